This is an optimization exercise on Yosys and OpenROAD, whose aim is small area, a short achievable clock period and few clock cycles, not a production implementation. RTL that was checked went through simulation tests only; none was proved equivalent to the original. Runs are listed by start time; runs that overlapped did not see each other's results, and the first one shown may already differ from the original design. Some runs may be left out. An edit can pass the tests and still lose a function that they never use. No functional check of the RTL was part of runs 3 to 5. Power and IR drop assume default switching activity.

==> design/flow/design.v <==
module programCounter (
  input   wire          clk,
  input   wire          reset,
  input         [31:0]  dataIn,
  output  wire  [31:0]  dataOut,
  input                 write,       
  input                 writeAdd,    
  input                 count        
);
    reg [31:0] programCounter;
    always @(posedge clk) begin
        if (reset) begin
            programCounter <= 0;
        end
        else if (write) begin
            programCounter <= writeAdd ? programCounter + $signed(dataIn) - 4 : dataIn;
        end
        else if (count) begin
            programCounter <= programCounter + 4;
        end
    end
    assign dataOut = programCounter;
endmodule
module registerBank (
    input  wire  clk,
    input  wire  reset, 
    output wire  [31:0]dataOut,   
    input        [31:0]dataIn,   
    input        [3:0]select,     
    input        write            
);
integer i;
reg [31:0] registers [0:15];  
always @(posedge clk ) begin
    if (reset) begin
        for (i = 0; i < 16; i = i + 1) begin
            registers[i] <= 0;
        end
    end
    if ((write == 1) && (select != 0)) begin
        registers[select] <= dataIn;
    end
end
assign dataOut = registers[select];
endmodule
module ALU (
  input     [3:0]   operation,
  input     [31:0]  A,
  input     [31:0]  B,
  output    [31:0]  Out
);
    parameter ADD = 4'h0;
    parameter SUB = 4'h1;
    parameter OR = 4'h2;
    parameter XOR = 4'h3;
    parameter AND = 4'h4;
    parameter LesserThanUnsigned = 4'h5;
    parameter LesserThanSigned = 4'h6;
    parameter ShiftRightUnsigned = 4'h7;
    parameter ShiftRightSigned = 4'h8;
    parameter ShiftLeftUnsigned = 4'h9;
    parameter ShiftLeftSigned = 4'hA;
    parameter GreaterThanOrEqualUnsigned = 4'hB;
    parameter GreaterThanOrEqualSigned = 4'hC;
    parameter Equal = 4'hD;
    parameter NotEqual = 4'hE;
    reg [31:0] result;
    integer i;
    always @(*) begin
        case (operation)
            ADD:  
                result = A + B;
            SUB: 
                result = A - B;
            OR: 
                result = A | B;
            XOR:
                result = A ^ B;
            AND:
                result = A & B;
            LesserThanUnsigned: 
                result = A < B;
            LesserThanSigned:
                result = $signed(A) < $signed(B);
            ShiftRightUnsigned:
                result = A >> (B % 32);
            ShiftRightSigned:
                result = $signed(A) >>> (B % 32);         
            ShiftLeftUnsigned:          
                result = A << (B % 32);                             
            ShiftLeftSigned:
                result = $signed(A) <<< (B % 32);          
            GreaterThanOrEqualUnsigned:
                result = A >= B;
            GreaterThanOrEqualSigned:
                result = $signed(A) >= $signed(B);
            Equal:  
                result = A == B;
            NotEqual:                   
                result = A != B;
            default:       
                result = 0;
        endcase
    end
    assign Out = result;
endmodule
module InstructionDecoder (
    input   wire          clk,
    input   wire          reset,
    input   wire  [31:0]  dataIn,
    output  reg   [31:0]  dataOut,
    output  reg   [31:0]  address,
    output  reg           busWriteEnable,      
    input   wire  [31:0]  pcDataOut,
    output  reg           pcWriteEnable,
    output  reg           pcWriteAdd,
    output  reg           pcCountEnable,
    output  reg   [31:0]  pcDataIn,
    output  reg   [31:0]  regIn,
    input   wire  [31:0]  regOut,
    output  reg   [3:0]   regNum,
    output  reg           regWriteEnable,
    input   wire  [31:0]   aluO,
    output  reg   [3:0]    aluOp,
    output  reg   [31:0]   aluX,
    output  reg   [31:0]   aluY
);
parameter ADD = 4'h0;
parameter SUB = 4'h1;
parameter OR = 4'h2;
parameter XOR = 4'h3;
parameter AND = 4'h4;
parameter LesserThanUnsigned = 4'h5;
parameter LesserThanSigned = 4'h6;
parameter ShiftRightUnsigned = 4'h7;
parameter ShiftRightSigned = 4'h8;
parameter ShiftLeftUnsigned = 4'h9;
parameter ShiftLeftSigned = 4'hA;
parameter GreaterThanOrEqualUnsigned = 4'hB;
parameter GreaterThanOrEqualSigned = 4'hC;
parameter Equal = 4'hD;
parameter NotEqual = 4'hE;
localparam ExceptionHandlerAddress = 32'h5E_F0DE0;
localparam Fetch0   = 4'h0;
localparam Fetch1   = 4'h1;
localparam Decode   = 4'h2;
localparam Execute0 = 4'h3;
localparam Execute1 = 4'h4;
localparam Execute2 = 4'h5;
localparam Execute3 = 4'h6;
localparam Execute4 = 4'h7;
localparam Execute5 = 4'h8;
reg   [3:0]  currentState;
wire  [6:0]  inputOpcode = dataIn[6:0];
wire  [2:0]  inputFunct3 = dataIn[14:12];
wire  [6:0]  inputFunct7 = dataIn[31:25];
wire  [4:0]  inputRd     = dataIn[11:7];
wire  [4:0]  inputRs1    = dataIn[19:15];
wire  [4:0]  inputRs2    = dataIn[24:20];                                                  
wire  [11:0] immTypeI    = dataIn[31:20];                                                  
wire  [11:0] immTypeS    = {dataIn[31:25], dataIn[11:7]};                                  
wire  [12:0] immTypeB    = {dataIn[31], dataIn[7], dataIn[30:25], dataIn[11:8], 1'b0};     
wire  [19:0] immTypeU    = dataIn[31:12];                                                  
wire  [19:0] immTypeJ    = {dataIn[31], dataIn[19:12], dataIn[20], dataIn[30:21], 1'b0};   
wire  [1:0]  inputByteOffset  = aluO[1:0];
wire  [1:0]  numberOfBytes    = funct3[1:0];
reg   [4:0]   rs1;
reg   [4:0]   rs2;
reg   [4:0]   rd;
reg   [31:0]  imm;
reg   [6:0]   opcode;
reg   [2:0]   funct3;
reg   [6:0]   funct7;
reg   [31:0]  tmpInstruction;  
always @(posedge clk) begin
    if (reset) begin
        currentState    <= Fetch0;
        rs1             <= 0;
        rs2             <= 0;
        rd              <= 0;
        imm             <= 0;
        opcode          <= 0;
        funct3          <= 0;
        funct7          <= 0;
        tmpInstruction  <= 0;
        dataOut         <= 0;
        address         <= 0;    
        busWriteEnable  <= 0;
        aluX            <= 0;
        aluY            <= 0;
        aluOp           <= 0;
        pcCountEnable   <= 0;
        pcWriteEnable   <= 0;
        pcDataIn        <= 0;
        pcWriteAdd      <= 0;
        regIn           <= 0;
        regNum          <= 0;
        regWriteEnable  <= 0;
    end
    else begin
        if (currentState == Fetch0) begin  
            busWriteEnable <= 0;
            regWriteEnable <= 0;
            pcWriteEnable  <= 0;
            pcWriteAdd     <= 0;
            address        <= pcDataOut;
            pcCountEnable  <= 1;
            currentState   <= Fetch1;
        end
        else if (currentState == Fetch1) begin
            pcCountEnable <= 0;
            currentState <= Decode;
        end
        else if (currentState == Decode) begin   
            tmpInstruction <= dataIn;
            opcode         <= inputOpcode;
            funct3         <= inputFunct3;
            funct7         <= inputFunct7;
            rd             <= inputRd;
            rs1            <= inputRs1;
            rs2            <= inputRs2;
            if (inputOpcode == 7'b0010011 || inputOpcode == 7'b1100111 || inputOpcode == 7'b0000011) begin   
                if (inputOpcode == 7'b0010011 && (inputFunct3 == 3'b001 || inputFunct3 == 3'b101)) begin  
                    imm <= immTypeI;
                end
                else begin  
                    imm <= { {20{immTypeI[11]}}, immTypeI[11:0] };
                end
            end
            else if (inputOpcode == 7'b0100011) begin
                imm <= { {20{immTypeS[11]}}, immTypeS[11:0] };
            end
            else if (inputOpcode == 7'b1100011) begin
                imm <= { {19{immTypeB[12]}}, immTypeB[12:0] };
            end
            else if (inputOpcode == 7'b0010111 || inputOpcode == 7'b0110111) begin
                imm <= { immTypeU[19:0], 12'b0 };
            end
            else if (inputOpcode == 7'b1101111) begin
                imm <= { {12{immTypeJ[19]}}, immTypeJ[19:0] };
            end
            currentState  <= Execute0;
        end
        else begin  
            if (opcode == 7'b0010011) begin  
                case (currentState)
                    Execute0: begin  
                        regNum <= rs1;
                        case (funct3)
                            0: aluOp <= ADD;
                            1: aluOp <= ShiftLeftUnsigned;
                            2: aluOp <= LesserThanSigned;
                            3: aluOp <= LesserThanUnsigned;
                            4: aluOp <= XOR;
                            5: aluOp <= imm[10] ? ShiftRightSigned : ShiftRightUnsigned;
                            6: aluOp <= OR;
                            7: aluOp <= AND;
                        endcase
                        aluY            <= funct3 == 5 ? {27'b0, imm[4:0]} : imm;
                        currentState    <= Execute1;
                    end
                    Execute1: begin  
                        aluX            <= regOut;
                        regNum          <= rd;
                        currentState    <= Execute2;
                    end
                    Execute2: begin  
                        regIn           <= aluO;
                        regWriteEnable  <= 1;
                        currentState    <= Fetch0;
                    end
                endcase
            end
            else if (opcode == 7'b0110011) begin  
                case (currentState)
                    Execute0: begin  
                        regNum <= rs1;
                        case (funct3)
                            0: aluOp <= funct7[5] ? SUB : ADD;
                            1: aluOp <= ShiftLeftUnsigned;
                            2: aluOp <= LesserThanSigned;
                            3: aluOp <= LesserThanUnsigned;
                            4: aluOp <= XOR;
                            5: aluOp <= funct7[5] ? ShiftRightSigned : ShiftRightUnsigned;
                            6: aluOp <= OR;
                            7: aluOp <= AND;
                        endcase
                        currentState <= Execute1;
                    end
                    Execute1: begin  
                        aluX            <= regOut;
                        regNum          <= rs2;
                        currentState    <= Execute2;
                    end
                    Execute2: begin  
                        aluY            <= regOut;
                        regNum          <= rd;
                        currentState    <= Execute3;
                    end
                    Execute3: begin  
                        regIn           <= aluO;
                        regWriteEnable  <= 1;
                        currentState    <= Fetch0;
                    end
                endcase
            end
            else if (opcode == 7'b1100011) begin  
                case (currentState)
                    Execute0: begin  
                        regNum <= rs1;
                        case (funct3)
                            0: aluOp <= Equal;
                            1: aluOp <= NotEqual;
                            4: aluOp <= LesserThanSigned;
                            5: aluOp <= GreaterThanOrEqualSigned;
                            6: aluOp <= LesserThanUnsigned;
                            7: aluOp <= GreaterThanOrEqualUnsigned;
                        endcase
                        currentState <= Execute1;
                    end
                    Execute1: begin  
                        aluX            <= regOut;
                        regNum          <= rs2;
                        currentState    <= Execute2;
                    end
                    Execute2: begin  
                        aluY            <= regOut;
                        currentState    <= Execute3;
                    end
                    Execute3: begin  
                        if (aluO[0]) begin
                            pcWriteEnable <= 1;
                            pcWriteAdd    <= 1;
                            pcDataIn      <= imm;
                        end
                        currentState <= Execute4;
                    end
                    Execute4: begin
                        pcWriteEnable <= 0;
                        pcWriteAdd    <= 0;
                        currentState  <= Fetch0;
                    end
                endcase
            end
            else if (opcode == 7'b0010111) begin  
                case (currentState)
                    Execute0: begin  
                        regNum          <= rd;
                        aluX            <= pcDataOut - 4;
                        aluY            <= imm;
                        aluOp           <= ADD;
                        currentState    <= Execute1;
                    end
                    Execute1: begin  
                        regIn           <= aluO;
                        regWriteEnable  <= 1;
                        currentState    <= Fetch0;
                    end
                endcase
            end
            else if (opcode == 7'b0110111) begin  
                case (currentState)
                    Execute0: begin  
                        regIn           <= imm;
                        regNum          <= rd;
                        regWriteEnable  <= 1;
                        currentState    <= Fetch0;
                    end
                endcase
            end
            else if (opcode == 7'b1101111) begin  
                case (currentState)
                    Execute0: begin
                        regNum          <= rd;           
                        regIn           <= pcDataOut;    
                        regWriteEnable  <= 1;            
                        aluX            <= pcDataOut-4;  
                        aluY            <= imm;          
                        aluOp           <= ADD;          
                        currentState    <= Execute1;
                    end
                    Execute1: begin
                        regWriteEnable  <= 0;          
                        pcDataIn        <= aluO;       
                        pcWriteEnable   <= 1;          
                        currentState    <= Execute2;
                    end
                    Execute2: begin
                        pcWriteEnable   <= 0;
                        currentState    <= Fetch0;
                    end
                endcase
            end
            else if (opcode == 7'b1100111) begin  
                case (currentState)
                    Execute0: begin
                        regNum          <= rs1;        
                        aluX            <= imm;        
                        aluOp           <= ADD;        
                        currentState    <= Execute1;
                    end
                    Execute1: begin
                        aluY            <= regOut;     
                        regNum          <= rd;         
                        regWriteEnable  <= 1;          
                        regIn           <= pcDataOut;  
                        currentState    <= Execute2;
                    end
                    Execute2: begin
                        regWriteEnable  <= 0;          
                        pcDataIn        <= aluO & ~1;  
                        pcWriteEnable   <= 1;          
                        currentState    <= Execute3;
                    end
                    Execute3: begin
                        pcWriteEnable   <= 0;
                        currentState    <= Fetch0;
                    end
                endcase
            end
            else if (opcode == 7'b0000011) begin  
                case (currentState)
                    Execute0: begin  
                        regNum        <= rs1;
                        aluX          <= imm;
                        aluOp         <= ADD;
                        currentState  <= Execute1;
                    end
                    Execute1: begin  
                        aluY          <= regOut;
                        regNum        <= rd;
                        currentState  <= Execute2;
                    end
                    Execute2: begin  
                        if ((inputByteOffset != 0 && numberOfBytes == 2) || (inputByteOffset == 3 && numberOfBytes == 1)) begin
                            currentState    <= Fetch0;
                            pcDataIn        <= ExceptionHandlerAddress;
                            regNum          <= 1;
                            regIn           <= pcDataOut - 4;
                            regWriteEnable  <= 1;
                            pcWriteEnable   <= 1;
                        end
                        else begin
                            address       <= {aluO[31:2], 2'b00};
                            currentState  <= Execute3;
                        end
                    end
                    Execute3: begin  
                        currentState  <= Execute4;
                    end
                    Execute4: begin  
                        case (inputByteOffset)
                            0: begin
                                case (numberOfBytes)
                                    0: regIn <= (funct3[2]) ? dataIn[7:0]  : { {24{dataIn[7]}},  dataIn[7:0]  };  
                                    1: regIn <= (funct3[2]) ? dataIn[15:0] : { {16{dataIn[15]}}, dataIn[15:0] };  
                                    2: regIn <= dataIn;                                                           
                                endcase
                            end
                            1: begin
                                case (numberOfBytes)
                                    0: regIn <= (funct3[2]) ? dataIn[15:8]  : { {24{dataIn[15]}},  dataIn[15:8]  };  
                                    1: regIn <= (funct3[2]) ? dataIn[23:8]  : { {16{dataIn[23]}},  dataIn[23:8]  };  
                                endcase
                            end
                            2: begin
                                case (numberOfBytes)
                                    0: regIn <= (funct3[2]) ? dataIn[23:16] : { {24{dataIn[23]}},  dataIn[23:16] };   
                                    1: regIn <= (funct3[2]) ? dataIn[31:16] : { {16{dataIn[31]}},  dataIn[31:16] };   
                                endcase
                            end
                            3: begin
                                regIn <= (funct3[2]) ? dataIn[31:24] : { {24{dataIn[31]}},  dataIn[31:24]  };    
                            end
                        endcase
                        regWriteEnable <= 1;
                        currentState <= Fetch0;
                    end
                endcase
            end
            else if (opcode == 7'b0100011) begin  
                case (currentState)  
                    Execute0: begin  
                        regNum          <= rs1;
                        aluX            <= imm;
                        aluOp           <= ADD;
                        currentState    <= Execute1;
                    end
                    Execute1: begin  
                        aluY            <= regOut;
                        regNum          <= rs2;
                        currentState    <= Execute2;
                    end
                    Execute2: begin  
                        if ((inputByteOffset != 0 && numberOfBytes == 2) || (inputByteOffset == 3 && numberOfBytes == 1)) begin
                            currentState    <= Fetch0;
                            pcDataIn        <= ExceptionHandlerAddress;
                            regNum          <= 1;
                            regIn           <= pcDataOut - 4;
                            regWriteEnable  <= 1;
                            pcWriteEnable   <= 1;
                        end
                        else begin
                            address <= {aluO[31:2], 2'b00};
                            currentState <= Execute3;
                        end
                    end
                    Execute3: begin  
                        currentState  <= Execute4;
                    end
                    Execute4: begin  
                        case (inputByteOffset)     
                            0: begin
                                case (numberOfBytes)   
                                    0: dataOut <= {dataIn[31:8], regOut[7:0]};     
                                    1: dataOut <= {dataIn[31:16], regOut[15:0]};   
                                    2: dataOut <= regOut;                          
                                endcase
                            end
                            1: begin
                                case (numberOfBytes)
                                    0: dataOut <= {dataIn[31:16], regOut[7:0], dataIn[7:0]};   
                                    1: dataOut <= {dataIn[31:24], regOut[15:0], dataIn[7:0]};  
                                endcase
                            end
                            2: begin
                                case (numberOfBytes)
                                    0: dataOut <= {dataIn[31:24], regOut[7:0], dataIn[15:0]};  
                                    1: dataOut <= {regOut[15:0], dataIn[15:0]};                
                                endcase
                            end
                            3: begin
                                dataOut <= {regOut[7:0], dataIn[23:0]};  
                            end
                        endcase
                        busWriteEnable <= 1;
                        currentState <= Fetch0;
                    end
                endcase
            end
        end
    end
end
endmodule
module CPU (
    input   wire          clk,
    input   wire          reset,
    input         [31:0]  dataIn,
    output  wire  [31:0]  dataOut,
    output  wire  [31:0]  address,
    output                busWriteEnable      
);
wire  [31:0]   pcDataOut;
wire  [31:0]   pcDataIn;
wire           pcWriteEnable;
wire           pcWriteAdd;
wire           pcCountEnable;
programCounter PC(.clk(clk), .reset(reset), .dataIn(pcDataIn), .dataOut(pcDataOut), .write(pcWriteEnable), .writeAdd(pcWriteAdd), .count(pcCountEnable));
wire  [31:0]  regIn;
wire  [31:0]  regOut;
wire  [3:0]   regNum;
wire          regWriteEnable;
registerBank registers(.clk(clk), .reset(reset), .dataIn(regIn), .dataOut(regOut), .select(regNum), .write(regWriteEnable));
wire  [3:0]   aluOp;
wire  [31:0]  aluX;
wire  [31:0]  aluY;
wire  [31:0]  aluO;
ALU alu(.operation(aluOp), .A(aluX), .B(aluY), .Out(aluO));
InstructionDecoder decoder(
    .clk(clk),
    .reset(reset),
    .dataIn(dataIn),
    .dataOut(dataOut),
    .address(address),
    .busWriteEnable(busWriteEnable),
    .pcDataOut(pcDataOut),
    .pcWriteEnable(pcWriteEnable),
    .pcWriteAdd(pcWriteAdd),
    .pcCountEnable(pcCountEnable),
    .pcDataIn(pcDataIn),
    .regIn(regIn),
    .regOut(regOut),
    .regNum(regNum),
    .regWriteEnable(regWriteEnable),
    .aluO(aluO),
    .aluOp(aluOp),
    .aluX(aluX),
    .aluY(aluY)
);
endmodule
==> design/flow/run.sh <==
#!/bin/bash
# synth_recipe.tcl (not shown) runs the flow's synth.tcl, then flattens the netlist and writes it again
# the make line also repeats each setting of config.mk as NAME=value (left out here)
make -C /OpenROAD-flow-scripts/flow DESIGN_CONFIG=/design/flow/config.mk WORK_HOME=/design/flow/orfs CLKGATE_MAP_FILE= SYNTH_SCRIPT=/design/flow/synth_recipe.tcl finish
==> design/flow/config.mk <==
export PLATFORM = sky130hd
export DESIGN_NAME = CPU
export DESIGN_NICKNAME = CPU
export VERILOG_FILES = /design/flow/design.v
export SDC_FILE = /design/flow/constraint.sdc
export NUM_CORES = 4
export LEC_CHECK = 0
export CAP_MARGIN = 20
export CORE_MARGIN = 2
export CORE_UTILIZATION = 35
export SLEW_MARGIN = 20
==> design/flow/constraint.sdc <==
create_clock -name core_clock -period 8.0 [get_ports {clk}]
set_input_delay 1.6000 -clock core_clock [delete_from_list [all_inputs] [get_ports {clk}]]
set_output_delay 1.6000 -clock core_clock [all_outputs]
set_load 0.01 [all_outputs]
==> flow_results.org, run 1 <==
** Outcome
- Outcome :: timing/DRC/antenna clean

** Global route
- Across every metal layer, demand over resource in global routing totals 0.294.
- First-pass GRT wire length :: 329 mm
- Vias in the first global route :: 45,100
- Initial antenna violation count :: 15
- Entering global routing, the biggest net connects 122 pins.
- Global routing finished with a remaining overflow of 0.

** STA
- Timing would allow up to 0.159 GHz.
- Number of slew-limit violations in the final report :: 0
- Across all setup checks in the final design, the least slack found is 1730 ps.
- Final TNS setup :: 0 ps
- Final number of hold-violating endpoints :: 0
- Setup violations remaining at the end of the flow were counted as 0.
- Final Cycle Share :: 0.784
- Normalized max-slew margin :: 0.189
- For the final database, setup skew stands at 39.5 ps.
- Across all hold checks on the routed design, the worst slack comes to 452 ps.
- The worst path needs 6270 ps of the cycle, external delays included.
- At the pin with the least slew margin, the transition time is 1210 ps.
- Setup repair after global routing left no endpoint under its margin.

** Placed design
- Port buffer count :: 98
- Final HPWL from detailed placement :: 160 mm
- Placed Instances :: 7,422
- Worst slack after detailed placement :: 1950 ps
- Routability cong. :: 1.05

** Yosys
- After synthesis the netlist holds a flip-flop and latch count of 812.
- For this run, the register share of the synthesized area comes to 0.405.
- Counting every instance in the synthesized netlist gives 5,622.
- The synthesized design contains 512 enable-type register cells.
- Post-synthesis cell type count :: 109
- The most used flip-flop cell after synthesis is sky130_fd_sc_hd__edfxtp_1.
- Async set or reset register ratio after synthesis :: 0
- The synthesized netlist occupies a cell area of 52,800 µm².
- Number of synthesis warnings :: 4
- Dividing the synthesized area by the synthesized cell count gives 9.40 µm².

** Cells and area
- Most common library cell in the layout ignoring fill and taps :: sky130_fd_sc_hd__edfxtp_1
- For this run, the number of standard cells in the final layout without fillers is 7,597.
- Multi-input gate area in the final layout :: 29,000 µm²
- Number of nets at the end of the flow :: 5,700
- Area grow syn2layout :: 11.9%
- Register Area :: 21,400 µm²
- The filler cells instantiated in the layout total 14,900.
- In the final layout, the share of cells above drive strength 1 is 0.120.
- In the layout the commonest cells are sky130_fd_sc_hd__edfxtp_1, sky130_fd_sc_hd__nand2_1, sky130_fd_sc_hd__nor2_1, sky130_fd_sc_hd__and2_1, sky130_fd_sc_hd__a21oi_1.

** Clock network
- Total clock sinks :: 812
- Hold repair after CTS inserted 0 buffers.
- Level count of the clock H-tree :: 3
- Worst-skew pair later-pin latency :: 720 ps
- Worst-path clk slew :: 60 ps
- No sink is reached through more buffers than the 3 on the longest clock path.
- The cell sitting at the root of the clock tree is a sky130_fd_sc_hd__clkbuf_16.
- The number of setup buffers added after CTS is 0.
- CTS tree :: built
- Number of buffers created by CTS :: 90
- Post-cts gate resize count :: 0

** Flow run
- Number of max-cap violations :: 0

** Power and ir drop
- Maximum resistive drop on vdd :: 0.000181 V
- Static power due to leakage :: 0.0205 µW
- For this design the ratio of total power to cell area is 163 nW/µm².

** Floorplanning
- The floorplan has 142 rows.
- Die span in x :: 393 µm
- The die is 393 µm tall.
- Initial Util :: 0.352
- IO Pins :: 99
- Floorplan die area :: 154,000 µm²
- Core box area :: 150,000 µm²

** Worst setup path
- Of all nets on the critical path, the largest fanout is 55.
- The cell that appears most often on the critical path is sky130_fd_sc_hd__a211oi_1.
- Traced cell by cell, the critical path runs through clkinv_1, fa_1, nor2b_1, o211ai_1, a211oi_1, or3_1, and3_1, o2bb2ai_1, nand3_2, buf_4, a31oi_1, o21a_1, a221oi_1, a211oi_1.
- The worst setup path is launched from a flop.
- Crit path buffers/inverters :: 2
- The critical path in this run is classified as flop to flop.
- STA puts the critical path data required time at 8610 ps.
- Data arrival at the endpoint of the critical path :: 6880 ps
- Largest delay contributor family on the critical path :: compound AO/OA/AOI/OAI gates
- The slowest stage of the critical path is the sky130_fd_sc_hd__dfxtp_4 cell.
- STA classifies the critical path endpoint as a flop.
- For this run, the slowest stage of the critical path takes 790 ps.

** Detailed routing
- DRC :: 0
- Starting DRC count in detailed routing :: 6,757
- Number of routed nets with antenna violations :: 0
- Wire per inst :: 30.6 µm
- DRT Wirelength :: 232 mm
- Number of detailed-routing iterations run before antenna repair :: 9
- Avg Vias per Cell :: 6.28
- Total via count after detailed routing :: 47,700

** Hold path
- Type of the worst min-delay path :: flop to flop
==> worst reg2reg max path, delay by kind of cell (launching register included) <==
family | cells | cell delay [ps]
flops | 1 | 790
fa+ha+maj | 1 | 600
simple gates | 4 | 1230
compound gates | 7 | 2650
buf+inv | 2 | 890
==> per-stage QoR <==
step | power, µW | utilization | cell area (µm²)
floorplan | 5030 | - | 53000
global placement | 5360 | 0.374 | 56000
detailed placement | 5360 | 0.374 | 56000
CTS | 9600 | 0.394 | 59100
global route | 9820 | 0.394 | 59100
finish | 9620 | 0.394 | 59100
==> cells in the mapped netlist (31+ instances only) <==
cell type / instances / share of area
sky130_fd_sc_hd__nor4_1: 70 / 0.0083
sky130_fd_sc_hd__buf_1: 49 / 0.0035
sky130_fd_sc_hd__nand3_1: 101 / 0.0096
sky130_fd_sc_hd__edfxtp_1: 512 / 0.29
sky130_fd_sc_hd__o221ai_1: 32 / 0.0053
sky130_fd_sc_hd__and2_1: 430 / 0.051
sky130_fd_sc_hd__mux2i_1: 108 / 0.020
sky130_fd_sc_hd__buf_2: 45 / 0.0043
sky130_fd_sc_hd__o22ai_1: 61 / 0.0072
sky130_fd_sc_hd__nand2_1: 463 / 0.033
sky130_fd_sc_hd__o211ai_1: 62 / 0.0088
sky130_fd_sc_hd__a221oi_1: 64 / 0.011
sky130_fd_sc_hd__nor3_1: 153 / 0.014
sky130_fd_sc_hd__a31oi_1: 52 / 0.0062
sky130_fd_sc_hd__o21ai_0: 355 / 0.034
sky130_fd_sc_hd__nor2_1: 470 / 0.033
sky130_fd_sc_hd__nand2b_1: 44 / 0.0052
sky130_fd_sc_hd__a21o_1: 41 / 0.0058
sky130_fd_sc_hd__a22oi_1: 60 / 0.0085
sky130_fd_sc_hd__inv_1: 230 / 0.016
sky130_fd_sc_hd__dfxtp_1: 300 / 0.11
sky130_fd_sc_hd__xnor2_1: 76 / 0.013
sky130_fd_sc_hd__ha_1: 164 / 0.039
sky130_fd_sc_hd__or3_1: 31 / 0.0037
sky130_fd_sc_hd__mux4_2: 210 / 0.089
sky130_fd_sc_hd__a211oi_1: 93 / 0.013
sky130_fd_sc_hd__or2_2: 32 / 0.0038
sky130_fd_sc_hd__clkbuf_1: 393 / 0.028
sky130_fd_sc_hd__a21oi_1: 433 / 0.041
==> sequential cells by signal (all words and copies together), names as in the netlist, 7 cells and up, named ones only <==
signal / cells
decoder.opcode: 7
decoder.aluX: 32
decoder.address: 32
decoder.regIn: 32
registers.registers: 512
decoder.aluY: 32
decoder.dataOut: 32
decoder.pcDataIn: 32
PC.programCounter: 32
decoder.imm: 32
==> kinds of logic (layout without fill, tap and decap cells) <==
family,count (synthesis),after routing,share of synthesized area
AO/OA/AOI/OAI,1542,1542,0.189
XOR/XNOR,90,90,0.0149
adder cells (fa/ha/maj),167,167,0.0400
buffers and inverters,739,659,0.0549
flip-flops,812,812,0.405
multiplexers,342,342,0.115
other,1,40,0.0000710
AND/OR/NAND/NOR,1929,1929,0.181
==> layout make-up <==
cell class,count,share of cell area
multi-input cells,4102,0.491
flip-flops and latches,812,0.362
well taps,2016,0.0427
clock buffers,117,0.0417
repair buffers,259,0.0377
inverters,234,0.0149
clock inverters,49,0.00959
diodes,8,0.000339
==> power by group <==
group          total [µW]  leakage (µW)  switching (µW)  internal, µW
clock                4310       0.00148            1860          2450
sequential           4590       0.00769            39.5          4550
combinational         722        0.0113             512           210
total                9620        0.0205            2410          7210
==> layer usage <==
| metal | vias to the layer above | track usage | share of wire |
|---|---|---|---|
| li1 | 20500 | - | - |
| met1 | 23500 | 0.374 | 0.38 |
| met2 | 2938 | 0.456 | 0.44 |
| met3 | 710 | 0.0735 | 0.11 |
| met4 | 18 | 0.161 | 0.065 |
| met5 | - | 0 | 0.00062 |
==> final timing paths <==
kind	cells after the start	slack, ps	end	start
setup / recovery	14	1730	decoder.pcDataIn[30]	decoder.aluY[1]
hold / removal	2	450	decoder.pcDataIn[19]	decoder.pcDataIn[19]
setup reg to reg	14	1730	decoder.pcDataIn[30]	decoder.aluY[1]
hold reg to reg	2	450	decoder.pcDataIn[19]	decoder.pcDataIn[19]
Testbench counts, summed over its fixed seeds: cycles 464,225.
==> inputs of run 2 (changes only) <==
==> design/flow/design.v (replaced) <==
module CPU (
    input   wire          clk,
    input   wire          reset,
    input         [31:0]  dataIn,
    output  wire  [31:0]  dataOut,
    output  wire  [31:0]  address,
    output                busWriteEnable      
);
reg  [11:0] fpc;         
reg         dslot;       
reg  [29:0] daddr;       
reg         we;          
reg  [31:0] sdat;        
reg  [3:0]  smask;       
reg         ldq1;        
reg         ldq2;        
reg         stq1;        
reg  [3:0]  ld1_rd, ld2_rd;      
reg  [2:0]  ld1_f3, ld2_f3;
reg  [1:0]  ld1_off, ld2_off;
reg         ld1_live, ld2_live;  
reg         dv;          
reg  [11:0] dpc;
reg         ev;
reg         e_wr;        
reg  [3:0]  erd;
reg  [31:0] opA, opB, estore;
reg         e_sub, s_add, s_log, s_sh, s_slt, s_link;
reg  [2:0]  e_f3;        
reg         e_left, e_arith, e_uns;
reg         e_br, e_pred, e_jalr, e_ld, e_st;
reg  [11:0] e_pcx;       
reg  [31:0] regs [1:15];
wire [31:0] bx   = e_sub ? ~opB : opB;
wire [32:0] sum  = {1'b0, opA} + {1'b0, bx} + {32'b0, e_sub};
wire        ltu  = ~sum[32];
wire        lts  = (opA[31] ^ opB[31]) ? opA[31] : sum[31];
wire        eq   = (opA == opB);
reg  [31:0] logr;
always @(*) begin
    case (e_f3[1:0])
        2'b00:   logr = opA ^ opB;
        2'b10:   logr = opA | opB;
        default: logr = opA & opB;
    endcase
end
function [31:0] rev32(input [31:0] x);
    integer k;
    begin
        for (k = 0; k < 32; k = k + 1) rev32[k] = x[31 - k];
    end
endfunction
wire [31:0] shin  = e_left ? rev32(opA) : opA;
wire        fill  = e_arith & opA[31];
wire [32:0] shr   = $signed({fill, shin}) >>> opB[4:0];
wire [31:0] shres = e_left ? rev32(shr[31:0]) : shr[31:0];
wire [31:0] eres = ({32{s_add}}  & sum[31:0])
                 | ({32{s_log}}  & logr)
                 | ({32{s_sh}}   & shres)
                 | ({32{s_slt}}  & {31'b0, e_uns ? ltu : lts})
                 | ({32{s_link}} & {18'b0, e_pcx, 2'b00});
wire        cond  = e_f3[2] ? (e_f3[1] ? ltu : lts) : eq;
wire        taken = cond ^ e_f3[0];
wire        redirE = ev & ((e_br & (taken != e_pred)) | e_jalr);
wire [11:0] tgtE   = e_jalr ? sum[13:2] : e_pcx;
wire        memE  = ev & (e_ld | e_st);
wire        rmwE  = ev & e_st & (e_f3[1:0] != 2'b10);
wire [31:0] ins   = dataIn;
wire [4:0]  opc   = ins[6:2];
wire [2:0]  f3    = ins[14:12];
wire [3:0]  rs1   = ins[18:15];
wire [3:0]  rs2   = ins[23:20];
wire [3:0]  rd    = ins[10:7];
wire isLUI   = opc == 5'b01101;
wire isAUIPC = opc == 5'b00101;
wire isJAL   = opc == 5'b11011;
wire isJALR  = opc == 5'b11001;
wire isBR    = opc == 5'b11000;
wire isLD    = opc == 5'b00000;
wire isST    = opc == 5'b01000;
wire isOPI   = opc == 5'b00100;
wire isOP    = opc == 5'b01100;
wire useRs1  = ~(isLUI | isAUIPC | isJAL);
wire useRs2  = isBR | isST | isOP;
wire wrRd    = isLUI | isAUIPC | isJAL | isJALR | isOPI | isOP;
wire [31:0] immI = {{20{ins[31]}}, ins[31:20]};
wire [31:0] immS = {{20{ins[31]}}, ins[31:25], ins[11:7]};
wire [31:0] immU = {ins[31:12], 12'b0};
wire [11:0] offB = {ins[31], ins[31], ins[7], ins[30:25], ins[11:9]};        
wire [11:0] offJ = {ins[13:12], ins[20], ins[30:22]};                
wire [31:0] rf1 = (rs1 == 4'd0) ? 32'b0 : regs[rs1];
wire [31:0] rf2 = (rs2 == 4'd0) ? 32'b0 : regs[rs2];
wire [31:0] a1  = (e_wr && erd == rs1) ? eres : rf1;
wire [31:0] a2  = (e_wr && erd == rs2) ? eres : rf2;
wire [31:0] lsh  = dataIn >> {ld2_off, 3'b000};
wire [31:0] ldata = (ld2_f3[1:0] == 2'b00) ? {{24{~ld2_f3[2] & lsh[7]}},  lsh[7:0]}  :
                    (ld2_f3[1:0] == 2'b01) ? {{16{~ld2_f3[2] & lsh[15]}}, lsh[15:0]} : lsh;
wire ldE    = ev & e_ld;
wire hitE   = (erd != 4'd0)    && ((useRs1 && rs1 == erd)    || (useRs2 && rs2 == erd));
wire hit1   = (ld1_rd != 4'd0) && ((useRs1 && rs1 == ld1_rd) || (useRs2 && rs2 == ld1_rd));
wire rawLd  = (ldE & hitE) | (ldq1 & hit1);
wire replayD = dv & ~redirE & (rawLd | (rmwE & (isLD | isST)));
wire killD   = redirE | replayD;
wire goD     = dv & ~killD;
wire predT   = isJAL | (isBR & ins[31]);
wire redirD  = goD & predT;
wire [11:0] dpc1 = dpc + 12'd1;
wire [11:0] tgtD = dpc + (isJAL ? offJ : offB);
integer i;
always @(posedge clk) begin
    if (reset) begin
        fpc   <= 12'd0;
        dslot <= 1'b0;
        we    <= 1'b0;
        ldq1  <= 1'b0;
        ldq2  <= 1'b0;
        stq1  <= 1'b0;
        dv    <= 1'b0;
        ev    <= 1'b0;
        e_wr  <= 1'b0;
    end else begin
        dv  <= ~dslot & ~redirE & ~replayD & ~redirD;
        dpc <= fpc;
        if (redirE)       fpc <= tgtE;
        else if (replayD) fpc <= dpc;
        else if (redirD)  fpc <= tgtD;
        else if (~dslot)  fpc <= fpc + 12'd1;
        dslot <= memE | stq1;
        we    <= (memE & e_st & ~rmwE) | stq1;
        ldq1  <= ldE;
        ldq2  <= ldq1;
        stq1  <= rmwE;
        ev   <= goD | ldq2;
        e_wr <= ldq2 ? (ld2_live & (ld2_rd != 4'd0)) : (goD & wrRd & (rd != 4'd0));
    end
    if (memE) begin
        daddr  <= sum[31:2];
        case (e_f3[1:0])
            2'b00: begin
                smask <= 4'b0001 << sum[1:0];
                sdat  <= {4{estore[7:0]}};
            end
            2'b01: begin
                smask <= 4'b0011 << sum[1:0];
                sdat  <= {sum[1] ? estore[15:8] : estore[7:0],
                          sum[1:0] == 2'b01 ? estore[15:8] : estore[7:0],
                          sum[1:0] == 2'b00 ? estore[15:8] : estore[7:0],
                          estore[7:0]};
            end
            default: begin
                smask <= 4'b1111;
                sdat  <= estore;
            end
        endcase
    end
    if (ldE) begin
        ld1_rd   <= erd;
        ld1_f3   <= e_f3;
        ld1_off  <= sum[1:0];
        ld1_live <= ~(goD & wrRd & rd == erd);
    end
    if (ldq1) begin
        ld2_rd   <= ld1_rd;
        ld2_f3   <= ld1_f3;
        ld2_off  <= ld1_off;
        ld2_live <= ld1_live & ~(goD & wrRd & rd == ld1_rd);
    end
    erd    <= ldq2 ? ld2_rd : rd;
    opA    <= (ldq2 | isLUI) ? 32'b0 : isAUIPC ? {18'b0, dpc, 2'b00} : a1;
    opB    <= ldq2 ? ldata : (isOP | isBR) ? a2 : isST ? immS : (isLUI | isAUIPC) ? immU : immI;
    estore <= a2;
    e_sub  <= ~ldq2 & (isBR | ((isOP | isOPI) & (f3[2:1] == 2'b01)) | (isOP & f3 == 3'b000 & ins[30]));
    s_add  <= ldq2 | ((isOP | isOPI) & f3 == 3'b000) | isLUI | isAUIPC;
    s_log  <= ~ldq2 & (isOP | isOPI) & f3[2] & (f3[1:0] != 2'b01);
    s_sh   <= ~ldq2 & (isOP | isOPI) & (f3[1:0] == 2'b01);
    s_slt  <= ~ldq2 & (isOP | isOPI) & (f3[2:1] == 2'b01);
    s_link <= ~ldq2 & (isJAL | isJALR);
    e_f3   <= ldq2 ? 3'b010 : f3;
    e_left <= ~f3[2];
    e_arith<= ins[30];
    e_uns  <= f3[0];
    e_br   <= ~ldq2 & isBR;
    e_pred <= ins[31];
    e_jalr <= ~ldq2 & isJALR;
    e_ld   <= ~ldq2 & isLD;
    e_st   <= ~ldq2 & isST;
    e_pcx  <= (isBR & ~ins[31]) ? tgtD : dpc1;
    for (i = 1; i < 16; i = i + 1)
        if (reset || (e_wr && erd == i))
            regs[i] <= reset ? 32'b0 : eres;
end
assign address        = dslot ? {daddr, 2'b00} : {18'b0, fpc, 2'b00};
assign busWriteEnable = we;
assign dataOut        = {smask[3] ? sdat[31:24] : dataIn[31:24],
                         smask[2] ? sdat[23:16] : dataIn[23:16],
                         smask[1] ? sdat[15:8]  : dataIn[15:8],
                         smask[0] ? sdat[7:0]   : dataIn[7:0]};
endmodule
==> run 2 against run 1 <==
Effect of this change:
- wire length is 32% lower
- critical path depth is 4 higher
- via count fell by 32%
- non-clock buffer count fell by 60
- core utilization is 0.87 points higher
- worst setup slack improved by 770 ps
- sequential cell count fell by 85
==> flow_results.org, run 2 <==
** STA
- Timing would allow up to 0.182 GHz.
- In the finished design, the share of the clock period the worst path needs comes to 0.688.
- The final hold violation count came to 0.
- Final critical-path required period :: 5500 ps
- In this run the tightest slew margin relative to its limit is 0.253.
- Setup total negative slack on the finished layout was measured at 0 ps.
- Setup repair after global routing left no endpoint under its margin.
- Number of setup violations in the final report :: 0
- At the pin with the least slew margin, the transition time is 1120 ps.
- Number of slew-limit violations in the final report :: 0
- For the final database, setup skew stands at 38.5 ps.

** Power and ir drop
- Clock Power Share :: 0.365
- Combinational Power Share :: 0.182
- VDD sags by at most 0.000156 V.
- The analysis attributes to cell leakage a power of 0.0158 µW.
- Of the total power, the share spent switching nets is 0.303.
- The share of total power dissipated in sequential elements is 0.453.
- For this design the ratio of total power to cell area is 232 nW/µm².
- The internal portion of the total power is 7090 µW.
- In this run the power spent charging and discharging nets is 3080 µW.

** Worst setup path
- On the critical path, the stage with the largest delay is an instance of sky130_fd_sc_hd__clkdlybuf4s50_1.
- Crit end category :: flop
- Of all nets on the critical path, the largest fanout is 11.
- The number of cells on the worst reg-to-reg path is 14.
- STA puts the critical path data required time at 8550 ps.
- Across all register-to-register paths, the minimum setup slack is 2600 ps.
- The endpoint identified for the worst register-to-register timing path is regs[12][28].
- By instance count, the cell type seen most on the critical path is sky130_fd_sc_hd__a21oi_1.
- Longest individual stage delay on the worst path :: 680 ps
- Crit start category :: input pin
- Data arrival at the endpoint of the critical path :: 6060 ps
- The worst setup path is of the input pin to flop kind.
- The critical path goes through clkdlybuf4s50_1, nand2_1, nor2_1, nand3_1, mux2_2, ha_1, fa_1, a21o_1, a21oi_1, nor2b_1, o21a_1, o41ai_1, o21bai_1, a21oi_1, xnor2_1, o221ai_1, a21boi_0, o31a_1.
- The startpoint identified for the worst register-to-register timing path is opB[0].

** Global route
- Congestion Overflow GR :: 0
- Initial antenna violation count :: 4
- Pin count of the biggest net entering global routing :: 81
- First-pass GRT wire length :: 221 mm
- Vias in the first global route :: 30,000
- Overall fraction of global-route tracks in use :: 0.273

** Yosys
- In this run, synthesis inferred 578 flip-flops with an integrated enable.
- Simple-gate share of the synthesized area :: 0.0960
- Count of state elements after synthesis :: 727
- Share of the yosys chip area belonging to registers :: 0.529
- Parity-gate share of the synthesized area counting xor and xnor cells :: 0.0257
- Counting every instance in the synthesized netlist gives 3,423.
- Fraction of the mapped netlist area in adder cells :: 0.0362
- After synthesis, the most frequently instantiated cells are sky130_fd_sc_hd__edfxtp_1, sky130_fd_sc_hd__a22oi_1, sky130_fd_sc_hd__nand2_1.
- Synth area leaders :: sky130_fd_sc_hd__edfxtp_1, sky130_fd_sc_hd__dfxtp_1, sky130_fd_sc_hd__a22oi_1, sky130_fd_sc_hd__ha_1, sky130_fd_sc_hd__a21oi_1
- Compound-gate portion of the synthesized area :: 0.198
- Post-synthesis cell type count :: 87
- In the synthesized netlist the dominant register cell turns out to be sky130_fd_sc_hd__edfxtp_1.
- In this run the cell area of the synthesized design comes to 38,500 µm².
- Share of the synthesized area in the top cell type :: 0.451
- Cell accounting for the most synthesized area :: sky130_fd_sc_hd__edfxtp_1
- Dominant combinational cell family by area after synthesis :: compound AO/OA/AOI/OAI gates
- Counting flops with an async set or reset pin after synthesis yields a share of 0.
- After synthesis, the mean cell area works out to 11.2 µm².
- Leading cell type by number of instances after synthesis :: sky130_fd_sc_hd__edfxtp_1
- The Yosys step of the flow raised 34 warnings.
- Mux cell area share after synthesis :: 0.0795

** Cells and area
- Largest register by flop count :: regs
- Number of nets at the end of the flow :: 3,588
- Filler instances :: 10,300
- Leaving out filler cells and counting taps, the final layout contains 4,920.
- Leaving out fill and tap cells, the most frequent cell in the layout is sky130_fd_sc_hd__edfxtp_1.
- Of the cells placed in the final design, the portion with a size suffix greater than 1 is 0.125.
- The number of antenna diodes in the final layout is 0.
- The register with the most flip-flops in the layout has 480 of them.
- From synthesis to final layout, the design area changed by 14.1%.
- Leaving out fill and tap cells, the most frequent cells in the layout are sky130_fd_sc_hd__edfxtp_1, sky130_fd_sc_hd__a22oi_1, sky130_fd_sc_hd__nand2_1, sky130_fd_sc_hd__a21oi_1, sky130_fd_sc_hd__nor2_1.

** Detailed routing
- Detailed-routed wire length on met3 :: 23.1 mm
- After detailed routing, the met2 layer carries 67.6 mm of wire.
- After the first detailed-routing iteration, the DRC count stood at 6,247.
- Wl on met1 :: 59.3 mm
- DRC :: 0
- Number of detailed-routing iterations run before antenna repair :: 10
- DRT Wirelength :: 159 mm
- The detailed router used layers up to and including met5.
- Avg Vias per Cell :: 6.58
- Total via count after detailed routing :: 32,400
- Number of routed nets with antenna violations :: 0
- Wire per inst :: 32.3 µm

** Clock network
- Total clock sinks :: 727
- Worst-skew pair later-pin latency :: 670 ps
- In this run the clock root is driven by a sky130_fd_sc_hd__clkbuf_16.
- CTS Hold Bufs :: 0
- Level count of the clock H-tree :: 3
- TritonCTS built the clock tree.
- Number of buffers between clock root and the deepest sink :: 3
- Post-CTS setup buffer count :: 0
- Worst-path clk slew :: 60 ps
- After clock tree synthesis, the repair step resized 0 gates.
- Number of buffers created by CTS :: 77

** Placed design
- Placed Instances :: 4,775
- At the end of routability-driven placement, the weighted congestion stood at 1.02.
- Final HPWL from detailed placement :: 100 mm
- Port buffer count :: 96

** Floorplanning
- Floorplan die area :: 113,000 µm²
- Initial Util :: 0.353
- Floorplan row count :: 121
- The die is 336 µm wide.
- The floorplan step defined a core boundary enclosing 109,000 µm².
- 99 I/O pins were placed.
- From bottom edge to top edge, the die measures 336 µm.

** Hold path
- Number of cells traversed by the worst hold path :: 0
- Hold_sp :: ld1_f3[0]
- In this run the worst hold path is classified as flop to flop.
- Hold-critical path endpoint :: ld2_f3[0]

** Outcome
- Outcome :: timing/DRC/antenna clean

** Flow run
- Number of max-cap violations :: 0
## run 2: cell types whose count changed after synthesis, sizes merged, moves of 70 or more
cell | before | now
and2 | 432 | 35
nor2 | 471 | 181
a22oi | 60 | 302
nand2 | 464 | 252
a21oi | 434 | 245
clkbuf | 394 | 209
o21ai | 371 | 202
mux4 | 210 | 42
dfxtp | 300 | 149
inv | 232 | 91
nor3 | 156 | 37
a222oi | 4 | 86
a211oi | 95 | 20
mux2 | 24 | 94
## run 2: worst max-delay path: cells and delay by family
kind | cells | cell delay, ps
compound gates | 9 | 1930
xor+xnor | 1 | 130
fa+ha+maj | 2 | 650
buf+inv | 1 | 680
mux | 1 | 380
simple gates | 4 | 680
## run 2: layout make-up
type | instances | area [µm²] | share of cell area
sequential | 727 | 20400 | 0.463
multi-input combinational | 2347 | 17100 | 0.390
clock buffer | 103 | 2090 | 0.0475
tap | 1414 | 1770 | 0.0403
timing repair buffer | 199 | 1730 | 0.0394
clock inverter | 38 | 498 | 0.0113
inverter | 92 | 345 | 0.00786
## run 2: worst max-delay path by stage
stage | from | end | slack, ps | depth (start not counted)
finish | dataIn[5] | fpc[10] | 2500 | 18
detailed placement | dataIn[5] | fpc[10] | 1860 | 18
global placement | dataIn[6] | fpc[10] | 1830 | 18
floorplan | dataIn[6] | fpc[10] | 2730 | 18
CTS | dataIn[5] | fpc[10] | 2540 | 18
global route | dataIn[5] | fpc[10] | 2150 | 18
## run 2: cells by family after synthesis
kind of cell / after synthesis
compound gates: 1111
xor+xnor: 113
fa+ha+maj: 110
buf+inv: 350
flops: 727
mux: 240
other cells: 1
simple gates: 771
## run 2: layer usage
metal,global-route usage,vias to the layer above
met4,0.125,2
li1,-,13400
met1,0.358,15700
met5,0,-
met3,0.0867,557
met2,0.410,2736
## run 2: per-stage QoR
| stage | utilization | hold slack [ps] | setup WS [ps] | cell area, µm² | total power [µW] |
|---|---|---|---|---|---|
| global placement | 0.379 | 400 | 1830 | 41300 | 6430 |
| finish | 0.403 | 420 | 2500 | 43900 | 10200 |
| CTS | 0.402 | 421 | 2540 | 43900 | 10100 |
| floorplan | - | 400 | 2730 | 38500 | 5660 |
| global route | 0.403 | 436 | 2150 | 43900 | 10400 |
| detailed placement | 0.379 | 407 | 1860 | 41300 | 6440 |
## run 2: power groups by stage
stage                     sequential [µW]  combinational, µW  clock, µW
final                                4610               1850       3720
after global placement               4660               1770          0
after CTS                            4590               1780       3740
after global routing                 4610               1940       3880
after floorplan                      4540               1120          0
after detailed placement             4670               1770          0
Testbench counts for the RTL of run 2, summed over its fixed seeds: cycles 107,312.
==> inputs of run 3 (changes only) <==
--- a/design/flow/design.v
+++ b/design/flow/design.v
@@ -11,9 +11,10 @@
 reg  [29:0] daddr;       
 reg         we;          
-reg  [31:0] sdat;        
+reg  [31:0] dout;        
 reg  [3:0]  smask;       
 reg         ldq1;        
 reg         ldq2;        
 reg         stq1;        
+reg         stq2;        
 reg  [3:0]  ld1_rd, ld2_rd;      
 reg  [2:0]  ld1_f3, ld2_f3;
@@ -100,5 +101,5 @@
 wire hit1   = (ld1_rd != 4'd0) && ((useRs1 && rs1 == ld1_rd) || (useRs2 && rs2 == ld1_rd));
 wire rawLd  = (ldE & hitE) | (ldq1 & hit1);
-wire replayD = dv & ~redirE & (rawLd | (rmwE & (isLD | isST)));
+wire replayD = dv & ~redirE & (rawLd | ((rmwE | stq1) & (isLD | isST)));
 wire killD   = redirE | replayD;
 wire goD     = dv & ~killD;
@@ -106,5 +107,23 @@
 wire redirD  = goD & predT;
 wire [11:0] dpc1 = dpc + 12'd1;
-wire [11:0] tgtD = dpc + (isJAL ? offJ : offB);
+function [11:0] add12(input [11:0] a, input [11:0] b);
+    reg [11:0] g, p;
+    integer k, l;
+    begin
+        g = a & b;
+        p = a ^ b;
+        add12 = p;
+        for (l = 1; l < 12; l = l * 2)
+            for (k = 11; k >= 0; k = k - 1)
+                if ((k / l) % 2 == 1) begin
+                    g[k] = g[k] | (p[k] & g[(k / l) * l - 1]);
+                    p[k] = p[k] & p[(k / l) * l - 1];
+                end
+        add12 = add12 ^ {g[10:0], 1'b0};
+    end
+endfunction
+wire [11:0] tgtB = add12(dpc, offB);
+wire [11:0] tgtJ = add12(dpc, offJ);
+wire [11:0] tgtD = ins[2] ? tgtJ : tgtB;
 integer i;
 always @(posedge clk) begin
@@ -116,4 +135,5 @@
         ldq2  <= 1'b0;
         stq1  <= 1'b0;
+        stq2  <= 1'b0;
         dv    <= 1'b0;
         ev    <= 1'b0;
@@ -126,9 +146,10 @@
         else if (redirD)  fpc <= tgtD;
         else if (~dslot)  fpc <= fpc + 12'd1;
-        dslot <= memE | stq1;
-        we    <= (memE & e_st & ~rmwE) | stq1;
+        dslot <= memE | stq2;
+        we    <= (memE & e_st & ~rmwE) | stq2;
         ldq1  <= ldE;
         ldq2  <= ldq1;
         stq1  <= rmwE;
+        stq2  <= stq1;
         ev   <= goD | ldq2;
         e_wr <= ldq2 ? (ld2_live & (ld2_rd != 4'd0)) : (goD & wrRd & (rd != 4'd0));
@@ -139,9 +160,9 @@
             2'b00: begin
                 smask <= 4'b0001 << sum[1:0];
-                sdat  <= {4{estore[7:0]}};
+                dout  <= {4{estore[7:0]}};
             end
             2'b01: begin
                 smask <= 4'b0011 << sum[1:0];
-                sdat  <= {sum[1] ? estore[15:8] : estore[7:0],
+                dout  <= {sum[1] ? estore[15:8] : estore[7:0],
                           sum[1:0] == 2'b01 ? estore[15:8] : estore[7:0],
                           sum[1:0] == 2'b00 ? estore[15:8] : estore[7:0],
@@ -150,8 +171,13 @@
             default: begin
                 smask <= 4'b1111;
-                sdat  <= estore;
+                dout  <= estore;
             end
         endcase
     end
+    if (stq2)
+        dout <= {smask[3] ? dout[31:24] : dataIn[31:24],
+                 smask[2] ? dout[23:16] : dataIn[23:16],
+                 smask[1] ? dout[15:8]  : dataIn[15:8],
+                 smask[0] ? dout[7:0]   : dataIn[7:0]};
     if (ldE) begin
         ld1_rd   <= erd;
@@ -192,7 +218,4 @@
 assign address        = dslot ? {daddr, 2'b00} : {18'b0, fpc, 2'b00};
 assign busWriteEnable = we;
-assign dataOut        = {smask[3] ? sdat[31:24] : dataIn[31:24],
-                         smask[2] ? sdat[23:16] : dataIn[23:16],
-                         smask[1] ? sdat[15:8]  : dataIn[15:8],
-                         smask[0] ? sdat[7:0]   : dataIn[7:0]};
+assign dataOut        = dout;
 endmodule
--- a/design/flow/config.mk
+++ b/design/flow/config.mk
@@ -9,3 +9,4 @@
 export CORE_MARGIN = 2
 export CORE_UTILIZATION = 35
+export SETUP_SLACK_MARGIN = 4
 export SLEW_MARGIN = 20
==> run 3 against run 2 <==
Effect of this change:
- still clean
- sequential share of layout area is 2.0 points lower
- critical path depth stayed put
- design area is 4.7% higher
- synthesized cell count is 2.7% higher
==> flow_results.org, run 3 <==
** Clock network
- Worst-skew pair later-pin latency :: 690 ps
- After clock tree synthesis, the clock-pin slew on the worst setup and hold paths is 60 ps.
- TritonCTS built the clock tree.
- Number of buffers created by CTS :: 77
- CTS saw 728 sinks.
- Clock Tree Root :: sky130_fd_sc_hd__clkbuf_16
- The number of hold buffers added after CTS was 0.
- Level count of the clock H-tree :: 3
- Number of buffers between clock root and the deepest sink :: 3

** Global route
- Entering global routing, the biggest net connects 71 pins.
- The number of antenna violations at the first check in global routing came to 8.
- For this run the aggregate overflow at the end of global routing stands at 0.
- The via count of the first global-routing pass was 31,600.
- Across every metal layer, demand over resource in global routing totals 0.277.
- First-pass GRT wire length :: 228 mm

** Power and ir drop
- Of the total power, registers draw 0.448.
- In this run the power spent charging and discharging nets is 3220 µW.
- Dividing total power by cell area gives a power density of 225 nW/µm².
- For this design the static power due to leakage is 0.0164 µW.
- Maximum resistive drop on vdd :: 0.000192 V
- The share of total power dissipated in combinational logic is 0.196.
- Clock Power Share :: 0.355
- Int Pwr :: 7130 µW
- Of the total power, the share spent switching nets is 0.311.
- Final Power :: 10,300 µW

** STA
- On the final layout, the worst clock skew is 43.5 ps.
- The final hold violation count came to 0.
- Final TNS setup :: 0 ps
- At the pin with the least slew margin, the transition time is 1130 ps.
- Maximum clock rate :: 0.242 GHz
- Setup violations remaining at the end of the flow were counted as 0.
- Setup repair after global routing could not meet its margin everywhere.
- Final critical-path required period :: 4120 ps
- Number of slew-limit violations in the final report :: 0
- In this run the tightest slew margin relative to its limit is 0.245.
- In the finished design, the share of the clock period the worst path needs comes to 0.516.

** Floorplanning
- Die span in x :: 338 µm
- Die extent in y :: 338 µm
- The core region is 111,000 µm².
- Floorplan die area :: 114,000 µm²
- Initial Util :: 0.352
- For this design the top-level I/O count stands at 99.
- The initialized floorplan defines 122 standard-cell rows.

** Worst setup path
- For the worst setup path, the data required time is 8550 ps.
- By startpoint and endpoint, the worst setup path is classified as flop to flop.
- Critical Path, Cell by Cell :: buf_12, buf_6, xor2_1, ha_1, o211ai_1, o211ai_1, buf_4, nand3_4, a21oi_4, o31a_1, o41a_1, a31oi_4, buf_6, buf_6, or4_4, and3_4, nor2_4, clkbuf_16
- STA classifies the critical path endpoint as a flop.
- In this design, the stage delay of the slowest critical-path cell is 470 ps.
- Largest delay contributor family on the critical path :: compound AO/OA/AOI/OAI gates
- In this design, the critical path's most frequently occurring cell is sky130_fd_sc_hd__buf_6.
- Along the worst path, the maximum fanout reaches 7.
- Data arrives at the worst endpoint at 4670 ps.
- Critical path's slowest cell :: sky130_fd_sc_hd__or4_4
- STA classifies the critical path startpoint as a flop.
- Crit path buffers/inverters :: 6

** Placed design
- At the end of routability-driven placement, the weighted congestion stood at 0.997.
- Final HPWL from detailed placement :: 104 mm
- Port buffer count :: 96

** Yosys
- sky130_fd_sc_hd__edfxtp_1 is the most common cell in the netlist.
- Post-synth EDFFs :: 578
- A synthesized cell averages 11.1 µm².
- After synthesis, the netlist uses 79 different library cells.
- Share of the yosys chip area belonging to registers :: 0.523
- Number of synthesis warnings :: 34
- Netlist area before placement :: 38,900 µm²
- The commonest cells after synthesis are sky130_fd_sc_hd__edfxtp_1, sky130_fd_sc_hd__a22oi_1, sky130_fd_sc_hd__a21oi_1.
- In the synthesized netlist, the number of instances is 3,514.
- In this run, synthesis produced a sequential element count of 728.
- Synth area leaders :: sky130_fd_sc_hd__edfxtp_1, sky130_fd_sc_hd__dfxtp_1, sky130_fd_sc_hd__a22oi_1, sky130_fd_sc_hd__ha_1, sky130_fd_sc_hd__a21oi_1
- Top flip-flop cell by instance count after synthesis :: sky130_fd_sc_hd__edfxtp_1
- Async set or reset register ratio after synthesis :: 0
- Of all cell types, the one taking the most synthesized area is sky130_fd_sc_hd__edfxtp_1.
- Of the post-synthesis cell area, the dominant cell type holds 0.446.

** Detailed routing
- DRC :: 0
- In the routed layout, each cell is associated on average with a via count of 6.56.
- Starting DRC count in detailed routing :: 7,000
- Total via count after detailed routing :: 33,800
- Number of detailed-routing iterations run before antenna repair :: 11
- DRT Wirelength :: 163 mm
- Number of routed nets with antenna violations :: 0
- Wire per inst :: 31.6 µm

** Cells and area
- Leading cell types in the layout, fill and taps excluded :: sky130_fd_sc_hd__edfxtp_1, sky130_fd_sc_hd__a22oi_1, sky130_fd_sc_hd__nand2_1, sky130_fd_sc_hd__a21oi_1, sky130_fd_sc_hd__o21ai_0
- Of the cells placed in the final design, the portion with a size suffix greater than 1 is 0.169.
- Compared with the post-synthesis result, the final layout area differs by 18.0%.
- Number of flip-flops in the largest register :: 480
- The register with the most flip-flops in the final layout is regs.
- Number of nets at the end of the flow :: 3,753
- Most common library cell in the layout ignoring fill and taps :: sky130_fd_sc_hd__edfxtp_1

** Outcome
- Outcome :: timing/DRC/antenna clean

** Flow run
- Number of max-cap violations :: 0

** Hold path
- The worst hold path belongs to the class flop to flop.
## run 3: cell count changes after synthesis, moves of 11 or more
cell                       before  now
sky130_fd_sc_hd__nand2_1      252  263
sky130_fd_sc_hd__o21ai_0      162  217
sky130_fd_sc_hd__nand2b_1      29   45
sky130_fd_sc_hd__nand4_1       59   70
sky130_fd_sc_hd__and4_1        17    6
sky130_fd_sc_hd__o21ai_1       39    8
sky130_fd_sc_hd__nor2_1       181  161
sky130_fd_sc_hd__inv_1         88  100
sky130_fd_sc_hd__a21oi_1      242  264
sky130_fd_sc_hd__nand3_1       74   89
sky130_fd_sc_hd__clkbuf_1     209  222
sky130_fd_sc_hd__mux2_2        88   77
## run 3: what timing repair did
action                                  in CTS  in global routing
setup buffers                               45                 26
endpoints found under the hold margin        0                  0
endpoints found under the setup margin     552                398
pin swaps                                   28                 30
gates resized for setup                    143                108
gates cloned                                 4                  1
## run 3: power groups by stage
| stage | clock network, µW | logic [µW] | registers, µW |
|---|---|---|---|
| after floorplan | 0 | 1140 | 4560 |
| after global placement | 0 | 1770 | 4700 |
| after detailed placement | 0 | 1780 | 4700 |
| after global routing | 3840 | 2130 | 4640 |
| after CTS | 3690 | 1870 | 4620 |
| final | 3680 | 2030 | 4640 |
## run 3: final timing paths
kind	endpoint	depth (start not counted)	slack, ps	start
max	regs[14][30]	18	3880	e_sub
min	ld2_f3[1]	0	420	ld1_f3[1]
max reg2reg	regs[14][30]	18	3880	e_sub
min reg2reg	ld2_f3[1]	0	420	ld1_f3[1]
## run 3: layout make-up
class	instances	area, µm²
timing repair buffer	271	2560
clock inverter	42	452
sequential	728	20400
clock buffer	100	2090
multi-input combinational	2415	18200
antenna	1	2.50
tap	1488	1860
fill	10300	64600
inverter	106	402
## run 3: per-layer routing
layer / GRT usage / routed length, µm / vias up
met5: 0 / 25 / -
met4: 0.146 / 10900 / 4
met3: 0.0825 / 21600 / 738
met2: 0.420 / 70200 / 2822
met1: 0.355 / 59900 / 16300
li1: - / - / 13900
## run 3: cells by family (layout without fill, tap and decap cells)
logic type      count (synthesis)  count (layout)  synth area share
other cells                     1               3         0.0000963
fa+ha+maj                     120             120            0.0403
simple gates                  801             803            0.0986
mux                           224             224            0.0769
buf+inv                       375             519            0.0374
compound gates               1158            1159             0.200
xor+xnor                      107             107            0.0241
flops                         728             728             0.523
## run 3: metrics by stage
step                      setup WS (ps)  hold slack (ps)  area (µm²)  utilization  std cells
after floorplan                    3560              400       39000            -       3515
after global placement             2410              402       41800        0.378       4930
after detailed placement           2430              413       41900        0.379       4932
after CTS                          3890              421       45200        0.409       5123
after global routing               3740              430       46000        0.416       5150
final                              3880              422       46000        0.416       5151
==> inputs of run 4 (changes only) <==
--- a/design/flow/design.v
+++ b/design/flow/design.v
@@ -33,9 +33,25 @@
 reg  [11:0] e_pcx;       
 reg  [31:0] regs [1:15];
-wire [31:0] bx   = e_sub ? ~opB : opB;
-wire [32:0] sum  = {1'b0, opA} + {1'b0, bx} + {32'b0, e_sub};
+function [32:0] addp(input [31:0] a, input [31:0] b, input cin);
+    reg [31:0] g, p, x;
+    integer k, l;
+    begin
+        x = a ^ b;
+        g = a & b;
+        p = x;
+        g[0] = g[0] | (p[0] & cin);
+        for (l = 1; l < 32; l = l * 2)
+            for (k = 31; k >= 0; k = k - 1)
+                if ((k / l) % 2 == 1) begin
+                    g[k] = g[k] | (p[k] & g[(k / l) * l - 1]);
+                    p[k] = p[k] & p[(k / l) * l - 1];
+                end
+        addp = {g[31], x ^ {g[30:0], cin}};
+    end
+endfunction
+wire [32:0] sum  = addp(opA, opB, e_sub);
 wire        ltu  = ~sum[32];
-wire        lts  = (opA[31] ^ opB[31]) ? opA[31] : sum[31];
-wire        eq   = (opA == opB);
+wire        lts  = (opA[31] == opB[31]) ? opA[31] : sum[31];
+wire        eq   = &(opA ^ opB);
 reg  [31:0] logr;
 always @(*) begin
@@ -107,4 +123,5 @@
 wire redirD  = goD & predT;
 wire [11:0] dpc1 = dpc + 12'd1;
+wire subD = ~ldq2 & (isBR | ((isOP | isOPI) & (f3[2:1] == 2'b01)) | (isOP & f3 == 3'b000 & ins[30]));
 function [11:0] add12(input [11:0] a, input [11:0] b);
     reg [11:0] g, p;
@@ -194,7 +211,7 @@
     erd    <= ldq2 ? ld2_rd : rd;
     opA    <= (ldq2 | isLUI) ? 32'b0 : isAUIPC ? {18'b0, dpc, 2'b00} : a1;
-    opB    <= ldq2 ? ldata : (isOP | isBR) ? a2 : isST ? immS : (isLUI | isAUIPC) ? immU : immI;
+    opB    <= (ldq2 ? ldata : (isOP | isBR) ? a2 : isST ? immS : (isLUI | isAUIPC) ? immU : immI) ^ {32{subD}};
     estore <= a2;
-    e_sub  <= ~ldq2 & (isBR | ((isOP | isOPI) & (f3[2:1] == 2'b01)) | (isOP & f3 == 3'b000 & ins[30]));
+    e_sub  <= subD;
     s_add  <= ldq2 | ((isOP | isOPI) & f3 == 3'b000) | isLUI | isAUIPC;
     s_log  <= ~ldq2 & (isOP | isOPI) & f3[2] & (f3[1:0] != 2'b01);
==> run 4 against run 3 <==
Effect of this change:
- still clean
- worst setup slack improved by 110 ps
- sequential share of layout area barely moved
- register-to-register slack better by 130 ps
- total power about the same
- hold slack better by 1.8 ps
- combinational power about the same
- synthesized area up 1.4%
- via count is 5.1% higher
- design area rose by 0.23%
- global-route usage increased by 1.6 points
- die area up 1.4%
- clock-buffer cell count is 3 lower
- largest cell class unchanged
==> flow_results.org, run 4 <==
** Outcome
- The run finished with no timing, DRC or antenna violations.

** Yosys
- In the synthesized netlist the dominant register cell turns out to be sky130_fd_sc_hd__edfxtp_1.
- Commonest cells in the netlist :: sky130_fd_sc_hd__edfxtp_1, sky130_fd_sc_hd__a22oi_1, sky130_fd_sc_hd__nand2_1
- Each instance of the synthesized netlist takes up on average 10.9 µm².
- For this run, asynchronously set or reset flops after synthesis account for 0.
- Share of the synthesized area in the top cell type :: 0.439
- The synthesized design contains 728 register bits.
- The most common cell in the synthesized netlist is sky130_fd_sc_hd__edfxtp_1.
- For this run, the register share of the synthesized area comes to 0.515.
- Synth area leaders :: sky130_fd_sc_hd__edfxtp_1, sky130_fd_sc_hd__dfxtp_1, sky130_fd_sc_hd__a22oi_1, sky130_fd_sc_hd__o21ai_0, sky130_fd_sc_hd__mux2i_1
- The largest total area in the synthesized netlist belongs to sky130_fd_sc_hd__edfxtp_1.
- In this run, synthesis inferred 578 flip-flops with an integrated enable.
- Number of instances in the synthesized netlist :: 3,622
- Netlist area before placement :: 39,500 µm²
- Counting distinct cell types in the post-synthesis netlist gives 92.
- For this run, the number of Yosys warnings is 34.

** Clock network
- Worst-path clk slew :: 60 ps
- In this run the clock root is driven by a sky130_fd_sc_hd__clkbuf_16.
- The clock passes through at most 3 buffers.
- CTS tree :: built
- CTS Hold Bufs :: 0
- Level count of the clock H-tree :: 3
- Total clock sinks :: 728
- Number of buffers created by CTS :: 78
- For the worst-skew pair, the clock arrives at the later sink with an insertion delay of 690 ps.

** Detailed routing
- Number of detailed-routing iterations run before antenna repair :: 14
- Length of routed met2 wiring :: 73.4 mm
- Number of routed nets with antenna violations :: 0
- After detailed routing, the wire length on met1 is 63.0 mm.
- For this run, design rule violations remaining after detail routing come to 0.
- Total via count after detailed routing :: 35,500
- The detailed router used layers up to and including met5.
- In the final routed layout, each cell accounts on average for 33.8 µm.
- Avg Vias per Cell :: 6.79
- For this block, the initial DRC count from the detailed router was 6,970.
- The routed design has 176 mm of wire.
- Detailed routing placed a total of 27.8 mm of wire on met3.

** Floorplanning
- The floorplan step defined a die boundary enclosing 116,000 µm².
- After floorplanning, the core was divided into 123 placement rows.
- The initial utilization of the core area, before any placement, comes to 0.352.
- In this run the horizontal extent of the chip is 340 µm.
- In this run the count of I/O pins placed on the die edge is 99.
- From bottom edge to top edge, the die measures 340 µm.
- The core region is 112,000 µm².

** Cells and area
- Counting the fill cells in the layout gives 10,600.
- Non-Filler Cell Area, Final :: 46,100 µm²
- Most common library cell in the layout ignoring fill and taps :: sky130_fd_sc_hd__edfxtp_1
- In the final layout, the share of cells above drive strength 1 is 0.149.
- The top cell types in the final layout, fill and taps aside, are sky130_fd_sc_hd__edfxtp_1, sky130_fd_sc_hd__a22oi_1, sky130_fd_sc_hd__nand2_1, sky130_fd_sc_hd__a21oi_1, sky130_fd_sc_hd__o21ai_0.
- Largest register by flop count :: regs
- In the final design database the tool counted 3,793 nets.
- Number of flip-flops in the largest register :: 480
- Antenna diode count :: 0
- Compared with the post-synthesis result, the final layout area differs by 16.6%.

** Worst setup path
- The worst setup path is of the input pin to flop kind.
- Along the worst path, the maximum fanout reaches 32.
- Crit end category :: flop
- STA puts the critical path data required time at 8510 ps.
- Crit start category :: input pin
- Data on the critical path arrives at its endpoint at 4530 ps.

** Placed design
- Port buffer count :: 96
- Worst slack after detailed placement :: 2330 ps
- Placed cell area :: 42,500 µm²
- Final HPWL from detailed placement :: 110 mm
- Routability cong. :: 0.996

** STA
- At the pin with the least slew margin, the transition time is 1280 ps.
- Setup repair after global routing could not meet its margin everywhere.
- The worst path needs 4010 ps of the cycle, external delays included.
- Static timing analysis puts the maximum clock frequency at 0.249 GHz.
- After routing, the total negative slack on setup checks comes to 0 ps.
- Normalized max-slew margin :: 0.138
- Once routing completed, OpenROAD measured the worst setup slack at 3990 ps.
- Worst Hold Slack :: 424 ps
- The total count of max-transition violations in the final report was 0.
- On the final layout, the worst clock skew is 63.2 ps.
- The final hold violation count is 0.
- Number of setup violations in the final report :: 0
- Dividing the final minimum period by the clock period gives 0.502.

** Power and ir drop
- Final Power :: 10,300 µW
- Maximum resistive drop on vdd :: 0.000173 V
- Power spread over the standard cell area amounts to 225 nW/µm².
- Static power due to leakage :: 0.0162 µW

** Hold path
- In this run the worst hold path is classified as flop to flop.

** Global route
- Congestion Overflow GR :: 0
- The via count of the first global-routing pass was 33,400.
- Pin count of the biggest net entering global routing :: 72
- The first global-routing pass estimated 246 mm of wire.
- Overall fraction of global-route tracks in use :: 0.293
- The number of antenna violations at the first check in global routing was 3.

** Flow run
- Max-cap violations in this run came to 0.
-- run 4: changes by cell type after synthesis, moves of 14 or more --
cell	delta
sky130_fd_sc_hd__a211oi_1	+25
sky130_fd_sc_hd__a21oi_1	-51
sky130_fd_sc_hd__a22oi_1	+26
sky130_fd_sc_hd__ha_1	-31
sky130_fd_sc_hd__mux2_2	-30
sky130_fd_sc_hd__mux2i_1	+14
sky130_fd_sc_hd__nand3_1	+29
sky130_fd_sc_hd__nor2_1	+39
sky130_fd_sc_hd__o21a_1	+17
sky130_fd_sc_hd__o21ai_0	+15
sky130_fd_sc_hd__xnor2_1	+20
sky130_fd_sc_hd__xor2_1	-45
-- run 4: metal layers --
layer  global-route usage  up-vias
li1                     -    14300
met4                0.164        6
met1                0.371    17200
met3                0.118      823
met2                0.424     3135
met5                    0        -
-- run 4: path summary, 6_finish.rpt --
kind	slack, ps	end	startpoint	cells after the start
max	3990	opB[10]	dataIn[20]	11
min	420	ld2_f3[1]	ld1_f3[1]	0
max reg2reg	4010	opB[8]	opA[0]	14
min reg2reg	420	ld2_f3[1]	ld1_f3[1]	0
-- run 4: cells by family (layout without fill, tap and decap cells) --
logic type / count (synthesis) / count (layout) / synth area share
AOI/OAI and AO/OA: 1231 / 1231 / 0.217
and+or+nand+nor: 884 / 885 / 0.109
DFF: 728 / 728 / 0.515
buffers and inverters: 400 / 503 / 0.0400
muxes: 202 / 202 / 0.0678
adders and majority gates: 94 / 94 / 0.0324
xor gates and xnor gates: 82 / 82 / 0.0182
other: 1 / 2 / 0.0000949
-- run 4: per-stage QoR --
stage                     instances  utilization
after global routing           5227        0.411
final                          5227        0.411
after global placement         5049        0.379
after CTS                      5207        0.406
after floorplan                3623            -
after detailed placement       5049        0.379
-- run 4: final cells by class --
type | instances | area, µm² | share of cell area
repair buffers | 250 | 2430 | 0.0527
clock buffers | 97 | 2030 | 0.0441
well taps | 1500 | 1880 | 0.0407
multi-input cells | 2496 | 18400 | 0.400
flip-flops and latches | 728 | 20400 | 0.443
clock inverters | 45 | 470 | 0.0102
inverters | 111 | 422 | 0.00915
-- run 4: report_power, final --
group / switching [µW] / internal [µW]
logic: 1310 / 729
registers: 326 / 4370
clock network: 1610 / 1990
-- run 4: critical path: stages --
cell and delay (ps):
sky130_fd_sc_hd__buf_4 220, sky130_fd_sc_hd__buf_12 220, sky130_fd_sc_hd__nor4bb_4 260, sky130_fd_sc_hd__buf_4 560
sky130_fd_sc_hd__a22oi_1 200, sky130_fd_sc_hd__and4_1 240, sky130_fd_sc_hd__a31oi_1 520, sky130_fd_sc_hd__nor2_1 150
sky130_fd_sc_hd__a211oi_1 270, sky130_fd_sc_hd__o211a_1 180, sky130_fd_sc_hd__a211oi_1 40
-- run 4: what timing repair did --
| action | in CTS | in global routing |
|---|---|---|
| gates resized for setup | 132 | 114 |
| setup endpoints to repair | 582 | 526 |
| cloned | 4 | 3 |
| buffers inserted | 12 | 17 |
| pin swaps | 11 | 17 |
==> inputs of run 5 (changes only) <==
--- a/design/flow/design.v
+++ b/design/flow/design.v
@@ -9,5 +9,6 @@
 reg  [11:0] fpc;         
 reg         dslot;       
-reg  [29:0] daddr;       
+reg  [11:0] daddr;       
+reg  [11:0] areg;        
 reg         we;          
 reg  [31:0] dout;        
@@ -27,4 +28,5 @@
 reg  [3:0]  erd;
 reg  [31:0] opA, opB, estore;
+reg  [4:0]  e_sh;        
 reg         e_sub, s_add, s_log, s_sh, s_slt, s_link;
 reg  [2:0]  e_f3;        
@@ -33,4 +35,5 @@
 reg  [11:0] e_pcx;       
 reg  [31:0] regs [1:15];
+reg  [15:1] rvalid;      
 function [32:0] addp(input [31:0] a, input [31:0] b, input cin);
     reg [31:0] g, p, x;
@@ -70,5 +73,5 @@
 wire [31:0] shin  = e_left ? rev32(opA) : opA;
 wire        fill  = e_arith & opA[31];
-wire [32:0] shr   = $signed({fill, shin}) >>> opB[4:0];
+wire [32:0] shr   = $signed({fill, shin}) >>> e_sh;
 wire [31:0] shres = e_left ? rev32(shr[31:0]) : shr[31:0];
 wire [31:0] eres = ({32{s_add}}  & sum[31:0])
@@ -89,13 +92,13 @@
 wire [3:0]  rs2   = ins[23:20];
 wire [3:0]  rd    = ins[10:7];
-wire isLUI   = opc == 5'b01101;
-wire isAUIPC = opc == 5'b00101;
-wire isJAL   = opc == 5'b11011;
-wire isJALR  = opc == 5'b11001;
-wire isBR    = opc == 5'b11000;
-wire isLD    = opc == 5'b00000;
-wire isST    = opc == 5'b01000;
-wire isOPI   = opc == 5'b00100;
-wire isOP    = opc == 5'b01100;
+wire isLUI   =  ins[5] &  ins[4] &  ins[2];
+wire isAUIPC = ~ins[5] &  ins[4] &  ins[2];
+wire isJAL   =  ins[3];
+wire isJALR  =  ins[6] &  ins[2] & ~ins[3];
+wire isBR    =  ins[6] & ~ins[2];
+wire isLD    = ~ins[5] & ~ins[4];
+wire isST    = ~ins[6] &  ins[5] & ~ins[4];
+wire isOPI   = ~ins[5] &  ins[4] & ~ins[2];
+wire isOP    =  ins[5] &  ins[4] & ~ins[2];
 wire useRs1  = ~(isLUI | isAUIPC | isJAL);
 wire useRs2  = isBR | isST | isOP;
@@ -106,6 +109,6 @@
 wire [11:0] offB = {ins[31], ins[31], ins[7], ins[30:25], ins[11:9]};        
 wire [11:0] offJ = {ins[13:12], ins[20], ins[30:22]};                
-wire [31:0] rf1 = (rs1 == 4'd0) ? 32'b0 : regs[rs1];
-wire [31:0] rf2 = (rs2 == 4'd0) ? 32'b0 : regs[rs2];
+wire [31:0] rf1 = (rs1 != 4'd0 && rvalid[rs1]) ? regs[rs1] : 32'b0;
+wire [31:0] rf2 = (rs2 != 4'd0 && rvalid[rs2]) ? regs[rs2] : 32'b0;
 wire [31:0] a1  = (e_wr && erd == rs1) ? eres : rf1;
 wire [31:0] a2  = (e_wr && erd == rs2) ? eres : rf2;
@@ -123,4 +126,6 @@
 wire redirD  = goD & predT;
 wire [11:0] dpc1 = dpc + 12'd1;
+wire        selR = ~ldq2 & (isOP | isBR);
+wire [31:0] immX = (ldq2 ? ldata : isST ? immS : (isLUI | isAUIPC) ? immU : immI) ^ {32{subD}};
 wire subD = ~ldq2 & (isBR | ((isOP | isOPI) & (f3[2:1] == 2'b01)) | (isOP & f3 == 3'b000 & ins[30]));
 function [11:0] add12(input [11:0] a, input [11:0] b);
@@ -143,8 +148,10 @@
 wire [11:0] tgtJ = add12(dpc, offJ);
 wire [11:0] tgtD = ins[2] ? tgtJ : tgtB;
+wire [11:0] fpcN = redirE ? tgtE : replayD ? dpc : redirD ? tgtD : ~dslot ? fpc + 12'd1 : fpc;
 integer i;
 always @(posedge clk) begin
     if (reset) begin
         fpc   <= 12'd0;
+        areg  <= 12'd0;
         dslot <= 1'b0;
         we    <= 1'b0;
@@ -159,8 +166,6 @@
         dv  <= ~dslot & ~redirE & ~replayD & ~redirD;
         dpc <= fpc;
-        if (redirE)       fpc <= tgtE;
-        else if (replayD) fpc <= dpc;
-        else if (redirD)  fpc <= tgtD;
-        else if (~dslot)  fpc <= fpc + 12'd1;
+        fpc  <= fpcN;
+        areg <= memE ? sum[13:2] : stq2 ? daddr : fpcN;
         dslot <= memE | stq2;
         we    <= (memE & e_st & ~rmwE) | stq2;
@@ -173,5 +178,5 @@
     end
     if (memE) begin
-        daddr  <= sum[31:2];
+        daddr  <= sum[13:2];
         case (e_f3[1:0])
             2'b00: begin
@@ -211,5 +216,6 @@
     erd    <= ldq2 ? ld2_rd : rd;
     opA    <= (ldq2 | isLUI) ? 32'b0 : isAUIPC ? {18'b0, dpc, 2'b00} : a1;
-    opB    <= (ldq2 ? ldata : (isOP | isBR) ? a2 : isST ? immS : (isLUI | isAUIPC) ? immU : immI) ^ {32{subD}};
+    e_sh   <= (isOP ? a2[4:0] : ins[24:20]);
+    opB    <= selR ? a2 ^ {32{subD}} : immX;
     estore <= a2;
     e_sub  <= subD;
@@ -229,9 +235,14 @@
     e_st   <= ~ldq2 & isST;
     e_pcx  <= (isBR & ~ins[31]) ? tgtD : dpc1;
-    for (i = 1; i < 16; i = i + 1)
-        if (reset || (e_wr && erd == i))
-            regs[i] <= reset ? 32'b0 : eres;
+    for (i = 1; i < 16; i = i + 1) begin
+        if (e_wr && erd == i)
+            regs[i] <= eres;
+        if (reset)
+            rvalid[i] <= 1'b0;
+        else if (e_wr && erd == i)
+            rvalid[i] <= 1'b1;
+    end
 end
-assign address        = dslot ? {daddr, 2'b00} : {18'b0, fpc, 2'b00};
+assign address        = {18'b0, areg, 2'b00};
 assign busWriteEnable = we;
 assign dataOut        = dout;
==> run 5 against run 4 <==
Effect of this change:
- still clean on timing, DRC and antenna
- design area up 0.92%
- sequential cell count up 14
- combinational power up 11%
- global-route usage down 0.72 points
- non-clock buffer count down 7
- worst setup slack worse by 43 ps
- wire length down 1.8%
- critical path type unchanged
- critical endpoint is now opB[14]
- largest cell class unchanged
- largest power group unchanged
==> flow_results.org, run 5 <==
** STA
- Maximum clock rate :: 0.246 GHz
- The smallest clock period supported by the final layout is computed as 4060 ps.
- Setup repair after global routing could not meet its margin everywhere.
- The total count of max-transition violations in the final report was 0.
- Setup slack on the critical path of the routed design comes to 3940 ps.
- Actual transition at the worst max-transition pin :: 1330 ps
- Number of setup violations in the final report :: 0
- The final hold violation count was 0.
- Across the routed clock network, the largest skew measured is 44.1 ps.
- Dividing the final minimum period by the clock period gives 0.507.
- After routing, the total negative slack on setup checks comes to 0 ps.
- Normalized max-slew margin :: 0.115

** Yosys
- After synthesis, the share of flip-flops with an asynchronous set or reset is 0.
- Synth area leaders :: sky130_fd_sc_hd__edfxtp_1, sky130_fd_sc_hd__dfxtp_1, sky130_fd_sc_hd__a22oi_1, sky130_fd_sc_hd__mux2i_1, sky130_fd_sc_hd__mux4_2
- Post-synth EDFFs :: 560
- Counting instances in the post-synthesis netlist gives the leading cell types as sky130_fd_sc_hd__edfxtp_1, sky130_fd_sc_hd__a22oi_1, sky130_fd_sc_hd__nand2_1.
- Yosys instantiated no cell more often than sky130_fd_sc_hd__edfxtp_1.
- Netlist area before placement :: 40,100 µm²
- Share of the synthesized area in the top cell type :: 0.420
- Post-synthesis cell type count :: 89
- The most used flip-flop cell after synthesis is sky130_fd_sc_hd__edfxtp_1.
- Share of the yosys chip area belonging to registers :: 0.511
- Each instance of the synthesized netlist takes up on average 10.9 µm².
- Of all cell types, the one taking the most synthesized area is sky130_fd_sc_hd__edfxtp_1.
- Number of synthesis warnings :: 34
- Synthesis inferred 742 register bits.
- Number of instances in the synthesized netlist :: 3,663

** Worst setup path
- Critical Path Fanout Max :: 12
- The signal on the critical path passes through clkdlybuf4s50_1, nand3b_1, buf_4, nor2b_1, a21oi_1, o21ai_4, or4b_1, and3_1.
- The worst setup path is launched from an input pin.
- For this run, the slowest stage of the critical path takes 710 ps.
- For this design, the slowest cell found on the critical path is sky130_fd_sc_hd__clkdlybuf4s50_1.
- Critical path class :: input pin to flop
- Required time of the worst setup path :: 8550 ps
- The number of buffers and inverters on the critical path is 2.
- Data arrival at the endpoint of the critical path :: 4610 ps
- Largest delay contributor family on the critical path :: simple AND/OR/NAND/NOR gates
- The worst setup path is captured at a flop.

** Floorplanning
- For this configuration, the core starts out at a cell density of 0.352.
- The die covers 117,000 µm².
- The die is 342 µm wide.
- The floorplan step set the die height to 342 µm.
- IO Pins :: 99
- Core box area :: 114,000 µm²
- Floorplan row count :: 124

** Global route
- The number of antenna violations at the first check in global routing came to 6.
- For this run, the total global-route usage over all layers was measured as 0.286.
- Pin count of the biggest net entering global routing :: 80
- The first global-routing pass estimated 242 mm of wire.
- Congestion Overflow GR :: 0
- Vias in the first global route :: 32,700

** Detailed routing
- Wire per inst :: 32.8 µm
- Once detail routing completed, the nets flagged for antenna violations numbered 0.
- Number of detailed-routing iterations run before antenna repair :: 8
- In the routed layout, each cell is associated on average with a via count of 6.62.
- The routed layout has 34,900 vias.
- Starting DRC count in detailed routing :: 6,740
- For this run, design rule violations remaining after detail routing come to 0.
- Wires add up to 173 mm.

** Power and ir drop
- Maximum resistive drop on vdd :: 0.000146 V
- Total power divided by cell area :: 233 nW/µm²
- Final Power :: 10,800 µW
- Static power due to leakage :: 0.0162 µW

** Placed design
- At the placement stage, the worst setup path has a slack of 2130 ps.
- Routability cong. :: 0.995
- Final HPWL from detailed placement :: 109 mm
- Summing all placed instances gives a cell area of 42,600 µm².
- Port buffer count :: 78

** Clock network
- The cell sitting at the root of the clock tree is a sky130_fd_sc_hd__clkbuf_16.
- Number of buffers between clock root and the deepest sink :: 3
- Worst-path clk slew :: 60 ps
- The clock net in this run drives a total of 742 sinks.
- TritonCTS built the clock tree.
- Worst-skew pair later-pin latency :: 670 ps
- Level count of the clock H-tree :: 3
- Hold repair after CTS inserted 0 buffers.
- Number of buffers created by CTS :: 79

** Cells and area
- In the final design database the tool counted 3,837 nets.
- Filler instances :: 10,800
- Leading cell types in the layout, fill and taps excluded :: sky130_fd_sc_hd__edfxtp_1, sky130_fd_sc_hd__a22oi_1, sky130_fd_sc_hd__nand2_1, sky130_fd_sc_hd__a21oi_1, sky130_fd_sc_hd__o21ai_0
- Most common library cell in the layout ignoring fill and taps :: sky130_fd_sc_hd__edfxtp_1
- Fraction of final layout cells sized beyond drive strength 1 :: 0.160
- Number of flip-flops in the largest register :: 480
- More flip-flops sit in one register than any other, and that register is regs.
- Non-Filler Cell Area, Final :: 46,500 µm²
- Area grow syn2layout :: 16.0%

** Hold path
- The path class of the tightest hold or removal check is flop to flop.

** Outcome
- Outcome :: timing/DRC/antenna clean

** Flow run
- Number of max-cap violations :: 0
[run 5: changes by cell type after synthesis, moves of 18 or more]
cell / change
sky130_fd_sc_hd__o21ai_0: -47
sky130_fd_sc_hd__a22o_1: +39
sky130_fd_sc_hd__a22oi_1: -38
sky130_fd_sc_hd__dfxtp_1: +32
sky130_fd_sc_hd__nand2_1: +32
sky130_fd_sc_hd__mux2i_1: +24
sky130_fd_sc_hd__nand4_1: -23
sky130_fd_sc_hd__inv_1: +22
sky130_fd_sc_hd__o21a_1: -22
sky130_fd_sc_hd__edfxtp_1: -18
[run 5: worst paths after layout]
kind,from,end,slack (ps),cells past startpoint
max,dataIn[5],opB[14],3940,8
min,ld1_f3[2],ld2_f3[2],410,0
max reg2reg,opA[0],opB[4],4020,14
min reg2reg,ld1_f3[2],ld2_f3[2],410,0
[run 5: logic make-up (layout without fill, tap and decap cells)]
kind of cell             count (synthesis)  after routing  synth area share
multiplexers                           249            249            0.0814
flip-flops                             742            742             0.511
buffers and inverters                  443            523            0.0452
other                                    1             22         0.0000936
adder cells (fa/ha/maj)                104            104            0.0351
AND/OR/NAND/NOR                        853            855             0.101
AO/OA/AOI/OAI                         1170           1171             0.205
XOR/XNOR                               101            101            0.0221
[run 5: final cells by class]
| cell class | instances | area, µm² | share of cell area |
|---|---|---|---|
| diodes | 2 | 5.00 | 0.000108 |
| clock inverters | 51 | 639 | 0.0138 |
| inverters | 133 | 510 | 0.0110 |
| multi-input cells | 2500 | 18600 | 0.400 |
| well taps | 1512 | 1890 | 0.0407 |
| repair buffers | 243 | 2240 | 0.0483 |
| flip-flops and latches | 742 | 20500 | 0.441 |
| clock buffers | 96 | 2100 | 0.0453 |
[run 5: worst register-to-register path: stages (launching register included)]
cell	delay, ps
sky130_fd_sc_hd__dfxtp_1	310
sky130_fd_sc_hd__buf_4	230
sky130_fd_sc_hd__fa_1	210
sky130_fd_sc_hd__inv_1	60
sky130_fd_sc_hd__fa_2	400
sky130_fd_sc_hd__nand3b_1	220
sky130_fd_sc_hd__buf_4	160
sky130_fd_sc_hd__nand2_1	60
sky130_fd_sc_hd__fa_1	460
sky130_fd_sc_hd__a22oi_1	290
sky130_fd_sc_hd__nand2_1	190
sky130_fd_sc_hd__a31oi_1	510
sky130_fd_sc_hd__o21ai_1	300
sky130_fd_sc_hd__a221oi_2	360
sky130_fd_sc_hd__xnor2_1	140
[run 5: report_power, final]
group          leakage [µW]  switching [µW]  internal [µW]
registers           0.00663             240           4450
clock network       0.00132            1670           2210
logic               0.00828            1470            785
[run 5: stage by stage]
stage                util  hold slack (ps)  instances
floorplan               -              400       3682
global placement    0.374              402       5074
detailed placement  0.374              407       5074
CTS                 0.403              408       5254
global route        0.408              417       5278
finish              0.408              409       5279
[run 5: layer usage]
layer | vias up | track usage | share of wire
met3 | 733 | 0.0833 | 0.14
li1 | 14300 | - | -
met1 | 17000 | 0.369 | 0.37
met4 | 8 | 0.155 | 0.068
met5 | - | 0 | 0.00030
met2 | 2922 | 0.431 | 0.43
[run 5: repair_timing]
item	in CTS	in global routing
gates cloned	2	3
endpoints found under the setup margin	334	152
resized for setup	133	118
pin swaps	12	25
setup buffers	31	19
==> inputs of run 6 (changes only) <==
--- a/design/flow/design.v
+++ b/design/flow/design.v
@@ -14,4 +14,6 @@
 reg  [31:0] dout;        
 reg  [3:0]  smask;       
+reg         cv;          
+reg         ld1_lat, ld2_lat;  
 reg         ldq1;        
 reg         ldq2;        
@@ -27,5 +29,5 @@
 reg         e_wr;        
 reg  [3:0]  erd;
-reg  [31:0] opA, opB, estore;
+reg  [31:0] opA, opB;   
 reg  [4:0]  e_sh;        
 reg         e_sub, s_add, s_log, s_sh, s_slt, s_link;
@@ -79,11 +81,20 @@
                  | ({32{s_sh}}   & shres)
                  | ({32{s_slt}}  & {31'b0, e_uns ? ltu : lts})
-                 | ({32{s_link}} & {18'b0, e_pcx, 2'b00});
+                 | ({32{s_link}} & opB);
+wire [13:0] asum  = opA[13:0] + {{2{e_pcx[11]}}, e_pcx};
 wire        cond  = e_f3[2] ? (e_f3[1] ? ltu : lts) : eq;
 wire        taken = cond ^ e_f3[0];
 wire        redirE = ev & ((e_br & (taken != e_pred)) | e_jalr);
-wire [11:0] tgtE   = e_jalr ? sum[13:2] : e_pcx;
+wire [11:0] tgtE   = e_jalr ? asum[13:2] : e_pcx;
 wire        memE  = ev & (e_ld | e_st);
-wire        rmwE  = ev & e_st & (e_f3[1:0] != 2'b10);
+wire        chit  = cv & (asum[13:2] == daddr);
+wire        rmwE  = ev & e_st & (e_f3[1:0] != 2'b10) & ~chit;    
+wire [3:0]  stmask = (e_f3[1:0] == 2'b00) ? 4'b0001 << asum[1:0] :
+                     (e_f3[1:0] == 2'b01) ? 4'b0011 << asum[1:0] : 4'b1111;
+wire [31:0] stpos  = (e_f3[1:0] == 2'b00) ? {4{opB[7:0]}} :
+                     (e_f3[1:0] == 2'b01) ? {asum[1] ? opB[15:8] : opB[7:0],
+                                             asum[1:0] == 2'b01 ? opB[15:8] : opB[7:0],
+                                             asum[1:0] == 2'b00 ? opB[15:8] : opB[7:0],
+                                             opB[7:0]} : opB;
 wire [31:0] ins   = dataIn;
 wire [4:0]  opc   = ins[6:2];
@@ -126,6 +137,6 @@
 wire redirD  = goD & predT;
 wire [11:0] dpc1 = dpc + 12'd1;
-wire        selR = ~ldq2 & (isOP | isBR);
-wire [31:0] immX = (ldq2 ? ldata : isST ? immS : (isLUI | isAUIPC) ? immU : immI) ^ {32{subD}};
+wire        selR = ~ldq2 & (isOP | isBR | isST);
+wire [31:0] immX = (ldq2 ? ldata : (isJAL | isJALR) ? {18'b0, dpc1, 2'b00} : (isLUI | isAUIPC) ? immU : immI) ^ {32{subD}};
 wire subD = ~ldq2 & (isBR | ((isOP | isOPI) & (f3[2:1] == 2'b01)) | (isOP & f3 == 3'b000 & ins[30]));
 function [11:0] add12(input [11:0] a, input [11:0] b);
@@ -160,4 +171,5 @@
         stq1  <= 1'b0;
         stq2  <= 1'b0;
+        cv    <= 1'b0;
         dv    <= 1'b0;
         ev    <= 1'b0;
@@ -167,5 +179,5 @@
         dpc <= fpc;
         fpc  <= fpcN;
-        areg <= memE ? sum[13:2] : stq2 ? daddr : fpcN;
+        areg <= memE ? asum[13:2] : stq2 ? daddr : fpcN;
         dslot <= memE | stq2;
         we    <= (memE & e_st & ~rmwE) | stq2;
@@ -174,27 +186,21 @@
         stq1  <= rmwE;
         stq2  <= stq1;
+        if (memE)
+            cv <= e_st ? ~rmwE : chit;
+        else if (stq2 | (ldq2 & ld2_lat))
+            cv <= 1'b1;
         ev   <= goD | ldq2;
         e_wr <= ldq2 ? (ld2_live & (ld2_rd != 4'd0)) : (goD & wrRd & (rd != 4'd0));
     end
-    if (memE) begin
-        daddr  <= sum[13:2];
-        case (e_f3[1:0])
-            2'b00: begin
-                smask <= 4'b0001 << sum[1:0];
-                dout  <= {4{estore[7:0]}};
-            end
-            2'b01: begin
-                smask <= 4'b0011 << sum[1:0];
-                dout  <= {sum[1] ? estore[15:8] : estore[7:0],
-                          sum[1:0] == 2'b01 ? estore[15:8] : estore[7:0],
-                          sum[1:0] == 2'b00 ? estore[15:8] : estore[7:0],
-                          estore[7:0]};
-            end
-            default: begin
-                smask <= 4'b1111;
-                dout  <= estore;
-            end
-        endcase
-    end
+    if (memE)
+        daddr <= asum[13:2];
+    if (memE & e_st) begin
+        smask <= stmask;
+        dout  <= {stmask[3] ? stpos[31:24] : dout[31:24],
+                  stmask[2] ? stpos[23:16] : dout[23:16],
+                  stmask[1] ? stpos[15:8]  : dout[15:8],
+                  stmask[0] ? stpos[7:0]   : dout[7:0]};
+    end else if (ldq2 & ld2_lat)
+        dout <= dataIn;
     if (stq2)
         dout <= {smask[3] ? dout[31:24] : dataIn[31:24],
@@ -205,5 +211,6 @@
         ld1_rd   <= erd;
         ld1_f3   <= e_f3;
-        ld1_off  <= sum[1:0];
+        ld1_off  <= asum[1:0];
+        ld1_lat  <= 1'b1;
         ld1_live <= ~(goD & wrRd & rd == erd);
     end
@@ -212,4 +219,5 @@
         ld2_f3   <= ld1_f3;
         ld2_off  <= ld1_off;
+        ld2_lat  <= ld1_lat & ~memE;
         ld2_live <= ld1_live & ~(goD & wrRd & rd == ld1_rd);
     end
@@ -218,5 +226,4 @@
     e_sh   <= (isOP ? a2[4:0] : ins[24:20]);
     opB    <= selR ? a2 ^ {32{subD}} : immX;
-    estore <= a2;
     e_sub  <= subD;
     s_add  <= ldq2 | ((isOP | isOPI) & f3 == 3'b000) | isLUI | isAUIPC;
@@ -234,5 +241,5 @@
     e_ld   <= ~ldq2 & isLD;
     e_st   <= ~ldq2 & isST;
-    e_pcx  <= (isBR & ~ins[31]) ? tgtD : dpc1;
+    e_pcx  <= isBR ? (ins[31] ? dpc1 : tgtD) : isST ? immS[11:0] : immI[11:0];
     for (i = 1; i < 16; i = i + 1) begin
         if (e_wr && erd == i)
==> run 6 against run 5 <==
Effect of this change:
- synthesized area down 0.84%
- sequential power is 4% lower
- synthesized cell count is 2.5% higher
- via count fell by 0.43%
- clock power decreased by 3%
- sequential share of layout area shrank 1.1 points
- maximum frequency fell by 2.9%
- still clean
- first-iteration DRC count shrank 2.0%
- cell count rose by 1.4%
- critical endpoint is now e_wr
- total power shrank 3.8%
- hold slack improved by 11 ps
- register-to-register slack lost 200 ps
==> flow_results.org, run 6 <==
** Outcome
- The flow ran to the end and the layout has no timing, DRC or antenna violations.

** Floorplanning
- IO Pins :: 99
- Floorplan die area :: 116,000 µm²
- Die extent in y :: 341 µm
- Core box area :: 112,000 µm²
- The floorplan has 123 rows.
- For this configuration, the core starts out at a cell density of 0.353.
- Die span in x :: 341 µm

** Worst setup path
- Tracing the worst setup path back leads to its startpoint at opA[0].
- Worst r2r src :: opA[0]
- Measured in cells, the most critical reg-to-reg path has a length of 16.
- Data on the critical path is required at its endpoint by 8570 ps.
- Critical Path Fanout Max :: 4
- STA classifies the critical path endpoint as a flop.
- Crit start category :: flop
- Data arrival at the endpoint of the critical path :: 4750 ps
- Endpoint of the worst register-to-register path :: e_wr
- The setup path with the least slack is of type flop to flop.
- The worst register-to-register path has a setup slack of 3820 ps.
- Critical path endpoint :: e_wr

** Global route
- First-pass GRT wire length :: 232 mm
- For this run the aggregate overflow at the end of global routing stands at 0.
- Pin count of the biggest net entering global routing :: 83
- The via count of the first global-routing pass came to 32,400.
- The number of antenna violations at the first check in global routing came to 4.
- In the global route stage, overall resource usage came out at 0.272.

** Clock network
- No sink is reached through more buffers than the 3 on the longest clock path.
- The tree is rooted in a sky130_fd_sc_hd__clkbuf_16.
- CTS Hold Bufs :: 0
- Worst-path clk slew :: 60 ps
- The clock reaches the later pin of the worst-skew pair after 670 ps.
- Total clock sinks :: 712
- TritonCTS created 78 clock buffers.
- TritonCTS built the clock tree.
- Level count of the clock H-tree :: 3

** Cells and area
- Of the cells placed in the final design, the portion with a size suffix greater than 1 is 0.165.
- In the final layout, flip-flops and latches occupy 20,000 µm².
- Number of flip-flops in the largest register :: 480
- Number of nets at the end of the flow :: 3,947
- regs holds more flip-flops than any other register.
- The top cell types in the final layout, fill and taps aside, are sky130_fd_sc_hd__edfxtp_1, sky130_fd_sc_hd__a22oi_1, sky130_fd_sc_hd__nand2_1, sky130_fd_sc_hd__a21oi_1, sky130_fd_sc_hd__nor2_1.
- In the final layout, the multi-input gates occupy 19,100 µm².
- Once layout is complete, the utilization of the core stands at 0.413.
- Filler instances :: 10,700
- Compared with the post-synthesis result, the final layout area differs by 16.8%.
- Most common library cell in the layout ignoring fill and taps :: sky130_fd_sc_hd__edfxtp_1

** Placed design
- Detailed placement ended at an HPWL of 104 mm.
- Port buffer count :: 78
- Routability cong. :: 1.00

** Yosys
- Async set or reset register ratio after synthesis :: 0
- Commonest cells in the netlist :: sky130_fd_sc_hd__edfxtp_1, sky130_fd_sc_hd__a22oi_1, sky130_fd_sc_hd__nand2_1
- Number of instances in the synthesized netlist :: 3,755
- By instance count, the leading cell after synthesis is sky130_fd_sc_hd__edfxtp_1.
- Count of state elements after synthesis :: 712
- Number of synthesis warnings :: 34
- Post-synthesis cell type count :: 90
- For this run, the leading register cell type out of synthesis is sky130_fd_sc_hd__edfxtp_1.
- Fraction of the mapped netlist area in adder cells :: 0.0413
- After synthesis, the share of cell area in mux cells is 0.0692.
- Parity-gate share of the synthesized area counting xor and xnor cells :: 0.0283
- By area the synthesized netlist is led by sky130_fd_sc_hd__edfxtp_1, sky130_fd_sc_hd__dfxtp_1, sky130_fd_sc_hd__a22oi_1, sky130_fd_sc_hd__ha_1, sky130_fd_sc_hd__a21oi_1.
- Share of the yosys chip area belonging to registers :: 0.500
- The cell area that synthesis handed to floorplanning was 39,700 µm².
- Of the total synthesized cell area, the portion taken by AND, OR, NAND and NOR gates is 0.107.
- Average footprint of a synthesized cell :: 10.6 µm²
- By area, the combinational part of the netlist is dominated by compound AO/OA/AOI/OAI gates.
- Summed over all instances, the cell type with the most area after synthesis is sky130_fd_sc_hd__edfxtp_1.
- The share of synthesized area in the top cell type comes to 0.424.
- The synthesized-area fraction occupied by ao, oa, aoi and oai cells is 0.209.
- Post-synth EDFFs :: 561

** Detailed routing
- Detailed routing inserted a total of 34,800 vias.
- In the routed layout, each cell is associated on average with a via count of 6.50.
- In the routed design, unresolved DRC markers number 0.
- DRT Wirelength :: 165 mm
- Starting DRC count in detailed routing :: 6,603
- Number of detailed-routing iterations run before antenna repair :: 11
- Number of routed nets with antenna violations :: 0
- Wire per inst :: 30.8 µm

** Hold path
- The path class of the tightest hold or removal check is flop to flop.
- In this run the most critical hold path is launched from ld1_f3[1].

** STA
- Measured against its own limit, the worst slew margin works out to 0.160.
- Setup violations remaining at the end of the flow were counted as 0.
- Final number of hold-violating endpoints :: 0
- For the pin with the worst max-slew slack, the measured transition is 1260 ps.
- Final TNS setup :: 0 ps
- Setup repair after global routing could not meet its margin everywhere.
- Of the available clock period, the critical path in the final layout requires 0.522.
- The clock arrives with 63.7 ps of skew.
- Final critical-path required period :: 4180 ps
- Maximum clock rate :: 0.239 GHz
- The total count of max-transition violations in the final report was 0.

** Power and ir drop
- The worst-case IR drop observed on VDD is 0.000144 V.
- For this design the static power due to leakage is 0.0161 µW.
- Total power divided by cell area :: 224 nW/µm²

** Flow run
- Number of max-cap violations :: 0
==> run 6: changes by cell type in the layout (fill, tap and decap cells not counted), sizes merged, moves of 23 or more <==
cell	change
dfxtp	-31
nor2	+58
a21oi	+43
o21ai	+59
nand4	+23
o22ai	+36
mux2i	-26
a22o	-34
==> run 6: through the flow <==
stage / hold WS (ps) / power [µW] / worst slack, ps / std cells / instance area, µm²
after floorplan: 400 / 5700 / 4000 / 3774 / 39900
after global placement: 403 / 6460 / 1480 / 5139 / 42200
after detailed placement: 417 / 6470 / 1480 / 5139 / 42200
after CTS: 416 / 10300 / 3950 / 5332 / 45900
after global routing: 424 / 10700 / 3750 / 5352 / 46400
final: 420 / 10400 / 3820 / 5354 / 46400
==> run 6: layer usage <==
layer | track usage | up-vias | share of wire
met5 | 0 | - | 0.00015
met3 | 0.0656 | 657 | 0.13
met1 | 0.370 | 16900 | 0.39
li1 | - | 14500 | -
met2 | 0.409 | 2718 | 0.43
met4 | 0.125 | 4 | 0.056
==> run 6: power breakdown <==
part,internal [µW],switching (µW)
clock network,2190,1570
registers,4280,225
logic,752,1400
==> run 6: critical path, stage by stage, from the launching register on <==
cell,delay (ps)
sky130_fd_sc_hd__dfxtp_4,390
sky130_fd_sc_hd__fa_2,350
sky130_fd_sc_hd__inv_2,70
sky130_fd_sc_hd__fa_2,190
sky130_fd_sc_hd__nand3b_1,150
sky130_fd_sc_hd__a21oi_2,100
sky130_fd_sc_hd__o31ai_4,380
sky130_fd_sc_hd__nand2_2,110
sky130_fd_sc_hd__a2111o_1,480
sky130_fd_sc_hd__a21o_1,280
sky130_fd_sc_hd__nor2b_4,150
sky130_fd_sc_hd__or3_4,420
sky130_fd_sc_hd__nor3b_4,270
sky130_fd_sc_hd__o21ai_2,110
sky130_fd_sc_hd__buf_4,160
sky130_fd_sc_hd__or3_1,320
sky130_fd_sc_hd__a21oi_2,150
==> run 6: worst min path at each step <==
| stage | end | slack (ps) | cells past startpoint |
|---|---|---|---|
| after floorplan | ld2_f3[0] | 400 | 0 |
| after global placement | ld2_f3[1] | 400 | 0 |
| after detailed placement | ld2_f3[0] | 420 | 0 |
| after CTS | ld2_f3[1] | 420 | 0 |
| after global routing | ld2_f3[1] | 420 | 0 |
| final | ld2_f3[1] | 420 | 0 |
==> run 6: logic make-up (layout without fill, tap and decap cells) <==
logic type	Yosys count	after routing
fa+ha+maj	122	122
mux	206	206
xor+xnor	125	125
compound gates	1229	1230
other cells	1	22
buf+inv	448	523
simple gates	912	914
flops	712	712
==> run 6: final cells by class <==
cell class                 count  share of cell area
antenna                        2            0.000108
tap                         1500              0.0404
clock inverter                52              0.0134
timing repair buffer         249              0.0498
multi-input combinational   2617               0.411
inverter                     133              0.0115
clock buffer                  89              0.0436
sequential                   712               0.430
==> run 6: what timing repair did <==
action / 4_1_cts / 5_1_grt
gates resized for setup: 231 / 104
buffers inserted: 47 / 20
gates cloned: 5 / 0
pin swaps: 46 / 36
setup endpoints to repair: 375 / 167
Testbench counts for the RTL of run 6, summed over its fixed seeds: cycles 105,547.
==> inputs of run 7 (changes only) <==
--- a/design/flow/design.v
+++ b/design/flow/design.v
@@ -87,4 +87,6 @@
 wire        redirE = ev & ((e_br & (taken != e_pred)) | e_jalr);
 wire [11:0] tgtE   = e_jalr ? asum[13:2] : e_pcx;
+wire        keepE  = ~e_jalr & ~dslot & (fpc == e_pcx);
+wire        jumpE  = redirE & ~keepE;
 wire        memE  = ev & (e_ld | e_st);
 wire        chit  = cv & (asum[13:2] == daddr);
@@ -159,5 +161,5 @@
 wire [11:0] tgtJ = add12(dpc, offJ);
 wire [11:0] tgtD = ins[2] ? tgtJ : tgtB;
-wire [11:0] fpcN = redirE ? tgtE : replayD ? dpc : redirD ? tgtD : ~dslot ? fpc + 12'd1 : fpc;
+wire [11:0] fpcN = jumpE ? tgtE : replayD ? dpc : redirD ? tgtD : ~dslot ? fpc + 12'd1 : fpc;
 integer i;
 always @(posedge clk) begin
@@ -176,5 +178,5 @@
         e_wr  <= 1'b0;
     end else begin
-        dv  <= ~dslot & ~redirE & ~replayD & ~redirD;
+        dv  <= ~dslot & ~jumpE & ~replayD & ~redirD;
         dpc <= fpc;
         fpc  <= fpcN;
--- a/design/flow/config.mk
+++ b/design/flow/config.mk
@@ -9,4 +9,5 @@
 export CORE_MARGIN = 2
 export CORE_UTILIZATION = 35
+export CTS_BUF_LIST = sky130_fd_sc_hd__clkbuf_8
 export SETUP_SLACK_MARGIN = 4
 export SLEW_MARGIN = 20
==> run 7 against run 6 <==
Effect of this change:
- still clean
- design area down 1.2%
- worst setup slack better by 190 ps
- critical path depth down 6
- global-route usage about the same
- clock-buffer cell count up 31
- clock power down 17%
- sequential share of layout area up 0.47 points
- core utilization down 1.1 points
- largest power group unchanged
==> flow_results.org, run 7 <==
** Outcome
- Outcome :: timing/DRC/antenna clean

** STA
- Dividing the final minimum period by the clock period gives 0.499.
- The worst path meets setup with 4010 ps of slack.
- Maximum clock rate :: 0.251 GHz
- Summed over all failing endpoints, the final setup total negative slack is 0 ps.
- Setup repair after global routing missed its margin :: yes
- Post-route clock skew :: 62.0 ps
- Number of setup violations in the final report :: 0
- The final hold violation count came to 0.
- The total count of max-transition violations in the final report is 0.
- In this run the tightest slew margin relative to its limit is 0.193.
- At the pin with the least slew margin, the transition time is 1210 ps.
- Counting I/O delays and the setup requirement, the final critical path takes 3990 ps.
- Hold is met by 411 ps.

** Detailed routing
- The detailed router finished its first iteration with 6,822 violations.
- For this block, the routed nets add up to 166 mm of wire.
- The detailed router placed 35,300 vias in this run.
- The pre-antenna-repair detailed-routing pass consisted of 9 iterations.
- Number of routed nets with antenna violations :: 0
- Avg Vias per Cell :: 6.52
- Dividing the detail-routed wire length by the instance count gives 30.8 µm.
- After detailed routing, the number of remaining DRC violations is 0.

** Yosys
- Dominant combinational cell family by area after synthesis :: compound AO/OA/AOI/OAI gates
- Average footprint of a synthesized cell :: 10.7 µm²
- The share of the Yosys chip area taken by registers is 0.495.
- Compound-gate portion of the synthesized area :: 0.213
- Post-synthesis cell type count :: 96
- In this run, synthesis produced a sequential element count of 712.
- Fraction of the mapped netlist area in adder cells :: 0.0409
- For this run, the number of Yosys warnings is 34.
- Of all cell types, the one taking the most synthesized area is sky130_fd_sc_hd__edfxtp_1.
- Mux cell area share after synthesis :: 0.0689
- Number of instances in the synthesized netlist :: 3,762
- Commonest cells in the netlist :: sky130_fd_sc_hd__edfxtp_1, sky130_fd_sc_hd__nand2_1, sky130_fd_sc_hd__a22oi_1
- Of the total synthesized cell area, the portion taken by AND, OR, NAND and NOR gates is 0.108.
- Netlist area before placement :: 40,100 µm²
- Leading cell type by number of instances after synthesis :: sky130_fd_sc_hd__edfxtp_1
- By area the synthesized netlist is led by sky130_fd_sc_hd__edfxtp_1, sky130_fd_sc_hd__dfxtp_1, sky130_fd_sc_hd__a22oi_1, sky130_fd_sc_hd__ha_1, sky130_fd_sc_hd__o21ai_0.
- Top flip-flop cell by instance count after synthesis :: sky130_fd_sc_hd__edfxtp_1
- For this run, asynchronously set or reset flops after synthesis account for 0.
- Parity-gate share of the synthesized area counting xor and xnor cells :: 0.0290
- Post-synth EDFFs :: 561
- Share of the synthesized area in the top cell type :: 0.420

** Power and ir drop
- Int Pwr :: 6690 µW
- Of the total power, combinational logic draws 0.231.
- In this run the power density over the cells is 218 nW/µm².
- Switching power :: 3310 µW
- Of the total power, the clock network draws 0.313.
- Static power due to leakage :: 0.0159 µW
- Of the total power, the share spent switching nets is 0.331.
- Maximum resistive drop on vdd :: 0.000167 V
- Share of power burned in registers :: 0.456

** Clock network
- In this run the clock root is driven by a sky130_fd_sc_hd__clkbuf_8.
- TritonCTS built the clock tree.
- Worst-path clk slew :: 60 ps
- Number of buffers between clock root and the deepest sink :: 3
- Level count of the clock H-tree :: 3
- Counting the buffers created by CTS gives 113.
- Total clock sinks :: 712
- For the worst-skew pair, the clock arrives at the later sink with an insertion delay of 780 ps.
- For this design, the CTS-stage hold fixing added 0 buffers.

** Global route
- Initial antenna violation count :: 9
- For this run, the total global-route usage over all layers was measured as 0.272.
- After global routing the overflow that remains totals 0.
- First-pass GRT wire length :: 235 mm
- Pin count of the biggest net entering global routing :: 80
- Vias in the first global route :: 32,800

** Cells and area
- Filler instances :: 11,000
- After the last flow step, the layout net total stands at 3,959.
- Ranked by flip-flop count, first place goes to regs.
- Fraction of final layout cells sized beyond drive strength 1 :: 0.146
- The library cells used most frequently in the layout, excluding fill and tap cells, are sky130_fd_sc_hd__edfxtp_1, sky130_fd_sc_hd__nand2_1, sky130_fd_sc_hd__a22oi_1, sky130_fd_sc_hd__o21ai_0, sky130_fd_sc_hd__a21oi_1.
- The register with the most flip-flops in the layout has 480 of them.
- The library cell used most frequently in the layout, excluding fill and tap cells, is sky130_fd_sc_hd__edfxtp_1.
- Relative to the synthesized area, the layout overhead comes to 14.3%.

** Worst setup path
- Required time of the worst setup path :: 8660 ps
- Critical Path, Cell by Cell :: clkdlybuf4s50_1, buf_4, and3_1, buf_4, a22o_1, a221oi_1, and3_1, a31oi_1, a211oi_1, a211oi_1
- In this run the critical register-to-register path is captured at regs[4][31].
- Critical path's slowest cell :: sky130_fd_sc_hd__and3_1
- Register-to-Register Setup Slack :: 4010 ps
- At the worst endpoint, the arrival time is 4650 ps.
- Of all nets on the critical path, the largest fanout is 21.
- For this run, the slowest stage of the critical path takes 690 ps.
- Critical path class :: input pin to flop
- Worst r2r src :: e_sh[0]
- STA classifies the critical path startpoint as an input pin.
- The number of cells on the worst reg-to-reg path is 10.
- Crit end category :: flop

** Placed design
- Detailed placement ended at an HPWL of 107 mm.
- Routability-driven placement finished with a final weighted congestion of 0.967.
- Worst slack after detailed placement :: 1810 ps
- The count of buffers added on input and output ports is 78.

** Hold path
- Counting instances, the worst hold path has a depth of 0.
- Hold_sp :: ld1_f3[1]
- The worst hold path terminates at ld2_f3[1].
- Type of the worst min-delay path :: flop to flop

** Floorplanning
- Die span in x :: 343 µm
- Initial Util :: 0.352
- IO Pins :: 99
- In this run the standard cell core region covers 114,000 µm².
- From bottom edge to top edge, the die measures 343 µm.
- The die covers 117,000 µm².
- In this run the core area contains 124 standard-cell rows.

** Flow run
- Across the run, the number of max-cap violations was 0.
==> run 7: cell types whose count changed in the layout (fill, tap and decap cells not counted), moves of 17 or more <==
cell                        before  now
sky130_fd_sc_hd__clkbuf_16      79    1
sky130_fd_sc_hd__o22ai_1        39    8
sky130_fd_sc_hd__a22o_1         23   53
sky130_fd_sc_hd__nand3_1       105   85
sky130_fd_sc_hd__buf_4         147  115
sky130_fd_sc_hd__and3_1         19   40
sky130_fd_sc_hd__a22oi_1       313  269
sky130_fd_sc_hd__a221oi_1       24   50
sky130_fd_sc_hd__clkbuf_8        3  120
sky130_fd_sc_hd__a31oi_1        17   34
sky130_fd_sc_hd__inv_1         124  143
sky130_fd_sc_hd__mux2_2         48   31
sky130_fd_sc_hd__mux4_1          0   17
==> run 7: worst max-delay path by stage <==
stage / start / to / slack [ps] / cells after the start
global placement: dataIn[15] / opA[8] / 1900 / 14
detailed placement: dataIn[15] / opA[12] / 1810 / 14
finish: dataIn[17] / opA[2] / 4010 / 10
CTS: opA[1] / e_wr / 3970 / 13
global route: e_left / regs[11][29] / 3900 / 10
floorplan: dataIn[20] / opB[7] / 4000 / 15
==> run 7: cell families (layout without fill, tap and decap cells) <==
kind of cell,after synthesis,count (layout)
compound gates,1251,1251
buf+inv,439,556
flops,712,712
other cells,1,23
mux,192,192
xor+xnor,126,126
simple gates,919,919
fa+ha+maj,122,122
==> run 7: what timing repair did <==
action | in CTS | in global routing
resized for setup | 161 | 95
gates cloned | 2 | 1
hold endpoints to repair | 0 | 0
buffers inserted | 17 | 20
setup endpoints to repair | 445 | 126
pin swaps | 5 | 19
==> run 7: worst max-delay path, delay by kind of cell <==
kind	cells	cell delay, ps
and+or+nand+nor	2	890
buffers and inverters	3	1330
AOI/OAI and AO/OA	5	800
==> run 7: layout make-up <==
cell class,instances,area (µm²),share of cell area
flip-flops and latches,712,19900,0.434
multi-input cells,2630,19300,0.421
repair buffers,214,1960,0.0428
well taps,1512,1890,0.0413
clock buffers,120,1650,0.0360
clock inverters,90,593,0.0129
inverters,131,533,0.0116
repair inverters,1,7.51,0.000164
diodes,3,7.51,0.000164
==> run 7: per-stage QoR <==
| step | utilization | instances | power [µW] | cell area, µm² |
|---|---|---|---|---|
| 5_1_grt | 0.402 | 5412 | 10300 | 45800 |
| 6_report | 0.402 | 5413 | 10000 | 45800 |
| 3_3_place_gp | 0.373 | 5159 | 6700 | 42500 |
| 4_1_cts | 0.398 | 5389 | 9870 | 45300 |
| 2_1_floorplan | - | 3781 | 5870 | 40300 |
| 3_5_place_dp | 0.373 | 5160 | 6710 | 42600 |
==> run 7: per-layer routing <==
metal / vias to the layer above / share of wire / wire, µm / global-route usage
met4: 8 / 0.059 / 9750 / 0.138
met3: 623 / 0.14 / 22700 / 0.0724
li1: 14700 / - / - / -
met2: 2921 / 0.43 / 71000 / 0.408
met5: - / 0.00028 / 46 / 0
met1: 17100 / 0.38 / 63000 / 0.362
==> run 7: power by group through the flow <==
| stage | clock network (µW) | logic [µW] | registers (µW) |
|---|---|---|---|
| finish | 3130 | 2310 | 4570 |
| global route | 3330 | 2460 | 4560 |
| CTS | 3160 | 2160 | 4550 |
| detailed placement | 0 | 2090 | 4620 |
| global placement | 0 | 2070 | 4630 |
| floorplan | 0 | 1400 | 4480 |
Testbench counts for the RTL of run 7, summed over its fixed seeds: cycles 105,002.
==> inputs of run 8 (changes only) <==
--- a/design/flow/config.mk
+++ b/design/flow/config.mk
@@ -9,5 +9,4 @@
 export CORE_MARGIN = 2
 export CORE_UTILIZATION = 35
-export CTS_BUF_LIST = sky130_fd_sc_hd__clkbuf_8
 export SETUP_SLACK_MARGIN = 4
 export SLEW_MARGIN = 20
==> run 8 against run 7 <==
Effect of this change:
- non-clock buffer count grew 6
- die area is the same
- sequential share of layout area shrank 0.53 points
- clock power grew about 20%
- global-route usage grew 0.13 points
- register-to-register slack is essentially flat
- wire length grew 0.59%
==> flow_results.org, run 8 <==
** Outcome
- Outcome :: timing/DRC/antenna clean

** Global route
- Pin count of the biggest net entering global routing :: 80
- Across every metal layer, demand over resource in global routing totals 0.274.
- First-pass GRT wire length :: 236 mm
- Congestion Overflow GR :: 0
- The via count of the first global-routing pass is 32,500.
- Initial antenna violation count :: 9

** Yosys
- Netlist area before placement :: 40,100 µm²
- Cell accounting for the most synthesized area :: sky130_fd_sc_hd__edfxtp_1
- Share of the synthesized area in the top cell type :: 0.420
- Synthesis handed over a netlist of 3,762 instances.
- Among all flip-flop cells after synthesis, the most frequent one is sky130_fd_sc_hd__edfxtp_1.
- Synth area leaders :: sky130_fd_sc_hd__edfxtp_1, sky130_fd_sc_hd__dfxtp_1, sky130_fd_sc_hd__a22oi_1, sky130_fd_sc_hd__ha_1, sky130_fd_sc_hd__o21ai_0
- Count of state elements after synthesis :: 712
- Async set or reset register ratio after synthesis :: 0
- Number of synthesis warnings :: 34
- The commonest cells after synthesis are sky130_fd_sc_hd__edfxtp_1, sky130_fd_sc_hd__nand2_1, sky130_fd_sc_hd__a22oi_1.
- Yosys instantiated no cell more often than sky130_fd_sc_hd__edfxtp_1.
- Post-synthesis cell type count :: 96
- The synthesized design contains 561 enable-type register cells.
- Share of the yosys chip area belonging to registers :: 0.495
- In this run the mean area of a mapped cell was 10.7 µm².

** Clock network
- In this run the clock root is driven by a sky130_fd_sc_hd__clkbuf_16.
- CTS tree :: built
- Total clock sinks :: 712
- In this run the number of H-tree levels came out at 3.
- Clock latency on the worst-skew pair, taken at its later pin, is 670 ps.
- Clock-pin slew was measured on the worst setup and hold paths at 60 ps.
- Number of buffers created by CTS :: 77
- The clock passes through at most 3 buffers.

** Floorplanning
- Die span in x :: 343 µm
- For this configuration, the core starts out at a cell density of 0.352.
- IO Pins :: 99
- Core box area :: 114,000 µm²
- From bottom edge to top edge, the die measures 343 µm.
- Floorplan row count :: 124
- Floorplan die area :: 117,000 µm²

** Cells and area
- In the final layout, flip-flops and latches occupy 19,900 µm².
- Of the cells placed in the final design, the portion with a size suffix greater than 1 is 0.142.
- Counting flops per register, the top entry is regs.
- With fillers left out, the area of the finished cells amounts to 46,400 µm².
- Most common library cell in the layout ignoring fill and taps :: sky130_fd_sc_hd__edfxtp_1
- Filler instances :: 10,900
- Layout Cells excl Fill :: 5,351
- The register with the most flip-flops in the layout has 480 of them.
- Util after Layout :: 0.407
- For this run, the post-layout net count is 3,932.
- Multi-input gate area in the final layout :: 19,400 µm²
- Relative to the synthesized area, the layout overhead comes to 15.7%.
- Leading cell types in the layout, fill and taps excluded :: sky130_fd_sc_hd__edfxtp_1, sky130_fd_sc_hd__nand2_1, sky130_fd_sc_hd__a22oi_1, sky130_fd_sc_hd__o21ai_0, sky130_fd_sc_hd__a21oi_1

** Detailed routing
- Using the TritonRoute via totals, the vias-per-cell ratio works out to 6.61.
- After detailed routing, the total wire length is 167 mm.
- Number of routed nets with antenna violations :: 0
- DRC :: 0
- Starting DRC count in detailed routing :: 6,552
- The routed layout has 35,300 vias.
- The pre-antenna-repair detailed-routing pass consisted of 9 iterations.
- Wire per inst :: 31.3 µm

** STA
- Maximum clock rate :: 0.247 GHz
- In this run the tightest slew margin relative to its limit is 0.210.
- Final critical-path required period :: 4040 ps
- Adding up every negative setup slack in the final design gives 0 ps.
- The total count of max-transition violations in the final report came to 0.
- Setup repair after global routing could not meet its margin everywhere.
- Dividing the final minimum period by the clock period gives 0.505.
- Final number of hold-violating endpoints :: 0
- Actual transition at the worst max-transition pin :: 1180 ps
- Clock skew on the completed layout was measured at 54.1 ps.
- Number of setup violations in the final report :: 0

** Worst setup path
- Crit end category :: flop
- Required time of the worst setup path :: 8530 ps
- Critical Path Fanout Max :: 27
- STA classifies the critical path startpoint as an input pin.
- Data arrives at the worst endpoint at 4570 ps.
- Critical path class :: input pin to flop

** Power and ir drop
- VDD sags by at most 0.000178 V.
- Static power due to leakage :: 0.0160 µW
- Total power divided by cell area :: 229 nW/µm²
- Final Power :: 10,700 µW

** Placed design
- At the end of routability-driven placement, the weighted congestion stood at 0.967.
- After detailed placement, the total cell area comes to 42,600 µm².
- During placement, the flow inserted port buffers numbering 78.
- Placed Instances :: 5,160
- Final HPWL from detailed placement :: 107 mm

** Flow run
- Across the run, the number of max-cap violations was 0.

** Hold path
- Type of the worst min-delay path :: flop to flop
[run 8: cell count changes in the layout (fill, tap and decap cells not counted), moves of 3 or more]
cell | before | now
sky130_fd_sc_hd__o21ai_1 | 31 | 34
sky130_fd_sc_hd__bufinv_16 | 5 | 11
sky130_fd_sc_hd__clkinv_2 | 17 | 7
sky130_fd_sc_hd__clkinv_1 | 29 | 12
sky130_fd_sc_hd__clkbuf_2 | 4 | 1
sky130_fd_sc_hd__buf_12 | 9 | 12
sky130_fd_sc_hd__and2_4 | 7 | 10
sky130_fd_sc_hd__buf_2 | 4 | 7
sky130_fd_sc_hd__a21oi_1 | 226 | 223
sky130_fd_sc_hd__clkbuf_8 | 120 | 5
sky130_fd_sc_hd__clkbuf_16 | 1 | 77
sky130_fd_sc_hd__inv_1 | 143 | 111
sky130_fd_sc_hd__buf_4 | 115 | 121
sky130_fd_sc_hd__clkbuf_1 | 0 | 22
[run 8: power breakdown]
group / switching (µW) / internal [µW] / leakage (µW) / total, µW
logic: 1490 / 831 / 0.00836 / 2320
clock network: 1560 / 2200 / 0.00127 / 3760
registers: 263 / 4300 / 0.00636 / 4570
total: 3320 / 7330 / 0.0160 / 10700
[run 8: area by class of cell]
type	count	area share
diodes	4	0.000216
clock buffers	104	0.0448
clock inverters	34	0.0120
inverters	131	0.0114
multi-input cells	2633	0.417
flip-flops and latches	712	0.429
well taps	1512	0.0408
repair buffers	220	0.0441
repair inverters	1	0.000108
[run 8: kinds of logic (layout without fill, tap and decap cells)]
logic type | after synthesis | after routing | share of synthesized area
DFF | 712 | 712 | 0.495
buffers and inverters | 439 | 490 | 0.0448
other | 1 | 24 | 0.0000935
adders and majority gates | 122 | 122 | 0.0409
muxes | 192 | 192 | 0.0689
and+or+nand+nor | 919 | 922 | 0.108
xor gates and xnor gates | 126 | 126 | 0.0290
AOI/OAI and AO/OA | 1251 | 1251 | 0.213
[run 8: repair_timing]
action | in CTS | in global routing
buffers inserted | 26 | 17
hold buffers | 0 | 0
gates cloned | 3 | 3
resized for setup | 192 | 94
pin swaps | 14 | 21
endpoints found under the hold margin | 0 | 0
setup endpoints to repair | 450 | 125
[run 8: critical path, cell delays in order]
cell and delay, ps:
sky130_fd_sc_hd__clkbuf_4 170, sky130_fd_sc_hd__buf_12 140, sky130_fd_sc_hd__buf_12 140, sky130_fd_sc_hd__nor2_1 430
sky130_fd_sc_hd__and2_2 350, sky130_fd_sc_hd__buf_4 550, sky130_fd_sc_hd__a22oi_1 150, sky130_fd_sc_hd__nand3_1 150
sky130_fd_sc_hd__o22a_1 190, sky130_fd_sc_hd__a21oi_1 110, sky130_fd_sc_hd__nand2_1 90, sky130_fd_sc_hd__mux2i_1 60
sky130_fd_sc_hd__a2111oi_1 390
[run 8: path summary, 6_finish.rpt]
path	from	to	slack, ps	cells past startpoint
hold reg to reg	ld1_f3[1]	ld2_f3[1]	420	0
hold / removal	ld1_f3[1]	ld2_f3[1]	420	0
setup reg to reg	opA[3]	areg[6]	4010	15
setup / recovery	dataIn[22]	opB[30]	3960	13
[run 8: routing by layer]
metal  track usage  up-vias  wire (µm)
met5             0        -         79
met4         0.138       10      10100
met3        0.0713      617      22900
met2         0.408     3001      71600
met1         0.367    17100      62800
li1              -    14600          -
[run 8: through the flow]
stage,worst slack [ps],hold WS [ps]
after floorplan,4000,400
after global routing,3870,438
final,3960,425
after global placement,1900,404
after detailed placement,1810,409
after CTS,4000,401
==> inputs of run 9 (changes only) <==
--- a/design/flow/design.v
+++ b/design/flow/design.v
@@ -26,6 +26,9 @@
 reg         dv;          
 reg  [11:0] dpc;
-reg         ev;
-reg         e_wr;        
+reg         ev_r;
+reg         e_wr_r;      
+reg         esq;         
+wire        ev   = ev_r & ~esq;
+wire        e_wr = e_wr_r & ~esq;
 reg  [3:0]  erd;
 reg  [31:0] opA, opB;   
@@ -87,6 +90,4 @@
 wire        redirE = ev & ((e_br & (taken != e_pred)) | e_jalr);
 wire [11:0] tgtE   = e_jalr ? asum[13:2] : e_pcx;
-wire        keepE  = ~e_jalr & ~dslot & (fpc == e_pcx);
-wire        jumpE  = redirE & ~keepE;
 wire        memE  = ev & (e_ld | e_st);
 wire        chit  = cv & (asum[13:2] == daddr);
@@ -133,7 +134,6 @@
 wire hit1   = (ld1_rd != 4'd0) && ((useRs1 && rs1 == ld1_rd) || (useRs2 && rs2 == ld1_rd));
 wire rawLd  = (ldE & hitE) | (ldq1 & hit1);
-wire replayD = dv & ~redirE & (rawLd | ((rmwE | stq1) & (isLD | isST)));
-wire killD   = redirE | replayD;
-wire goD     = dv & ~killD;
+wire replayD = dv & (rawLd | ((rmwE | stq1) & (isLD | isST)));
+wire goD     = dv & ~replayD;     
 wire predT   = isJAL | (isBR & ins[31]);
 wire redirD  = goD & predT;
@@ -161,5 +161,5 @@
 wire [11:0] tgtJ = add12(dpc, offJ);
 wire [11:0] tgtD = ins[2] ? tgtJ : tgtB;
-wire [11:0] fpcN = jumpE ? tgtE : replayD ? dpc : redirD ? tgtD : ~dslot ? fpc + 12'd1 : fpc;
+wire [11:0] fpcN = redirE ? tgtE : replayD ? dpc : redirD ? tgtD : ~dslot ? fpc + 12'd1 : fpc;
 integer i;
 always @(posedge clk) begin
@@ -175,8 +175,9 @@
         cv    <= 1'b0;
         dv    <= 1'b0;
-        ev    <= 1'b0;
-        e_wr  <= 1'b0;
+        ev_r  <= 1'b0;
+        e_wr_r <= 1'b0;
+        esq   <= 1'b0;
     end else begin
-        dv  <= ~dslot & ~jumpE & ~replayD & ~redirD;
+        dv  <= ~dslot & ~redirE & ~replayD & ~redirD;
         dpc <= fpc;
         fpc  <= fpcN;
@@ -192,6 +193,7 @@
         else if (stq2 | (ldq2 & ld2_lat))
             cv <= 1'b1;
-        ev   <= goD | ldq2;
-        e_wr <= ldq2 ? (ld2_live & (ld2_rd != 4'd0)) : (goD & wrRd & (rd != 4'd0));
+        ev_r   <= goD | ldq2;
+        esq    <= redirE & ~ldq2;
+        e_wr_r <= ldq2 ? (ld2_live & (ld2_rd != 4'd0)) : (goD & wrRd & (rd != 4'd0));
     end
     if (memE)
@@ -222,5 +224,5 @@
         ld2_off  <= ld1_off;
         ld2_lat  <= ld1_lat & ~memE;
-        ld2_live <= ld1_live & ~(goD & wrRd & rd == ld1_rd);
+        ld2_live <= ld1_live & ~(goD & ~redirE & wrRd & rd == ld1_rd);
     end
     erd    <= ldq2 ? ld2_rd : rd;
--- a/design/flow/config.mk
+++ b/design/flow/config.mk
@@ -9,4 +9,5 @@
 export CORE_MARGIN = 2
 export CORE_UTILIZATION = 35
+export CTS_BUF_LIST = sky130_fd_sc_hd__clkbuf_8
 export SETUP_SLACK_MARGIN = 4
 export SLEW_MARGIN = 20
==> run 9 against run 8 <==
Effect of this change:
- critical path depth down 1
- highest routed layer unchanged
- largest cell class unchanged
- register-to-register slack worse by 80 ps
- clock power down 19%
- synthesized cell count down 0.24%
- largest power group unchanged
- core utilization down 0.11 points
==> flow_results.org, run 9 <==
** Cells and area
- After routing the design area is 45,700 µm².
- Largest register by flop count :: regs
- The filler cells instantiated in the layout total 10,800.
- The net count of the finished layout is 3,965.
- The register with the most flip-flops in the layout has 480 of them.
- The multi-input combinational cells in the finished layout cover a total of 19,000 µm².
- Register Area :: 20,000 µm²
- The library cells used most frequently in the layout, excluding fill and tap cells, are sky130_fd_sc_hd__edfxtp_1, sky130_fd_sc_hd__a22oi_1, sky130_fd_sc_hd__nand2_1, sky130_fd_sc_hd__a21oi_1, sky130_fd_sc_hd__o21ai_0.
- Fraction of final layout cells sized beyond drive strength 1 :: 0.151
- The area growth from synthesis to layout is 14.9%.
- Most common library cell in the layout ignoring fill and taps :: sky130_fd_sc_hd__edfxtp_1

** Worst setup path
- Of all nets on the critical path, the largest fanout is 8.
- Required time of the worst setup path :: 8660 ps
- Crit start category :: input pin
- The critical path starts at dataIn[28].
- In this run the critical register-to-register path is captured at areg[10].
- Worst r2r src :: opA[0]
- The critical path ends at areg[11].
- Data arrival at the endpoint of the critical path :: 4770 ps
- The critical path in this run is classified as input pin to flop.
- STA classifies the critical path endpoint as a flop.
- R2r worst-path depth :: 13
- Across all register-to-register paths, the minimum setup slack is 3930 ps.

** Yosys
- The Yosys step of the flow raised 34 warnings.
- Commonest cells in the netlist :: sky130_fd_sc_hd__edfxtp_1, sky130_fd_sc_hd__a22oi_1, sky130_fd_sc_hd__nand2_1
- By area the synthesized netlist is led by sky130_fd_sc_hd__edfxtp_1, sky130_fd_sc_hd__dfxtp_1, sky130_fd_sc_hd__a22oi_1, sky130_fd_sc_hd__ha_1, sky130_fd_sc_hd__o21ai_0.
- Summing every instance area after synthesis gives 39,700 µm².
- Of the total synthesized cell area, the portion taken by AND, OR, NAND and NOR gates is 0.107.
- The portion of synthesized area spent on multiplexers is 0.0665.
- Cell accounting for the most synthesized area :: sky130_fd_sc_hd__edfxtp_1
- Share of the yosys chip area belonging to registers :: 0.500
- Number of instances in the synthesized netlist :: 3,753
- By area, the combinational part of the netlist is dominated by compound AO/OA/AOI/OAI gates.
- Async set or reset register ratio after synthesis :: 0
- Count of state elements after synthesis :: 713
- Average footprint of a synthesized cell :: 10.6 µm²
- Share of the synthesized area in the top cell type :: 0.424
- Top flip-flop cell by instance count after synthesis :: sky130_fd_sc_hd__edfxtp_1
- Parity-gate share of the synthesized area counting xor and xnor cells :: 0.0308
- Post-synth EDFFs :: 561
- The netlist uses 90 different library cells.
- sky130_fd_sc_hd__edfxtp_1 is the most common cell in the netlist.
- Of the total synthesized cell area, the portion taken by full adders, half adders and majority gates is 0.0412.
- The synthesized-area fraction occupied by ao, oa, aoi and oai cells came to 0.209.

** Hold path
- The worst hold path belongs to the class flop to flop.
- The worst hold path begins at ld1_f3[2].

** Flow run
- Across the run, the number of max-cap violations was 0.

** Placed design
- Worst slack after detailed placement :: 2220 ps
- Once detailed placement completed, the half-perimeter wirelength came to 107 mm.
- Buffers placed on the I/O ports in this run total 78.
- Routability cong. :: 1.01
- Placed cell area :: 42,200 µm²

** Detailed routing
- The detail route stage leaves a number of antenna-violating nets equal to 0.
- In the routed layout, each cell is associated on average with a via count of 6.50.
- In the final routed layout, each cell accounts on average for 30.7 µm.
- After the first detailed-routing iteration, the DRC count stood at 6,912.
- Number of detailed-routing iterations run before antenna repair :: 10
- The final layout contains routed wiring with a total length of 166 mm.
- For this block, the via count after detailed routing is 35,100.
- After detailed routing, the number of remaining DRC violations is 0.

** Clock network
- CTS tree :: built
- Worst-path clk slew :: 60 ps
- Number of buffers created by CTS :: 113
- CTS Hold Bufs :: 0
- The clock reaches the later pin of the worst-skew pair after 800 ps.
- Clock tree synthesis selected as its root buffer the cell sky130_fd_sc_hd__clkbuf_8.
- Total clock sinks :: 713
- CTS built an H-tree with a depth of 3.
- In this run the deepest clock path goes through 3 buffers.

** STA
- The total count of max-transition violations in the final report was 0.
- Headroom to the max-slew limit came out at 0.367.
- The final hold violation count was 0.
- Post-route clock skew :: 58.3 ps
- Final TNS setup :: 0 ps
- For this run, the top clock speed supported by timing is 0.243 GHz.
- Setup violations remaining at the end of the flow were counted as 0.
- For the pin with the worst max-slew slack, the measured transition is 949 ps.
- In the post-route analysis, the smallest setup slack over all paths is 3890 ps.
- Setup repair after global routing could not meet its margin everywhere.
- Final critical-path required period :: 4110 ps
- Of the available clock period, the critical path in the final layout requires 0.514.

** Power and ir drop
- Static power due to leakage :: 0.0159 µW
- Total power divided by cell area :: 213 nW/µm²
- Maximum resistive drop on vdd :: 0.000131 V

** Floorplanning
- In this run the count of I/O pins placed on the die edge is 99.
- After floorplanning, the core was divided into 123 placement rows.
- Initial Util :: 0.353
- The floorplan step defined a core boundary enclosing 112,000 µm².
- The die is 341 µm tall.
- From left edge to right edge, the die measures 341 µm.
- The die covers 116,000 µm².

** Global route
- Global routing finished with a remaining overflow of 0.
- The number of antenna violations at the first check in global routing came to 9.
- The first global-routing pass estimated 233 mm of wire.
- The via count of the first global-routing pass was 32,700.
- Overall fraction of global-route tracks in use :: 0.272
- Pin count of the biggest net entering global routing :: 88

** Outcome
- The run finished with no timing, DRC or antenna violations.
[run 9: timing repair]
| item | CTS | global route |
|---|---|---|
| buffers inserted | 30 | 27 |
| setup endpoints to repair | 289 | 114 |
| pin swaps | 22 | 17 |
| cloned | 1 | 2 |
| gates resized for setup | 176 | 85 |
[run 9: per-stage QoR]
step / total power, µW / cells / utilization / hold WS (ps)
floorplan: 5710 / 3772 / - / 400
finish: 9720 / 5405 / 0.406 / 423
CTS: 9570 / 5371 / 0.401 / 412
detailed placement: 6490 / 5133 / 0.375 / 415
global route: 10000 / 5402 / 0.406 / 412
global placement: 6480 / 5133 / 0.375 / 403
[run 9: layout make-up]
cell class                 count  area share
sequential                   713       0.437
inverter                     128      0.0109
clock inverter                89      0.0120
timing repair buffer         238      0.0481
multi-input combinational   2615       0.415
tap                         1500      0.0411
antenna                        4    0.000219
clock buffer                 118      0.0356
[run 9: worst min-delay path by stage]
stage	endpoint	slack, ps	cells after the start
6_report	ld2_f3[2]	420	0
5_1_grt	ld2_f3[2]	410	0
4_1_cts	ld2_f3[2]	410	0
3_5_place_dp	ld2_off[1]	410	0
3_3_place_gp	ld2_f3[1]	400	0
2_1_floorplan	ld2_f3[0]	400	0
[run 9: report_power, final]
part / internal (µW) / total, µW / switching, µW
Combinational: 733 / 2130 / 1400
Clock: 1530 / 3060 / 1530
Sequential: 4290 / 4530 / 239
[run 9: per-layer routing]
| layer | wire length, µm | track usage |
|---|---|---|
| met1 | 61900 | 0.357 |
| met2 | 69700 | 0.402 |
| met3 | 23100 | 0.0777 |
| met4 | 11300 | 0.156 |
| met5 | 198 | 0 |
[run 9: cells by family (layout without fill, tap and decap cells)]
family | count (synthesis) | count (layout)
AOI/OAI and AO/OA | 1237 | 1237
muxes | 194 | 194
DFF | 713 | 713
and+or+nand+nor | 908 | 908
buffers and inverters | 444 | 573
other | 1 | 24
xor gates and xnor gates | 134 | 134
adders and majority gates | 122 | 122
[run 9: critical path, cell delays in order]
cell                            delay (ps)
sky130_fd_sc_hd__dlygate4sd2_1         610
sky130_fd_sc_hd__ha_1                  390
sky130_fd_sc_hd__a21o_1                200
sky130_fd_sc_hd__a21oi_4               190
sky130_fd_sc_hd__nand2_1               100
sky130_fd_sc_hd__a311o_1               370
sky130_fd_sc_hd__a221oi_2              260
sky130_fd_sc_hd__a21oi_1                90
sky130_fd_sc_hd__xor2_1                180
sky130_fd_sc_hd__mux2_4                310
sky130_fd_sc_hd__a221oi_4              360
sky130_fd_sc_hd__o21ai_2               110
Testbench counts for the RTL of run 9, summed over its fixed seeds: cycles 105,547.
==> inputs of run 10 (changes only) <==
--- a/design/flow/design.v
+++ b/design/flow/design.v
@@ -90,4 +90,5 @@
 wire        redirE = ev & ((e_br & (taken != e_pred)) | e_jalr);
 wire [11:0] tgtE   = e_jalr ? asum[13:2] : e_pcx;
+wire        keepE  = ~e_jalr & ~dslot & (fpc == e_pcx);
 wire        memE  = ev & (e_ld | e_st);
 wire        chit  = cv & (asum[13:2] == daddr);
@@ -161,5 +162,5 @@
 wire [11:0] tgtJ = add12(dpc, offJ);
 wire [11:0] tgtD = ins[2] ? tgtJ : tgtB;
-wire [11:0] fpcN = redirE ? tgtE : replayD ? dpc : redirD ? tgtD : ~dslot ? fpc + 12'd1 : fpc;
+wire [11:0] fpcN = redirE ? (keepE ? fpc + 12'd1 : tgtE) : replayD ? dpc : redirD ? tgtD : ~dslot ? fpc + 12'd1 : fpc;
 integer i;
 always @(posedge clk) begin
@@ -179,5 +180,5 @@
         esq   <= 1'b0;
     end else begin
-        dv  <= ~dslot & ~redirE & ~replayD & ~redirD;
+        dv  <= ~dslot & (redirE ? keepE : ~replayD & ~redirD);
         dpc <= fpc;
         fpc  <= fpcN;
==> run 10 against run 9 <==
Effect of this change:
- maximum frequency down 0.98%
- sequential power about the same
- critical path type is now flop to flop
- via count up 3.2%
- non-clock buffer count down 2
- register-to-register slack worse by 80 ps
- clock-buffer cell count up 1
- still clean
- critical path depth up 2
- sequential cell count unchanged
- die area up 1.9%
- cell count up 1.8%
==> flow_results.org, run 10 <==
** Cells and area
- Compared with the post-synthesis result, the final layout area differs by 14.3%.
- The register with the most flip-flops in the layout has 480 of them.
- In the final design database the tool counted 4,054 nets.
- Non-Filler Cell Area, Final :: 46,300 µm²
- Fraction of final layout cells sized beyond drive strength 1 :: 0.155
- Leading cell types in the layout, fill and taps excluded :: sky130_fd_sc_hd__edfxtp_1, sky130_fd_sc_hd__nand2_1, sky130_fd_sc_hd__a22oi_1, sky130_fd_sc_hd__a21oi_1, sky130_fd_sc_hd__o21ai_0
- Largest register by flop count :: regs
- Most common library cell in the layout ignoring fill and taps :: sky130_fd_sc_hd__edfxtp_1

** Worst setup path
- Required time of the worst setup path :: 8670 ps
- The worst register-to-register path begins at opA[8].
- Cell repeated most along the worst path :: sky130_fd_sc_hd__buf_4
- R2r worst-path depth :: 14
- In this run the number of cells on the critical path is 14.
- The kind of cell with the highest combined delay along the critical path is compound AO/OA/AOI/OAI gates.
- Crit start category :: flop
- Critical path endpoint :: areg[10]
- Critical Path Fanout Max :: 10
- The number of buffers and inverters on the critical path is 2.
- The worst setup path is of the flop to flop kind.
- Longest individual stage delay on the worst path :: 570 ps
- The slowest stage of the critical path belongs to the cell sky130_fd_sc_hd__dfxtp_2.
- Critical Path, Cell by Cell :: ha_1, and3_4, and2_1, a311oi_2, xnor3_1, a2111oi_4, buf_4, nand4b_4, a211oi_4, mux2i_1, nor3_2, a221oi_2, buf_4, o21ai_1
- Data arrival at the endpoint of the critical path :: 4820 ps
- Start point of the critical path :: opA[8]
- Crit end category :: flop
- Setup slack on the worst reg-to-reg path comes out at 3850 ps.
- Endpoint of the worst register-to-register path :: areg[10]

** STA
- The total count of max-transition violations in the final report was 0.
- On the final layout, the worst clock skew is 105 ps.
- Actual transition at the worst max-transition pin :: 1090 ps
- Normalized max-slew margin :: 0.275
- Final number of hold-violating endpoints :: 0
- Setup repair after global routing missed its margin :: yes
- Setup violations remaining at the end of the flow were counted as 0.
- Static timing analysis puts the maximum clock frequency at 0.241 GHz.
- Final critical-path required period :: 4150 ps
- Final Cycle Share :: 0.519
- Final hold analysis gives a worst-case slack of 423 ps.
- For the final routed database, the setup TNS stands at 0 ps.

** Outcome
- The flow ran to the end and the layout has no timing, DRC or antenna violations.

** Floorplanning
- IO Pins :: 99
- Core box area :: 115,000 µm²
- Initial Util :: 0.354
- In this run the vertical extent of the chip is 344 µm.
- Floorplan row count :: 124
- In this run the horizontal extent of the chip is 344 µm.
- Floorplan die area :: 118,000 µm²

** Global route
- Met3 Resource Use GR :: 0.0850
- Congestion Overflow GR :: 0
- The number of antenna violations at the first check in global routing is 4.
- First-pass GRT wire length :: 242 mm
- Most Used Layer, Global Route :: met2
- The via count of the first global-routing pass came to 33,600.
- Overall fraction of global-route tracks in use :: 0.281
- Entering global routing, the biggest net connects 82 pins.
- Met1 usage :: 0.372
- Fraction of met2 tracks used by global routing :: 0.418

** Yosys
- The mapped netlist covers 40,500 µm².
- After synthesis the netlist holds a flip-flop and latch count of 713.
- Commonest cells in the netlist :: sky130_fd_sc_hd__edfxtp_1, sky130_fd_sc_hd__nand2_1, sky130_fd_sc_hd__a22oi_1
- Top flip-flop cell by instance count after synthesis :: sky130_fd_sc_hd__edfxtp_1
- By area the synthesized netlist is led by sky130_fd_sc_hd__edfxtp_1, sky130_fd_sc_hd__dfxtp_1, sky130_fd_sc_hd__a22oi_1, sky130_fd_sc_hd__ha_1, sky130_fd_sc_hd__a21oi_1.
- For this run, the number of Yosys warnings is 34.
- Average footprint of a synthesized cell :: 10.5 µm²
- In this run, synthesis inferred 561 flip-flops with an integrated enable.
- The share of synthesized area in the top cell type comes to 0.416.
- Post-synthesis cell type count :: 99
- Async set or reset register ratio after synthesis :: 0
- Cell accounting for the most synthesized area :: sky130_fd_sc_hd__edfxtp_1
- Leading cell type by number of instances after synthesis :: sky130_fd_sc_hd__edfxtp_1
- Share of the yosys chip area belonging to registers :: 0.491
- Number of instances in the synthesized netlist :: 3,847

** Placed design
- Final HPWL from detailed placement :: 111 mm
- Routability cong. :: 0.970
- Placed cell area :: 43,000 µm²
- Buffers placed on the I/O ports in this run total 78.

** Clock network
- Clock tree synthesis found a total of 713 sinks.
- CTS tree :: built
- In this run the clock root is driven by a sky130_fd_sc_hd__clkbuf_8.
- Level count of the clock H-tree :: 3
- Number of buffers created by CTS :: 114
- After clock tree synthesis, the clock-pin slew on the worst setup and hold paths is 70 ps.
- No sink is reached through more buffers than the 3 on the longest clock path.
- At the later pin of the worst-skew pair, clock insertion delay measures 810 ps.
- For this design, the CTS-stage hold fixing added 0 buffers.

** Detailed routing
- Number of routed nets with antenna violations :: 0
- Number of detailed-routing iterations run before antenna repair :: 10
- For this run, design rule violations remaining after detail routing come to 0.
- Summing over every cut layer, the via total after detailed routing is 36,200.
- Starting DRC count in detailed routing :: 6,587
- DRT Wirelength :: 173 mm
- Dividing the detail-routed wire length by the instance count gives 31.5 µm.
- After detailed routing, the number of vias per cell comes to 6.59.

** Power and ir drop
- VDD sags by at most 0.000149 V.
- Summed over all cells, the static leakage comes to 0.0163 µW.
- For this design the ratio of total power to cell area is 210 nW/µm².

** Flow run
- Number of max-cap violations :: 0

** Hold path
- The tightest min-delay check is of the flop to flop type.
-- run 10: cell count changes in the layout (fill, tap and decap cells not counted), moves of 9 or more --
cell and change:
sky130_fd_sc_hd__and3_1 +10, sky130_fd_sc_hd__nor2_1 -9, sky130_fd_sc_hd__nor3_1 +18, sky130_fd_sc_hd__o21a_1 +15, sky130_fd_sc_hd__dfxtp_1 +9, sky130_fd_sc_hd__a221o_1 -12
sky130_fd_sc_hd__nand2b_1 -16, sky130_fd_sc_hd__o21ai_0 -11, sky130_fd_sc_hd__nand2_1 +14
-- run 10: cell type report --
class / count / area, µm²
fillers: 11000 / 68200
well taps: 1512 / 1890
diodes: 1 / 2.50
flip-flops and latches: 713 / 19900
clock inverters: 89 / 518
multi-input cells: 2703 / 19600
inverters: 130 / 512
repair buffers: 236 / 2140
clock buffers: 119 / 1640
-- run 10: power by group --
group | total, µW | internal [µW] | switching (µW)
registers | 4520 | 4280 | 243
logic | 2150 | 746 | 1400
clock network | 3060 | 1470 | 1590
total | 9730 | 6490 | 3240
-- run 10: logic make-up (layout without fill, tap and decap cells) --
group / count (synthesis) / count (layout) / share of synthesized area
buffers and inverters: 451 / 574 / 0.0448
flip-flops: 713 / 713 / 0.491
XOR/XNOR: 135 / 135 / 0.0314
AND/OR/NAND/NOR: 965 / 966 / 0.113
AO/OA/AOI/OAI: 1253 / 1253 / 0.209
multiplexers: 207 / 207 / 0.0697
other: 1 / 21 / 0.0000926
adder cells (fa/ha/maj): 122 / 122 / 0.0405
-- run 10: what timing repair did --
action,CTS,global route
pin swaps,17,40
gates resized for setup,133,112
setup endpoints to repair,470,159
cloned,2,0
setup buffers,22,23
endpoints found under the hold margin,0,0
-- run 10: metal layers --
layer	share of wire	wire length [µm]
met3	0.14	24700
met4	0.062	10700
met1	0.37	64800
met5	0.000075	13
met2	0.42	73100
-- run 10: through the flow --
stage                     std cells  power [µW]  setup WS (ps)   util
after floorplan                3866        5720           4030      -
final                          5503        9730           3850  0.404
after CTS                      5479        9580           3950  0.399
after global placement         5247        6520           2090  0.376
after detailed placement       5247        6540           2010  0.376
after global routing           5503       10000           3770  0.404
-- run 10: how the worst min path moves through the flow --
stage / start / endpoint / slack, ps / depth (start not counted)
6_report: ld1_f3[0] / ld2_f3[0] / 420 / 0
5_1_grt: ld1_f3[1] / ld2_f3[1] / 430 / 0
3_5_place_dp: ld1_off[0] / ld2_off[0] / 400 / 0
4_1_cts: ld1_off[1] / ld2_off[1] / 410 / 0
3_3_place_gp: ld1_f3[0] / ld2_f3[0] / 410 / 0
2_1_floorplan: ld1_f3[0] / ld2_f3[0] / 400 / 0
Testbench counts for the RTL of run 10, summed over its fixed seeds: cycles 105,002.
==> inputs of run 11 (changes only) <==
--- a/design/flow/design.v
+++ b/design/flow/design.v
@@ -26,9 +26,6 @@
 reg         dv;          
 reg  [11:0] dpc;
-reg         ev_r;
-reg         e_wr_r;      
-reg         esq;         
-wire        ev   = ev_r & ~esq;
-wire        e_wr = e_wr_r & ~esq;
+reg         ev;
+reg         e_wr;        
 reg  [3:0]  erd;
 reg  [31:0] opA, opB;   
@@ -91,4 +88,5 @@
 wire [11:0] tgtE   = e_jalr ? asum[13:2] : e_pcx;
 wire        keepE  = ~e_jalr & ~dslot & (fpc == e_pcx);
+wire        jumpE  = redirE & ~keepE;
 wire        memE  = ev & (e_ld | e_st);
 wire        chit  = cv & (asum[13:2] == daddr);
@@ -135,6 +133,7 @@
 wire hit1   = (ld1_rd != 4'd0) && ((useRs1 && rs1 == ld1_rd) || (useRs2 && rs2 == ld1_rd));
 wire rawLd  = (ldE & hitE) | (ldq1 & hit1);
-wire replayD = dv & (rawLd | ((rmwE | stq1) & (isLD | isST)));
-wire goD     = dv & ~replayD;     
+wire replayD = dv & ~redirE & (rawLd | ((rmwE | stq1) & (isLD | isST)));
+wire killD   = redirE | replayD;
+wire goD     = dv & ~killD;
 wire predT   = isJAL | (isBR & ins[31]);
 wire redirD  = goD & predT;
@@ -162,5 +161,5 @@
 wire [11:0] tgtJ = add12(dpc, offJ);
 wire [11:0] tgtD = ins[2] ? tgtJ : tgtB;
-wire [11:0] fpcN = redirE ? (keepE ? fpc + 12'd1 : tgtE) : replayD ? dpc : redirD ? tgtD : ~dslot ? fpc + 12'd1 : fpc;
+wire [11:0] fpcN = jumpE ? tgtE : replayD ? dpc : redirD ? tgtD : ~dslot ? fpc + 12'd1 : fpc;
 integer i;
 always @(posedge clk) begin
@@ -176,9 +175,8 @@
         cv    <= 1'b0;
         dv    <= 1'b0;
-        ev_r  <= 1'b0;
-        e_wr_r <= 1'b0;
-        esq   <= 1'b0;
+        ev    <= 1'b0;
+        e_wr  <= 1'b0;
     end else begin
-        dv  <= ~dslot & (redirE ? keepE : ~replayD & ~redirD);
+        dv  <= ~dslot & ~jumpE & ~replayD & ~redirD;
         dpc <= fpc;
         fpc  <= fpcN;
@@ -194,7 +192,6 @@
         else if (stq2 | (ldq2 & ld2_lat))
             cv <= 1'b1;
-        ev_r   <= goD | ldq2;
-        esq    <= redirE & ~ldq2;
-        e_wr_r <= ldq2 ? (ld2_live & (ld2_rd != 4'd0)) : (goD & wrRd & (rd != 4'd0));
+        ev   <= goD | ldq2;
+        e_wr <= ldq2 ? (ld2_live & (ld2_rd != 4'd0)) : (goD & wrRd & (rd != 4'd0));
     end
     if (memE)
@@ -225,5 +222,5 @@
         ld2_off  <= ld1_off;
         ld2_lat  <= ld1_lat & ~memE;
-        ld2_live <= ld1_live & ~(goD & ~redirE & wrRd & rd == ld1_rd);
+        ld2_live <= ld1_live & ~(goD & wrRd & rd == ld1_rd);
     end
     erd    <= ldq2 ? ld2_rd : rd;
--- a/design/flow/config.mk
+++ b/design/flow/config.mk
@@ -9,5 +9,5 @@
 export CORE_MARGIN = 2
 export CORE_UTILIZATION = 35
-export CTS_BUF_LIST = sky130_fd_sc_hd__clkbuf_8
+export CTS_BUF_LIST = sky130_fd_sc_hd__clkbuf_4 sky130_fd_sc_hd__clkbuf_8
 export SETUP_SLACK_MARGIN = 4
 export SLEW_MARGIN = 20
==> run 11 against run 10 <==
Effect of this change:
- still clean on timing, DRC and antenna
- first-iteration DRC count fell by 0.91%
- sequential share of layout area rose by 0.16 points
- worst setup slack improved by 83 ps
- sequential cell count fell by 1
- via count fell by 2.0%
- maximum frequency rose by 2.1%
- clock power rose by 7.5%
- design area fell by 0.45%
- cell count fell by 1.5%
- core utilization barely moved
- combinational power rose by 8%
- critical endpoint is now opB[9]
- largest cell class unchanged
==> flow_results.org, run 11 <==
** Detailed routing
- Wire per inst :: 30.7 µm
- The detail route stage leaves a number of antenna-violating nets equal to 0.
- Total via count after detailed routing :: 35,500
- DRT Wirelength :: 167 mm
- Number of detailed-routing iterations run before antenna repair :: 10
- DRC :: 0
- Starting DRC count in detailed routing :: 6,527
- Avg Vias per Cell :: 6.55

** Clock network
- Number of buffers created by CTS :: 113
- Clock Tree Root :: sky130_fd_sc_hd__clkbuf_8
- CTS saw 712 sinks.
- Worst-path clk slew :: 60 ps
- Number of buffers between clock root and the deepest sink :: 3
- Level count of the clock H-tree :: 3
- CTS tree :: built
- Worst-skew pair later-pin latency :: 790 ps

** Global route
- First-pass GRT wire length :: 235 mm
- Pin count of the biggest net entering global routing :: 80
- Initial antenna violation count :: 9
- After global routing the overflow that remains totals 0.
- Vias in the first global route :: 32,800
- For this run, the total global-route usage over all layers was measured as 0.273.

** Cells and area
- The register with the most flip-flops in the layout has 480 of them.
- Fraction of final layout cells sized beyond drive strength 1 :: 0.157
- The library cell used most frequently in the layout, excluding fill and tap cells, is sky130_fd_sc_hd__edfxtp_1.
- Number of nets at the end of the flow :: 3,969
- The area growth from synthesis to layout is 14.8%.
- Layout Cells excl Fill :: 5,423
- Leading cell types in the layout, fill and taps excluded :: sky130_fd_sc_hd__edfxtp_1, sky130_fd_sc_hd__nand2_1, sky130_fd_sc_hd__a22oi_1, sky130_fd_sc_hd__o21ai_0, sky130_fd_sc_hd__a21oi_1
- Largest register by flop count :: regs

** Placed design
- Final HPWL from detailed placement :: 107 mm
- The congestion estimate from routability-driven global placement came to 0.967.
- Placed Instances :: 5,160
- The count of buffers added on input and output ports is 78.

** Yosys
- The Yosys step of the flow raised 34 warnings.
- Leading cell type by number of instances after synthesis :: sky130_fd_sc_hd__edfxtp_1
- After technology mapping, the gate count stands at 3,762.
- The average instance in the mapped netlist occupies 10.7 µm².
- In the post-synthesis netlist, the biggest area contributors are sky130_fd_sc_hd__edfxtp_1, sky130_fd_sc_hd__dfxtp_1, sky130_fd_sc_hd__a22oi_1, sky130_fd_sc_hd__ha_1, sky130_fd_sc_hd__o21ai_0.
- Netlist area before placement :: 40,100 µm²
- Share of the synthesized area in the top cell type :: 0.420
- Counting flops with an async set or reset pin after synthesis yields a share of 0.
- The number of different library cells used by synthesis comes to 96.
- Share of the yosys chip area belonging to registers :: 0.495
- Cell accounting for the most synthesized area :: sky130_fd_sc_hd__edfxtp_1
- Top flip-flop cell by instance count after synthesis :: sky130_fd_sc_hd__edfxtp_1
- Post-synth EDFFs :: 561
- Synthesis inferred 712 register bits.
- Commonest cells in the netlist :: sky130_fd_sc_hd__edfxtp_1, sky130_fd_sc_hd__nand2_1, sky130_fd_sc_hd__a22oi_1

** Floorplanning
- In this run the count of I/O pins placed on the die edge is 99.
- Initial Util :: 0.352
- Floorplan die area :: 117,000 µm²
- Core box area :: 114,000 µm²
- The floorplan step set the die height to 343 µm.
- After floorplanning, the core was divided into 124 placement rows.
- Die span in x :: 343 µm

** STA
- Setup repair after global routing missed its margin :: yes
- Of the available clock period, the critical path in the final layout requires 0.509.
- Maximum clock rate :: 0.246 GHz
- Summed over all failing endpoints, the final setup total negative slack is 0 ps.
- Final number of hold-violating endpoints :: 0
- The total count of max-transition violations in the final report was 0.
- The routed design could run at a clock period as short as 4070 ps.
- For the pin with the worst max-slew slack, the measured transition is 1210 ps.
- Normalized max-slew margin :: 0.189
- Number of setup violations in the final report :: 0
- On the final layout, the worst clock skew is 64.2 ps.

** Worst setup path
- Critical Path Fanout Max :: 26
- Crit start category :: input pin
- Critical path's slowest cell :: sky130_fd_sc_hd__buf_4
- Data on the critical path arrives at its endpoint at 4680 ps.
- Critical path class :: input pin to flop
- The worst setup path is captured at a flop.
- Crit path buffers/inverters :: 3
- STA puts the critical path data required time at 8610 ps.
- The cell family contributing the most delay on the critical path is buffers and inverters.
- Critical Path, Cell by Cell :: dlygate4sd2_1, buf_12, nor2b_2, and2_2, buf_4, a22oi_1, nand4_1, o221ai_1, a31oi_1, xor2_1, o21ai_1
- Longest individual stage delay on the worst path :: 540 ps

** Flow run
- Max-cap violations in this run came to 0.

** Hold path
- Type of the worst min-delay path :: flop to flop

** Power and ir drop
- In this run the static leakage power is 0.0159 µW.
- Total power divided by cell area :: 221 nW/µm²
- Maximum resistive drop on vdd :: 0.000169 V

** Outcome
- The run finished with no timing, DRC or antenna violations.
## run 11: cell count changes in the layout (fill, tap and decap cells not counted), sizes merged, moves of 13 or more
cell    delta
clkbuf    +32
a311oi    +14
inv       -37
mux2i     -14
nand2     -43
a211oi    +13
nand3     -26
and3      +15
a22oi     -56
a21oi     -19
a22o      +34
o22ai     -15
a221oi    +33
nor2      +32
## run 11: per-layer routing
layer	vias up	wire, µm	part of all wire	global-route usage
met4	8	9090	0.055	0.135
met1	17200	63100	0.38	0.362
li1	14700	-	-	-
met2	3021	71800	0.43	0.409
met5	-	43	0.00026	0.000401
met3	627	22700	0.14	0.0751
## run 11: final timing paths
check,start,to,slack [ps],depth (start not counted)
hold / removal,ld1_f3[1],ld2_f3[1],400,0
setup reg to reg,e_sh[0],regs[13][6],4000,10
hold reg to reg,ld1_f3[1],ld2_f3[1],400,0
setup / recovery,dataIn[23],opB[9],3930,11
## run 11: area by class of cell
class | instances | area [µm²]
Fill cell | 10900 | 68000
Sequential cell | 712 | 19900
Multi-Input combinational cell | 2630 | 19300
Timing Repair Buffer | 224 | 2040
Clock buffer | 154 | 1910
Tap cell | 1512 | 1890
Inverter | 131 | 533
Clock inverter | 56 | 465
Timing Repair inverter | 1 | 7.51
Antenna cell | 3 | 7.51
## run 11: cells by family after synthesis
family                   Yosys count  share of synthesized area
flip-flops                       712                      0.495
XOR/XNOR                         126                     0.0290
AO/OA/AOI/OAI                   1251                      0.213
AND/OR/NAND/NOR                  919                      0.108
buffers and inverters            439                     0.0448
other                              1                  0.0000935
multiplexers                     192                     0.0689
adder cells (fa/ha/maj)          122                     0.0409
## run 11: what timing repair did
| action | in CTS | in global routing |
|---|---|---|
| endpoints found under the setup margin | 445 | 126 |
| gates resized for setup | 160 | 94 |
| hold buffers | 0 | 0 |
| buffers inserted | 18 | 29 |
| cloned | 2 | 1 |
| pin swaps | 5 | 18 |
## run 11: power by group
group | total [µW] | internal (µW) | switching (µW)
registers | 4560 | 4300 | 263
logic | 2320 | 829 | 1490
clock network | 3290 | 1730 | 1560
total | 10200 | 6860 | 3320
## run 11: metrics by stage
step                       util  instance area [µm²]  setup slack [ps]  power [µW]  hold slack (ps)
after global placement    0.373                42500              1900        6700              404
after CTS                 0.399                45500              3970       10000              393
after global routing      0.404                46100              3940       10500              422
after detailed placement  0.373                42600              1810        6710              409
final                     0.404                46100              3930       10200              405
after floorplan               -                40300              4000        5870              400
Testbench counts for the RTL of run 11, summed over its fixed seeds: cycles 105,002.
==> inputs of run 12 (changes only) <==
--- a/design/flow/config.mk
+++ b/design/flow/config.mk
@@ -9,5 +9,5 @@
 export CORE_MARGIN = 2
 export CORE_UTILIZATION = 35
-export CTS_BUF_LIST = sky130_fd_sc_hd__clkbuf_4 sky130_fd_sc_hd__clkbuf_8
-export SETUP_SLACK_MARGIN = 4
+export CTS_BUF_LIST = sky130_fd_sc_hd__clkbuf_8
+export SETUP_SLACK_MARGIN = 4.2
 export SLEW_MARGIN = 20
==> run 12 against run 11 <==
Effect of this change:
- via count up 0.68%
- design area increased by 2.1%
- cell count rose by 0.96%
- critical path type unchanged
- highest routed layer unchanged
==> flow_results.org, run 12 <==
** Worst setup path
- By startpoint and endpoint, the worst setup path is classified as input pin to flop.
- Required time of the worst setup path :: 8700 ps
- STA classifies the critical path startpoint as an input pin.
- The worst register-to-register path has a depth of 12.
- At the worst endpoint, the arrival time is 4600 ps.
- In this run the worst path has a maximum fanout of 19.
- Longest individual stage delay on the worst path :: 540 ps
- Crit end category :: flop
- Among the stages of the critical path, the cell type that occurs most often is sky130_fd_sc_hd__nor2_1.
- Endpoint of the worst register-to-register path :: areg[11]
- The setup check on the worst reg-to-reg path leaves a slack of 4110 ps.
- Worst r2r src :: opB[14]
- The slowest stage of the critical path belongs to the cell sky130_fd_sc_hd__a311oi_2.
- Critical Path, Cell by Cell :: clkdlybuf4s50_1, buf_6, nor2_1, and2_4, buf_4, a221oi_1, and3_1, a311oi_2, a21oi_1, nor2_1

** Clock network
- The H-tree was split into 3 levels.
- Total clock sinks :: 712
- The cell sitting at the root of the clock tree is a sky130_fd_sc_hd__clkbuf_8.
- No sink is reached through more buffers than the 3 on the longest clock path.
- CTS tree :: built
- Worst-skew pair later-pin latency :: 850 ps
- Number of buffers created by CTS :: 115
- After clock tree synthesis, the clock-pin slew on the worst setup and hold paths is 60 ps.

** STA
- After layout, the minimum clock period comes to 3910 ps.
- Setup repair after global routing could not meet its margin everywhere.
- The clock arrives with 75.2 ps of skew.
- Number of setup violations in the final report :: 0
- Final Cycle Share :: 0.488
- Number of slew-limit violations in the final report :: 0
- Worst setup margin :: 4090 ps
- Actual transition at the worst max-transition pin :: 1070 ps
- The final hold violation count came to 0.
- Maximum clock rate :: 0.256 GHz
- Summed over all failing endpoints, the final setup total negative slack is 0 ps.
- Normalized max-slew margin :: 0.284

** Global route
- Entering global routing, the biggest net connects 83 pins.
- First-pass GRT wire length :: 239 mm
- For this run, the total global-route usage over all layers was measured as 0.278.
- Congestion Overflow GR :: 0
- Initial antenna violation count :: 5
- The via count of the first global-routing pass is 33,500.

** Yosys
- Of all cell types, the one taking the most synthesized area is sky130_fd_sc_hd__edfxtp_1.
- For this run, asynchronously set or reset flops after synthesis account for 0.
- For this run, the leading register cell type out of synthesis is sky130_fd_sc_hd__edfxtp_1.
- Share of the yosys chip area belonging to registers :: 0.495
- Synth area leaders :: sky130_fd_sc_hd__edfxtp_1, sky130_fd_sc_hd__dfxtp_1, sky130_fd_sc_hd__a22oi_1, sky130_fd_sc_hd__ha_1, sky130_fd_sc_hd__o21ai_0
- The most common cell in the synthesized netlist is sky130_fd_sc_hd__edfxtp_1.
- The share of synthesized area in the top cell type comes to 0.420.
- Average footprint of a synthesized cell :: 10.7 µm²
- Number of instances in the synthesized netlist :: 3,762
- In the synthesized netlist, the cells that appear most often are sky130_fd_sc_hd__edfxtp_1, sky130_fd_sc_hd__nand2_1, sky130_fd_sc_hd__a22oi_1.
- In this run, distinct cell masters in the synthesized netlist total 96.
- In this run, synthesis inferred 561 flip-flops with an integrated enable.
- Count of state elements after synthesis :: 712
- The Yosys step of the flow raised 34 warnings.
- After synthesis the cells add up to 40,100 µm².

** Detailed routing
- Wl on met1 :: 64.4 mm
- After detailed routing, the number of vias per cell comes to 6.53.
- Once detail routing completed, the nets flagged for antenna violations numbered 0.
- For this run, design rule violations remaining after detail routing come to 0.
- Detailed-routed wire length on met3 :: 22.1 mm
- Wires add up to 170 mm.
- After detailed routing, the average wire length per cell comes to 31.0 µm.
- Total via count after detailed routing :: 35,800
- Number of detailed-routing iterations run before antenna repair :: 13
- Starting DRC count in detailed routing :: 6,223
- The highest metal layer carrying signal wires in the routed design is met5.
- In the detailed route, the total length drawn on met2 is 72.4 mm.

** Power and ir drop
- In this run the power density over the cells is 216 nW/µm².
- Share of power burned in registers :: 0.448
- The share of total power dissipated in combinational logic is 0.246.
- Of the total power, the share spent switching nets is 0.335.
- The worst-case IR drop observed on VDD is 0.000146 V.
- Summed over all nets, the switching power comes to 3400 µW.
- Final Power :: 10,200 µW
- Static power due to leakage :: 0.0163 µW
- The share of total power dissipated in the clock network is 0.306.
- Int Pwr :: 6770 µW

** Floorplanning
- Floorplan row count :: 124
- From bottom edge to top edge, the die measures 343 µm.
- IO Pins :: 99
- Core box area :: 114,000 µm²
- Floorplan die area :: 117,000 µm²
- For this configuration, the core starts out at a cell density of 0.352.
- From left edge to right edge, the die measures 343 µm.

** Outcome
- The run finished with no timing, DRC or antenna violations.

** Cells and area
- Most common library cell in the layout ignoring fill and taps :: sky130_fd_sc_hd__edfxtp_1
- Layout Cells excl Fill :: 5,475
- Number of flip-flops in the largest register :: 480
- The register with the most flip-flops in the final layout is regs.
- Compared with the post-synthesis result, the final layout area differs by 17.3%.
- Of the cells placed in the final design, the portion with a size suffix greater than 1 is 0.181.
- The final layout contains 4,025 nets.
- Util after Layout :: 0.412
- The top cell types in the final layout, fill and taps aside, are sky130_fd_sc_hd__edfxtp_1, sky130_fd_sc_hd__nand2_1, sky130_fd_sc_hd__a22oi_1, sky130_fd_sc_hd__o21ai_0, sky130_fd_sc_hd__nor2_1.

** Hold path
- The startpoint identified for the worst hold timing path is ld1_f3[1].
- Hold-critical path endpoint :: ld2_f3[1]
- In this run the worst hold path is classified as flop to flop.
- The worst hold path was traced through 0 stages.

** Placed design
- Prior to clock tree synthesis, the placed netlist has a worst setup slack of 2070 ps.
- In this run, placement finished with an instance count of 5,167.
- In this run the tool buffered the top-level ports with 78 buffer cells.
- Routability cong. :: 0.987
- The wire-length estimate of the detail-placed layout is 108 mm.

** Flow run
- Across the run, the number of max-cap violations was 0.
[run 12: worst max-delay path by stage]
stage	depth (start not counted)	start	end	slack [ps]
final	10	dataIn[18]	opA[23]	4090
after global routing	13	opA[6]	areg[11]	4070
after CTS	13	dataIn[23]	opB[23]	4190
after detailed placement	14	dataIn[15]	opA[4]	2070
after global placement	14	dataIn[15]	opA[4]	2140
after floorplan	15	dataIn[21]	opB[7]	4010
[run 12: power groups by stage]
stage	registers (µW)	clock network, µW	logic, µW
detailed placement	4620	0	2120
CTS	4540	3140	2280
global placement	4620	0	2090
floorplan	4480	0	1410
global route	4550	3300	2640
finish	4560	3110	2500
[run 12: timing repair]
item / CTS / global route
endpoints found under the hold margin: 0 / 0
cloned: 4 / 5
endpoints found under the setup margin: 494 / 192
gates resized for setup: 237 / 158
hold buffers: 0 / 0
setup buffers: 42 / 46
pin swaps: 26 / 38
[run 12: routing by layer]
layer / vias to the layer above / global-route usage
li1: 14800 / -
met1: 17200 / 0.368
met2: 3022 / 0.414
met3: 711 / 0.0742
met4: 4 / 0.151
met5: - / 0
[run 12: final cells by class]
class                   instances  area (µm²)
fillers                     10800       67000
flip-flops and latches        712       19900
multi-input cells            2633       19800
repair buffers                276        2670
well taps                    1512        1890
clock buffers                 120        1650
clock inverters                89         564
inverters                     131         552
diodes                          2        5.00
[run 12: logic make-up after synthesis]
| group | count (synthesis) | synth area share |
|---|---|---|
| buf+inv | 439 | 0.0448 |
| xor+xnor | 126 | 0.0290 |
| compound gates | 1251 | 0.213 |
| mux | 192 | 0.0689 |
| other cells | 1 | 0.0000935 |
| simple gates | 919 | 0.108 |
| flops | 712 | 0.495 |
| fa+ha+maj | 122 | 0.0409 |
[run 12: per-stage QoR]
stage / cell area (µm²) / hold WS [ps]
after floorplan: 40400 / 400
after global placement: 42600 / 404
after detailed placement: 42700 / 405
after CTS: 46000 / 404
after global routing: 47000 / 426
final: 47000 / 420
[run 12: critical path: cells and delay by family]
family                 cells  cell delay (ps)
and+or+nand+nor            4             1130
AOI/OAI and AO/OA          3              780
buffers and inverters      3             1070

==> port drivers added, routing unchanged <==
No port has a modelled driver above. Below, the same layouts with a new extraction and two added sets of constraints. Step 1, drivers: a clkbuf_16 drives clk and a buf_2 each remaining input, both assumed. Step 2, shift: input delay + t, output delay - t, t = (earliest + latest rising clock arrival at the registers) / 2. This alone moves slack from input paths to output paths. Three values: ideal, step 1, step 2; two values: the first two.
| run | t (ns) | setup WS [ns] | worst hold slack (ns) | worst slew at a driven data input, ns | pins driven straight from the clock port |
|---|---|---|---|---|---|
| run 1 | 0.776 | 1.726 / 1.726 / 1.726 | 0.452 / 0.452 / 0.452 | 0.16 | 1 |
| run 2 | 0.721 | 2.497 / 2.543 / 1.822 | 0.420 / 0.420 / 0.420 | 0.04 | 1 |
| run 3 | 0.735 | 3.876 / 3.876 / 3.296 | 0.422 / 0.422 / 0.422 | 0.05 | 1 |
| run 4 | 0.728 | 3.985 / 4.006 / 3.302 | 0.424 / 0.424 / 0.424 | 0.05 | 1 |
| run 5 | 0.724 | 3.942 / 3.994 / 3.270 | 0.409 / 0.409 / 0.409 | 0.12 | 1 |
| run 6 | 0.713 | 3.823 / 3.823 / 3.261 | 0.420 / 0.420 / 0.420 | 0.07 | 1 |
| run 7 | 0.820 | 4.009 / 3.994 / 3.174 | 0.411 / 0.411 / 0.411 | 0.11 | 1 |
| run 8 | 0.710 | 3.957 / 3.984 / 3.274 | 0.425 / 0.425 / 0.425 | 0.12 | 1 |
| run 9 | 0.833 | 3.889 / 3.926 / 3.093 | 0.423 / 0.423 / 0.423 | 0.15 | 1 |
| run 10 | 0.826 | 3.848 / 3.848 / 3.060 | 0.423 / 0.423 / 0.423 | 0.15 | 1 |
| run 11 | 0.820 | 3.932 / 3.942 / 3.123 | 0.405 / 0.405 / 0.405 | 0.11 | 1 |
| run 12 | 0.884 | 4.093 / 4.112 / 3.244 | 0.420 / 0.420 / 0.420 | 0.11 | 1 |
After both steps every run listed still meets setup and hold. The setup slack of run 12, which loses most, moves by +0.019 ns with the drivers and by -0.849 ns with both steps.
